What follows belongs to an exercise in optimizing a design on an open flow for small area, a short achievable clock period and few clock cycles per item; a production flow would make more cautious choices.
RTL that was checked went through simulation tests only; none was proved equivalent to the original.
The runs stand in the order in which they began. Some may have run side by side, so a run need not build on the results above it, and the first need not be the original design.
The series may have gaps, and a smaller design here may also do less where the tests do not look.
For runs 7 to 9, 12, 19 and 22, only the layout was checked, not whether the RTL still works.

===== design/flow/run.sh =====
#!/bin/bash
# synth_recipe.tcl (not shown) runs the flow's synth.tcl, then flattens the netlist and writes it again
# the make line also repeats each setting of config.mk as NAME=value (left out here)
make -C /OpenROAD-flow-scripts/flow DESIGN_CONFIG=/design/flow/config.mk WORK_HOME=/design/flow/orfs CLKGATE_MAP_FILE= SYNTH_SCRIPT=/design/flow/synth_recipe.tcl finish

===== design/flow/config.mk =====
export PLATFORM = sky130hd
export DESIGN_NAME = sha128_simple
export DESIGN_NICKNAME = sha128_simple
export VERILOG_FILES = /design/flow/design.v
export SDC_FILE = /design/flow/constraint.sdc
export NUM_CORES = 4
export LEC_CHECK = 0
export CAP_MARGIN = 20
export CORE_MARGIN = 2
export CORE_UTILIZATION = 40
export PLACE_DENSITY = 0.6
export SLEW_MARGIN = 20

===== design/flow/constraint.sdc =====
create_clock -name core_clock -period 13.0 [get_ports {CLK}]
set_input_delay 2.6000 -clock core_clock [delete_from_list [all_inputs] [get_ports {CLK}]]
set_output_delay 2.6000 -clock core_clock [all_outputs]
set_load 0.01 [all_outputs]

===== design/flow/design.v =====
module sha256 (
    input  wire         clk,
    input  wire         reset,
    input  wire         start,
    input  wire [15:0]  data_in,
    output wire         ready,
    output wire [127:0] hash_out
);
    localparam [31:0] IV0 = 32'h6a09e667, IV1 = 32'hbb67ae85, IV2 = 32'h3c6ef372, IV3 = 32'ha54ff53a;
    localparam [31:0] IV4 = 32'h510e527f, IV5 = 32'h9b05688c, IV6 = 32'h1f83d9ab, IV7 = 32'h5be0cd19;
    localparam [31:0] CA = 32'hfc08884d, CE = 32'h98c7e2a2;
    function [31:0] kconst;
        input [5:0] i;
        begin
            case (i)
            6'd0: kconst = 32'h428a2f98;  6'd1: kconst = 32'h71374491;
            6'd2: kconst = 32'hb5c0fbcf;  6'd3: kconst = 32'he9b5dba5;
            6'd4: kconst = 32'h3956c25b;  6'd5: kconst = 32'h59f111f1;
            6'd6: kconst = 32'h923f82a4;  6'd7: kconst = 32'hab1c5ed5;
            6'd8: kconst = 32'hd807aa98;  6'd9: kconst = 32'h12835b01;
            6'd10: kconst = 32'h243185be; 6'd11: kconst = 32'h550c7dc3;
            6'd12: kconst = 32'h72be5d74; 6'd13: kconst = 32'h80deb1fe;
            6'd14: kconst = 32'h9bdc06a7; 6'd15: kconst = 32'hc19bf174;
            6'd16: kconst = 32'he49b69c1; 6'd17: kconst = 32'hefbe4786;
            6'd18: kconst = 32'h0fc19dc6; 6'd19: kconst = 32'h240ca1cc;
            6'd20: kconst = 32'h2de92c6f; 6'd21: kconst = 32'h4a7484aa;
            6'd22: kconst = 32'h5cb0a9dc; 6'd23: kconst = 32'h76f988da;
            6'd24: kconst = 32'h983e5152; 6'd25: kconst = 32'ha831c66d;
            6'd26: kconst = 32'hb00327c8; 6'd27: kconst = 32'hbf597fc7;
            6'd28: kconst = 32'hc6e00bf3; 6'd29: kconst = 32'hd5a79147;
            6'd30: kconst = 32'h06ca6351; 6'd31: kconst = 32'h14292967;
            6'd32: kconst = 32'h27b70a85; 6'd33: kconst = 32'h2e1b2138;
            6'd34: kconst = 32'h4d2c6dfc; 6'd35: kconst = 32'h53380d13;
            6'd36: kconst = 32'h650a7354; 6'd37: kconst = 32'h766a0abb;
            6'd38: kconst = 32'h81c2c92e; 6'd39: kconst = 32'h92722c85;
            6'd40: kconst = 32'ha2bfe8a1; 6'd41: kconst = 32'ha81a664b;
            6'd42: kconst = 32'hc24b8b70; 6'd43: kconst = 32'hc76c51a3;
            6'd44: kconst = 32'hd192e819; 6'd45: kconst = 32'hd6990624;
            6'd46: kconst = 32'hf40e3585; 6'd47: kconst = 32'h106aa070;
            6'd48: kconst = 32'h19a4c116; 6'd49: kconst = 32'h1e376c08;
            6'd50: kconst = 32'h2748774c; 6'd51: kconst = 32'h34b0bcb5;
            6'd52: kconst = 32'h391c0cb3; 6'd53: kconst = 32'h4ed8aa4a;
            6'd54: kconst = 32'h5b9cca4f; 6'd55: kconst = 32'h682e6ff3;
            6'd56: kconst = 32'h748f82ee; 6'd57: kconst = 32'h78a5636f;
            6'd58: kconst = 32'h84c87814; 6'd59: kconst = 32'h8cc70208;
            6'd60: kconst = 32'h90befffa; 6'd61: kconst = 32'ha4506ceb;
            6'd62: kconst = 32'hbef9a3f7;
            default: kconst = 32'h177fcb71;
            endcase
        end
    endfunction
    function [31:0] rotr;
        input [31:0] x;
        input integer n;
        begin
            rotr = (x >> n) | (x << (32 - n));
        end
    endfunction
    function [31:0] s0;
        input [31:0] x;
        begin
            s0 = rotr(x, 7) ^ rotr(x, 18) ^ (x >> 3);
        end
    endfunction
    function [31:0] s1;
        input [31:0] x;
        begin
            s1 = rotr(x, 17) ^ rotr(x, 19) ^ (x >> 10);
        end
    endfunction
    function [31:0] S0;
        input [31:0] x;
        begin
            S0 = rotr(x, 2) ^ rotr(x, 13) ^ rotr(x, 22);
        end
    endfunction
    function [31:0] S1;
        input [31:0] x;
        begin
            S1 = rotr(x, 6) ^ rotr(x, 11) ^ rotr(x, 25);
        end
    endfunction
    function [63:0] csa;
        input [31:0] x, y, z;
        reg   [31:0] c;
        begin
            c = (x & y) | (x & z) | (y & z);
            csa = {c[30:0], 1'b0, x ^ y ^ z};
        end
    endfunction
    reg [31:0] a, b, c, d, e, f, g, h;
    reg [31:0] w [0:15];       
    reg [5:0]  t;              
    reg        busy;
    wire last = (t == 6'd63);
    wire [31:0] kt  = kconst(t);
    wire [31:0] s1e = S1(e);
    wire [31:0] che = (e & f) | (~e & g);
    wire [31:0] s0a = S0(a);
    wire [31:0] mja = (a & b) | (a & c) | (b & c);
    wire [63:0] r0 = csa(h, kt, w[0]);             
    wire [63:0] e1 = csa(d, r0[31:0], r0[63:32]);
    wire [63:0] e2 = csa(s1e, che, e1[31:0]);
    wire [63:0] e3 = csa(e2[31:0], e2[63:32], e1[63:32]);
    wire [31:0] e_new = e3[31:0] + e3[63:32];
    wire [63:0] a1 = csa(s1e, che, s0a);
    wire [63:0] a2 = csa(mja, r0[31:0], r0[63:32]);
    wire [63:0] a3 = csa(a1[31:0], a1[63:32], a2[31:0]);
    wire [63:0] a4 = csa(a3[31:0], a3[63:32], a2[63:32]);
    wire [31:0] a_new = a4[31:0] + a4[63:32];
    wire [63:0] m1 = csa(s1(w[14]), w[9], s0(w[1]));
    wire [63:0] m2 = csa(m1[31:0], m1[63:32], w[0]);
    wire [31:0] w_new = m2[31:0] + m2[63:32];
    wire [31:0] w0  = {data_in, 16'h8000};
    wire [31:0] a_0 = CA + w0;
    wire [31:0] e_0 = CE + w0;
    wire go = start & ~busy;
    assign ready    = ~busy;
    assign hash_out = {e, f, g, h};
    integer i;
    always @(posedge clk or posedge reset) begin
        if (reset) begin
            busy <= 1'b0;
            e <= IV4; f <= IV5; g <= IV6; h <= IV7;
        end else if (go) begin
            busy <= 1'b1;
            e <= e_0; f <= IV4; g <= IV5; h <= IV6;
        end else if (busy) begin
            if (last) begin
                busy <= 1'b0;
                e <= e_new;         
                f <= e + IV5;
                g <= f + IV6;
                h <= g + IV7;
            end else begin
                e <= e_new; f <= e; g <= f; h <= g;
            end
        end
    end
    always @(posedge clk) begin
        if (go) begin
            t <= 6'd1;
            a <= a_0; b <= IV0; c <= IV1; d <= IV2;
            for (i = 0; i < 14; i = i + 1) w[i] <= 32'd0;
            w[14] <= {16'h0000, data_in};    
            w[15] <= w0;                     
        end else begin
            t <= t + 6'd1;
            a <= a_new; b <= a; c <= b; d <= c;
            for (i = 0; i < 15; i = i + 1) w[i] <= w[i + 1];
            w[15] <= w_new;
        end
    end
endmodule
module sha128_simple (
    input  wire         CLK,
    input  wire [15:0]  DATA_IN,
    input  wire         RESET,
    input  wire         START,
    output wire         READY,
    output wire [127:0] DATA_OUT
);
    sha256 sha256_comp (
        .clk      (CLK),
        .reset    (RESET),
        .start    (START),
        .data_in  (DATA_IN),
        .ready    (READY),
        .hash_out (DATA_OUT)
    );
endmodule

==> results.cfg, run 1 <==
[floorplanning]
core_mm2 = 0.1057
ios = 148
start_util_pct = 40.44
fp.dieW_um = 330.9
die_area_mm2 = 0.1095
num_rows = 119
die_h_um = 330.9

[cts]
postCtsHoldBufs = 0
clockBufferDepth = 3
cts_root_buffer = clkbuf_16
clock_sinks = 807
cts_tree = built
cts_setup_buffers = 0
cts.repair.resized = 0
path_clk_slew_ns = 0.06
cts_made_buffers = 87
htree_num_levels = 3
clkLatencyLatePin_ns = 0.68

[route]
wirelength_mm = 129.3
wl_per_cell_um = 22.33
drc = 0
routed_via_density = 5.266
antenna_left = 0
vias = 30490
first_iter_violations = 3345
first_pass_iters = 6

[logic_synthesis]
synthTopCellsByArea = dfxtp_1, fa_1, and2_1
syn-num-nets = 4778
async_reset_ff_share_pct = 15.99
synth_area_mm2 = 0.04275
post-synth-top-area-cell = dfxtp_1
synthDistinctLibCells = 95
ys_warn_count = 2
synth_top_area_share_pct = 31.75
yosys_register_bits = 807
synth_top_flop_cell = dfxtp_1
synthCells = 4335
avgSynthCellArea_um2 = 9.861
ys_seq_area_share_pct = 39.49
synth-edff-count = 0

[worst_setup_path]
critical_path_arrival_ns = 6.68
cp-start-kind = primary input
setup.worst_path.class = in2reg
cp_slowest_cell = o21ai_1
cp_num_buf_inv = 6
crit_chain = buf_4 -> inv_2 -> buf_4 -> nor2_4 -> buf_4 -> or2_2 -> inv_2 -> buf_4 -> nand2_1 -> o21ai_1 -> nor2_1 -> a22oi_1 -> nor2_1 -> a21oi_1
path_common_cell = buf_4
cp_max_fo = 80
cp_top_family = buffers and inverters
endpoint_kind = flop
max_stage_delay_ns = 0.68
required_ns = 13.60

[grt]
antenna_found_initial = 2
grt_max_degree = 297
grt_pass1_wl_mm = 192.0
grt_overflow = 0
grt_util_all_layers_pct = 23.67
grt_pass1_vias = 28860

[timing]
grt_setup_unrepaired = false
slew_headroom_pct = 27.85
skew_ns = 0.03218
worst_pin_slew_ns = 1.082
setup_tns_ns = 0
finalSetupViolations = 0
finalCritPeriodShare_pct = 46.81
min_period_ns = 6.085
hold_violations = 0
fmax_ghz = 0.1643
drv_slew = 0

[finish]
nNetsFinal = 4772
syn_to_final_growth_pct = 12.57
drive_above_1_share_pct = 7.097

[run_status]
status = finished clean

[placed_design]
gp_congestion = 0.9257
numPortBuffers = 147
place_hpwl_mm = 97.06

[worst_hold_path]
min_path_type = reg2reg

[run]
maxCapViolations = 0
-- worst register-to-register path, stage by stage (launching register included) --
cell       delay, ns
dfrtp_1         0.77
xnor2_1         0.19
xnor2_1         0.45
fa_1            0.56
fa_1            0.50
inv_1           0.05
fa_1            0.43
inv_1           0.07
ha_1            0.17
inv_1           0.07
fa_1            0.44
nand2b_1        0.22
a211oi_1        0.30
o2111ai_1       0.23
a21boi_1        0.30
o31ai_1         0.13
nand2_1         0.29
a21oi_1         0.14
or4b_1          0.48
nand3_1         0.08
-- path summary, 6_finish.rpt --
kind	start	to	slack (ns)	cells after the start
max	START	sha256_comp.kt[18]$_DFF_P_	6.91	14
min	sha256_comp.w[2][26]$_SDFF_PP0_	sha256_comp.w[1][26]$_SDFF_PP0_	0.40	1
max reg2reg	sha256_comp.e[27]$_DFFE_PP0P_	sha256_comp.a[28]$_DFF_P_	7.07	19
min reg2reg	sha256_comp.w[2][26]$_SDFF_PP0_	sha256_comp.w[1][26]$_SDFF_PP0_	0.40	1
max in group asynchronous	RESET	sha256_comp.busy$_DFF_PP0_	9.24	3
min in group asynchronous	RESET	sha256_comp.g[4]$_DFFE_PP0P_	2.41	2
-- cell usage after synthesis, types with 11 or more instances --
cell        n
dfrtp_1    66
o211ai_1   23
dfxtp_1   678
o31ai_1    15
maj3_1     29
a211oi_1   22
nand3_1    84
clkbuf_1  217
a31o_2     11
a21oi_1   246
xor2_1     96
and2_1    516
nand4_1    15
a21o_1     41
a31oi_1    28
o21bai_1   16
o21ai_1    26
nand2_1   267
ha_1      123
buf_2      30
xnor2_1   351
nor3_1     99
o21a_1     12
or3_1      13
mux2i_1    11
fa_1      301
nor2b_1    13
inv_1     236
o21ai_0   194
dfstp_2    63
nor2_1    178
buf_1      17
mux2_2     29
o311ai_0   11
nor3b_1    12
nor4_1     11
nand2b_1   75
-- sequential cells by signal, indices dropped and copies added, names as in the netlist --
name / flops
sha256_comp.f: 32
sha256_comp.busy: 1
sha256_comp.e: 32
sha256_comp.h: 32
sha256_comp.g: 32
sha256_comp.b: 32
sha256_comp.c: 32
sha256_comp.a: 32
sha256_comp.d: 32
sha256_comp.kt: 32
sha256_comp.t: 6
sha256_comp.w: 512
-- logic make-up after synthesis --
group	synth area share, %
AO/OA/AOI/OAI	10.75
XOR/XNOR	9.159
adder cells (fa/ha/maj)	18.38
buffers and inverters	4.604
flip-flops	39.49
multiplexers	1.074
AND/OR/NAND/NOR	16.55
-- metrics by stage --
stage          hold WS (ns)  cells  setup WS [ns]  cell area [um2]  util (%)
2_1_floorplan        0.3988   4335          7.063            42750         -
3_3_place_gp         0.4057   5631          6.300            45130     42.69
3_5_place_dp         0.4097   5631          6.238            45130     42.69
4_1_cts              0.3982   5787          6.953            48120     45.52
5_1_grt              0.4084   5787          6.541            48120     45.52
6_report             0.4002   5789          6.915            48120     45.52
-- metal layers --
metal / global-route usage [%] / routed length [um]
met5: 0 / 0
met4: 7.354 / 3903
met3: 4.318 / 10130
met2: 34.35 / 54240
met1: 35.49 / 61020
-- placed cells by master (no fill, tap or decap), drive strengths merged, types with 13 or more instances in the layout --
| cell | instances |
|---|---|
| dfrtp | 66 |
| a31oi | 28 |
| clkinv | 18 |
| nand4 | 15 |
| ha | 123 |
| fa | 301 |
| xor2 | 96 |
| maj3 | 29 |
| nand2 | 268 |
| o21ai | 222 |
| a21oi | 247 |
| clkdlybuf4s50 | 146 |
| o311ai | 14 |
| dfxtp | 678 |
| nand3 | 84 |
| mux2 | 29 |
| a21o | 41 |
| nor2 | 180 |
| and2 | 517 |
| clkbuf | 124 |
| o21bai | 17 |
| inv | 246 |
| or3 | 13 |
| o31ai | 17 |
| dfstp | 63 |
| nor3 | 101 |
| nor2b | 14 |
| o211ai | 23 |
| a211oi | 23 |
| xnor2 | 351 |
| nand2b | 75 |
| buf | 27 |
| or2 | 13 |
-- area by class of cell --
| class | count | area, um2 |
|---|---|---|
| Fill cell | 9966 | 57590 |
| Multi-Input combinational cell | 3018 | 23920 |
| Sequential cell | 807 | 16880 |
| Clock buffer | 124 | 2486 |
| Tap cell | 1391 | 1740 |
| Timing Repair Buffer | 173 | 1677 |
| Inverter | 242 | 913.4 |
| Clock inverter | 32 | 496.7 |
| Antenna cell | 2 | 5.005 |
Testbench counts, summed over its fixed seeds: cycles 16,384, hashes 256.
Power of run 1 is not shown: default switching activity piles up to over one toggle a cycle in this logic, so the estimate is an artifact.
==> inputs of run 2 (changes only) <==
==> design/flow/design.v (replaced) <==
module sha256 (
    input  wire         clk,
    input  wire         reset,
    input  wire         start,
    input  wire [15:0]  data_in,
    output wire         ready,
    output wire [127:0] hash_out
);
    localparam [31:0] IV0 = 32'h6a09e667, IV1 = 32'hbb67ae85, IV2 = 32'h3c6ef372, IV3 = 32'ha54ff53a;
    localparam [31:0] IV4 = 32'h510e527f, IV5 = 32'h9b05688c, IV6 = 32'h1f83d9ab, IV7 = 32'h5be0cd19;
    localparam [31:0] CA = 32'hfc08884d, CE = 32'h98c7e2a2, H1 = 32'h90bb1e3c;
    localparam [2047:0] KTAB = 2048'h5be0cd19177fcb71bef9a3f7a4506ceb90befffa8cc7020884c8781478a5636f748f82ee682e6ff35b9cca4f4ed8aa4a391c0cb334b0bcb52748774c1e376c0819a4c116106aa070f40e3585d6990624d192e819c76c51a3c24b8b70a81a664ba2bfe8a192722c8581c2c92e766a0abb650a735453380d134d2c6dfc2e1b213827b70a851429296706ca6351d5a79147c6e00bf3bf597fc7b00327c8a831c66d983e515276f988da5cb0a9dc4a7484aa2de92c6f240ca1cc0fc19dc6efbe4786e49b69c1c19bf1749bdc06a780deb1fe72be5d74550c7dc3243185be12835b01d807aa98ab1c5ed5923f82a459f111f13956c25be9b5dba5b5c0fbcf71374491;
    function [31:0] knext;
        input [5:0] i;
        begin
            knext = KTAB >> {i, 5'd0};
        end
    endfunction
    function [31:0] rotr;
        input [31:0] x;
        input integer n;
        begin
            rotr = (x >> n) | (x << (32 - n));
        end
    endfunction
    function [31:0] s0;
        input [31:0] x;
        begin
            s0 = rotr(x, 7) ^ rotr(x, 18) ^ (x >> 3);
        end
    endfunction
    function [31:0] s1;
        input [31:0] x;
        begin
            s1 = rotr(x, 17) ^ rotr(x, 19) ^ (x >> 10);
        end
    endfunction
    function [31:0] S0;
        input [31:0] x;
        begin
            S0 = rotr(x, 2) ^ rotr(x, 13) ^ rotr(x, 22);
        end
    endfunction
    function [31:0] S1;
        input [31:0] x;
        begin
            S1 = rotr(x, 6) ^ rotr(x, 11) ^ rotr(x, 25);
        end
    endfunction
    function [63:0] csa;
        input [31:0] x, y, z;
        reg   [31:0] c;
        begin
            c = (x & y) | (x & z) | (y & z);
            csa = {c[30:0], 1'b0, x ^ y ^ z};
        end
    endfunction
    reg [31:0] a, b, c, d, e, f, g, h;
    reg [31:0] w [0:15];       
    reg [5:0]  t;              
    reg        busy;
    reg        z0, z1, z9, last;
    reg [31:0] kn;             
    wire [31:0] w0m = z0 ? 32'd0 : w[0];              
    wire [31:0] w1m = (z1 | last) ? 32'd0 : w[1];     
    wire [31:0] w9m = z9 ? 32'd0 : w[9];              
    wire [31:0] s1e = S1(e);
    wire [31:0] che = (e & f) | (~e & g);
    wire [31:0] s0a = S0(a);
    wire [31:0] mja = (a & b) | (a & c) | (b & c);
    wire [63:0] e1 = csa(s1e, che, d);
    wire [63:0] e2 = csa(e1[31:0], e1[63:32], h);
    wire [31:0] e_new = e2[31:0] + e2[63:32];
    wire [63:0] a1 = csa(s1e, che, h);
    wire [63:0] a2 = csa(a1[31:0], a1[63:32], s0a);
    wire [63:0] a3 = csa(a2[31:0], a2[63:32], mja);
    wire [31:0] a_new = a3[31:0] + a3[63:32];
    wire [63:0] p1 = csa(g, kn, w1m);
    wire [31:0] h_new = p1[31:0] + p1[63:32];
    wire [63:0] m1 = csa(s1(w[14]), w9m, s0(w1m));
    wire [63:0] m2 = csa(m1[31:0], m1[63:32], w0m);
    wire [31:0] w_new = m2[31:0] + m2[63:32];
    wire [31:0] w0  = {data_in, 16'h8000};
    wire [31:0] a_0 = CA + w0;
    wire [31:0] e_0 = CE + w0;
    wire go = start & ~busy;
    assign ready    = ~busy;
    assign hash_out = {e, f, g, h};
    integer i;
    always @(posedge clk or posedge reset) begin
        if (reset) begin
            busy <= 1'b0;
            e <= IV4; f <= IV5; g <= IV6; h <= IV7;
        end else if (go) begin
            busy <= 1'b1;
            e <= e_0; f <= IV4; g <= IV5; h <= H1;
        end else if (busy) begin
            e <= e_new;
            h <= h_new;
            if (last) begin
                busy <= 1'b0;
                f <= e + IV5;
                g <= f + IV6;
            end else begin
                f <= e; g <= f;
            end
        end
    end
    always @(posedge clk) begin
        kn <= busy ? knext(t + 6'd1) : knext(6'd1);
        if (go) begin
            t <= 6'd1;
            z0 <= 1'b1; z1 <= 1'b1; z9 <= 1'b1; last <= 1'b0;
            a <= a_0; b <= IV0; c <= IV1; d <= IV2;
            w[14] <= {16'h0000, data_in};    
            w[15] <= w0;                     
        end else begin
            t <= t + 6'd1;
            z0 <= (t <= 6'd13); z1 <= (t <= 6'd12); z9 <= (t <= 6'd4); last <= (t == 6'd62);
            a <= a_new; b <= a; c <= b; d <= c;
            w[14] <= w[15];
            w[15] <= w_new;
        end
        for (i = 0; i < 14; i = i + 1) w[i] <= w[i + 1];
    end
endmodule
module sha128_simple (
    input  wire         CLK,
    input  wire [15:0]  DATA_IN,
    input  wire         RESET,
    input  wire         START,
    output wire         READY,
    output wire [127:0] DATA_OUT
);
    sha256 sha256_comp (
        .clk      (CLK),
        .reset    (RESET),
        .start    (START),
        .data_in  (DATA_IN),
        .ready    (READY),
        .hash_out (DATA_OUT)
    );
endmodule
==> run 2 against run 1 <==
First-iteration DRC count fell by 4.2%. Sequential share of layout area up 1.3 points. Via count shrank 0.65%. Cell area is 3.1% lower. Maximum frequency is 5.7% higher. Core utilization rose by 0.31 points. Synthesized cell count fell by 2.5%. Largest cell class unchanged.
==> results.cfg, run 2 <==
[logic_synthesis]
synth_area_mm2 = 0.04104
synth-edff-count = 0
async_reset_ff_share_pct = 15.91
ys_warn_count = 2
synth_top_flop_cell = dfxtp_1
yosys_register_bits = 811
synthDistinctLibCells = 86
avgSynthCellArea_um2 = 9.706
ys_seq_area_share_pct = 41.33
synth_top_area_share_pct = 33.27
syn-num-nets = 4648
synth_most_common_cell = dfxtp_1
post-synth-top-area-cell = dfxtp_1
synthTopCellsByArea = dfxtp_1, fa_1, xnor2_1
synthCells = 4228
synth_common_cells = dfxtp_1, inv_1, nand2_1, xnor2_1, fa_1

[timing]
skew_ns = 0.04471
grt_setup_unrepaired = false
setup_tns_ns = 0
slew_headroom_pct = 23.79
worst_pin_slew_ns = 1.138
hold_violations = 0
fmax_ghz = 0.1736
finalSetupViolations = 0
drv_slew = 0
min_period_ns = 5.760
finalCritPeriodShare_pct = 44.30

[floorplanning]
ios = 148
num_rows = 117
core_mm2 = 0.1017
fp.dieW_um = 324.3
start_util_pct = 40.33
die_area_mm2 = 0.1052
die_h_um = 324.3

[finish]
nNetsFinal = 4696
drive_above_1_share_pct = 6.604
n_fill_cell = 9728
final_cell_mix = dfxtp_1, inv_1, nand2_1, xnor2_1, fa_1
regMostFlops = sha256_comp.w
syn_to_final_growth_pct = 13.63
largest_reg_flops = 512
layout_commonest_cell = dfxtp_1

[worst_setup_path]
critical_path_arrival_ns = 6.28
cp_num_buf_inv = 2
max_stage_delay_ns = 0.64
cp-start-kind = flop
cp_top_family = compound AO/OA/AOI/OAI gates
path_common_cell = fa_1
endpoint_kind = flop
required_ns = 13.52
setup.worst_path.class = reg2reg
cp_slowest_cell = dfrtp_1
ff2ff_setup_slack_ns = 7.24
cp_max_fo = 11
crit_chain = xnor2_1 -> xnor2_1 -> fa_1 -> inv_1 -> fa_1 -> fa_1 -> inv_1 -> ha_1 -> a211oi_1 -> o21ai_1 -> o221a_2 -> a2111oi_4 -> o21ai_2 -> a221oi_2 -> o211ai_1 -> a21oi_1 -> xor2_1 -> o21ai_1

[cts]
clkLatencyLatePin_ns = 0.67
cts_root_buffer = clkbuf_16
cts_tree = built
clockBufferDepth = 3
cts_made_buffers = 83
cts_setup_buffers = 0
htree_num_levels = 3
cts.repair.resized = 0
path_clk_slew_ns = 0.07
clock_sinks = 811
postCtsHoldBufs = 0

[route]
routed_via_density = 5.299
antenna_left = 0
wl_per_cell_um = 22.75
wirelength_mm = 130.0
first_pass_iters = 5
drc = 0
vias = 30290
first_iter_violations = 3204

[placed_design]
numPortBuffers = 147
gp_congestion = 0.9644
place_hpwl_mm = 98.19

[grt]
grt_pass1_wl_mm = 191.1
grt_max_degree = 85
grt_overflow = 0
grt_pass1_vias = 28930
antenna_found_initial = 7
grt_util_all_layers_pct = 24.63

[run_status]
status = finished clean

[run]
maxCapViolations = 0

[worst_hold_path]
min_path_type = reg2reg
==> run 2: cell types whose count changed in the layout (fill, tap and decap cells not counted), moves of 29 or more <==
cell / change
nor2_1: +34
xor2_1: +38
nand2b_1: +46
nor2b_1: +33
xnor2_1: -47
inv_1: +205
fa_1: -54
nand2_1: +58
o21ai_0: -42
ha_1: +30
and2_1: -432
o21ai_1: +52
mux2_2: -29
==> run 2: per-layer routing <==
metal	track usage [%]	vias to the layer above	part of all wire [%]
li1	-	13950	-
met2	38.38	1196	44
met3	4.881	234	8.3
met5	0	-	0.021
met1	34.51	14910	44
met4	7.407	4	3.3
==> run 2: final timing paths <==
check	cells past startpoint	from	end
setup / recovery	18	sha256_comp.e[8]$_DFFE_PP0P_	sha256_comp.a[30]$_DFF_P_
hold / removal	0	sha256_comp.w[2][12]$_DFF_P_	sha256_comp.w[1][12]$_DFF_P_
setup reg to reg	18	sha256_comp.e[8]$_DFFE_PP0P_	sha256_comp.a[30]$_DFF_P_
hold reg to reg	0	sha256_comp.w[2][12]$_DFF_P_	sha256_comp.w[1][12]$_DFF_P_
max in group asynchronous	3	RESET	sha256_comp.busy$_DFF_PP0_
min in group asynchronous	2	RESET	sha256_comp.g[2]$_DFFE_PP0P_
==> run 2: stage by stage <==
stage	worst slack [ns]	hold WS (ns)	util [%]	area (um2)	cells
4_1_cts	7.272	0.3107	45.83	46620	5714
6_report	7.240	0.3206	45.83	46630	5716
3_5_place_dp	7.280	0.3121	42.95	43700	5559
3_3_place_gp	7.338	0.3097	42.95	43700	5559
5_1_grt	6.881	0.3169	45.83	46630	5715
2_1_floorplan	7.063	0.3096	-	41040	4228
==> run 2: final cells by class <==
cell class | count | area, um2 | area share, %
multi-input cells | 2760 | 21660 | 46.46
flip-flops and latches | 811 | 16970 | 36.39
clock buffers | 111 | 2323 | 4.983
well taps | 1368 | 1712 | 3.671
repair buffers | 175 | 1677 | 3.596
inverters | 445 | 1677 | 3.596
clock inverters | 44 | 605.6 | 1.299
diodes | 2 | 5.005 | 0.01073
==> run 2: worst reg2reg max path, delay by kind of cell (launching register included) <==
kind                       cells  cell delay, ns
xor gates and xnor gates       3            0.77
adders and majority gates      4            1.77
DFF                            1            0.64
buffers and inverters          2            0.13
AOI/OAI and AO/OA              9            2.32
==> run 2: cells by family after synthesis <==
family / after synthesis / share of synthesized area [%]
and+or+nand+nor: 1026 / 11.99
DFF: 811 / 41.33
adders and majority gates: 424 / 17.31
buffers and inverters: 657 / 6.095
xor gates and xnor gates: 444 / 9.495
muxes: 37 / 0.9635
AOI/OAI and AO/OA: 829 / 12.82
Testbench counts for the RTL of run 2, summed over its fixed seeds: cycles 16,384, hashes 256.
Power of run 2 is left out for the same reason.
==> inputs of run 3 (changes only) <==
--- a/design/flow/config.mk
+++ b/design/flow/config.mk
@@ -7,6 +7,6 @@
 export LEC_CHECK = 0
 export CAP_MARGIN = 20
 export CORE_MARGIN = 2
-export CORE_UTILIZATION = 40
-export PLACE_DENSITY = 0.6
+export CORE_UTILIZATION = 65
+export PLACE_DENSITY = 0.8
 export SLEW_MARGIN = 20
==> run 3 against run 2 <==
Die area decreased by 38%. Hold slack got worse by 0.012 ns. Still clean on timing, DRC and antenna. Core utilization increased by 27 points. Sequential cell count unchanged. Maximum frequency about the same. Via count increased by 3.6%. Area after synthesis unchanged. Synthesized cell count unchanged. Register-to-register slack about the same. Worst setup slack improved by 0.0012 ns. First-iteration DRC count increased by 13%. Critical path depth increased by 2.
==> results.cfg, run 3 <==
[floorplanning]
ios = 148
core_mm2 = 0.06274
die_area_mm2 = 0.06516
die_h_um = 255.3
fp.dieW_um = 255.3
num_rows = 92
start_util_pct = 65.41

[route]
drc = 0
top_layer = met5
vias = 31370
dr_wl_met3_mm = 15.15
wl_met2_mm = 54.84
wirelength_mm = 127.2
wl_per_cell_um = 24.54
first_iter_violations = 3630
antenna_left = 0
routed_via_density = 6.049
wl_met1_mm = 50.69
first_pass_iters = 9

[worst_setup_path]
cp_slowest_cell = dfstp_2
cp_max_fo = 7
endpoint_kind = flop
cp-start-kind = flop
max_stage_delay_ns = 0.64
required_ns = 13.50
crit_chain = mux2i_1 -> inv_1 -> fa_1 -> inv_1 -> fa_1 -> fa_1 -> inv_1 -> ha_1 -> inv_1 -> fa_1 -> nor2b_1 -> o211ai_1 -> a21oi_1 -> o2111ai_1 -> a21oi_1 -> nor2_1 -> a21oi_1 -> a221oi_1 -> xnor2_1 -> o21ai_1
setup.worst_path.class = reg2reg
critical_path_arrival_ns = 6.25

[logic_synthesis]
synth_top_flop_cell = dfxtp_1
ys_seq_area_share_pct = 41.33
synthDistinctLibCells = 86
ys_warn_count = 2
synthCells = 4228
synth-edff-count = 0
synth_common_cells = dfxtp_1, inv_1, nand2_1, xnor2_1, fa_1
post-synth-top-area-cell = dfxtp_1
async_reset_ff_share_pct = 15.91
synth_most_common_cell = dfxtp_1
yosys_register_bits = 811
synth_top_area_share_pct = 33.27
avgSynthCellArea_um2 = 9.706
synthTopCellsByArea = dfxtp_1, fa_1, xnor2_1
synth_area_mm2 = 0.04104
syn-num-nets = 4648

[timing]
finalCritPeriodShare_pct = 44.30
fmax_ghz = 0.1737
finalSetupViolations = 0
min_period_ns = 5.758
hold_violations = 0
setup_tns_ns = 0
worst_pin_slew_ns = 1.166
slew_headroom_pct = 21.62
skew_ns = 0.03306
grt_setup_unrepaired = false
drv_slew = 0

[cts]
htree_num_levels = 3
path_clk_slew_ns = 0.06
clkLatencyLatePin_ns = 0.66
cts_root_buffer = clkbuf_16
clock_sinks = 811
clockBufferDepth = 3
cts_tree = built
postCtsHoldBufs = 0
cts.repair.resized = 0
cts_made_buffers = 80
cts_setup_buffers = 0

[finish]
regMostFlops = sha256_comp.w
final_cell_mix = dfxtp_1, inv_1, nand2_1, xnor2_1, fa_1
layout_commonest_cell = dfxtp_1
nNetsFinal = 4694
syn_to_final_growth_pct = 11.91
largest_reg_flops = 512
num_antenna_cells = 0
n_fill_cell = 4493
drive_above_1_share_pct = 6.475

[worst_hold_path]
min_path_type = reg2reg

[grt]
grt_pass1_vias = 30300
grt_overflow = 0
grt_util_all_layers_pct = 39.59
grt_max_degree = 106
antenna_found_initial = 4
grt_pass1_wl_mm = 189.9

[placed_design]
place_hpwl_mm = 92.39
gp_congestion = 1.013
numPortBuffers = 147

[run_status]
status = finished clean

[run]
maxCapViolations = 0
-- run 3: cell counts after synthesis --
Identical to the previous run, type by type.
-- run 3: critical path, delay by kind of cell, from the launching register on --
kind	cells	cell delay, ns
fa+ha+maj	5	2.01
compound gates	7	1.71
flops	1	0.64
mux	1	0.45
buf+inv	4	0.31
simple gates	2	0.26
xor+xnor	1	0.20
-- run 3: layout make-up --
class	count	area [um2]	area share, %
Sequential cell	811	16970	36.94
Clock inverter	39	631.9	1.376
Inverter	445	1677	3.651
Tap cell	846	1059	2.305
Clock buffer	109	2251	4.902
Timing Repair Buffer	176	1684	3.667
Multi-Input combinational cell	2760	21660	47.16
-- run 3: kinds of logic after synthesis --
| group | after synthesis | share of synthesized area, % |
|---|---|---|
| buf+inv | 657 | 6.095 |
| fa+ha+maj | 424 | 17.31 |
| xor+xnor | 444 | 9.495 |
| simple gates | 1026 | 11.99 |
| compound gates | 829 | 12.82 |
| mux | 37 | 0.9635 |
| flops | 811 | 41.33 |
-- run 3: final timing paths --
kind,startpoint,to,slack [ns],cells past startpoint
min in group asynchronous,RESET,sha256_comp.h[5]$_DFFE_PP0P_,2.36,2
worst min-delay path,sha256_comp.w[5][27]$_DFF_P_,sha256_comp.w[4][27]$_DFF_P_,0.31,0
worst max register to register,sha256_comp.e[1]$_DFFE_PP1P_,sha256_comp.a[31]$_DFF_P_,7.24,20
max in group asynchronous,RESET,sha256_comp.busy$_DFF_PP0_,9.17,3
worst min register to register,sha256_comp.w[5][27]$_DFF_P_,sha256_comp.w[4][27]$_DFF_P_,0.31,0
worst max-delay path,sha256_comp.e[1]$_DFFE_PP1P_,sha256_comp.a[31]$_DFF_P_,7.24,20
-- run 3: stage by stage --
| stage | hold slack [ns] | std cells | util, % | area, um2 | setup WS [ns] |
|---|---|---|---|---|---|
| final | 0.3090 | 5186 | 73.20 | 45920 | 7.242 |
| after CTS | 0.3067 | 5186 | 73.20 | 45920 | 7.355 |
| after global placement | 0.3095 | 5038 | 68.60 | 43040 | 7.368 |
| after detailed placement | 0.3121 | 5038 | 68.60 | 43040 | 7.375 |
| after global routing | 0.3075 | 5186 | 73.20 | 45920 | 7.002 |
| after floorplan | 0.3096 | 4228 | - | 41040 | 7.063 |
-- run 3: per-layer routing --
metal	track usage, %	vias to the layer above
li1	-	13970
met1	54.21	15140
met2	59.49	1851
met3	9.753	408
met4	18.28	4
met5	0	-
Power of run 3 is left out for the same reason.
==> inputs of run 4 (changes only) <==
==> design/flow/flow/run.sh (new file) <==
#!/bin/bash
set -euo pipefail
export SETUP_SLACK_MARGIN=${MARGIN:-8}
bash standard.sh > standard_flow.log 2>&1
==> design/flow/standard.sh (new file) <==
#!/bin/bash
# synth_recipe.tcl (not shown) runs the flow's synth.tcl, then flattens the netlist and writes it again
# the make line also repeats each setting of config.mk as NAME=value (left out here)
make -C /OpenROAD-flow-scripts/flow DESIGN_CONFIG=/design/flow/config.mk WORK_HOME=/design/flow/orfs CLKGATE_MAP_FILE= SYNTH_SCRIPT=/design/flow/synth_recipe.tcl "${@:-finish}"
--- a/design/flow/config.mk
+++ b/design/flow/config.mk
@@ -7,6 +7,6 @@
 export LEC_CHECK = 0
 export CAP_MARGIN = 20
 export CORE_MARGIN = 2
-export CORE_UTILIZATION = 65
-export PLACE_DENSITY = 0.8
+export CORE_UTILIZATION = 40
+export PLACE_DENSITY = 0.6
 export SLEW_MARGIN = 20
removed: design/flow/run.sh
==> run 4 against run 3 <==
Cell count up 11%. Via count shrank 2.0%. Critical path depth did not move. Global-route usage fell by 15 points. Still clean. First-iteration DRC count decreased by 18%. Hold slack worse by 0.0035 ns.
==> results.cfg, run 4 <==
[route]
wirelength_mm = 132.9
drc = 0
vias = 30740
antenna_left = 0
first_pass_iters = 5
first_iter_violations = 2968
routed_via_density = 5.337
wl_per_cell_um = 23.07

[finish]
layout_commonest_cell = dfxtp_1
n_fill_cell = 9575
regMostFlops = sha256_comp.w
largest_reg_flops = 512
final_cell_mix = dfxtp_1, inv_1, nand2_1, xnor2_1, fa_1
num_antenna_cells = 0
syn_to_final_growth_pct = 16.28
nNetsFinal = 4747
drive_above_1_share_pct = 10.09

[grt]
antenna_found_initial = 1
grt_pass1_wl_mm = 193.7
gr-usage-met2_pct = 38.67
use_met3_pct = 3.866
busiest_layer = met2
grt_overflow = 0
use_met1_pct = 35.71
grt_util_all_layers_pct = 25.00
grt_pass1_vias = 29220
grt_max_degree = 95

[logic_synthesis]
synth_area_mm2 = 0.04104
synth_common_cells = dfxtp_1, inv_1, nand2_1, xnor2_1, fa_1
ys_warn_count = 2
synth_most_common_cell = dfxtp_1
ys_seq_area_share_pct = 41.33
synth_adder_area_share_pct = 17.31
synthCells = 4228
synth_top_family_by_area = adder cells
post-synth-top-area-cell = dfxtp_1
synth.mux.area_fraction_pct = 0.9635
syn-num-nets = 4648
synth-xor-area-share_pct = 9.495
synth_top_area_share_pct = 33.27
synth_top_flop_cell = dfxtp_1
synth-simple-area-share_pct = 11.99
synth_compound_area_share_pct = 12.82
avgSynthCellArea_um2 = 9.706
async_reset_ff_share_pct = 15.91
synthDistinctLibCells = 86
yosys_register_bits = 811
synth-edff-count = 0
synthTopCellsByArea = dfxtp_1, fa_1, xnor2_1

[cts]
postCtsHoldBufs = 0
clkLatencyLatePin_ns = 0.67
cts_tree = built
cts_made_buffers = 82
cts_root_buffer = clkbuf_16
path_clk_slew_ns = 0.07
clock_sinks = 811
htree_num_levels = 3
clockBufferDepth = 3

[placed_design]
gp_congestion = 0.9769
numPortBuffers = 147
place_hpwl_mm = 98.71

[timing]
finalSetupViolations = 0
grt_setup_unrepaired = true
min_period_ns = 4.925
skew_ns = 0.04921
worst_pin_slew_ns = 0.9910
setup_tns_ns = 0
slew_headroom_pct = 33.93
fmax_ghz = 0.2030
drv_slew = 0
hold_violations = 0
finalCritPeriodShare_pct = 37.89

[worst_setup_path]
regToRegStartpoint = sha256_comp.e[8]$_DFFE_PP0P_
setup.worst_path.class = reg2reg
endpoint_kind = flop
cp-start-kind = flop
ff2ff_setup_slack_ns = 8.07
r2r_cells = 20
cp_max_fo = 3
critical_path_arrival_ns = 5.44
required_ns = 13.52
r2r-end = sha256_comp.a[30]$_DFF_P_

[worst_hold_path]
hp-start = sha256_comp.w[3][22]$_DFF_P_
min_to = sha256_comp.w[2][22]$_DFF_P_
whs_path_depth = 0
min_path_type = reg2reg

[run_status]
status = finished clean

[floorplanning]
core_mm2 = 0.1017
start_util_pct = 40.33
die_h_um = 324.3
fp.dieW_um = 324.3
num_rows = 117
die_area_mm2 = 0.1052
ios = 148

[run]
maxCapViolations = 0
-- run 4: repair_timing --
item                       in CTS  in global routing
pin swaps                      20                 46
cloned                          0                  3
setup endpoints to repair      26                 32
buffers inserted               25                 22
resized for setup              60                 91
-- run 4: metal layers --
| layer | part of all wire [%] | vias to the layer above |
|---|---|---|
| li1 | - | 14090 |
| met1 | 44 | 15200 |
| met2 | 45 | 1234 |
| met3 | 8.0 | 225 |
| met4 | 3.4 | 0 |
| met5 | 0 | - |
-- run 4: worst max-delay path by stage --
stage                            startpoint                   endpoint  slack, ns
6_report       sha256_comp.e[8]$_DFFE_PP0P_  sha256_comp.a[30]$_DFF_P_       8.07
4_1_cts        sha256_comp.e[8]$_DFFE_PP0P_  sha256_comp.a[30]$_DFF_P_       7.96
5_1_grt        sha256_comp.e[2]$_DFFE_PP1P_  sha256_comp.a[30]$_DFF_P_       7.90
3_3_place_gp   sha256_comp.e[1]$_DFFE_PP1P_  sha256_comp.a[31]$_DFF_P_       7.40
3_5_place_dp   sha256_comp.e[8]$_DFFE_PP0P_  sha256_comp.a[30]$_DFF_P_       7.34
2_1_floorplan  sha256_comp.e[2]$_DFFE_PP1P_  sha256_comp.a[30]$_DFF_P_       8.02
-- run 4: through the flow --
stage	worst slack (ns)	area (um2)	instances	utilization [%]	hold slack, ns
finish	8.075	47710	5760	46.90	0.3055
global route	7.902	47710	5760	46.90	0.3216
CTS	7.957	47100	5735	46.30	0.3046
detailed placement	7.336	43720	5561	42.97	0.3121
global placement	7.396	43720	5561	42.97	0.3098
floorplan	8.019	41060	4228	-	0.3096
-- run 4: logic make-up (layout without fill, tap and decap cells) --
logic type                 after synthesis  in the layout
AOI/OAI and AO/OA                      829            829
and+or+nand+nor                       1026           1027
xor gates and xnor gates               444            444
DFF                                    811            811
muxes                                   37             37
adders and majority gates              424            424
buffers and inverters                  657            820
-- run 4: final cells by class --
class | count | area (um2) | area share (%)
multi-input combinational | 2761 | 22270 | 46.67
sequential | 811 | 17020 | 35.67
clock buffer | 118 | 2357 | 4.940
timing repair buffer | 226 | 2131 | 4.466
tap | 1368 | 1712 | 3.587
inverter | 445 | 1675 | 3.511
clock inverter | 31 | 550.5 | 1.154
-- run 4: critical path: stages, from the launching register on --
cell and delay, ns:
dfrtp_2 0.43, xnor2_2 0.16, xnor2_2 0.30, buf_4 0.18, fa_1 0.42, inv_2 0.07, fa_1 0.41, fa_1 0.54
inv_2 0.06, ha_4 0.22, a211oi_4 0.22, o21ai_2 0.11, o221a_4 0.25, a2111oi_4 0.30, buf_6 0.18, o21ai_4 0.08
a221oi_4 0.33, o211ai_1 0.12, a21oi_1 0.17, xor2_1 0.16, o21ai_1 0.06
Power of run 4 is left out for the same reason.
==> inputs of run 5 (changes only) <==
==> design/flow/flow/run.sh (replaced) <==
#!/bin/bash
set -euo pipefail
export SETUP_SLACK_MARGIN=${MARGIN:-9.5}
bash standard.sh > standard_flow.log 2>&1
==> run 5 against run 4 <==
Cell count increased by 6.6%. Wire length increased by 11%. Sequential cell count unchanged. Still clean on timing, DRC and antenna.
==> results.cfg, run 5 <==
[run_status]
status = finished clean

[route]
first_pass_iters = 7
wirelength_mm = 148.1
antenna_left = 0
wl_per_cell_um = 24.13
drc = 0
vias = 33190
routed_via_density = 5.406
first_iter_violations = 3233

[cts]
clock_sinks = 811
clockBufferDepth = 3
cts_tree = built
cts_root_buffer = clkbuf_16
postCtsHoldBufs = 0
clkLatencyLatePin_ns = 0.69
path_clk_slew_ns = 0.07
cts_made_buffers = 82
htree_num_levels = 3

[timing]
worst_pin_slew_ns = 0.9853
min_period_ns = 4.930
setup_tns_ns = 0
skew_ns = 0.04896
slew_headroom_pct = 33.84
finalCritPeriodShare_pct = 37.92
finalSetupViolations = 0
grt_setup_unrepaired = true
drv_slew = 0
fmax_ghz = 0.2028
hold_violations = 0

[floorplanning]
ios = 148
core_mm2 = 0.1017
fp.dieW_um = 324.3
num_rows = 117
start_util_pct = 40.33
die_area_mm2 = 0.1052
die_h_um = 324.3

[logic_synthesis]
ys_seq_area_share_pct = 41.33
async_reset_ff_share_pct = 15.91
synthCells = 4228
synth_common_cells = dfxtp_1, inv_1, nand2_1, xnor2_1, fa_1
synthDistinctLibCells = 86
synth_top_flop_cell = dfxtp_1
avgSynthCellArea_um2 = 9.706
syn-num-nets = 4648
synth_top_area_share_pct = 33.27
synth_most_common_cell = dfxtp_1
yosys_register_bits = 811
synth_area_mm2 = 0.04104
ys_warn_count = 2
synth-edff-count = 0
post-synth-top-area-cell = dfxtp_1
synthTopCellsByArea = dfxtp_1, fa_1, xnor2_1

[placed_design]
numPortBuffers = 147
place_hpwl_mm = 99.56
gp_congestion = 0.9655

[worst_setup_path]
path_common_cell = fa_1
r2r_cells = 19
cp_num_buf_inv = 4
crit_chain = buf_4 -> xnor2_1 -> xnor2_2 -> fa_1 -> inv_1 -> fa_1 -> fa_1 -> inv_1 -> ha_1 -> a21o_1 -> o221a_4 -> a2111oi_4 -> buf_6 -> o21ai_4 -> a221oi_4 -> o211ai_1 -> a21oi_1 -> xor2_1 -> o21ai_1
worstSetupEndpoint = sha256_comp.a[30]$_DFF_P_
setup.worst_path.class = reg2reg
worst-path-stages = 19
required_ns = 13.57
endpoint_kind = flop
cp_top_family = adder cells
cp_max_fo = 5
max_stage_delay_ns = 0.48
ff2ff_setup_slack_ns = 8.07
cp-start-kind = flop
regToRegStartpoint = sha256_comp.e[13]$_DFFE_PP0P_
critical_path_arrival_ns = 5.50
r2r-end = sha256_comp.a[30]$_DFF_P_
crit_path_start = sha256_comp.e[13]$_DFFE_PP0P_
cp_slowest_cell = fa_1

[grt]
busiest_layer = met2
use_met1_pct = 38.06
grt_pass1_vias = 31060
grt_util_all_layers_pct = 27.42
grt_max_degree = 98
grt_pass1_wl_mm = 209.2
gr-usage-met2_pct = 42.19
use_met3_pct = 5.827
antenna_found_initial = 3
grt_overflow = 0

[worst_hold_path]
min_path_type = reg2reg

[finish]
largest_reg_flops = 512
drive_above_1_share_pct = 27.62
nNetsFinal = 5122
final_cell_mix = dfxtp_1, inv_1, nand2_1, buf_4, buf_6
layout_commonest_cell = dfxtp_1
regMostFlops = sha256_comp.w
syn_to_final_growth_pct = 31.54

[run]
maxCapViolations = 0
[run 5: area by class of cell]
| class | instances | area [um2] |
|---|---|---|
| fillers | 8943 | 47760 |
| multi-input cells | 2761 | 24340 |
| flip-flops and latches | 811 | 17200 |
| repair buffers | 601 | 6102 |
| clock buffers | 109 | 2305 |
| well taps | 1368 | 1712 |
| inverters | 445 | 1694 |
| clock inverters | 41 | 619.3 |
| diodes | 3 | 7.507 |
[run 5: how the worst min path moves through the flow]
stage / from / endpoint / slack [ns] / cells after the start
global placement: sha256_comp.w[4][21]$_DFF_P_ / sha256_comp.w[3][21]$_DFF_P_ / 0.31 / 0
global route: sha256_comp.w[13][0]$_DFF_P_ / sha256_comp.w[12][0]$_DFF_P_ / 0.29 / 0
floorplan: sha256_comp.w[2][10]$_DFF_P_ / sha256_comp.w[1][10]$_DFF_P_ / 0.31 / 0
detailed placement: sha256_comp.w[12][13]$_DFF_P_ / sha256_comp.w[11][13]$_DFF_P_ / 0.31 / 0
CTS: sha256_comp.w[13][0]$_DFF_P_ / sha256_comp.w[12][0]$_DFF_P_ / 0.28 / 0
finish: sha256_comp.w[6][1]$_DFF_P_ / sha256_comp.w[5][1]$_DFF_P_ / 0.30 / 0
[run 5: per-stage QoR]
stage / instances / utilization [%] / instance area [um2] / hold WS (ns) / worst slack [ns]
finish: 6139 / 53.06 / 53980 / 0.2957 / 8.070
global route: 6136 / 53.05 / 53970 / 0.2902 / 7.897
CTS: 6030 / 51.08 / 51970 / 0.2784 / 8.124
detailed placement: 5562 / 43.43 / 44190 / 0.3121 / 7.423
global placement: 5562 / 43.43 / 44190 / 0.3095 / 7.454
floorplan: 4228 / - / 41730 / 0.3095 / 8.204
[run 5: routing by layer]
layer	wire length (um)	up-vias
li1	-	14850
met1	62440	16530
met2	65450	1517
met3	14210	287
met4	6021	2
met5	13	-
[run 5: cell families (layout without fill, tap and decap cells)]
family	Yosys count	after routing	synth area share, %
buf+inv	657	1196	6.095
flops	811	811	41.33
xor+xnor	444	444	9.495
other cells	0	3	0
mux	37	37	0.9635
fa+ha+maj	424	424	17.31
simple gates	1026	1027	11.99
compound gates	829	829	12.82
[run 5: repair_timing]
item / CTS / global route
gates cloned: 7 / 3
hold endpoints to repair: 0 / 0
pin swaps: 194 / 121
buffers inserted: 311 / 103
gates resized for setup: 1150 / 288
endpoints found under the setup margin: 475 / 355
Power of run 5 is left out for the same reason.
==> inputs of run 6 (changes only) <==
==> design/flow/flow/run.sh (replaced) <==
#!/bin/bash
set -euo pipefail
export SYNTH_ARGS=-noabc
export SETUP_SLACK_MARGIN=${MARGIN:-9.5}
bash standard.sh > standard_flow.log 2>&1
==> run 6 against run 5 <==
Still clean on timing, DRC and antenna. Clock-buffer cell count rose by 10. Via count down 4.2%. Core utilization increased by 1.0 points. Sequential cell count unchanged. Register-to-register slack lost 0.09 ns. Largest cell class unchanged.
==> results.cfg, run 6 <==
[run_status]
status = finished clean

[floorplanning]
start_util_pct = 40.28
core_mm2 = 0.09813
ios = 148
die_h_um = 318.4
die_area_mm2 = 0.1014
num_rows = 115
fp.dieW_um = 318.4

[cts]
clockBufferDepth = 3
cts_root_buffer = clkbuf_16
path_clk_slew_ns = 0.06
cts_tree = built
clock_sinks = 811
clkLatencyLatePin_ns = 0.71
postCtsHoldBufs = 0
htree_num_levels = 3
cts_made_buffers = 83

[logic_synthesis]
post-synth-top-area-cell = dfxtp_1
ys_seq_area_share_pct = 42.90
synth_top_area_share_pct = 34.54
syn-num-nets = 4224
synth_area_mm2 = 0.03953
synthCells = 3823
synthTopCellsByArea = dfxtp_1, fa_1, xnor2_1
async_reset_ff_share_pct = 15.91
yosys_register_bits = 811
synth-edff-count = 0
synth_top_flop_cell = dfxtp_1
synth_common_cells = dfxtp_1, xnor2_1, nand2_1, fa_1, nor2_1
synth_most_common_cell = dfxtp_1
ys_warn_count = 2
synthDistinctLibCells = 94
avgSynthCellArea_um2 = 10.34

[timing]
finalSetupViolations = 0
setup_tns_ns = 0
drv_slew = 0
setup_slack_ns = 7.978
min_period_ns = 5.022
grt_setup_unrepaired = true
hold_violations = 0
skew_ns = 0.05798
fmax_ghz = 0.1991
slew_headroom_pct = 34.63
finalCritPeriodShare_pct = 38.63
finalHoldWorstSlack_ns = 0.2749
worst_pin_slew_ns = 0.9735

[run]
maxCapViolations = 0

[worst_setup_path]
cp_top_family = adder cells
critical_path_arrival_ns = 5.56
endpoint_kind = flop
required_ns = 13.54
path_common_cell = fa_1
setup.worst_path.class = reg2reg
cp_num_buf_inv = 0
max_stage_delay_ns = 0.66
cp_slowest_cell = dfstp_2
cp-start-kind = flop
cp_max_fo = 7
crit_chain = xnor2_1 -> xnor2_1 -> fa_1 -> fa_1 -> fa_1 -> ha_4 -> or4_4 -> nand4_1 -> o21a_1 -> o21ai_2 -> a2111o_1 -> a2111oi_4 -> nor3b_1

[route]
routed_via_density = 5.578
wl_per_cell_um = 25.47
first_pass_iters = 8
wirelength_mm = 145.1
vias = 31790
drc = 0
first_iter_violations = 3345
antenna_left = 0

[placed_design]
numPortBuffers = 147
post-place-ws_ns = 7.533
place_hpwl_mm = 96.19
gp_congestion = 0.9596

[finish]
regMostFlops = sha256_comp.w
drive_above_1_share_pct = 33.21
nNetsFinal = 4745
syn_to_final_growth_pct = 34.31
largest_reg_flops = 512
multi_input_area_mm2 = 0.02467
n_fill_cell = 8412
final_cell_mix = dfxtp_1, buf_4, buf_6, nand2_1, xnor2_1
layout_commonest_cell = dfxtp_1
seqCellArea_mm2 = 0.01718

[grt]
grt_pass1_wl_mm = 208.4
grt_overflow = 0
grt_util_all_layers_pct = 27.76
grt_max_degree = 88
grt_pass1_vias = 30530
antenna_found_initial = 7

[worst_hold_path]
min_path_type = reg2reg
-- run 6: cell types whose count changed after synthesis, moves of 33 or more --
cell	previous run	this run
and2_1	84	38
inv_1	443	55
mux2_2	0	33
nand2b_1	120	19
nor2b_1	46	140
o21ai_0	152	235
o21ai_1	78	9
or2_2	9	62
-- run 6: metal layers --
layer | track usage (%) | wire [um] | up-vias
met3 | 5.323 | 12660 | 269
met2 | 42.40 | 64480 | 1540
met5 | 0 | 50 | -
li1 | - | - | 14100
met1 | 39.24 | 62610 | 15870
met4 | 9.679 | 5335 | 6
-- run 6: logic make-up (layout without fill, tap and decap cells) --
| family | after synthesis | in the layout | synth area share, % |
|---|---|---|---|
| xor+xnor | 438 | 438 | 9.704 |
| simple gates | 1001 | 1004 | 12.26 |
| buf+inv | 284 | 869 | 2.801 |
| other cells | 0 | 1 | 0 |
| flops | 811 | 811 | 42.90 |
| fa+ha+maj | 414 | 414 | 17.61 |
| mux | 41 | 41 | 1.143 |
| compound gates | 834 | 834 | 13.57 |
-- run 6: per-stage QoR --
step | area (um2) | utilization [%] | instances
6_report | 53090 | 54.10 | 5699
3_3_place_gp | 43150 | 43.97 | 5055
2_1_floorplan | 41260 | - | 3823
4_1_cts | 51070 | 52.04 | 5571
5_1_grt | 53090 | 54.10 | 5698
3_5_place_dp | 43150 | 43.97 | 5055
-- run 6: final timing paths --
kind | startpoint | to | slack (ns) | cells past startpoint
worst max-delay path | sha256_comp.e[2]$_DFFE_PP1P_ | sha256_comp.a[30]$_DFF_P_ | 7.98 | 13
worst min-delay path | sha256_comp.w[12][27]$_DFF_P_ | sha256_comp.w[11][27]$_DFF_P_ | 0.27 | 0
worst max register to register | sha256_comp.e[2]$_DFFE_PP1P_ | sha256_comp.a[30]$_DFF_P_ | 7.98 | 13
worst min register to register | sha256_comp.w[12][27]$_DFF_P_ | sha256_comp.w[11][27]$_DFF_P_ | 0.27 | 0
max in group asynchronous | RESET | sha256_comp.e[29]$_DFFE_PP0P_ | 9.62 | 4
min in group asynchronous | RESET | sha256_comp.g[4]$_DFFE_PP0P_ | 2.45 | 3
-- run 6: what timing repair did --
item / CTS / global route
resized for setup: 1096 / 255
gates cloned: 7 / 1
endpoints found under the hold margin: 0 / 0
pin swaps: 186 / 185
endpoints found under the setup margin: 461 / 404
setup buffers: 357 / 126
-- run 6: cell type report --
type	instances	area share, %
antenna	1	0.004713
clock buffer	119	4.489
timing repair buffer	657	12.06
inverter	58	0.4713
sequential	811	32.37
clock inverter	33	1.046
timing repair inverter	2	0.06127
tap	1287	3.033
multi-input combinational	2731	46.46
Power of run 6 is left out for the same reason.
==> inputs of run 7 (changes only) <==
--- a/design/flow/design.v
+++ b/design/flow/design.v
@@ -9,11 +9,13 @@
     localparam [31:0] IV0 = 32'h6a09e667, IV1 = 32'hbb67ae85, IV2 = 32'h3c6ef372, IV3 = 32'ha54ff53a;
     localparam [31:0] IV4 = 32'h510e527f, IV5 = 32'h9b05688c, IV6 = 32'h1f83d9ab, IV7 = 32'h5be0cd19;
     localparam [31:0] CA = 32'hfc08884d, CE = 32'h98c7e2a2, H1 = 32'h90bb1e3c;
-    localparam [2047:0] KTAB = 2048'h5be0cd19177fcb71bef9a3f7a4506ceb90befffa8cc7020884c8781478a5636f748f82ee682e6ff35b9cca4f4ed8aa4a391c0cb334b0bcb52748774c1e376c0819a4c116106aa070f40e3585d6990624d192e819c76c51a3c24b8b70a81a664ba2bfe8a192722c8581c2c92e766a0abb650a735453380d134d2c6dfc2e1b213827b70a851429296706ca6351d5a79147c6e00bf3bf597fc7b00327c8a831c66d983e515276f988da5cb0a9dc4a7484aa2de92c6f240ca1cc0fc19dc6efbe4786e49b69c1c19bf1749bdc06a780deb1fe72be5d74550c7dc3243185be12835b01d807aa98ab1c5ed5923f82a459f111f13956c25be9b5dba5b5c0fbcf71374491;
+    localparam [2047:0] KB = 2048'h3e003fe01f81f0e681f03e1e1871cc9531ce2199874d8a4fe9adf85456e02dbba579810305bb20dc7697341bfc6f8602e03316d5ac532960c02a8c2e940b645fafb498a0b86bf916f61246702c5a301ae945c4d6d9f90a35783d19c585f1fa7d6afa779f64cdfc604de9a48290953ced4cc16bf9b281d9a965811281d74ac3b5e8b4caa0117652aedb638daa2581cd4f3b5769cb662cd4820a06240814825d56da7d0af6cc6a8dc6984f3146071b2e416df21318af0121eee942a62f7ea7df1638cc24d28e77b6f779f2430a7feedc5a79cc56b349187a34ea4cca1f28e05ad99db30933037c128a23a6b06ad52f7a6639f885345cdb360af16c2dd4fd08a55f;
     function [31:0] knext;
         input [5:0] i;
+        integer b;
         begin
-            knext = KTAB >> {i, 5'd0};
+            for (b = 0; b < 32; b = b + 1)
+                knext[b] = KB[64 * b + i];
         end
     endfunction
     function [31:0] rotr;
@@ -55,12 +57,27 @@
             csa = {c[30:0], 1'b0, x ^ y ^ z};
         end
     endfunction
+    function [31:0] add32;
+        input [31:0] x, y;
+        reg   [31:0] g, p;
+        integer i, l;
+        begin
+            g = x & y;
+            p = x ^ y;
+            for (l = 0; l < 5; l = l + 1)
+                for (i = 0; i < 32; i = i + 1)
+                    if (i[l]) begin
+                        g[i] = g[i] | (p[i] & g[((i >> l) << l) - 1]);
+                        p[i] = p[i] & p[((i >> l) << l) - 1];
+                    end
+            add32 = x ^ y ^ {g[30:0], 1'b0};
+        end
+    endfunction
     reg [31:0] a, b, c, d, e, f, g, h;
     reg [31:0] w [0:15];       
     reg [5:0]  t;              
     reg        busy;
     reg        z0, z1, z9, last;
-    reg [31:0] kn;             
     wire [31:0] w0m = z0 ? 32'd0 : w[0];              
     wire [31:0] w1m = (z1 | last) ? 32'd0 : w[1];     
     wire [31:0] w9m = z9 ? 32'd0 : w[9];              
@@ -68,14 +85,13 @@
     wire [31:0] che = (e & f) | (~e & g);
     wire [31:0] s0a = S0(a);
     wire [31:0] mja = (a & b) | (a & c) | (b & c);
-    wire [63:0] e1 = csa(s1e, che, d);
-    wire [63:0] e2 = csa(e1[31:0], e1[63:32], h);
-    wire [31:0] e_new = e2[31:0] + e2[63:32];
-    wire [63:0] a1 = csa(s1e, che, h);
-    wire [63:0] a2 = csa(a1[31:0], a1[63:32], s0a);
-    wire [63:0] a3 = csa(a2[31:0], a2[63:32], mja);
-    wire [31:0] a_new = a3[31:0] + a3[63:32];
-    wire [63:0] p1 = csa(g, kn, w1m);
+    wire [63:0] t1 = csa(s1e, che, h);
+    wire [63:0] e1 = csa(t1[31:0], t1[63:32], d);
+    wire [31:0] e_new = add32(e1[31:0], e1[63:32]);
+    wire [63:0] a1 = csa(t1[31:0], t1[63:32], s0a);
+    wire [63:0] a2 = csa(a1[31:0], a1[63:32], mja);
+    wire [31:0] a_new = add32(a2[31:0], a2[63:32]);
+    wire [63:0] p1 = csa(g, knext(t), w1m);
     wire [31:0] h_new = p1[31:0] + p1[63:32];
     wire [63:0] m1 = csa(s1(w[14]), w9m, s0(w1m));
     wire [63:0] m2 = csa(m1[31:0], m1[63:32], w0m);
@@ -107,7 +123,6 @@
         end
     end
     always @(posedge clk) begin
-        kn <= busy ? knext(t + 6'd1) : knext(6'd1);
         if (go) begin
             t <= 6'd1;
             z0 <= 1'b1; z1 <= 1'b1; z9 <= 1'b1; last <= 1'b0;
==> design/flow/flow/run.sh (replaced) <==
#!/bin/bash
set -euo pipefail
export SYNTH_ARGS=-noabc
export SETUP_SLACK_MARGIN=${MARGIN:-8}
bash standard.sh > standard_flow.log 2>&1
==> run 7 against run 6 <==
Worst setup slack worse by 0.060 ns. Clock skew decreased by 0.025 ns. Still clean. Sequential share of layout area up 4.5 points. Core utilization fell by 5.4 points. Non-clock buffer count decreased by 342. Via count down 13%. Cell area down 16%. Area after synthesis down 6.7%. Hold slack better by 0.032 ns. First-iteration DRC count decreased by 20%. Highest routed layer unchanged. Global-route usage down 1.6 points.
==> results.cfg, run 7 <==
[run_status]
status = finished clean

[route]
first_pass_iters = 8
vias = 27530
wirelength_mm = 127.2
routed_via_density = 5.518
first_iter_violations = 2689
antenna_left = 0
drc = 0
wl_per_cell_um = 25.50

[timing]
finalCritPeriodShare_pct = 39.09
worst_pin_slew_ns = 0.9263
drv_slew = 0
min_period_ns = 5.082
slew_headroom_pct = 38.25
finalSetupViolations = 0
fmax_ghz = 0.1968
setup_tns_ns = 0
grt_setup_unrepaired = true
skew_ns = 0.03308
hold_violations = 0

[floorplanning]
ios = 148
num_rows = 111
fp.dieW_um = 307.7
die_h_um = 307.7
core_mm2 = 0.09152
die_area_mm2 = 0.09467
start_util_pct = 40.31

[worst_hold_path]
hp-start = sha256_comp.w[2][30]$_DFF_P_
min_path_type = reg2reg
min_to = sha256_comp.w[1][30]$_DFF_P_
whs_path_depth = 0

[finish]
nNetsFinal = 4113
largest_reg_flops = 512
n_fill_cell = 8339
drive_above_1_share_pct = 17.86
regMostFlops = sha256_comp.w
syn_to_final_growth_pct = 20.75
final_cell_mix = dfxtp_1, xnor2_1, nand2_1, o21ai_0, nor2_1
fin_area_mm2 = 0.04455
layout_commonest_cell = dfxtp_1

[placed_design]
gp_congestion = 0.9336
place_hpwl_mm = 90.23
placed_area_mm2 = 0.03935
numPortBuffers = 147

[worst_setup_path]
required_ns = 13.53
endpoint_kind = flop
ff2ff_setup_slack_ns = 7.92
r2r-end = sha256_comp.a[31]$_DFF_P_
cp-start-kind = flop
cp_max_fo = 3
regToRegStartpoint = sha256_comp.e[1]$_DFFE_PP1P_
r2r_cells = 16
setup.worst_path.class = reg2reg
critical_path_arrival_ns = 5.61

[logic_synthesis]
synthCells = 3555
synth-edff-count = 0
synth_most_common_cell = dfxtp_1
ys_warn_count = 2
synth_area_mm2 = 0.03689
synth_top_flop_cell = dfxtp_1
synth_common_cells = dfxtp_1, xnor2_1, nand2_1, nor2_1, fa_1
ys_seq_area_share_pct = 44.24
avgSynthCellArea_um2 = 10.38
post-synth-top-area-cell = dfxtp_1
yosys_register_bits = 779
synthDistinctLibCells = 84
syn-num-nets = 3931
synthTopCellsByArea = dfxtp_1, fa_1, xnor2_1
async_reset_ff_share_pct = 16.56
synth_top_area_share_pct = 35.27

[grt]
grt_pass1_vias = 25980
grt_util_all_layers_pct = 26.19
grt_overflow = 0
grt_max_degree = 187
antenna_found_initial = 4
grt_pass1_wl_mm = 180.7

[cts]
path_clk_slew_ns = 0.07
cts_tree = built
clock_sinks = 779
htree_num_levels = 3
clkLatencyLatePin_ns = 0.67
cts_root_buffer = clkbuf_16
cts_made_buffers = 82
clockBufferDepth = 3
postCtsHoldBufs = 0

[run]
maxCapViolations = 0
==> run 7: changes by cell type after synthesis, sizes merged, moves of 14 or more <==
cell    previous run  this run
fa               248       223
dfxtp            682       650
o21ai            244       226
nand3             68        46
o211ai            32        13
inv               56        42
==> run 7: kinds of logic (layout without fill, tap and decap cells) <==
family	after synthesis	in the layout	share of synthesized area, %
buf+inv	261	506	2.741
simple gates	928	930	11.95
flops	779	779	44.24
compound gates	719	719	11.94
xor+xnor	440	440	10.45
other cells	0	1	0
mux	39	39	1.167
fa+ha+maj	389	389	17.52
==> run 7: layout make-up <==
class	instances	area, um2	area share, %
tap	1186	1484	3.331
multi-input combinational	2517	20440	45.88
sequential	779	16410	36.85
clock inverter	35	506.7	1.138
antenna	1	2.502	0.005618
inverter	42	173.9	0.3904
clock buffer	114	2395	5.376
timing repair buffer	315	3132	7.030
==> run 7: timing repair <==
| item | in CTS | in global routing |
|---|---|---|
| setup buffers | 66 | 56 |
| setup endpoints to repair | 56 | 42 |
| endpoints found under the hold margin | 0 | 0 |
| resized for setup | 136 | 159 |
| pin swaps | 44 | 96 |
| gates cloned | 2 | 8 |
==> run 7: worst max path at each step <==
stage                               endpoint                     startpoint  slack (ns)
2_1_floorplan      sha256_comp.a[31]$_DFF_P_   sha256_comp.e[2]$_DFFE_PP1P_        8.04
6_report           sha256_comp.a[31]$_DFF_P_   sha256_comp.e[1]$_DFFE_PP1P_        7.92
4_1_cts            sha256_comp.a[31]$_DFF_P_   sha256_comp.e[2]$_DFFE_PP1P_        7.99
5_1_grt            sha256_comp.a[31]$_DFF_P_  sha256_comp.e[17]$_DFFE_PP1P_        7.81
3_5_place_dp   sha256_comp.h[29]$_DFFE_PP0P_    sha256_comp.t[2]$_SDFF_PP0_        6.70
3_3_place_gp   sha256_comp.h[29]$_DFFE_PP0P_    sha256_comp.t[2]$_SDFF_PP0_        6.72
==> run 7: stage by stage <==
| stage | setup slack, ns | cells | util (%) | hold WS, ns |
|---|---|---|---|---|
| 4_1_cts | 7.989 | 4924 | 47.27 | 0.3052 |
| 6_report | 7.918 | 4989 | 48.67 | 0.3068 |
| 5_1_grt | 7.813 | 4988 | 48.67 | 0.3117 |
| 2_1_floorplan | 8.040 | 3555 | - | 0.3096 |
| 3_5_place_dp | 6.704 | 4707 | 42.99 | 0.3121 |
| 3_3_place_gp | 6.725 | 4707 | 42.99 | 0.3095 |
==> run 7: critical path, cell delays in order (launching register included) <==
cell      delay [ns]
dfstp_2         0.56
mux2_2          0.37
fa_2            0.64
fa_2            0.47
fa_2            0.48
ha_1            0.24
a21o_1          0.18
a21o_1          0.20
a31oi_4         0.20
o211a_1         0.26
o21bai_4        0.08
a32o_2          0.27
a41o_1          0.22
o41a_1          0.37
a21oi_2         0.17
xnor2_1         0.14
o21ai_1         0.08
==> run 7: metal layers <==
layer  global-route usage [%]  vias to the layer above  part of all wire (%)
li1                         -                    12350                     -
met1                    38.71                    13610                    45
met2                    37.87                     1296                    42
met3                    5.278                      273                   9.1
met4                    8.962                        2                   3.7
met5                        0                        -                0.0094
Power of run 7 is left out for the same reason.
==> inputs of run 8 (changes only) <==
--- a/design/flow/design.v
+++ b/design/flow/design.v
@@ -57,22 +57,6 @@
             csa = {c[30:0], 1'b0, x ^ y ^ z};
         end
     endfunction
-    function [31:0] add32;
-        input [31:0] x, y;
-        reg   [31:0] g, p;
-        integer i, l;
-        begin
-            g = x & y;
-            p = x ^ y;
-            for (l = 0; l < 5; l = l + 1)
-                for (i = 0; i < 32; i = i + 1)
-                    if (i[l]) begin
-                        g[i] = g[i] | (p[i] & g[((i >> l) << l) - 1]);
-                        p[i] = p[i] & p[((i >> l) << l) - 1];
-                    end
-            add32 = x ^ y ^ {g[30:0], 1'b0};
-        end
-    endfunction
     reg [31:0] a, b, c, d, e, f, g, h;
     reg [31:0] w [0:15];       
     reg [5:0]  t;              
@@ -87,10 +71,10 @@
     wire [31:0] mja = (a & b) | (a & c) | (b & c);
     wire [63:0] t1 = csa(s1e, che, h);
     wire [63:0] e1 = csa(t1[31:0], t1[63:32], d);
-    wire [31:0] e_new = add32(e1[31:0], e1[63:32]);
+    wire [31:0] e_new = e1[31:0] + e1[63:32];
     wire [63:0] a1 = csa(t1[31:0], t1[63:32], s0a);
     wire [63:0] a2 = csa(a1[31:0], a1[63:32], mja);
-    wire [31:0] a_new = add32(a2[31:0], a2[63:32]);
+    wire [31:0] a_new = a2[31:0] + a2[63:32];
     wire [63:0] p1 = csa(g, knext(t), w1m);
     wire [31:0] h_new = p1[31:0] + p1[63:32];
     wire [63:0] m1 = csa(s1(w[14]), w9m, s0(w1m));
==> design/flow/flow/run.sh (replaced) <==
#!/bin/bash
set -euo pipefail
export ADDER_MAP_FILE=
export SETUP_SLACK_MARGIN=${MARGIN:-8.3}
bash standard.sh > standard_flow.log 2>&1
==> run 8 against run 7 <==
Still clean on timing, DRC and antenna. Cell count is 27% higher. Maximum frequency is 4.9% higher. Worst setup slack better by 0.24 ns. Clock skew shrank 0.0054 ns. Global-route usage rose by 1.3 points. Cell area increased by 17%. Hold slack improved by 0.011 ns.
==> results.cfg, run 8 <==
[grt]
grt_overflow = 0
grt_pass1_vias = 32660
grt_max_degree = 86
grt_pass1_wl_mm = 224.2
antenna_found_initial = 7
grt_util_all_layers_pct = 27.53

[worst_setup_path]
r2r-end = sha256_comp.a[29]$_DFF_P_
required_ns = 13.53
ff2ff_setup_slack_ns = 8.15
r2r_cells = 15
cp-start-kind = flop
cp_max_fo = 6
setup.worst_path.class = reg2reg
regToRegStartpoint = sha256_comp.e[12]$_DFFE_PP1P_
crit_path_start = sha256_comp.e[12]$_DFFE_PP1P_
critical_path_arrival_ns = 5.38
endpoint_kind = flop

[route]
wl_per_cell_um = 25.05
wirelength_mm = 158.4
antenna_left = 0
first_iter_violations = 4025
drc = 0
routed_via_density = 5.584
vias = 35320
first_pass_iters = 5

[worst_hold_path]
hp-start = sha256_comp.w[13][6]$_DFF_P_
min_path_type = reg2reg
whs_path_depth = 0
min_to = sha256_comp.w[12][6]$_DFF_P_

[logic_synthesis]
post-synth-top-area-cell = dfxtp_1
synth_top_area_share_pct = 30.38
async_reset_ff_share_pct = 16.56
yosys_register_bits = 779
avgSynthCellArea_um2 = 9.290
synth-edff-count = 0
synthTopCellsByArea = dfxtp_1, xnor2_1, maj3_1
synth_most_common_cell = dfxtp_1
ys_warn_count = 2
ys_seq_area_share_pct = 38.11
synth_area_mm2 = 0.04283
synthCells = 4610
syn-num-nets = 4629
synth_common_cells = dfxtp_1, nand2_1, xnor2_1, nor2_1, a21oi_1
synth_top_flop_cell = dfxtp_1
synthDistinctLibCells = 102

[finish]
drive_above_1_share_pct = 18.61
layout_commonest_cell = dfxtp_1
nNetsFinal = 4874
n_fill_cell = 9873
regMostFlops = sha256_comp.w
seqCellArea_mm2 = 0.01646
syn_to_final_growth_pct = 21.41
largest_reg_flops = 512
final_cell_mix = dfxtp_1, nand2_1, xnor2_1, nor2_1, a21oi_1
multi_input_area_mm2 = 0.02644
num_antenna_cells = 0

[cts]
htree_num_levels = 3
postCtsHoldBufs = 0
cts_tree = built
clock_sinks = 779
cts_made_buffers = 85
path_clk_slew_ns = 0.07
clockBufferDepth = 3
cts_root_buffer = clkbuf_16
clkLatencyLatePin_ns = 0.68

[placed_design]
gp_congestion = 0.9198
place_hpwl_mm = 109.8
numPortBuffers = 147

[timing]
skew_ns = 0.02765
min_period_ns = 4.846
finalSetupViolations = 0
hold_violations = 0
worst_pin_slew_ns = 1.077
grt_setup_unrepaired = true
fmax_ghz = 0.2064
drv_slew = 0
finalCritPeriodShare_pct = 37.28
slew_headroom_pct = 28.20
setup_tns_ns = 0

[run_status]
status = finished clean

[floorplanning]
die_area_mm2 = 0.1097
fp.dieW_um = 331.2
ios = 148
core_mm2 = 0.1066
start_util_pct = 40.17
die_h_um = 331.2
num_rows = 120

[run]
maxCapViolations = 0
## run 8: changes by cell type after synthesis, sizes merged, moves of 50 or more
cell / previous run / this run
xnor3: 0 / 108
xnor2: 318 / 461
o21ai: 226 / 276
nor2: 229 / 320
ha: 134 / 0
xor2: 122 / 223
fa: 223 / 0
nand2b: 10 / 141
nor2b: 143 / 73
a21oi: 214 / 277
nand2: 291 / 471
and2: 39 / 119
inv: 42 / 124
maj3: 32 / 236
## run 8: kinds of logic after synthesis
family	Yosys count	share of synthesized area, %
and+or+nand+nor	1409	15.82
AOI/OAI and AO/OA	920	13.28
xor gates and xnor gates	835	22.18
adders and majority gates	236	5.554
DFF	779	38.11
muxes	62	1.513
buffers and inverters	369	3.550
## run 8: metal layers
layer  GRT usage, %  up-vias  wire length (um)  part of all wire (%)
met1          39.46    17130             70990                    45
met4          10.69        2              6942                   4.4
met3          5.554      345             14480                   9.1
li1               -    16180                 -                     -
met2          40.53     1660             66010                    42
met5              0        -                11                0.0069
## run 8: worst max path at each step
stage                                               end  slack (ns)  cells after the start
after global routing          sha256_comp.a[29]$_DFF_P_        8.04                     17
after global placement    sha256_comp.h[31]$_DFFE_PP0P_        6.94                     17
after detailed placement  sha256_comp.h[31]$_DFFE_PP0P_        6.89                     17
final                         sha256_comp.a[29]$_DFF_P_        8.15                     15
after floorplan               sha256_comp.a[16]$_DFF_P_        8.30                     17
after CTS                     sha256_comp.a[31]$_DFF_P_        8.17                     19
## run 8: through the flow
stage	hold slack [ns]	cell area (um2)	cells	util [%]	setup slack, ns
after floorplan	0.3096	42870	4610	-	8.302
after global placement	0.3096	45430	5966	42.62	6.943
after detailed placement	0.3121	45430	5966	42.62	6.892
after CTS	0.3137	50410	6247	47.29	8.173
after global routing	0.3133	51990	6325	48.77	8.042
final	0.3177	51990	6325	48.77	8.154
## run 8: cell type report
| type | count | area share, % |
|---|---|---|
| clock buffer | 121 | 4.702 |
| clock inverter | 33 | 0.8711 |
| inverter | 126 | 0.9409 |
| multi-input combinational | 3462 | 50.86 |
| sequential | 779 | 31.66 |
| tap | 1403 | 3.376 |
| timing repair buffer | 401 | 7.595 |
## run 8: worst max-delay path: stages, from the launching register on
cell     delay (ns)
dfstp_4        0.72
buf_4          0.18
xor3_1         0.48
maj3_1         0.48
maj3_1         0.49
maj3_1         0.44
xor2_1         0.39
and2_1         0.21
nand2_1        0.07
inv_1          0.10
nand2_1        0.11
o32ai_2        0.38
a21oi_2        0.11
maj3_2         0.31
xnor2_1        0.15
o21ai_1        0.07
## run 8: timing repair
action / in CTS / in global routing
pin swaps: 83 / 68
gates cloned: 4 / 7
resized for setup: 268 / 194
setup endpoints to repair: 101 / 65
buffers inserted: 123 / 70
Power of run 8 is left out for the same reason.
==> inputs of run 9 (changes only) <==
--- a/design/flow/design.v
+++ b/design/flow/design.v
@@ -8,7 +8,7 @@
 );
     localparam [31:0] IV0 = 32'h6a09e667, IV1 = 32'hbb67ae85, IV2 = 32'h3c6ef372, IV3 = 32'ha54ff53a;
     localparam [31:0] IV4 = 32'h510e527f, IV5 = 32'h9b05688c, IV6 = 32'h1f83d9ab, IV7 = 32'h5be0cd19;
-    localparam [31:0] CA = 32'hfc08884d, CE = 32'h98c7e2a2, H1 = 32'h90bb1e3c;
+    localparam [31:0] T1C = 32'hf377ed68, CE = 32'h98c7e2a2, H1 = 32'h90bb1e3c;
     localparam [2047:0] KB = 2048'h3e003fe01f81f0e681f03e1e1871cc9531ce2199874d8a4fe9adf85456e02dbba579810305bb20dc7697341bfc6f8602e03316d5ac532960c02a8c2e940b645fafb498a0b86bf916f61246702c5a301ae945c4d6d9f90a35783d19c585f1fa7d6afa779f64cdfc604de9a48290953ced4cc16bf9b281d9a965811281d74ac3b5e8b4caa0117652aedb638daa2581cd4f3b5769cb662cd4820a06240814825d56da7d0af6cc6a8dc6984f3146071b2e416df21318af0121eee942a62f7ea7df1638cc24d28e77b6f779f2430a7feedc5a79cc56b349187a34ea4cca1f28e05ad99db30933037c128a23a6b06ad52f7a6639f885345cdb360af16c2dd4fd08a55f;
     function [31:0] knext;
         input [5:0] i;
@@ -57,7 +57,9 @@
             csa = {c[30:0], 1'b0, x ^ y ^ z};
         end
     endfunction
-    reg [31:0] a, b, c, d, e, f, g, h;
+    reg [31:0] a, b, c, e, f, g, h;
+    reg [31:0] t1s, t1c;       
+    reg [31:0] kn;             
     reg [31:0] w [0:15];       
     reg [5:0]  t;              
     reg        busy;
@@ -67,21 +69,20 @@
     wire [31:0] w9m = z9 ? 32'd0 : w[9];              
     wire [31:0] s1e = S1(e);
     wire [31:0] che = (e & f) | (~e & g);
+    wire [63:0] t1 = csa(s1e, che, h);
+    wire [63:0] e1 = csa(t1[31:0], t1[63:32], c);
+    wire [31:0] e_new = e1[31:0] + e1[63:32];
     wire [31:0] s0a = S0(a);
     wire [31:0] mja = (a & b) | (a & c) | (b & c);
-    wire [63:0] t1 = csa(s1e, che, h);
-    wire [63:0] e1 = csa(t1[31:0], t1[63:32], d);
-    wire [31:0] e_new = e1[31:0] + e1[63:32];
-    wire [63:0] a1 = csa(t1[31:0], t1[63:32], s0a);
-    wire [63:0] a2 = csa(a1[31:0], a1[63:32], mja);
+    wire [63:0] a1 = csa(s0a, mja, t1s);
+    wire [63:0] a2 = csa(a1[31:0], a1[63:32], t1c);
     wire [31:0] a_new = a2[31:0] + a2[63:32];
-    wire [63:0] p1 = csa(g, knext(t), w1m);
+    wire [63:0] p1 = csa(g, kn, w1m);
     wire [31:0] h_new = p1[31:0] + p1[63:32];
     wire [63:0] m1 = csa(s1(w[14]), w9m, s0(w1m));
     wire [63:0] m2 = csa(m1[31:0], m1[63:32], w0m);
     wire [31:0] w_new = m2[31:0] + m2[63:32];
     wire [31:0] w0  = {data_in, 16'h8000};
-    wire [31:0] a_0 = CA + w0;
     wire [31:0] e_0 = CE + w0;
     wire go = start & ~busy;
     assign ready    = ~busy;
@@ -107,16 +108,20 @@
         end
     end
     always @(posedge clk) begin
-        if (go) begin
+        if (!busy) begin
             t <= 6'd1;
+            kn <= knext(6'd1);
             z0 <= 1'b1; z1 <= 1'b1; z9 <= 1'b1; last <= 1'b0;
-            a <= a_0; b <= IV0; c <= IV1; d <= IV2;
+            a <= IV0; b <= IV1; c <= IV2;
+            t1s <= w0; t1c <= T1C;           
             w[14] <= {16'h0000, data_in};    
             w[15] <= w0;                     
         end else begin
             t <= t + 6'd1;
+            kn <= knext(t + 6'd1);
             z0 <= (t <= 6'd13); z1 <= (t <= 6'd12); z9 <= (t <= 6'd4); last <= (t == 6'd62);
-            a <= a_new; b <= a; c <= b; d <= c;
+            a <= a_new; b <= a; c <= b;
+            t1s <= t1[31:0]; t1c <= t1[63:32];
             w[14] <= w[15];
             w[15] <= w_new;
         end
==> design/flow/flow/run.sh (replaced) <==
#!/bin/bash
set -euo pipefail
export SYNTH_ARGS=-noabc
export SETUP_SLACK_MARGIN=${MARGIN:-8.5}
bash standard.sh > standard_flow.log 2>&1
==> run 9 against run 8 <==
Core utilization shrank 1.7 points. Via count decreased by 16%. Critical endpoint is now sha256_comp.w[15][19]$_DFF_P_. Register-to-register slack better by 0.35 ns. Clock skew increased by 0.018 ns.
==> results.cfg, run 9 <==
[timing]
skew_ns = 0.04558
setup_tns_ns = 0
drv_slew = 0
min_period_ns = 4.498
hold_violations = 0
fmax_ghz = 0.2223
slew_headroom_pct = 24.63
grt_setup_unrepaired = true
finalSetupViolations = 0
worst_pin_slew_ns = 1.129
finalCritPeriodShare_pct = 34.60

[logic_synthesis]
synthDistinctLibCells = 81
synth_top_area_share_pct = 36.15
synthCells = 3867
post-synth-top-area-cell = dfxtp_1
synth-edff-count = 0
avgSynthCellArea_um2 = 10.21
yosys_register_bits = 842
ys_warn_count = 2
synth_top_flop_cell = dfxtp_1
synth_common_cells = dfxtp_1, nand2_1, xnor2_1, nor2_1, a21oi_1
synth_area_mm2 = 0.03949
synth_most_common_cell = dfxtp_1
syn-num-nets = 4233
ys_seq_area_share_pct = 44.52
synthTopCellsByArea = dfxtp_1, fa_1, xnor2_1
async_reset_ff_share_pct = 15.32

[grt]
grt_max_degree = 124
grt_util_all_layers_pct = 25.28
grt_pass1_wl_mm = 190.8
antenna_found_initial = 3
grt_overflow = 0
grt_pass1_vias = 28060

[cts]
path_clk_slew_ns = 0.07
htree_num_levels = 3
cts_tree = built
clockBufferDepth = 3
cts_root_buffer = clkbuf_16
clock_sinks = 842
postCtsHoldBufs = 0
cts_made_buffers = 87
clkLatencyLatePin_ns = 0.67

[placed_design]
gp_congestion = 0.9905
numPortBuffers = 147
placed_cells = 5106
place_hpwl_mm = 94.97

[worst_setup_path]
max_stage_delay_ns = 0.64
ff2ff_setup_slack_ns = 8.50
cp-start-kind = flop
cp_top_family = adder cells
endpoint_kind = flop
crit_chain = xor2_1 -> xnor2_1 -> nor2_1 -> fa_1 -> fa_1 -> ha_1 -> and4_1 -> and4bb_1 -> or4b_4 -> a41o_1 -> a21o_1 -> o31ai_4 -> xor2_1 -> o21ai_1
cp_num_buf_inv = 0
required_ns = 13.50
cp_slowest_cell = dfxtp_1
cp_max_fo = 6
critical_path_arrival_ns = 5.00
setup.worst_path.class = reg2reg

[finish]
drive_above_1_share_pct = 12.39
largest_reg_flops = 512
nNetsFinal = 4353
layout_commonest_cell = dfxtp_1
syn_to_final_growth_pct = 17.03
seqCellArea_mm2 = 0.01770
multi_input_area_mm2 = 0.02119
regMostFlops = sha256_comp.w
final_cell_mix = dfxtp_1, nand2_1, xnor2_1, nor2_1, a21oi_1
n_fill_cell = 9091
stdcell_count = 5349

[route]
first_pass_iters = 6
antenna_left = 0
wl_per_cell_um = 24.39
wirelength_mm = 130.4
routed_via_density = 5.534
first_iter_violations = 2996
vias = 29600
drc = 0

[run]
maxCapViolations = 0

[floorplanning]
die_area_mm2 = 0.1012
start_util_pct = 40.24
fp.dieW_um = 318.2
ios = 148
num_rows = 115
core_mm2 = 0.09813
die_h_um = 318.2

[run_status]
status = finished clean

[worst_hold_path]
min_path_type = reg2reg
==> run 9: worst register-to-register path: cells and delay by family (launching register included) <==
family | cells | cell delay (ns)
adders and majority gates | 3 | 1.37
AOI/OAI and AO/OA | 4 | 0.74
xor gates and xnor gates | 3 | 0.52
and+or+nand+nor | 4 | 1.06
DFF | 1 | 0.64
==> run 9: what timing repair did <==
action | 4_1_cts | 5_1_grt
gates resized for setup | 63 | 76
pin swaps | 3 | 24
buffers inserted | 53 | 25
endpoints found under the setup margin | 108 | 47
cloned | 1 | 0
==> run 9: layout make-up <==
type | count | share of cell area (%)
Multi-Input combinational cell | 2746 | 45.86
Sequential cell | 842 | 38.29
Clock buffer | 120 | 5.434
Timing Repair Buffer | 259 | 5.158
Tap cell | 1287 | 3.485
Clock inverter | 41 | 1.324
Inverter | 51 | 0.4278
Antenna cell | 3 | 0.01625
==> run 9: metrics by stage <==
| stage | setup WS, ns | area, um2 | utilization, % | hold WS (ns) |
|---|---|---|---|---|
| after CTS | 8.332 | 45770 | 46.64 | 0.2903 |
| final | 8.502 | 46210 | 47.09 | 0.2966 |
| after detailed placement | 7.557 | 42060 | 42.86 | 0.3121 |
| after global routing | 8.375 | 46200 | 47.08 | 0.3016 |
| after floorplan | 8.514 | 39510 | - | 0.3096 |
| after global placement | 7.581 | 42060 | 42.86 | 0.3099 |
==> run 9: kinds of logic (layout without fill, tap and decap cells) <==
group	count (synthesis)	count (layout)	share of synthesized area [%]
AO/OA/AOI/OAI	852	852	13.71
XOR/XNOR	398	398	8.828
adder cells (fa/ha/maj)	379	379	15.95
buffers and inverters	280	471	2.709
flip-flops	842	842	44.52
multiplexers	44	44	1.226
other	0	3	0
AND/OR/NAND/NOR	1072	1073	13.05
==> run 9: worst paths after layout <==
| kind | start | to | cells past startpoint |
|---|---|---|---|
| worst min-delay path | sha256_comp.w[4][0]$_DFF_P_ | sha256_comp.w[3][0]$_DFF_P_ | 0 |
| max in group asynchronous | RESET | sha256_comp.e[31]$_DFFE_PP0P_ | 4 |
| min in group asynchronous | RESET | sha256_comp.h[2]$_DFFE_PP0P_ | 3 |
| worst min register to register | sha256_comp.w[4][0]$_DFF_P_ | sha256_comp.w[3][0]$_DFF_P_ | 0 |
| worst max-delay path | sha256_comp.w[1][14]$_DFF_P_ | sha256_comp.w[15][19]$_DFF_P_ | 14 |
| worst max register to register | sha256_comp.w[1][14]$_DFF_P_ | sha256_comp.w[15][19]$_DFF_P_ | 14 |
==> run 9: metal layers <==
| metal | GRT usage [%] | vias up | share of wire (%) |
|---|---|---|---|
| met5 | 0 | - | 0 |
| met4 | 9.415 | 0 | 4.1 |
| met3 | 3.949 | 250 | 8.5 |
| met2 | 37.38 | 1376 | 42 |
| met1 | 37.11 | 14500 | 45 |
| li1 | - | 13480 | - |
Power of run 9 is left out for the same reason.
==> inputs of run 10 (changes only) <==
--- a/design/flow/design.v
+++ b/design/flow/design.v
@@ -57,6 +57,22 @@
             csa = {c[30:0], 1'b0, x ^ y ^ z};
         end
     endfunction
+    function [31:0] add32;
+        input [31:0] x, y;
+        reg   [31:0] g, p;
+        integer i, l;
+        begin
+            g = x & y;
+            p = x ^ y;
+            for (l = 0; l < 5; l = l + 1)
+                for (i = 0; i < 32; i = i + 1)
+                    if (i[l]) begin
+                        g[i] = g[i] | (p[i] & g[((i >> l) << l) - 1]);
+                        p[i] = p[i] & p[((i >> l) << l) - 1];
+                    end
+            add32 = x ^ y ^ {g[30:0], 1'b0};
+        end
+    endfunction
     reg [31:0] a, b, c, e, f, g, h;
     reg [31:0] t1s, t1c;       
     reg [31:0] kn;             
@@ -71,12 +87,12 @@
     wire [31:0] che = (e & f) | (~e & g);
     wire [63:0] t1 = csa(s1e, che, h);
     wire [63:0] e1 = csa(t1[31:0], t1[63:32], c);
-    wire [31:0] e_new = e1[31:0] + e1[63:32];
+    wire [31:0] e_new = add32(e1[31:0], e1[63:32]);
     wire [31:0] s0a = S0(a);
     wire [31:0] mja = (a & b) | (a & c) | (b & c);
     wire [63:0] a1 = csa(s0a, mja, t1s);
     wire [63:0] a2 = csa(a1[31:0], a1[63:32], t1c);
-    wire [31:0] a_new = a2[31:0] + a2[63:32];
+    wire [31:0] a_new = add32(a2[31:0], a2[63:32]);
     wire [63:0] p1 = csa(g, kn, w1m);
     wire [31:0] h_new = p1[31:0] + p1[63:32];
     wire [63:0] m1 = csa(s1(w[14]), w9m, s0(w1m));
==> run 10 against run 9 <==
Non-clock buffer count rose by 19. Sequential cell count did not move. Via count fell by 4.7%. Highest routed layer is now met5. First-iteration DRC count fell by 9.9%. Worst setup slack improved by 0.0042 ns. Area after synthesis fell by 2.0%. Critical path type is now reg2out. Global-route usage barely moved. Die area fell by 2.0%. Maximum frequency barely moved. Sequential share of layout area rose by 0.27 points. Wire length fell by 2.3%.
==> results.cfg, run 10 <==
[worst_hold_path]
whs_path_depth = 0
min_path_type = reg2reg

[route]
vias = 28220
first_iter_violations = 2700
wirelength_mm = 127.4
drc = 0
routed_via_density = 5.415
first_pass_iters = 8
antenna_left = 0
wl_per_cell_um = 24.45

[grt]
grt_pass1_wl_mm = 184.4
antenna_found_initial = 17
grt_overflow = 0
grt_pass1_vias = 27330
grt_util_all_layers_pct = 25.27
grt_max_degree = 100

[logic_synthesis]
synthDistinctLibCells = 82
synth_most_common_cell = dfxtp_1
synth_top_area_share_pct = 36.90
ys_warn_count = 2
syn-num-nets = 4071
synth_top_flop_cell = dfxtp_1
synth-edff-count = 0
synth_area_mm2 = 0.03868
synthTopCellsByArea = dfxtp_1, fa_1, xnor2_1
synth_common_cells = dfxtp_1, nand2_1, xnor2_1, a21oi_1, fa_1
ys_seq_area_share_pct = 45.45
avgSynthCellArea_um2 = 10.45
post-synth-top-area-cell = dfxtp_1
synthCells = 3700
async_reset_ff_share_pct = 15.32
yosys_register_bits = 842

[placed_design]
gp_congestion = 0.9650
placed_area_mm2 = 0.04127
post-place-ws_ns = 7.935
place_hpwl_mm = 92.74
numPortBuffers = 147

[timing]
skew_ns = 0.05336
worst_pin_slew_ns = 1.099
finalCritPeriodShare_pct = 34.57
finalHoldWorstSlack_ns = 0.2878
slew_headroom_pct = 26.76
setup_tns_ns = 0
setup_slack_ns = 8.506
drv_slew = 0
min_period_ns = 4.494
finalSetupViolations = 0
hold_violations = 0
grt_setup_unrepaired = true
fmax_ghz = 0.2225

[finish]
nNetsFinal = 4222
final_cell_mix = dfxtp_1, nand2_1, xnor2_1, a21oi_1, nor2_1
syn_to_final_growth_pct = 18.80
fin_area_mm2 = 0.04595
largest_reg_flops = 512
multi_input_area_mm2 = 0.02075
layout_commonest_cell = dfxtp_1
seqCellArea_mm2 = 0.01772
drive_above_1_share_pct = 14.56
n_fill_cell = 8826
regMostFlops = sha256_comp.w

[worst_setup_path]
cp-start-kind = flop
setup.worst_path.class = reg2out
critical_path_arrival_ns = 1.89
cp_top_family = flip-flops
cp_num_buf_inv = 1
crit_chain = clkdlybuf4s50_1
cp_slowest_cell = dfstp_2
max_stage_delay_ns = 0.64
r2r_cells = 16
endpoint_kind = output pin
worst-path-stages = 1
required_ns = 10.40
cp_max_fo = 3

[floorplanning]
start_util_pct = 40.17
ios = 148
num_rows = 114
fp.dieW_um = 315.0
die_h_um = 315.0
core_mm2 = 0.09628
die_area_mm2 = 0.09920

[run_status]
status = finished clean

[cts]
path_clk_slew_ns = 0.07
cts_made_buffers = 89
cts_root_buffer = clkbuf_16
clockBufferDepth = 3
cts_tree = built
htree_num_levels = 3
postCtsHoldBufs = 0
clock_sinks = 842
clkLatencyLatePin_ns = 0.69

[run]
maxCapViolations = 0
==> run 10: cell count changes after synthesis, moves of 11 or more <==
cell       previous run  this run
o21ai_0             208       192
o21bai_1              8        23
o2111ai_1            16         5
buf_2                15         2
xnor2_1             286       305
nor3_1               55        68
nor2_1              244       215
a31oi_1              47        18
or3_1                21         8
nand3_1              61        46
nand2_1             341       307
clkbuf_1            182       194
==> run 10: metrics by stage <==
step / cells / util [%]
floorplan: 3700 / -
global placement: 4934 / 42.87
detailed placement: 4934 / 42.87
CTS: 5177 / 46.99
global route: 5206 / 47.71
finish: 5212 / 47.73
==> run 10: area by class of cell <==
class,count,area share (%)
diodes,8,0.04357
clock buffers,119,5.582
clock inverters,49,1.228
inverters,42,0.3785
multi-input cells,2598,45.15
flip-flops and latches,842,38.56
well taps,1276,3.474
repair buffers,278,5.577
==> run 10: layer usage <==
layer  routed length [um]  part of all wire (%)  global-route usage, %  up-vias
met3                 9996                   7.8                  4.947      236
met4                 4741                   3.7                  8.766        2
met5                   12                0.0094                      0        -
met2                54720                    43                  37.60     1168
li1                     -                     -                      -    12850
met1                57960                    45                  36.51    13970
==> run 10: cell families (layout without fill, tap and decap cells) <==
logic type / after synthesis / after routing / share of synthesized area (%)
adder cells (fa/ha/maj): 384 / 384 / 16.56
buffers and inverters: 261 / 488 / 2.539
AO/OA/AOI/OAI: 756 / 756 / 12.29
other: 0 / 8 / 0
flip-flops: 842 / 842 / 45.45
AND/OR/NAND/NOR: 1001 / 1002 / 12.57
XOR/XNOR: 409 / 409 / 9.261
multiplexers: 47 / 47 / 1.323
==> run 10: timing repair <==
| action | 4_1_cts | 5_1_grt |
|---|---|---|
| pin swaps | 31 | 49 |
| endpoints found under the setup margin | 102 | 54 |
| endpoints found under the hold margin | 0 | 0 |
| setup buffers | 74 | 24 |
| cloned | 1 | 3 |
| gates resized for setup | 97 | 122 |
==> run 10: final timing paths <==
path / startpoint / slack [ns] / to
setup / recovery: sha256_comp.g[26]$_DFFE_PP1P_ / 8.51 / DATA_OUT[58]
hold / removal: sha256_comp.w[2][2]$_DFF_P_ / 0.29 / sha256_comp.w[1][2]$_DFF_P_
setup reg to reg: sha256_comp.last$_SDFF_PN0_ / 8.53 / sha256_comp.h[29]$_DFFE_PP0P_
hold reg to reg: sha256_comp.w[2][2]$_DFF_P_ / 0.29 / sha256_comp.w[1][2]$_DFF_P_
max in group asynchronous: RESET / 8.86 / sha256_comp.e[16]$_DFFE_PP0P_
min in group asynchronous: RESET / 2.54 / sha256_comp.f[0]$_DFFE_PP0P_
Testbench counts for the RTL of run 10, summed over its fixed seeds: cycles 16,384, hashes 256.
Power of run 10 is left out for the same reason.
==> inputs of run 11 (changes only) <==
==> design/flow/flow/run.sh (replaced) <==
#!/bin/bash
set -euo pipefail
export SYNTH_ARGS=-noabc
export BUFFER_PORTS_ARGS="-buffer_cell sky130_fd_sc_hd__buf_2"
export CTS_ARGS="-sink_clustering_enable -repair_clock_nets -dont_use_dummy_load -buf_list sky130_fd_sc_hd__clkbuf_8"
export SETUP_SLACK_MARGIN=${MARGIN:-8.8}
bash standard.sh > standard_flow.log 2>&1
==> run 11 against run 10 <==
Via count is 2.3% higher. Non-clock buffer count is 77 higher. Global-route usage rose by 0.57 points. Hold slack worse by 0.023 ns. Sequential cell count unchanged. First-iteration DRC count grew 10%. Register-to-register slack better by 0.04 ns. Core utilization is 0.34 points lower. Clock skew rose by 0.049 ns. Worst setup slack better by 0.066 ns. Critical path type is now reg2reg. Largest cell class unchanged.
==> results.cfg, run 11 <==
[run_status]
status = finished clean

[worst_setup_path]
setup.worst_path.class = reg2reg
cp_max_fo = 3
max_stage_delay_ns = 0.57
r2r_cells = 13
critical_path_arrival_ns = 5.11
crit_chain = mux2_2 -> fa_2 -> fa_1 -> ha_1 -> a21o_1 -> a21oi_2 -> o211a_1 -> o211a_4 -> nor3_4 -> o21a_1 -> o2111a_1 -> or4_1 -> a31o_1
regToRegStartpoint = sha256_comp.e[2]$_DFFE_PP1P_
endpoint_kind = flop
r2r-end = sha256_comp.e[31]$_DFFE_PP0P_
cp-start-kind = flop
required_ns = 13.68
cp_slowest_cell = dfstp_2
ff2ff_setup_slack_ns = 8.57

[placed_design]
gp_congestion = 0.9578
place_hpwl_mm = 90.06
numPortBuffers = 147

[logic_synthesis]
avgSynthCellArea_um2 = 10.45
synth_area_mm2 = 0.03868
post-synth-top-area-cell = dfxtp_1
synth_common_cells = dfxtp_1, nand2_1, xnor2_1, a21oi_1, fa_1
synth_most_common_cell = dfxtp_1
synth_top_area_share_pct = 36.90
synth-edff-count = 0
syn-num-nets = 4071
synthDistinctLibCells = 82
synth_adder_area_share_pct = 16.56
ys_seq_area_share_pct = 45.45
synth_top_family_by_area = adder cells
synth-xor-area-share_pct = 9.261
synth.mux.area_fraction_pct = 1.323
async_reset_ff_share_pct = 15.32
synth-simple-area-share_pct = 12.57
synthTopCellsByArea = dfxtp_1, fa_1, xnor2_1
synth_compound_area_share_pct = 12.29
ys_warn_count = 2
synthCells = 3700
synth_top_flop_cell = dfxtp_1
yosys_register_bits = 842

[route]
vias = 28880
wl_per_cell_um = 24.46
routed_via_density = 5.494
antenna_left = 0
first_pass_iters = 9
first_iter_violations = 2982
drc = 0
wirelength_mm = 128.6

[floorplanning]
num_rows = 114
ios = 148
fp.dieW_um = 315.0
start_util_pct = 40.17
core_mm2 = 0.09628
die_h_um = 315.0
die_area_mm2 = 0.09920

[worst_hold_path]
min_to = sha256_comp.w[5][10]$_DFF_P_
min_path_type = reg2reg
whs_path_depth = 0
hp-start = sha256_comp.w[6][10]$_DFF_P_

[timing]
fmax_ghz = 0.2258
worst_pin_slew_ns = 0.9767
slew_headroom_pct = 34.89
grt_setup_unrepaired = true
setup_tns_ns = 0
hold_violations = 0
finalCritPeriodShare_pct = 34.06
drv_slew = 0
finalSetupViolations = 0
skew_ns = 0.1020
min_period_ns = 4.428

[cts]
cts_made_buffers = 139
cts_root_buffer = clkbuf_8
clock_sinks = 842
htree_num_levels = 4
postCtsHoldBufs = 0
path_clk_slew_ns = 0.06
cts_tree = built
clockBufferDepth = 3
clkLatencyLatePin_ns = 0.83

[finish]
final_util_pct = 47.39
nNetsFinal = 4349
final_cell_mix = dfxtp_1, nand2_1, xnor2_1, a21oi_1, fa_1
drive_above_1_share_pct = 22.36
regMostFlops = sha256_comp.w
layout_commonest_cell = dfxtp_1
largest_reg_flops = 512
syn_to_final_growth_pct = 17.96

[grt]
grt_overflow = 0
grt_max_degree = 100
grt_pass1_vias = 27790
grt_pass1_wl_mm = 187.8
grt_util_all_layers_pct = 25.84
antenna_found_initial = 9

[run]
maxCapViolations = 0
==> run 11: cell type report <==
cell class	instances	area, um2
diodes	5	12.51
clock buffers	139	1913
fillers	8913	50650
inverters	42	173.9
multi-input cells	2598	21320
flip-flops and latches	842	17790
well taps	1276	1597
repair buffers	355	2821
==> run 11: kinds of logic (layout without fill, tap and decap cells) <==
kind of cell,count (synthesis),count (layout)
other cells,0,5
compound gates,756,756
buf+inv,261,536
mux,47,47
fa+ha+maj,384,384
xor+xnor,409,409
simple gates,1001,1002
flops,842,842
==> run 11: metrics by stage <==
step | setup WS, ns | std cells | instance area, um2 | hold slack [ns]
after floorplan | 8.697 | 3700 | 38920 | 0.3096
after global placement | 7.833 | 4933 | 40630 | 0.3096
after detailed placement | 7.767 | 4933 | 40630 | 0.3121
after CTS | 8.520 | 5218 | 44660 | 0.2633
after global routing | 8.492 | 5256 | 45620 | 0.2752
final | 8.572 | 5257 | 45630 | 0.2651
==> run 11: timing repair <==
| item | 4_1_cts | 5_1_grt |
|---|---|---|
| buffers inserted | 142 | 33 |
| cloned | 4 | 1 |
| pin swaps | 73 | 115 |
| setup endpoints to repair | 150 | 82 |
| resized for setup | 250 | 176 |
==> run 11: per-layer routing <==
metal	vias to the layer above	wire, um	share of wire, %	global-route usage (%)
met3	253	11250	8.8	5.249
met5	-	13	0.010	0
met1	14220	56690	44	37.09
li1	12990	-	-	-
met4	2	4872	3.8	9.654
met2	1414	55750	43	38.29
==> run 11: critical path, delay by kind of cell (launching register included) <==
kind | cells | cell delay [ns]
AO/OA/AOI/OAI | 7 | 1.53
adder cells (fa/ha/maj) | 3 | 1.32
flip-flops | 1 | 0.57
multiplexers | 1 | 0.38
AND/OR/NAND/NOR | 2 | 0.52
==> run 11: how the worst max path moves through the flow <==
stage / start / end
CTS: sha256_comp.e[24]$_DFFE_PP1P_ / sha256_comp.e[31]$_DFFE_PP0P_
global placement: sha256_comp.last$_SDFF_PN0_ / sha256_comp.w[15][27]$_DFF_P_
detailed placement: sha256_comp.last$_SDFF_PN0_ / sha256_comp.w[15][27]$_DFF_P_
global route: sha256_comp.e[18]$_DFFE_PP1P_ / sha256_comp.e[31]$_DFFE_PP0P_
floorplan: sha256_comp.e[14]$_DFFE_PP1P_ / sha256_comp.e[31]$_DFFE_PP0P_
finish: sha256_comp.e[2]$_DFFE_PP1P_ / sha256_comp.e[31]$_DFFE_PP0P_
Power of run 11 is left out for the same reason.
==> inputs of run 12 (changes only) <==
--- a/design/flow/design.v
+++ b/design/flow/design.v
@@ -86,17 +86,18 @@
     wire [31:0] s1e = S1(e);
     wire [31:0] che = (e & f) | (~e & g);
     wire [63:0] t1 = csa(s1e, che, h);
-    wire [63:0] e1 = csa(t1[31:0], t1[63:32], c);
-    wire [31:0] e_new = add32(e1[31:0], e1[63:32]);
+    wire [63:0] e1 = csa(che, h, c);
+    wire [63:0] e2 = csa(e1[31:0], e1[63:32], s1e);
+    wire [31:0] e_new = add32(e2[31:0], e2[63:32]);
     wire [31:0] s0a = S0(a);
     wire [31:0] mja = (a & b) | (a & c) | (b & c);
-    wire [63:0] a1 = csa(s0a, mja, t1s);
-    wire [63:0] a2 = csa(a1[31:0], a1[63:32], t1c);
+    wire [63:0] a1 = csa(t1s, t1c, mja);
+    wire [63:0] a2 = csa(a1[31:0], a1[63:32], s0a);
     wire [31:0] a_new = add32(a2[31:0], a2[63:32]);
     wire [63:0] p1 = csa(g, kn, w1m);
     wire [31:0] h_new = p1[31:0] + p1[63:32];
-    wire [63:0] m1 = csa(s1(w[14]), w9m, s0(w1m));
-    wire [63:0] m2 = csa(m1[31:0], m1[63:32], w0m);
+    wire [63:0] m1 = csa(w9m, w0m, s1(w[14]));
+    wire [63:0] m2 = csa(m1[31:0], m1[63:32], s0(w1m));
     wire [31:0] w_new = m2[31:0] + m2[63:32];
     wire [31:0] w0  = {data_in, 16'h8000};
     wire [31:0] e_0 = CE + w0;
==> design/flow/flow/run.sh (replaced) <==
#!/bin/bash
set -euo pipefail
export SYNTH_ARGS=-noabc
export BUFFER_PORTS_ARGS="-buffer_cell sky130_fd_sc_hd__buf_2"
export CTS_ARGS="-sink_clustering_enable -repair_clock_nets -dont_use_dummy_load -buf_list sky130_fd_sc_hd__clkbuf_8"
export SETUP_SLACK_MARGIN=${MARGIN:-8.5}
bash standard.sh > standard_flow.log 2>&1
==> run 12 against run 11 <==
Cell count decreased by 2.3%. Non-clock buffer count down 151. Sequential share of layout area grew 1.6 points.
==> results.cfg, run 12 <==
[run_status]
status = finished clean

[timing]
min_period_ns = 4.463
drv_slew = 0
grt_setup_unrepaired = true
finalSetupViolations = 0
worst_pin_slew_ns = 1.010
finalCritPeriodShare_pct = 34.33
skew_ns = 0.1056
hold_violations = 0
slew_headroom_pct = 32.65
setup_tns_ns = 0
fmax_ghz = 0.2241

[placed_design]
numPortBuffers = 147
gp_congestion = 0.9500
place_hpwl_mm = 94.22

[logic_synthesis]
synth-edff-count = 0
synth_area_mm2 = 0.03926
synthCells = 3722
ys_warn_count = 2
yosys_register_bits = 842
synth_common_cells = dfxtp_1, xnor2_1, nand2_1, fa_1, a21oi_1
async_reset_ff_share_pct = 15.32
post-synth-top-area-cell = dfxtp_1
synth_top_flop_cell = dfxtp_1
syn-num-nets = 4127
synthTopCellsByArea = dfxtp_1, fa_1, xnor2_1
synth_top_area_share_pct = 36.36
synthDistinctLibCells = 83
synth_most_common_cell = dfxtp_1
avgSynthCellArea_um2 = 10.55
ys_seq_area_share_pct = 44.78

[cts]
clkLatencyLatePin_ns = 0.84
clock_sinks = 842
htree_num_levels = 4
cts_made_buffers = 140
cts_tree = built
cts_root_buffer = clkbuf_8
clockBufferDepth = 3
path_clk_slew_ns = 0.06

[floorplanning]
die_area_mm2 = 0.1007
core_mm2 = 0.09699
die_h_um = 317.3
num_rows = 114
start_util_pct = 40.48
fp.dieW_um = 317.3
ios = 148

[worst_setup_path]
regToRegStartpoint = sha256_comp.w[14][25]$_SDFF_PN0_
cp_max_fo = 33
endpoint_kind = output pin
setup.worst_path.class = reg2out
cp_slowest_cell = dfrtp_4
max_stage_delay_ns = 0.61
cp-start-kind = flop
crit_path_start = sha256_comp.busy$_DFF_PP0_
crit_chain = inv_8 -> buf_2
critical_path_arrival_ns = 1.86
required_ns = 10.40

[grt]
grt_max_degree = 92
grt_overflow = 0
antenna_found_initial = 13
grt_pass1_vias = 27060
grt_util_all_layers_pct = 25.20
grt_pass1_wl_mm = 184.4

[route]
drc = 0
first_pass_iters = 8
wl_per_cell_um = 24.81
vias = 28280
first_iter_violations = 3115
wirelength_mm = 127.4
antenna_left = 0
routed_via_density = 5.508

[run]
maxCapViolations = 0

[worst_hold_path]
min_path_type = reg2reg
hp-start = sha256_comp.w[6][11]$_DFF_P_

[finish]
final_cell_mix = dfxtp_1, xnor2_1, nand2_1, fa_1, a21oi_1
syn_to_final_growth_pct = 10.56
nNetsFinal = 4251
layout_commonest_cell = dfxtp_1
drive_above_1_share_pct = 13.24
largest_reg_flops = 512
regMostFlops = sha256_comp.w
run 12: changes by cell type after synthesis, moves of 12 or more:
cell / previous run / this run
a211oi_1: 31 / 18
a31oi_1: 18 / 30
clkbuf_1: 194 / 181
fa_1: 224 / 254
nor3_1: 68 / 54
o21ai_0: 192 / 210
o21bai_1: 23 / 11
xor2_1: 104 / 117
run 12: area by class of cell:
class / instances / area (um2)
timing repair buffer: 204 / 1197
antenna: 14 / 35.03
tap: 1276 / 1597
inverter: 41 / 165.2
multi-input combinational: 2617 / 20880
clock buffer: 140 / 1927
fill: 9265 / 53590
sequential: 842 / 17610
run 12: worst max-delay path: cells and delay by family (launching register included):
kind                   cells  cell delay (ns)
buffers and inverters      2             0.47
flip-flops                 1             0.61
run 12: kinds of logic (layout without fill, tap and decap cells):
family / Yosys count / after routing / synth area share, %
xor+xnor: 426 / 426 / 9.503
other cells: 0 / 14 / 0
buf+inv: 264 / 385 / 2.565
compound gates: 746 / 746 / 11.85
flops: 842 / 842 / 44.78
fa+ha+maj: 418 / 418 / 17.97
simple gates: 982 / 983 / 12.09
mux: 44 / 44 / 1.230
run 12: final timing paths:
path / end / slack [ns] / cells after the start
max in group asynchronous: sha256_comp.e[29]$_DFFE_PP0P_ / 9.27 / 4
min in group asynchronous: sha256_comp.g[2]$_DFFE_PP0P_ / 1.89 / 2
max: READY / 8.54 / 2
min: sha256_comp.w[5][11]$_DFF_P_ / 0.29 / 0
max reg2reg: sha256_comp.w[15][29]$_DFF_P_ / 8.63 / 14
min reg2reg: sha256_comp.w[5][11]$_DFF_P_ / 0.29 / 0
run 12: metrics by stage:
step / cells / hold slack [ns] / instance area, um2 / worst slack, ns / utilization, %
floorplan: 3722 / 0.3096 / 39260 / 8.679 / -
global placement: 4957 / 0.3096 / 41100 / 8.002 / 42.38
detailed placement: 4957 / 0.3121 / 41100 / 7.922 / 42.38
CTS: 5103 / 0.2838 / 43120 / 8.431 / 44.46
global route: 5126 / 0.2902 / 43380 / 8.414 / 44.73
finish: 5134 / 0.2898 / 43400 / 8.537 / 44.75
run 12: layer usage:
metal,up-vias,GRT usage (%),routed length [um],share of wire [%]
met5,-,0,43,0.034
met4,6,10.06,4614,3.6
met3,265,5.661,10880,8.5
met2,1285,36.05,53730,42
met1,13950,36.70,58130,46
li1,12770,-,-,-
run 12: repair_timing:
action                     in CTS  in global routing
gates cloned                    0                  1
hold endpoints to repair        0                  0
resized for setup              13                 36
pin swaps                       0                  4
buffers inserted                6                 16
hold buffers                    0                  0
setup endpoints to repair      39                 37
Power of run 12 is left out for the same reason.
==> inputs of run 13 (changes only) <==
--- a/design/flow/design.v
+++ b/design/flow/design.v
@@ -86,18 +86,17 @@
     wire [31:0] s1e = S1(e);
     wire [31:0] che = (e & f) | (~e & g);
     wire [63:0] t1 = csa(s1e, che, h);
-    wire [63:0] e1 = csa(che, h, c);
-    wire [63:0] e2 = csa(e1[31:0], e1[63:32], s1e);
-    wire [31:0] e_new = add32(e2[31:0], e2[63:32]);
+    wire [63:0] e1 = csa(t1[31:0], t1[63:32], c);
+    wire [31:0] e_new = add32(e1[31:0], e1[63:32]);
     wire [31:0] s0a = S0(a);
     wire [31:0] mja = (a & b) | (a & c) | (b & c);
-    wire [63:0] a1 = csa(t1s, t1c, mja);
-    wire [63:0] a2 = csa(a1[31:0], a1[63:32], s0a);
+    wire [63:0] a1 = csa(s0a, mja, t1s);
+    wire [63:0] a2 = csa(a1[31:0], a1[63:32], t1c);
     wire [31:0] a_new = add32(a2[31:0], a2[63:32]);
     wire [63:0] p1 = csa(g, kn, w1m);
     wire [31:0] h_new = p1[31:0] + p1[63:32];
-    wire [63:0] m1 = csa(w9m, w0m, s1(w[14]));
-    wire [63:0] m2 = csa(m1[31:0], m1[63:32], s0(w1m));
+    wire [63:0] m1 = csa(s1(w[14]), w9m, s0(w1m));
+    wire [63:0] m2 = csa(m1[31:0], m1[63:32], w0m);
     wire [31:0] w_new = m2[31:0] + m2[63:32];
     wire [31:0] w0  = {data_in, 16'h8000};
     wire [31:0] e_0 = CE + w0;
==> run 13 against run 12 <==
Still clean on timing, DRC and antenna. Wire length down 1.2%. Sequential cell count unchanged. Non-clock buffer count up 69. Clock-buffer cell count did not move. Clock skew grew 0.0024 ns. Area after synthesis down 1.5%. Worst setup slack improved by 0.0023 ns. Critical path depth rose by 12. Global-route usage shrank 0.18 points. Via count down 0.18%. Die area shrank 1.5%. Largest cell class unchanged.
==> results.cfg, run 13 <==
[run_status]
status = finished clean

[worst_setup_path]
cp_max_fo = 4
cp_slowest_cell = dfstp_4
endpoint_kind = flop
crit_chain = xnor2_2 -> xnor2_2 -> fa_2 -> fa_1 -> ha_4 -> and3_4 -> a221o_1 -> a21oi_2 -> o211a_4 -> nor3_4 -> o21a_1 -> o2111a_1 -> or4_4 -> a31o_1
cp_top_family = compound AO/OA/AOI/OAI gates
max_stage_delay_ns = 0.67
critical_path_arrival_ns = 5.14
cp-start-kind = flop
setup.worst_path.class = reg2reg
cp_num_buf_inv = 0
required_ns = 13.67
path_common_cell = xnor2_2

[timing]
drv_slew = 0
worst_pin_slew_ns = 1.063
finalCritPeriodShare_pct = 34.31
slew_headroom_pct = 28.84
min_period_ns = 4.461
skew_ns = 0.1080
setup_tns_ns = 0
fmax_ghz = 0.2242
finalSetupViolations = 0
grt_setup_unrepaired = true
hold_violations = 0

[finish]
n_fill_cell = 9084
multi_input_area_mm2 = 0.02075
syn_to_final_growth_pct = 13.65
drive_above_1_share_pct = 17.59
regMostFlops = sha256_comp.w
seqCellArea_mm2 = 0.01769
final_cell_mix = dfxtp_1, nand2_1, xnor2_1, a21oi_1, nor2_1
largest_reg_flops = 512
layout_commonest_cell = dfxtp_1
nNetsFinal = 4268

[logic_synthesis]
synth_common_cells = dfxtp_1, nand2_1, xnor2_1, a21oi_1, fa_1
ys_seq_area_share_pct = 45.45
post-synth-top-area-cell = dfxtp_1
ys_warn_count = 2
yosys_register_bits = 842
synth_top_area_share_pct = 36.90
synthCells = 3700
synthDistinctLibCells = 82
synth-edff-count = 0
synthTopCellsByArea = dfxtp_1, fa_1, xnor2_1
synth_top_flop_cell = dfxtp_1
synth_area_mm2 = 0.03868
async_reset_ff_share_pct = 15.32
avgSynthCellArea_um2 = 10.45
syn-num-nets = 4071
synth_most_common_cell = dfxtp_1

[route]
wirelength_mm = 125.9
drc = 0
antenna_left = 0
vias = 28230
first_pass_iters = 6
first_iter_violations = 2628
routed_via_density = 5.452
wl_per_cell_um = 24.31

[cts]
cts_root_buffer = clkbuf_8
postCtsHoldBufs = 0
clkLatencyLatePin_ns = 0.82
cts_tree = built
clock_sinks = 842
clockBufferDepth = 3
path_clk_slew_ns = 0.06
htree_num_levels = 4
cts_made_buffers = 140

[placed_design]
gp_congestion = 0.9532
numPortBuffers = 147
place_hpwl_mm = 91.98

[grt]
grt_pass1_vias = 27280
antenna_found_initial = 16
grt_pass1_wl_mm = 182.4
grt_overflow = 0
grt_util_all_layers_pct = 25.01
grt_max_degree = 118

[floorplanning]
die_area_mm2 = 0.09920
die_h_um = 315.0
num_rows = 114
ios = 148
core_mm2 = 0.09628
fp.dieW_um = 315.0
start_util_pct = 40.17

[worst_hold_path]
min_path_type = reg2reg

[run]
maxCapViolations = 0
[run 13: changes by cell type after synthesis, moves of 12 or more]
| cell | previous run | this run |
|---|---|---|
| a211oi_1 | 18 | 31 |
| a31oi_1 | 30 | 18 |
| clkbuf_1 | 181 | 194 |
| fa_1 | 254 | 224 |
| nor3_1 | 54 | 68 |
| o21ai_0 | 210 | 192 |
| o21bai_1 | 11 | 23 |
| xor2_1 | 117 | 104 |
[run 13: worst paths after layout]
kind	slack (ns)	cells after the start	start	endpoint
setup / recovery	8.54	14	sha256_comp.e[24]$_DFFE_PP1P_	sha256_comp.e[31]$_DFFE_PP0P_
hold / removal	0.27	0	sha256_comp.w[12][30]$_DFF_P_	sha256_comp.w[11][30]$_DFF_P_
setup reg to reg	8.54	14	sha256_comp.e[24]$_DFFE_PP1P_	sha256_comp.e[31]$_DFFE_PP0P_
hold reg to reg	0.27	0	sha256_comp.w[12][30]$_DFF_P_	sha256_comp.w[11][30]$_DFF_P_
max in group asynchronous	9.35	4	RESET	sha256_comp.e[26]$_DFFE_PP0P_
min in group asynchronous	2.07	3	RESET	sha256_comp.f[12]$_DFFE_PP0P_
[run 13: area by class of cell]
| cell class | count | area share, % |
|---|---|---|
| Tap cell | 1276 | 3.632 |
| Clock buffer | 140 | 4.383 |
| Antenna cell | 6 | 0.03416 |
| Multi-Input combinational cell | 2598 | 47.21 |
| Inverter | 42 | 0.3956 |
| Timing Repair Buffer | 273 | 4.087 |
| Sequential cell | 842 | 40.25 |
[run 13: cell families after synthesis]
group	share of synthesized area [%]
buf+inv	2.539
mux	1.323
flops	45.45
simple gates	12.57
compound gates	12.29
xor+xnor	9.261
fa+ha+maj	16.56
[run 13: routing by layer]
| metal | up-vias | routed length, um | GRT usage, % |
|---|---|---|---|
| met3 | 272 | 10580 | 5.414 |
| met5 | - | 0 | 0 |
| li1 | 12840 | - | - |
| met1 | 13880 | 55910 | 35.46 |
| met4 | 0 | 5417 | 10.26 |
| met2 | 1235 | 53960 | 36.89 |
[run 13: through the flow]
step,setup slack [ns],instances,area [um2],utilization [%],hold slack (ns)
finish,8.539,5177,43960,45.66,0.2724
global route,8.398,5172,43950,45.64,0.2773
CTS,8.471,5116,43040,44.71,0.2615
detailed placement,8.102,4933,40540,42.11,0.3121
global placement,8.125,4933,40540,42.11,0.3096
floorplan,8.504,3700,38730,-,0.3096
[run 13: repair_timing]
action | CTS | global route
setup endpoints to repair | 43 | 38
buffers inserted | 41 | 52
gates resized for setup | 63 | 115
gates cloned | 2 | 3
pin swaps | 27 | 65
Testbench counts for the RTL of run 13, summed over its fixed seeds: cycles 16,384, hashes 256.
Power of run 13 is left out for the same reason.
==> inputs of run 14 (changes only) <==
--- a/design/flow/design.v
+++ b/design/flow/design.v
@@ -75,6 +75,7 @@
     endfunction
     reg [31:0] a, b, c, e, f, g, h;
     reg [31:0] t1s, t1c;       
+    reg [31:0] ew;             
     reg [31:0] kn;             
     reg [31:0] w [0:15];       
     reg [5:0]  t;              
@@ -83,20 +84,21 @@
     wire [31:0] w0m = z0 ? 32'd0 : w[0];              
     wire [31:0] w1m = (z1 | last) ? 32'd0 : w[1];     
     wire [31:0] w9m = z9 ? 32'd0 : w[9];              
-    wire [31:0] s1e = S1(e);
-    wire [31:0] che = (e & f) | (~e & g);
+    wire [31:0] s1e = S1(ew);
+    wire [31:0] che = (ew & f) | (~ew & g);
     wire [63:0] t1 = csa(s1e, che, h);
-    wire [63:0] e1 = csa(t1[31:0], t1[63:32], c);
-    wire [31:0] e_new = add32(e1[31:0], e1[63:32]);
+    wire [63:0] e1 = csa(che, h, c);
+    wire [63:0] e2 = csa(e1[31:0], e1[63:32], s1e);
+    wire [31:0] e_new = add32(e2[31:0], e2[63:32]);
     wire [31:0] s0a = S0(a);
     wire [31:0] mja = (a & b) | (a & c) | (b & c);
-    wire [63:0] a1 = csa(s0a, mja, t1s);
-    wire [63:0] a2 = csa(a1[31:0], a1[63:32], t1c);
+    wire [63:0] a1 = csa(t1s, t1c, mja);
+    wire [63:0] a2 = csa(a1[31:0], a1[63:32], s0a);
     wire [31:0] a_new = add32(a2[31:0], a2[63:32]);
     wire [63:0] p1 = csa(g, kn, w1m);
     wire [31:0] h_new = p1[31:0] + p1[63:32];
-    wire [63:0] m1 = csa(s1(w[14]), w9m, s0(w1m));
-    wire [63:0] m2 = csa(m1[31:0], m1[63:32], w0m);
+    wire [63:0] m1 = csa(w9m, w0m, s1(w[14]));
+    wire [63:0] m2 = csa(m1[31:0], m1[63:32], s0(w1m));
     wire [31:0] w_new = m2[31:0] + m2[63:32];
     wire [31:0] w0  = {data_in, 16'h8000};
     wire [31:0] e_0 = CE + w0;
@@ -129,6 +131,7 @@
             kn <= knext(6'd1);
             z0 <= 1'b1; z1 <= 1'b1; z9 <= 1'b1; last <= 1'b0;
             a <= IV0; b <= IV1; c <= IV2;
+            ew <= e_0;
             t1s <= w0; t1c <= T1C;           
             w[14] <= {16'h0000, data_in};    
             w[15] <= w0;                     
@@ -137,6 +140,7 @@
             kn <= knext(t + 6'd1);
             z0 <= (t <= 6'd13); z1 <= (t <= 6'd12); z9 <= (t <= 6'd4); last <= (t == 6'd62);
             a <= a_new; b <= a; c <= b;
+            ew <= e_new;
             t1s <= t1[31:0]; t1c <= t1[63:32];
             w[14] <= w[15];
             w[15] <= w_new;
==> design/flow/flow/run.sh (replaced) <==
#!/bin/bash
set -euo pipefail
export SYNTH_ARGS=-noabc
export BUFFER_PORTS_ARGS="-buffer_cell sky130_fd_sc_hd__buf_2"
export CTS_ARGS="-sink_clustering_enable -repair_clock_nets -dont_use_dummy_load -buf_list sky130_fd_sc_hd__clkbuf_8"
export SETUP_SLACK_MARGIN=${MARGIN:-8.7}
bash standard.sh > standard_flow.log 2>&1
==> run 14 against run 13 <==
Core utilization decreased by 0.10 points. Hold slack improved by 0.0023 ns. Largest cell class unchanged. Cell count increased by 0.17%. Still clean. Cell area increased by 2.0%. Sequential cell count increased by 32. Wire length increased by 2.8%. Critical path type is now reg2out. Die area increased by 2.6%. Highest routed layer unchanged. First-iteration DRC count increased by 1.0%. Worst setup slack improved by 0.19 ns. Clock skew decreased by 0.021 ns. Area after synthesis increased by 2.6%.
==> results.cfg, run 14 <==
[logic_synthesis]
async_reset_ff_share_pct = 14.76
syn-num-nets = 4101
synthTopCellsByArea = dfxtp_1, fa_1, xnor2_1
yosys_register_bits = 874
synth-edff-count = 0
ys_warn_count = 2
synth_most_common_cell = dfxtp_1
synthCells = 3696
post-synth-top-area-cell = dfxtp_1
synth_top_area_share_pct = 37.57
synthDistinctLibCells = 79
synth_area_mm2 = 0.03970
avgSynthCellArea_um2 = 10.74
synth_top_flop_cell = dfxtp_1
synth_common_cells = dfxtp_1, xnor2_1, nand2_1, fa_1, a21oi_1
ys_seq_area_share_pct = 45.90

[finish]
multi_input_area_mm2 = 0.02123
stdcell_count = 5186
syn_to_final_growth_pct = 12.95
largest_reg_flops = 512
n_fill_cell = 9255
drive_above_1_share_pct = 16.14
seqCellArea_mm2 = 0.01833
layout_commonest_cell = dfxtp_1
regMostFlops = sha256_comp.w
nNetsFinal = 4298
final_cell_mix = dfxtp_1, xnor2_1, nand2_1, fa_1, a21oi_1

[route]
wirelength_mm = 129.4
drc = 0
first_pass_iters = 6
first_iter_violations = 2655
vias = 28340
routed_via_density = 5.464
antenna_left = 0
wl_per_cell_um = 24.96

[worst_setup_path]
max_stage_delay_ns = 0.65
cp_max_fo = 2
critical_path_arrival_ns = 1.67
cp_num_buf_inv = 1
crit_chain = buf_2
required_ns = 10.40
cp_slowest_cell = dfstp_2
cp-start-kind = flop
setup.worst_path.class = reg2out
endpoint_kind = output pin
cp_top_family = flip-flops

[grt]
antenna_found_initial = 11
grt_pass1_wl_mm = 187.4
grt_max_degree = 200
grt_pass1_vias = 27200
grt_util_all_layers_pct = 25.06
grt_overflow = 0

[placed_design]
placed_cells = 4980
gp_congestion = 0.9612
place_hpwl_mm = 94.98
numPortBuffers = 147

[floorplanning]
start_util_pct = 40.33
die_area_mm2 = 0.1018
die_h_um = 319.0
fp.dieW_um = 319.0
num_rows = 115
core_mm2 = 0.09842
ios = 148

[timing]
hold_violations = 0
min_period_ns = 4.270
slew_headroom_pct = 27.74
drv_slew = 0
grt_setup_unrepaired = false
setup_tns_ns = 0
worst_pin_slew_ns = 1.080
finalCritPeriodShare_pct = 32.85
finalSetupViolations = 0
fmax_ghz = 0.2342
skew_ns = 0.08696

[cts]
clockBufferDepth = 3
path_clk_slew_ns = 0.07
clock_sinks = 874
clkLatencyLatePin_ns = 0.84
postCtsHoldBufs = 0
cts_tree = built
htree_num_levels = 4
cts_root_buffer = clkbuf_8
cts_made_buffers = 144

[run_status]
status = finished clean

[worst_hold_path]
min_path_type = reg2reg

[run]
maxCapViolations = 0
run 14: changes by cell type after synthesis, moves of 14 or more:
cell	before	now
clkbuf_1	194	161
o21ai_0	192	225
dfxtp_1	713	745
fa_1	224	254
nand2_1	307	285
nor3_1	68	46
a21o_1	47	67
xnor2_1	305	319
run 14: stage by stage:
step / hold slack (ns) / setup slack (ns) / utilization (%) / cell area [um2]
final: 0.2748 / 8.730 / 45.55 / 44830
after global routing: 0.2876 / 8.668 / 45.55 / 44830
after floorplan: 0.3096 / 8.757 / - / 39700
after detailed placement: 0.3121 / 8.042 / 42.35 / 41680
after global placement: 0.3097 / 8.105 / 42.35 / 41680
after CTS: 0.2745 / 8.648 / 44.76 / 44050
run 14: path summary, 6_finish.rpt:
kind | start | to | slack, ns | cells past startpoint
max in group asynchronous | RESET | sha256_comp.f[21]$_DFFE_PP0P_ | 9.47 | 4
min in group asynchronous | RESET | sha256_comp.f[0]$_DFFE_PP0P_ | 2.09 | 3
worst max-delay path | sha256_comp.h[24]$_DFFE_PP1P_ | DATA_OUT[24] | 8.73 | 1
worst min register to register | sha256_comp.w[2][12]$_DFF_P_ | sha256_comp.w[1][12]$_DFF_P_ | 0.27 | 0
worst min-delay path | sha256_comp.w[2][12]$_DFF_P_ | sha256_comp.w[1][12]$_DFF_P_ | 0.27 | 0
worst max register to register | sha256_comp.z9$_SDFF_PN1_ | sha256_comp.w[15][24]$_DFF_P_ | 8.75 | 15
run 14: cells by family (layout without fill, tap and decap cells):
kind of cell,after synthesis,in the layout,synth area share [%]
adders and majority gates,418,418,17.78
other,0,8,0
AOI/OAI and AO/OA,780,780,12.15
buffers and inverters,221,415,2.099
xor gates and xnor gates,426,426,9.399
muxes,51,51,1.396
and+or+nand+nor,926,927,11.27
DFF,874,874,45.90
run 14: cell type report:
| cell class | instances | area share [%] |
|---|---|---|
| Inverter | 38 | 0.3321 |
| Antenna cell | 8 | 0.04465 |
| Timing Repair Buffer | 233 | 3.380 |
| Clock buffer | 144 | 4.421 |
| Multi-Input combinational cell | 2602 | 47.34 |
| Sequential cell | 874 | 40.89 |
| Tap cell | 1287 | 3.592 |
run 14: what timing repair did:
item / CTS / global route
pin swaps: 9 / 46
cloned: 1 / 3
gates resized for setup: 60 / 118
setup buffers: 25 / 25
endpoints found under the setup margin: 77 / 57
run 14: per-layer routing:
metal	up-vias	GRT usage (%)	routed length, um
li1	12840	-	-
met1	14090	36.79	59660
met2	1186	36.19	54840
met3	221	6.204	11400
met4	0	7.516	3527
met5	-	0	0
Testbench counts for the RTL of run 14, summed over its fixed seeds: cycles 16,384, hashes 256.
Power of run 14 is left out for the same reason.
==> inputs of run 15 (changes only) <==
==> design/flow/flow/run.sh (replaced) <==
#!/bin/bash
set -euo pipefail
export SYNTH_ARGS=-noabc
export BUFFER_PORTS_ARGS="-buffer_cell sky130_fd_sc_hd__buf_2"
export CTS_ARGS="-sink_clustering_enable -repair_clock_nets -dont_use_dummy_load -buf_list sky130_fd_sc_hd__clkbuf_8 -sink_clustering_size 12 -sink_clustering_max_diameter 60"
export SETUP_SLACK_MARGIN=${MARGIN:-8.9}
bash standard.sh > standard_flow.log 2>&1
==> run 15 against run 14 <==
First-iteration DRC count up 24%. Cell count up 0.37%. Global-route usage up 0.22 points. Highest routed layer is now met5. Core utilization up 0.53 points. Wire length up 2.3%. Critical path type is now reg2reg.
==> results.cfg, run 15 <==
[finish]
regMostFlops = sha256_comp.w
multi_input_area_mm2 = 0.02150
final_cell_mix = dfxtp_1, xnor2_1, nand2_1, fa_1, a21oi_1
seqCellArea_mm2 = 0.01844
nNetsFinal = 4320
largest_reg_flops = 512
layout_commonest_cell = dfxtp_1
drive_above_1_share_pct = 19.17
syn_to_final_growth_pct = 14.27
n_fill_cell = 9212

[timing]
slew_headroom_pct = 27.40
skew_ns = 0.08772
hold_violations = 0
worst_pin_slew_ns = 1.089
setup_tns_ns = 0
finalCritPeriodShare_pct = 32.83
grt_setup_unrepaired = true
drv_slew = 0
min_period_ns = 4.268
fmax_ghz = 0.2343
finalSetupViolations = 0

[logic_synthesis]
synthCells = 3696
avgSynthCellArea_um2 = 10.74
synth-edff-count = 0
ys_warn_count = 2
syn-num-nets = 4101
synthTopCellsByArea = dfxtp_1, fa_1, xnor2_1
async_reset_ff_share_pct = 14.76
synth_top_flop_cell = dfxtp_1
synth_common_cells = dfxtp_1, xnor2_1, nand2_1, fa_1, a21oi_1
post-synth-top-area-cell = dfxtp_1
synth_most_common_cell = dfxtp_1
ys_seq_area_share_pct = 45.90
synth_top_area_share_pct = 37.57
synth_area_mm2 = 0.03970
yosys_register_bits = 874
synthDistinctLibCells = 79

[cts]
clkLatencyLatePin_ns = 0.74
postCtsHoldBufs = 0
cts_made_buffers = 92
cts_root_buffer = clkbuf_8
path_clk_slew_ns = 0.08
clock_sinks = 874
htree_num_levels = 3
clockBufferDepth = 3
cts_tree = built

[grt]
antenna_found_initial = 16
grt_pass1_wl_mm = 190.1
grt_max_degree = 194
grt_pass1_vias = 27600
grt_util_all_layers_pct = 25.27
grt_overflow = 0

[worst_setup_path]
endpoint_kind = flop
required_ns = 13.58
cp-start-kind = flop
crit_chain = xnor2_1 -> xnor2_1 -> fa_1 -> ha_4 -> o21a_1 -> o21a_1 -> o21a_1 -> o2111a_1 -> o211a_4 -> o21ai_4 -> a211oi_2 -> or3_1 -> a31o_2
cp_max_fo = 4
max_stage_delay_ns = 0.59
cp_num_buf_inv = 0
path_common_cell = o21a_1
critical_path_arrival_ns = 4.85
setup.worst_path.class = reg2reg
cp_top_family = compound AO/OA/AOI/OAI gates
cp_slowest_cell = dfxtp_1

[placed_design]
gp_congestion = 0.9452
place_hpwl_mm = 95.91
numPortBuffers = 147

[route]
first_iter_violations = 3302
wl_per_cell_um = 25.43
antenna_left = 0
wirelength_mm = 132.4
drc = 0
vias = 28650
routed_via_density = 5.505
first_pass_iters = 6

[run]
maxCapViolations = 0

[floorplanning]
die_area_mm2 = 0.1018
start_util_pct = 40.33
num_rows = 115
die_h_um = 319.0
ios = 148
core_mm2 = 0.09842
fp.dieW_um = 319.0

[worst_hold_path]
min_path_type = reg2reg

[run_status]
status = finished clean
==> run 15: cell counts after synthesis <==
Identical to the previous run, type by type.
==> run 15: logic make-up after synthesis <==
logic type,synth area share (%)
compound gates,12.15
simple gates,11.27
mux,1.396
flops,45.90
xor+xnor,9.399
buf+inv,2.099
fa+ha+maj,17.78
==> run 15: routing by layer <==
layer  up-vias  GRT usage [%]  routed length (um)  part of all wire (%)
li1      12870              -                   -                     -
met1     14130          36.43               58500                    44
met2      1379          37.16               56170                    42
met3       271          6.427               13350                    10
met4         6          7.600                4302                   3.3
met5         -              0                  41                 0.031
==> run 15: worst reg2reg max path, cell delays in order, from the launching register on <==
cell	delay [ns]
dfxtp_1	0.59
xnor2_1	0.22
xnor2_1	0.53
fa_1	0.57
ha_4	0.27
o21a_1	0.18
o21a_1	0.16
o21a_1	0.21
o2111a_1	0.29
o211a_4	0.20
o21ai_4	0.22
a211oi_2	0.10
or3_1	0.40
a31o_2	0.24
==> run 15: layout make-up <==
type	count	area share [%]
multi-input combinational	2601	47.40
sequential	874	40.65
timing repair buffer	307	5.200
tap	1287	3.550
clock buffer	92	2.792
inverter	38	0.3558
antenna	5	0.02758
timing repair inverter	1	0.01931
==> run 15: path summary, 6_finish.rpt <==
path / depth (start not counted) / endpoint / slack [ns] / from
max: 13 / sha256_comp.e[31]$_DFFE_PP0P_ / 8.73 / sha256_comp.ew[23]$_DFF_P_
min: 0 / sha256_comp.w[5][9]$_DFF_P_ / 0.30 / sha256_comp.w[6][9]$_DFF_P_
max reg2reg: 13 / sha256_comp.e[31]$_DFFE_PP0P_ / 8.73 / sha256_comp.ew[23]$_DFF_P_
min reg2reg: 0 / sha256_comp.w[5][9]$_DFF_P_ / 0.30 / sha256_comp.w[6][9]$_DFF_P_
max in group asynchronous: 4 / sha256_comp.h[26]$_DFFE_PP0P_ / 9.30 / RESET
min in group asynchronous: 3 / sha256_comp.f[5]$_DFFE_PP0P_ / 2.12 / RESET
==> run 15: metrics by stage <==
| stage | util [%] | hold WS (ns) | instances | setup slack, ns | area [um2] |
|---|---|---|---|---|---|
| 3_3_place_gp | 42.35 | 0.3096 | 4980 | 8.324 | 41680 |
| 6_report | 46.09 | 0.3002 | 5205 | 8.732 | 45360 |
| 5_1_grt | 46.08 | 0.2968 | 5203 | 8.709 | 45350 |
| 4_1_cts | 45.12 | 0.2933 | 5162 | 8.808 | 44410 |
| 2_1_floorplan | - | 0.3096 | 3696 | 8.822 | 39710 |
| 3_5_place_dp | 42.35 | 0.3121 | 4980 | 8.228 | 41680 |
==> run 15: what timing repair did <==
item                       CTS  global route
setup endpoints to repair  186            89
pin swaps                   41            78
cloned                       1             5
setup buffers               89            33
gates resized for setup    227           136
Power of run 15 is left out for the same reason.
==> inputs of run 16 (changes only) <==
==> design/flow/flow/run.sh (replaced) <==
#!/bin/bash
set -euo pipefail
export SYNTH_ARGS=-noabc
export BUFFER_PORTS_ARGS="-buffer_cell sky130_fd_sc_hd__buf_2"
export CTS_ARGS="-sink_clustering_enable -repair_clock_nets -dont_use_dummy_load -buf_list sky130_fd_sc_hd__clkbuf_8 -sink_clustering_size 12 -sink_clustering_max_diameter 60"
export SETUP_SLACK_MARGIN=${MARGIN:-8.7}
bash standard.sh > standard_flow.log 2>&1
--- a/design/flow/config.mk
+++ b/design/flow/config.mk
@@ -7,6 +7,6 @@
 export LEC_CHECK = 0
 export CAP_MARGIN = 20
 export CORE_MARGIN = 2
-export CORE_UTILIZATION = 40
-export PLACE_DENSITY = 0.6
+export CORE_UTILIZATION = 55
+export PLACE_DENSITY = 0.7
 export SLEW_MARGIN = 20
==> run 16 against run 15 <==
Sequential share of layout area up 1.6 points. Cell area down 4.2%. Critical path type unchanged. First-iteration DRC count up 9.0%. Clock-buffer cell count down 2. Worst setup slack better by 0.028 ns. Sequential cell count unchanged. Synthesized cell count unchanged. Wire length down 10%. Highest routed layer is now met4. Largest cell class unchanged.
==> results.cfg, run 16 <==
[route]
wl_met2_mm = 50.06
first_iter_violations = 3599
top_layer = met4
wl_met1_mm = 53.85
dr_wl_met3_mm = 10.17
wirelength_mm = 118.9
routed_via_density = 5.903
drc = 0
antenna_left = 0
first_pass_iters = 7
vias = 28250
wl_per_cell_um = 24.85

[timing]
fmax_ghz = 0.2359
finalSetupViolations = 0
finalCritPeriodShare_pct = 32.61
worst_pin_slew_ns = 1.062
drv_slew = 0
grt_setup_unrepaired = true
skew_ns = 0.08451
slew_headroom_pct = 28.91
min_period_ns = 4.240
setup_tns_ns = 0
hold_violations = 0

[finish]
layout_commonest_cell = dfxtp_1
syn_to_final_growth_pct = 9.450
final_cell_mix = dfxtp_1, xnor2_1, nand2_1, fa_1, a21oi_1
regMostFlops = sha256_comp.w
largest_reg_flops = 512
nNetsFinal = 4236
n_fill_cell = 5905
drive_above_1_share_pct = 14.55

[cts]
clock_sinks = 874
cts_tree = built
clockBufferDepth = 3
clkLatencyLatePin_ns = 0.71
postCtsHoldBufs = 0
path_clk_slew_ns = 0.09
cts_made_buffers = 90
cts_root_buffer = clkbuf_8
htree_num_levels = 3

[logic_synthesis]
async_reset_ff_share_pct = 14.76
ys_warn_count = 2
synth_top_flop_cell = dfxtp_1
synth_area_mm2 = 0.03970
synth-edff-count = 0
synth_top_area_share_pct = 37.57
synthTopCellsByArea = dfxtp_1, fa_1, xnor2_1
synthCells = 3696
synthDistinctLibCells = 79
post-synth-top-area-cell = dfxtp_1
avgSynthCellArea_um2 = 10.74
ys_seq_area_share_pct = 45.90
synth_common_cells = dfxtp_1, xnor2_1, nand2_1, fa_1, a21oi_1
yosys_register_bits = 874
syn-num-nets = 4101
synth_most_common_cell = dfxtp_1

[floorplanning]
core_mm2 = 0.07149
start_util_pct = 55.53
ios = 148
die_h_um = 272.7
die_area_mm2 = 0.07434
num_rows = 98
fp.dieW_um = 272.7

[grt]
grt_pass1_wl_mm = 175.0
grt_overflow = 0
antenna_found_initial = 10
grt_pass1_vias = 26680
grt_util_all_layers_pct = 31.83
grt_max_degree = 108

[worst_setup_path]
required_ns = 13.56
cp-start-kind = flop
critical_path_arrival_ns = 4.80
r2r_cells = 13
setup.worst_path.class = reg2reg
ff2ff_setup_slack_ns = 8.76
r2r-end = sha256_comp.w[15][28]$_DFF_P_
regToRegStartpoint = sha256_comp.z0$_SDFF_PN1_
endpoint_kind = flop
cp_max_fo = 32

[worst_hold_path]
hp-start = sha256_comp.w[2][21]$_DFF_P_
whs_path_depth = 0
min_to = sha256_comp.w[1][21]$_DFF_P_
min_path_type = reg2reg

[run_status]
status = finished clean

[placed_design]
place_hpwl_mm = 88.96
numPortBuffers = 147
gp_congestion = 0.9998

[run]
maxCapViolations = 0
run 16: cell counts after synthesis:
Identical to the previous run, type by type.
run 16: critical path, stage by stage, from the launching register on:
cell,delay (ns)
dfxtp_1,0.32
buf_8,0.18
nor2b_1,0.24
fa_1,0.48
fa_1,0.52
ha_2,0.31
a2111oi_2,0.37
inv_1,0.07
o31a_1,0.39
a2111oi_4,0.48
nor3_2,0.13
o31ai_2,0.29
mux2i_1,0.21
nand3_1,0.08
run 16: how the worst max path moves through the flow:
stage	start	to	slack [ns]	depth (start not counted)
global route	sha256_comp.last$_SDFF_PN0_	sha256_comp.h[31]$_DFFE_PP0P_	8.61	16
global placement	sha256_comp.last$_SDFF_PN0_	sha256_comp.h[31]$_DFFE_PP0P_	8.31	16
finish	sha256_comp.z0$_SDFF_PN1_	sha256_comp.w[15][28]$_DFF_P_	8.76	13
detailed placement	sha256_comp.last$_SDFF_PN0_	sha256_comp.h[31]$_DFFE_PP0P_	8.25	16
floorplan	sha256_comp.ew[2]$_SDFF_PN0_	sha256_comp.e[31]$_DFFE_PP0P_	8.76	13
CTS	sha256_comp.busy$_DFF_PP0_	READY	8.69	2
run 16: routing by layer:
metal	global-route usage, %	vias up
met2	46.19	1404
met1	47.77	13870
met3	5.193	261
met5	0	-
met4	11.87	0
li1	-	12710
run 16: through the flow:
step	cell area, um2	setup WS [ns]	std cells	util (%)	hold slack (ns)
detailed placement	41240	8.245	4642	57.69	0.3121
finish	43450	8.760	4785	60.78	0.2815
global route	43440	8.614	4781	60.76	0.2711
floorplan	39700	8.757	3696	-	0.3096
global placement	41240	8.308	4642	57.69	0.3096
CTS	42910	8.690	4752	60.03	0.2654
run 16: area by class of cell:
class / instances / area, um2 / area share [%]
diodes: 6 / 15.01 / 0.03456
clock buffers: 90 / 1239 / 2.851
inverters: 38 / 162.7 / 0.3744
multi-input cells: 2601 / 21080 / 48.52
flip-flops and latches: 874 / 18340 / 42.20
well taps: 950 / 1189 / 2.736
repair buffers: 225 / 1415 / 3.257
repair inverters: 1 / 8.758 / 0.02016
run 16: what timing repair did:
item,4_1_cts,5_1_grt
gates cloned,3,0
pin swaps,8,40
resized for setup,73,86
buffers inserted,17,27
setup endpoints to repair,49,40
run 16: cell families (layout without fill, tap and decap cells):
group,Yosys count,count (layout),share of synthesized area [%]
other,0,6,0
multiplexers,51,51,1.396
adder cells (fa/ha/maj),418,418,17.78
buffers and inverters,221,354,2.099
XOR/XNOR,426,426,9.399
AND/OR/NAND/NOR,926,926,11.27
AO/OA/AOI/OAI,780,780,12.15
flip-flops,874,874,45.90
Power of run 16 is left out for the same reason.
==> inputs of run 17 (changes only) <==
==> design/flow/flow/run.sh (replaced) <==
#!/bin/bash
set -euo pipefail
export SYNTH_ARGS=-noabc
export BUFFER_PORTS_ARGS="-buffer_cell sky130_fd_sc_hd__buf_2"
export CTS_ARGS="-sink_clustering_enable -repair_clock_nets -dont_use_dummy_load -buf_list sky130_fd_sc_hd__clkbuf_8 -sink_clustering_size 16 -sink_clustering_max_diameter 80"
export SETUP_SLACK_MARGIN=${MARGIN:-8.7}
bash standard.sh > standard_flow.log 2>&1
--- a/design/flow/config.mk
+++ b/design/flow/config.mk
@@ -7,6 +7,6 @@
 export LEC_CHECK = 0
 export CAP_MARGIN = 20
 export CORE_MARGIN = 2
-export CORE_UTILIZATION = 55
-export PLACE_DENSITY = 0.7
+export CORE_UTILIZATION = 40
+export PLACE_DENSITY = 0.6
 export SLEW_MARGIN = 20
==> run 17 against run 16 <==
Non-clock buffer count grew 11. Die area grew 37%. Cell area grew 0.87%. Maximum frequency shrank 1.2%. Clock-buffer cell count shrank 20. Cell count grew 6.8%. Wire length grew 7.2%. Largest cell class unchanged. Highest routed layer unchanged.
==> results.cfg, run 17 <==
[placed_design]
numPortBuffers = 147
gp_congestion = 0.9612
place_hpwl_mm = 94.98

[route]
antenna_left = 0
top_layer = met4
vias = 27840
wl_met2_mm = 54.28
dr_wl_met3_mm = 10.07
drc = 0
first_iter_violations = 2761
wl_per_cell_um = 24.94
routed_via_density = 5.446
wl_met1_mm = 59.77
first_pass_iters = 6
wirelength_mm = 127.5

[worst_hold_path]
whs_path_depth = 0
min_path_type = reg2reg

[run]
maxCapViolations = 0

[grt]
grt_util_all_layers_pct = 24.52
grt_overflow = 0
grt_pass1_wl_mm = 184.6
grt_pass1_vias = 26560
antenna_found_initial = 11
grt_max_degree = 200

[floorplanning]
core_mm2 = 0.09842
fp.dieW_um = 319.0
die_area_mm2 = 0.1018
num_rows = 115
ios = 148
start_util_pct = 40.33
die_h_um = 319.0

[logic_synthesis]
async_reset_ff_share_pct = 14.76
synthCells = 3696
synth_top_flop_cell = dfxtp_1
synth_common_cells = dfxtp_1, xnor2_1, nand2_1, fa_1, a21oi_1
synth_area_mm2 = 0.03970
ys_seq_area_share_pct = 45.90
ys_warn_count = 2
synth_most_common_cell = dfxtp_1
synthDistinctLibCells = 79
yosys_register_bits = 874
synth-edff-count = 0
synth_top_area_share_pct = 37.57
synthTopCellsByArea = dfxtp_1, fa_1, xnor2_1
syn-num-nets = 4101
post-synth-top-area-cell = dfxtp_1
avgSynthCellArea_um2 = 10.74

[worst_setup_path]
cp_max_fo = 5
critical_path_arrival_ns = 4.87
required_ns = 13.58
endpoint_kind = flop
cp-start-kind = flop
setup.worst_path.class = reg2reg
r2r_cells = 15

[cts]
cts_root_buffer = clkbuf_8
postCtsHoldBufs = 0
clockBufferDepth = 3
cts_made_buffers = 70
path_clk_slew_ns = 0.10
cts_tree = built
clkLatencyLatePin_ns = 0.72
htree_num_levels = 3
clock_sinks = 874

[timing]
grt_setup_unrepaired = true
hold_violations = 0
drv_slew = 0
fmax_ghz = 0.2329
worst_pin_slew_ns = 1.118
slew_headroom_pct = 25.19
finalCritPeriodShare_pct = 33.03
skew_ns = 0.08600
min_period_ns = 4.293
finalSetupViolations = 0
setup_tns_ns = 0

[finish]
nNetsFinal = 4227
syn_to_final_growth_pct = 10.40
layout_commonest_cell = dfxtp_1
drive_above_1_share_pct = 14.69
largest_reg_flops = 512
final_cell_mix = dfxtp_1, xnor2_1, nand2_1, fa_1, a21oi_1
regMostFlops = sha256_comp.w
final_util_pct = 44.53

[run_status]
status = finished clean
## run 17: cell counts after synthesis
Identical to the previous run, type by type.
## run 17: cell type report
| class | instances | area (um2) |
|---|---|---|
| clock buffer | 70 | 963.4 |
| timing repair buffer | 236 | 1544 |
| antenna | 5 | 12.51 |
| fill | 9299 | 54600 |
| tap | 1287 | 1610 |
| sequential | 874 | 18360 |
| inverter | 38 | 148.9 |
| multi-input combinational | 2602 | 21180 |
## run 17: stage by stage
| stage | instances | hold slack (ns) | worst slack, ns | area (um2) |
|---|---|---|---|---|
| 6_report | 5112 | 0.3048 | 8.707 | 43820 |
| 5_1_grt | 5111 | 0.3190 | 8.629 | 43820 |
| 4_1_cts | 5068 | 0.3066 | 8.631 | 43000 |
| 3_5_place_dp | 4980 | 0.3121 | 8.042 | 41680 |
| 3_3_place_gp | 4980 | 0.3097 | 8.105 | 41680 |
| 2_1_floorplan | 3696 | 0.3096 | 8.757 | 39700 |
## run 17: path summary, 6_finish.rpt
kind                                             startpoint                            end  slack [ns]
min in group asynchronous                             RESET   sha256_comp.f[6]$_DFFE_PP0P_        2.16
setup / recovery           sha256_comp.w[14][21]$_SDFF_PN0_  sha256_comp.w[15][28]$_DFF_P_        8.71
hold reg to reg               sha256_comp.w[10][13]$_DFF_P_   sha256_comp.w[9][13]$_DFF_P_        0.30
max in group asynchronous                             RESET  sha256_comp.f[17]$_DFFE_PP0P_        9.37
setup reg to reg           sha256_comp.w[14][21]$_SDFF_PN0_  sha256_comp.w[15][28]$_DFF_P_        8.71
hold / removal                sha256_comp.w[10][13]$_DFF_P_   sha256_comp.w[9][13]$_DFF_P_        0.30
## run 17: cells by family (layout without fill, tap and decap cells)
logic type | after synthesis | in the layout | share of synthesized area [%]
AOI/OAI and AO/OA | 780 | 780 | 12.15
muxes | 51 | 51 | 1.396
DFF | 874 | 874 | 45.90
adders and majority gates | 418 | 418 | 17.78
buffers and inverters | 221 | 344 | 2.099
and+or+nand+nor | 926 | 927 | 11.27
xor gates and xnor gates | 426 | 426 | 9.399
other | 0 | 5 | 0
## run 17: worst max-delay path, stage by stage, from the launching register on
cell	delay [ns]
dfxtp_4	0.41
xnor2_2	0.15
xnor2_1	0.22
fa_1	0.47
fa_1	0.57
ha_4	0.25
a21oi_2	0.16
o211ai_1	0.11
nor3b_2	0.17
o31a_1	0.38
a2111oi_4	0.45
buf_4	0.20
nor3_4	0.05
o31ai_2	0.28
mux2i_1	0.22
nand3_1	0.09
## run 17: repair_timing
item                                   in CTS  in global routing
endpoints found under the hold margin       0                  0
setup buffers                              17                 35
setup endpoints to repair                  63                 54
pin swaps                                  10                 41
gates cloned                                1                  4
resized for setup                          70                113
## run 17: per-layer routing
metal | GRT usage (%) | vias to the layer above
met5 | 0 | -
met4 | 6.237 | 0
met3 | 4.737 | 198
met2 | 36.17 | 1116
met1 | 36.66 | 13850
li1 | - | 12680
Power of run 17 is left out for the same reason.
==> inputs of run 18 (changes only) <==
==> design/flow/flow/run.sh (replaced) <==
#!/bin/bash
set -euo pipefail
export SYNTH_ARGS=-noabc
export BUFFER_PORTS_ARGS="-buffer_cell sky130_fd_sc_hd__buf_2"
export CTS_ARGS="-sink_clustering_enable -repair_clock_nets -dont_use_dummy_load -buf_list sky130_fd_sc_hd__clkbuf_8 -sink_clustering_size 12 -sink_clustering_max_diameter 60"
export SETUP_SLACK_MARGIN=${MARGIN:-8.7}
bash standard.sh > standard_flow.log 2>&1
==> run 18 against run 17 <==
Cell count grew 0.31%. Non-clock buffer count is 8 lower. Clock-buffer cell count grew 23. Still clean on timing, DRC and antenna. Critical path depth down 14. Sequential share of layout area decreased by 0.32 points. Hold slack got worse by 0.012 ns.
==> results.cfg, run 18 <==
[worst_setup_path]
cp_slowest_cell = dfstp_2
r2r_cells = 13
cp_top_family = flip-flops
crit_chain = buf_2
cp_max_fo = 4
endpoint_kind = output pin
critical_path_arrival_ns = 1.65
regToRegStartpoint = sha256_comp.g[2]$_DFFE_PP0P_
required_ns = 10.40
cp_num_buf_inv = 1
max_stage_delay_ns = 0.68
cp-start-kind = flop
setup.worst_path.class = reg2out
ff2ff_setup_slack_ns = 8.76
r2r-end = sha256_comp.e[31]$_DFFE_PP0P_

[placed_design]
numPortBuffers = 147
post-place-ws_ns = 8.042
place_hpwl_mm = 94.98
gp_congestion = 0.9612

[cts]
clock_sinks = 874
clkLatencyLatePin_ns = 0.78
htree_num_levels = 3
clockBufferDepth = 3
cts_root_buffer = clkbuf_8
cts_tree = built
path_clk_slew_ns = 0.08
cts_made_buffers = 93

[logic_synthesis]
synth_top_flop_cell = dfxtp_1
synth_area_mm2 = 0.03970
synthTopCellsByArea = dfxtp_1, fa_1, xnor2_1
post-synth-top-area-cell = dfxtp_1
synth_top_area_share_pct = 37.57
syn-num-nets = 4101
avgSynthCellArea_um2 = 10.74
synth_common_cells = dfxtp_1, xnor2_1, nand2_1, fa_1, a21oi_1
synth-edff-count = 0
async_reset_ff_share_pct = 14.76
ys_warn_count = 2
yosys_register_bits = 874
ys_seq_area_share_pct = 45.90
synth_most_common_cell = dfxtp_1
synthCells = 3696
synthDistinctLibCells = 79

[worst_hold_path]
min_path_type = reg2reg
whs_path_depth = 0
hp-start = sha256_comp.w[12][13]$_DFF_P_
min_to = sha256_comp.w[11][13]$_DFF_P_

[route]
routed_via_density = 5.440
wl_per_cell_um = 24.92
first_pass_iters = 8
antenna_left = 0
vias = 27900
wirelength_mm = 127.8
first_iter_violations = 2750
drc = 0

[timing]
worst_pin_slew_ns = 1.137
finalSetupViolations = 0
fmax_ghz = 0.2353
skew_ns = 0.09580
finalCritPeriodShare_pct = 32.69
slew_headroom_pct = 23.92
grt_setup_unrepaired = true
finalHoldWorstSlack_ns = 0.2924
drv_slew = 0
hold_violations = 0
min_period_ns = 4.250
setup_tns_ns = 0
setup_slack_ns = 8.750

[finish]
largest_reg_flops = 512
layout_commonest_cell = dfxtp_1
final_util_pct = 44.79
n_fill_cell = 9291
final_cell_mix = dfxtp_1, xnor2_1, nand2_1, fa_1, a21oi_1
syn_to_final_growth_pct = 11.06
drive_above_1_share_pct = 14.87
seqCellArea_mm2 = 0.01833
multi_input_area_mm2 = 0.02118
regMostFlops = sha256_comp.w
nNetsFinal = 4241

[grt]
grt_pass1_wl_mm = 185.2
grt_overflow = 0
grt_pass1_vias = 26690
grt_util_all_layers_pct = 24.63
grt_max_degree = 200
antenna_found_initial = 11

[floorplanning]
start_util_pct = 40.33
die_area_mm2 = 0.1018
fp.dieW_um = 319.0
core_mm2 = 0.09842
ios = 148
die_h_um = 319.0
num_rows = 115

[run_status]
status = finished clean

[run]
maxCapViolations = 0
run 18: cell counts after synthesis:
Identical to the previous run, type by type.
run 18: kinds of logic (layout without fill, tap and decap cells):
kind of cell | after synthesis | after routing | synth area share [%]
buf+inv | 221 | 359 | 2.099
flops | 874 | 874 | 45.90
xor+xnor | 426 | 426 | 9.399
fa+ha+maj | 418 | 418 | 17.78
other cells | 0 | 7 | 0
simple gates | 926 | 926 | 11.27
mux | 51 | 51 | 1.396
compound gates | 780 | 780 | 12.15
run 18: area by class of cell:
class | instances | area share [%]
clock buffer | 93 | 2.903
multi-input combinational | 2601 | 48.05
timing repair buffer | 228 | 3.431
inverter | 38 | 0.3377
sequential | 874 | 41.58
antenna | 7 | 0.03973
tap | 1287 | 3.653
run 18: repair_timing:
| action | 4_1_cts | 5_1_grt |
|---|---|---|
| setup buffers | 18 | 27 |
| gates cloned | 0 | 3 |
| setup endpoints to repair | 65 | 55 |
| gates resized for setup | 64 | 108 |
| hold buffers | 0 | 0 |
| pin swaps | 9 | 41 |
run 18: worst max-delay path by stage:
stage	startpoint	endpoint	slack, ns	cells past startpoint
after CTS	sha256_comp.w[14][18]$_SDFF_PN0_	sha256_comp.w[15][31]$_DFF_P_	8.65	15
after global routing	sha256_comp.g[2]$_DFFE_PP0P_	sha256_comp.ew[31]$_DFF_P_	8.66	13
final	sha256_comp.h[28]$_DFFE_PP1P_	DATA_OUT[28]	8.75	1
after global placement	sha256_comp.last$_SDFF_PN0_	sha256_comp.w[15][31]$_DFF_P_	8.11	15
after floorplan	sha256_comp.ew[2]$_SDFF_PN0_	sha256_comp.e[31]$_DFFE_PP0P_	8.76	13
after detailed placement	sha256_comp.last$_SDFF_PN0_	sha256_comp.w[15][31]$_DFF_P_	8.04	15
run 18: routing by layer:
layer	wire, um	up-vias	GRT usage, %	share of wire (%)
met5	13	-	0	0.010
met4	3582	2	6.834	2.8
met3	11200	211	5.474	8.8
met2	53940	1210	35.97	42
met1	59050	13750	36.46	46
li1	-	12720	-	-
run 18: through the flow:
stage,cells,cell area (um2)
floorplan,3696,39700
global placement,4980,41680
detailed placement,4980,41680
CTS,5091,43320
global route,5125,44080
finish,5128,44080
Power of run 18 is left out for the same reason.
==> inputs of run 19 (changes only) <==
--- a/design/flow/design.v
+++ b/design/flow/design.v
@@ -76,7 +76,6 @@
     reg [31:0] a, b, c, e, f, g, h;
     reg [31:0] t1s, t1c;       
     reg [31:0] ew;             
-    reg [31:0] kn;             
     reg [31:0] w [0:15];       
     reg [5:0]  t;              
     reg        busy;
@@ -95,7 +94,7 @@
     wire [63:0] a1 = csa(t1s, t1c, mja);
     wire [63:0] a2 = csa(a1[31:0], a1[63:32], s0a);
     wire [31:0] a_new = add32(a2[31:0], a2[63:32]);
-    wire [63:0] p1 = csa(g, kn, w1m);
+    wire [63:0] p1 = csa(g, knext(t), w1m);
     wire [31:0] h_new = p1[31:0] + p1[63:32];
     wire [63:0] m1 = csa(w9m, w0m, s1(w[14]));
     wire [63:0] m2 = csa(m1[31:0], m1[63:32], s0(w1m));
@@ -128,7 +127,6 @@
     always @(posedge clk) begin
         if (!busy) begin
             t <= 6'd1;
-            kn <= knext(6'd1);
             z0 <= 1'b1; z1 <= 1'b1; z9 <= 1'b1; last <= 1'b0;
             a <= IV0; b <= IV1; c <= IV2;
             ew <= e_0;
@@ -137,7 +135,6 @@
             w[15] <= w0;                     
         end else begin
             t <= t + 6'd1;
-            kn <= knext(t + 6'd1);
             z0 <= (t <= 6'd13); z1 <= (t <= 6'd12); z9 <= (t <= 6'd4); last <= (t == 6'd62);
             a <= a_new; b <= a; c <= b;
             ew <= e_new;
==> run 19 against run 18 <==
Non-clock buffer count increased by 108. Worst setup slack lost 0.34 ns. Maximum frequency down 7.5%. Register-to-register slack lost 0.35 ns. First-iteration DRC count grew 16%. Clock skew down 0.018 ns.
==> results.cfg, run 19 <==
[cts]
cts_tree = built
clkLatencyLatePin_ns = 0.75
cts_root_buffer = clkbuf_8
clockBufferDepth = 3
cts_made_buffers = 87
htree_num_levels = 3
path_clk_slew_ns = 0.07
clock_sinks = 842

[logic_synthesis]
synth_common_cells = dfxtp_1, xnor2_1, nand2_1, fa_1, nor2_1
synthCells = 3693
avgSynthCellArea_um2 = 10.60
synthDistinctLibCells = 82
post-synth-top-area-cell = dfxtp_1
ys_seq_area_share_pct = 44.90
yosys_register_bits = 842
syn-num-nets = 4098
synth_top_flop_cell = dfxtp_1
synthTopCellsByArea = dfxtp_1, fa_1, xnor2_1
synth_area_mm2 = 0.03916
ys_warn_count = 2
synth-edff-count = 0
async_reset_ff_share_pct = 15.32
synth_top_area_share_pct = 36.45
synth_most_common_cell = dfxtp_1

[placed_design]
gp_congestion = 0.9716
placed_area_mm2 = 0.04102
numPortBuffers = 147
place_hpwl_mm = 92.77

[worst_hold_path]
whs_path_depth = 0
min_to = sha256_comp.w[11][25]$_DFF_P_
min_path_type = reg2reg
hp-start = sha256_comp.w[12][25]$_DFF_P_

[finish]
nNetsFinal = 4339
largest_reg_flops = 512
layout_commonest_cell = dfxtp_1
drive_above_1_share_pct = 20.45
n_fill_cell = 9008
final_util_pct = 46.98
regMostFlops = sha256_comp.w
syn_to_final_growth_pct = 16.20
fin_area_mm2 = 0.04550
final_cell_mix = dfxtp_1, xnor2_1, nand2_1, fa_1, nor2_1

[route]
first_iter_violations = 3202
wl_met1_mm = 56.52
wl_per_cell_um = 25.03
top_layer = met4
routed_via_density = 5.545
first_pass_iters = 8
antenna_left = 0
dr_wl_met3_mm = 12.28
wirelength_mm = 130.4
vias = 28890
wl_met2_mm = 56.04
drc = 0

[worst_setup_path]
setup.worst_path.class = reg2reg
required_ns = 13.65
ff2ff_setup_slack_ns = 8.41
critical_path_arrival_ns = 5.24
r2r-end = sha256_comp.h[31]$_DFFE_PP0P_
r2r_cells = 19
cp_max_fo = 13
endpoint_kind = flop
cp-start-kind = flop
regToRegStartpoint = sha256_comp.t[0]$_SDFF_PN1_
crit_path_start = sha256_comp.t[0]$_SDFF_PN1_

[grt]
grt_pass1_wl_mm = 187.8
grt_pass1_vias = 27730
grt_overflow = 0
antenna_found_initial = 6
grt_max_degree = 238
grt_util_all_layers_pct = 25.58

[timing]
hold_violations = 0
fmax_ghz = 0.2177
setup_tns_ns = 0
drv_slew = 0
worst_pin_slew_ns = 1.133
grt_setup_unrepaired = true
min_period_ns = 4.594
finalSetupViolations = 0
skew_ns = 0.07780
slew_headroom_pct = 23.84
finalCritPeriodShare_pct = 35.34

[run_status]
status = finished clean

[floorplanning]
die_h_um = 316.9
fp.dieW_um = 316.9
ios = 148
num_rows = 114
die_area_mm2 = 0.1004
core_mm2 = 0.09685
start_util_pct = 40.43

[run]
maxCapViolations = 0
-- run 19: cell types whose count changed after synthesis, moves of 12 or more --
cell and delta:
nor2_1 +14, nand2_1 +34, dfxtp_1 -32, a21oi_1 -27
o21ai_0 -12, inv_1 +12
-- run 19: repair_timing --
item,in CTS,in global routing
setup endpoints to repair,107,74
buffers inserted,80,69
cloned,13,5
hold buffers,0,0
gates resized for setup,247,175
pin swaps,60,72
-- run 19: how the worst max path moves through the flow --
stage / to / slack, ns
global route: sha256_comp.h[31]$_DFFE_PP0P_ / 8.23
finish: sha256_comp.h[31]$_DFFE_PP0P_ / 8.41
detailed placement: sha256_comp.h[27]$_DFFE_PP1P_ / 7.08
global placement: sha256_comp.h[27]$_DFFE_PP1P_ / 7.15
CTS: sha256_comp.h[31]$_DFFE_PP0P_ / 8.49
floorplan: sha256_comp.h[27]$_DFFE_PP1P_ / 8.71
-- run 19: stage by stage --
stage	cells	setup WS, ns	hold WS [ns]
5_1_grt	5210	8.232	0.2827
2_1_floorplan	3693	8.706	0.3096
3_3_place_gp	4954	7.154	0.3096
4_1_cts	5134	8.491	0.2827
6_report	5210	8.406	0.2856
3_5_place_dp	4954	7.084	0.3121
-- run 19: layer usage --
| layer | global-route usage [%] | vias to the layer above |
|---|---|---|
| met3 | 6.000 | 320 |
| met1 | 36.21 | 14360 |
| li1 | - | 12890 |
| met4 | 9.134 | 0 |
| met2 | 38.13 | 1331 |
| met5 | 0 | - |
-- run 19: area by class of cell --
type / instances / area [um2] / area share (%)
repair buffers: 336 / 2821 / 6.201
multi-input cells: 2615 / 21850 / 48.02
diodes: 2 / 5.005 / 0.01100
inverters: 50 / 264.0 / 0.5803
repair inverters: 2 / 18.77 / 0.04125
clock buffers: 87 / 1197 / 2.632
flip-flops and latches: 842 / 17740 / 39.00
well taps: 1276 / 1597 / 3.509
-- run 19: worst max-delay path, cell delays in order (launching register included) --
cell and delay (ns):
dfxtp_4 0.38, buf_4 0.15, bufbuf_16 0.29, nor2_2 0.28, a222oi_1 0.22, nor2_1 0.17, nor3_1 0.09, fa_1 0.41
ha_2 0.21, fa_2 0.42, a211oi_4 0.28, o21ai_2 0.10, a21oi_2 0.25, a211oi_2 0.13, o211ai_2 0.24, buf_4 0.16
a211oi_2 0.05, o31ai_1 0.24, mux2_2 0.36, nor2_1 0.08
-- run 19: kinds of logic (layout without fill, tap and decap cells) --
family	after synthesis	count (layout)	share of synthesized area [%]
buffers and inverters	237	475	2.285
AO/OA/AOI/OAI	759	759	12.15
XOR/XNOR	422	422	9.440
other	0	2	0
multiplexers	49	49	1.364
flip-flops	842	842	44.90
AND/OR/NAND/NOR	966	967	11.84
adder cells (fa/ha/maj)	418	418	18.02
Power of run 19 is left out for the same reason.
==> inputs of run 20 (changes only) <==
--- a/design/flow/design.v
+++ b/design/flow/design.v
@@ -76,6 +76,7 @@
     reg [31:0] a, b, c, e, f, g, h;
     reg [31:0] t1s, t1c;       
     reg [31:0] ew;             
+    reg [31:0] kn;             
     reg [31:0] w [0:15];       
     reg [5:0]  t;              
     reg        busy;
@@ -94,7 +95,7 @@
     wire [63:0] a1 = csa(t1s, t1c, mja);
     wire [63:0] a2 = csa(a1[31:0], a1[63:32], s0a);
     wire [31:0] a_new = add32(a2[31:0], a2[63:32]);
-    wire [63:0] p1 = csa(g, knext(t), w1m);
+    wire [63:0] p1 = csa(g, kn, w1m);
     wire [31:0] h_new = p1[31:0] + p1[63:32];
     wire [63:0] m1 = csa(w9m, w0m, s1(w[14]));
     wire [63:0] m2 = csa(m1[31:0], m1[63:32], s0(w1m));
@@ -127,6 +128,7 @@
     always @(posedge clk) begin
         if (!busy) begin
             t <= 6'd1;
+            kn <= knext(6'd1);
             z0 <= 1'b1; z1 <= 1'b1; z9 <= 1'b1; last <= 1'b0;
             a <= IV0; b <= IV1; c <= IV2;
             ew <= e_0;
@@ -135,6 +137,7 @@
             w[15] <= w0;                     
         end else begin
             t <= t + 6'd1;
+            kn <= knext(t + 6'd1);
             z0 <= (t <= 6'd13); z1 <= (t <= 6'd12); z9 <= (t <= 6'd4); last <= (t == 6'd62);
             a <= a_new; b <= a; c <= b;
             ew <= e_new;
==> design/flow/flow/run.sh (replaced) <==
#!/bin/bash
set -euo pipefail
export SYNTH_ARGS=-noabc
export BUFFER_PORTS_ARGS="-buffer_cell sky130_fd_sc_hd__buf_2"
export CTS_ARGS="-sink_clustering_enable -repair_clock_nets -dont_use_dummy_load -buf_list sky130_fd_sc_hd__clkbuf_8 -sink_clustering_size 12 -sink_clustering_max_diameter 60"
export SETUP_SLACK_MARGIN=${MARGIN:-8.8}
bash standard.sh > standard_flow.log 2>&1
==> run 20 against run 19 <==
Critical path depth fell by 18. Cell area fell by 1.8%. Critical path type is now reg2out. Sequential share of layout area rose by 2.1 points. Maximum frequency rose by 10%. Clock skew rose by 0.011 ns. Global-route usage fell by 0.69 points. Worst setup slack improved by 0.43 ns.
==> results.cfg, run 20 <==
[run_status]
status = finished clean

[floorplanning]
die_area_mm2 = 0.1018
num_rows = 115
start_util_pct = 40.33
ios = 148
die_h_um = 319.0
core_mm2 = 0.09842
fp.dieW_um = 319.0

[logic_synthesis]
synth_most_common_cell = dfxtp_1
synth_top_flop_cell = dfxtp_1
synth-edff-count = 0
async_reset_ff_share_pct = 14.76
synth_area_mm2 = 0.03970
yosys_register_bits = 874
avgSynthCellArea_um2 = 10.74
synth_top_area_share_pct = 37.57
synthCells = 3696
synthDistinctLibCells = 79
ys_seq_area_share_pct = 45.90
post-synth-top-area-cell = dfxtp_1
ys_warn_count = 2
syn-num-nets = 4101
synth_common_cells = dfxtp_1, xnor2_1, nand2_1, fa_1, a21oi_1
synthTopCellsByArea = dfxtp_1, fa_1, xnor2_1

[route]
first_pass_iters = 5
dr_wl_met3_mm = 11.95
first_iter_violations = 3040
routed_via_density = 5.490
drc = 0
wl_per_cell_um = 25.09
wirelength_mm = 129.4
wl_met2_mm = 54.31
wl_met1_mm = 58.97
antenna_left = 0
top_layer = met5
vias = 28320

[cts]
cts_made_buffers = 92
htree_num_levels = 3
clkLatencyLatePin_ns = 0.73
path_clk_slew_ns = 0.08
cts_root_buffer = clkbuf_8
clock_sinks = 874
postCtsHoldBufs = 0
cts_tree = built
clockBufferDepth = 3

[finish]
syn_to_final_growth_pct = 12.60
regMostFlops = sha256_comp.w
final_cell_mix = dfxtp_1, xnor2_1, nand2_1, fa_1, a21oi_1
final_util_pct = 45.42
nNetsFinal = 4277
drive_above_1_share_pct = 17.44
largest_reg_flops = 512
n_fill_cell = 9380
layout_commonest_cell = dfxtp_1

[timing]
hold_violations = 0
setup_tns_ns = 0
fmax_ghz = 0.2402
min_period_ns = 4.164
finalSetupViolations = 0
finalCritPeriodShare_pct = 32.03
drv_slew = 0
slew_headroom_pct = 28.73
worst_pin_slew_ns = 1.065
skew_ns = 0.08903
grt_setup_unrepaired = true

[grt]
grt_overflow = 0
grt_max_degree = 212
grt_util_all_layers_pct = 24.89
grt_pass1_vias = 26960
grt_pass1_wl_mm = 186.5
antenna_found_initial = 18

[worst_setup_path]
crit_chain = buf_2
cp_top_family = flip-flops
cp_max_fo = 2
cp_slowest_cell = dfstp_2
endpoint_kind = output pin
cp-start-kind = flop
required_ns = 10.40
max_stage_delay_ns = 0.66
critical_path_arrival_ns = 1.56
setup.worst_path.class = reg2out
cp_num_buf_inv = 1

[placed_design]
numPortBuffers = 147
gp_congestion = 0.9728
place_hpwl_mm = 95.45

[worst_hold_path]
min_path_type = reg2reg

[run]
maxCapViolations = 0
==> run 20: changes by cell type after synthesis, moves of 12 or more <==
cell and delta:
a21oi_1 +27, dfxtp_1 +32, inv_1 -12, nand2_1 -34
nor2_1 -14, o21ai_0 +12
==> run 20: kinds of logic after synthesis <==
group                    count (synthesis)  synth area share, %
flip-flops                             874                45.90
AND/OR/NAND/NOR                        926                11.27
multiplexers                            51                1.396
XOR/XNOR                               426                9.399
AO/OA/AOI/OAI                          780                12.15
buffers and inverters                  221                2.099
adder cells (fa/ha/maj)                418                17.78
==> run 20: through the flow <==
step	hold WS [ns]	area [um2]	setup slack, ns	cells
global placement	0.3096	41660	8.292	4977
CTS	0.2746	43550	8.705	5110
detailed placement	0.3121	41660	8.197	4977
finish	0.2714	44700	8.836	5159
floorplan	0.3096	39700	8.809	3696
global route	0.2796	44700	8.736	5158
==> run 20: path summary, 6_finish.rpt <==
path	startpoint	to	slack, ns	cells after the start
max in group asynchronous	RESET	sha256_comp.f[19]$_DFFE_PP0P_	9.13	4
worst max-delay path	sha256_comp.h[21]$_DFFE_PP1P_	DATA_OUT[21]	8.84	1
worst max register to register	sha256_comp.g[10]$_DFFE_PP0P_	sha256_comp.e[17]$_DFFE_PP1P_	8.86	12
worst min register to register	sha256_comp.w[5][20]$_DFF_P_	sha256_comp.w[4][20]$_DFF_P_	0.27	0
worst min-delay path	sha256_comp.w[5][20]$_DFF_P_	sha256_comp.w[4][20]$_DFF_P_	0.27	0
min in group asynchronous	RESET	sha256_comp.h[7]$_DFFE_PP0P_	1.98	2
==> run 20: area by class of cell <==
class / instances / area (um2) / area share [%]
multi-input cells: 2601 / 21440 / 47.97
flip-flops and latches: 874 / 18390 / 41.15
diodes: 2 / 5.005 / 0.01120
repair inverters: 2 / 17.52 / 0.03919
inverters: 38 / 162.7 / 0.3639
repair buffers: 263 / 1803 / 4.034
well taps: 1287 / 1610 / 3.603
clock buffers: 92 / 1266 / 2.833
==> run 20: routing by layer <==
metal	GRT usage, %	up-vias
li1	-	12800
met1	36.85	14030
met2	35.89	1276
met3	5.531	214
met4	7.820	2
met5	0	-
==> run 20: repair_timing <==
item | 4_1_cts | 5_1_grt
endpoints found under the hold margin | 0 | 0
endpoints found under the setup margin | 83 | 66
gates resized for setup | 93 | 175
cloned | 3 | 4
pin swaps | 16 | 71
setup buffers | 38 | 43
Testbench counts for the RTL of run 20, summed over its fixed seeds: cycles 16,384, hashes 256.
Power of run 20 is left out for the same reason.
==> inputs of run 21 (changes only) <==
==> design/flow/flow/run.sh (replaced) <==
#!/bin/bash
set -euo pipefail
export SYNTH_ARGS=-noabc
export BUFFER_PORTS_ARGS="-buffer_cell sky130_fd_sc_hd__buf_2"
export CTS_ARGS="-sink_clustering_enable -repair_clock_nets -dont_use_dummy_load -buf_list sky130_fd_sc_hd__clkbuf_8 -sink_clustering_size 12 -sink_clustering_max_diameter 60"
export SETUP_SLACK_MARGIN=${MARGIN:-8.6}
bash standard.sh > standard_flow.log 2>&1
==> run 21 against run 20 <==
Still clean. Hold slack improved by 0.028 ns. Die area unchanged. Maximum frequency shrank 2.6%. Highest routed layer unchanged.
==> results.cfg, run 21 <==
[worst_hold_path]
min_to = sha256_comp.w[11][13]$_DFF_P_
min_path_type = reg2reg
hp-start = sha256_comp.w[12][13]$_DFF_P_
whs_path_depth = 0

[cts]
clkLatencyLatePin_ns = 0.77
cts_tree = built
clockBufferDepth = 3
postCtsHoldBufs = 0
htree_num_levels = 3
cts_made_buffers = 93
path_clk_slew_ns = 0.07
clock_sinks = 874
cts_root_buffer = clkbuf_8

[grt]
grt_pass1_vias = 26630
grt_pass1_wl_mm = 184.6
grt_util_all_layers_pct = 24.53
grt_overflow = 0
antenna_found_initial = 11
grt_max_degree = 200

[timing]
finalSetupViolations = 0
finalCritPeriodShare_pct = 32.89
drv_slew = 0
grt_setup_unrepaired = true
worst_pin_slew_ns = 1.145
hold_violations = 0
skew_ns = 0.09155
fmax_ghz = 0.2339
slew_headroom_pct = 23.67
min_period_ns = 4.276
setup_tns_ns = 0

[worst_setup_path]
ff2ff_setup_slack_ns = 8.72
critical_path_arrival_ns = 4.90
cp_max_fo = 6
r2r-end = sha256_comp.ew[31]$_DFF_P_
endpoint_kind = flop
cp-start-kind = flop
required_ns = 13.62
setup.worst_path.class = reg2reg
r2r_cells = 13
regToRegStartpoint = sha256_comp.g[2]$_DFFE_PP0P_

[floorplanning]
core_mm2 = 0.09842
die_area_mm2 = 0.1018
ios = 148
fp.dieW_um = 319.0
num_rows = 115
die_h_um = 319.0
start_util_pct = 40.33

[logic_synthesis]
synth-edff-count = 0
synthCells = 3696
avgSynthCellArea_um2 = 10.74
synth_most_common_cell = dfxtp_1
yosys_register_bits = 874
synth_area_mm2 = 0.03970
async_reset_ff_share_pct = 14.76
synth_top_area_share_pct = 37.57
synthDistinctLibCells = 79
post-synth-top-area-cell = dfxtp_1
synthTopCellsByArea = dfxtp_1, fa_1, xnor2_1
syn-num-nets = 4101
synth_top_flop_cell = dfxtp_1
ys_seq_area_share_pct = 45.90
ys_warn_count = 2
synth_common_cells = dfxtp_1, xnor2_1, nand2_1, fa_1, a21oi_1

[route]
wl_met2_mm = 53.02
top_layer = met5
wl_per_cell_um = 24.68
wl_met1_mm = 59.20
first_pass_iters = 7
dr_wl_met3_mm = 10.11
vias = 27520
drc = 0
antenna_left = 0
first_iter_violations = 2740
routed_via_density = 5.399
wirelength_mm = 125.8

[placed_design]
gp_congestion = 0.9612
numPortBuffers = 147
place_hpwl_mm = 94.98

[finish]
largest_reg_flops = 512
final_util_pct = 44.19
final_cell_mix = dfxtp_1, xnor2_1, nand2_1, fa_1, a21oi_1
n_fill_cell = 9350
syn_to_final_growth_pct = 9.573
drive_above_1_share_pct = 13.21
regMostFlops = sha256_comp.w
nNetsFinal = 4214
layout_commonest_cell = dfxtp_1

[run_status]
status = finished clean

[run]
maxCapViolations = 0
[run 21: changes by cell type in the layout (fill, tap and decap cells not counted), sizes merged]
cell and delta:
buf -58, clkbuf -3, diode +2, inv -2
[run 21: worst max-delay path, stage by stage (launching register included)]
cell      delay [ns]
dfrtp_2         0.45
mux2_4          0.31
fa_1            0.47
fa_1            0.53
ha_1            0.30
a21o_1          0.17
a21o_1          0.18
a31o_1          0.27
a41o_4          0.27
o211a_4         0.29
o21ai_4         0.16
a211oi_1        0.10
or3_1           0.41
a31o_2          0.25
[run 21: worst max path at each step]
stage | from | endpoint | slack (ns)
final | sha256_comp.g[2]$_DFFE_PP0P_ | sha256_comp.ew[31]$_DFF_P_ | 8.72
after global routing | sha256_comp.w[14][18]$_SDFF_PN0_ | sha256_comp.w[15][31]$_DFF_P_ | 8.55
after CTS | sha256_comp.z0$_SDFF_PN1_ | sha256_comp.w[15][28]$_DFF_P_ | 8.60
after detailed placement | sha256_comp.last$_SDFF_PN0_ | sha256_comp.w[15][31]$_DFF_P_ | 8.04
after global placement | sha256_comp.last$_SDFF_PN0_ | sha256_comp.w[15][31]$_DFF_P_ | 8.11
after floorplan | sha256_comp.ew[2]$_SDFF_PN0_ | sha256_comp.e[31]$_DFFE_PP0P_ | 8.76
[run 21: what timing repair did]
item                                   in CTS  in global routing
endpoints found under the hold margin       0                  0
pin swaps                                   6                 12
gates resized for setup                    44                 67
buffers inserted                            8                 13
setup endpoints to repair                  43                 43
[run 21: kinds of logic (layout without fill, tap and decap cells)]
family          count (synthesis)  after routing  synth area share [%]
flops                         874            874                 45.90
mux                            51             51                 1.396
buf+inv                       221            332                 2.099
fa+ha+maj                     418            418                 17.78
compound gates                780            780                 12.15
xor+xnor                      426            426                 9.399
simple gates                  926            926                 11.27
other cells                     0              4                     0
[run 21: through the flow]
step                      hold slack [ns]  worst slack [ns]  instance area [um2]  cells
after floorplan                    0.3096             8.757                39700   3696
after global placement             0.3097             8.105                41680   4980
after detailed placement           0.3121             8.042                41680   4980
after CTS                          0.3120             8.601                43160   5081
after global routing               0.3104             8.548                43500   5098
final                              0.2989             8.724                43500   5098
[run 21: final cells by class]
cell class | count | area [um2] | area share (%)
multi-input combinational | 2601 | 20940 | 48.13
inverter | 38 | 148.9 | 0.3423
clock buffer | 93 | 1280 | 2.943
timing repair buffer | 201 | 1211 | 2.785
antenna | 4 | 10.01 | 0.02301
sequential | 874 | 18300 | 42.07
tap | 1287 | 1610 | 3.702
[run 21: layer usage]
| metal | GRT usage, % | vias up |
|---|---|---|
| li1 | - | 12660 |
| met1 | 36.24 | 13560 |
| met2 | 35.91 | 1105 |
| met3 | 5.449 | 200 |
| met4 | 6.813 | 2 |
| met5 | 0 | - |
Power of run 21 is left out for the same reason.
==> inputs of run 22 (changes only) <==
--- a/design/flow/design.v
+++ b/design/flow/design.v
@@ -96,10 +96,10 @@
     wire [63:0] a2 = csa(a1[31:0], a1[63:32], s0a);
     wire [31:0] a_new = add32(a2[31:0], a2[63:32]);
     wire [63:0] p1 = csa(g, kn, w1m);
-    wire [31:0] h_new = p1[31:0] + p1[63:32];
+    wire [31:0] h_new = add32(p1[31:0], p1[63:32]);
     wire [63:0] m1 = csa(w9m, w0m, s1(w[14]));
     wire [63:0] m2 = csa(m1[31:0], m1[63:32], s0(w1m));
-    wire [31:0] w_new = m2[31:0] + m2[63:32];
+    wire [31:0] w_new = add32(m2[31:0], m2[63:32]);
     wire [31:0] w0  = {data_in, 16'h8000};
     wire [31:0] e_0 = CE + w0;
     wire go = start & ~busy;
@@ -112,16 +112,16 @@
             e <= IV4; f <= IV5; g <= IV6; h <= IV7;
         end else if (go) begin
             busy <= 1'b1;
-            e <= e_0; f <= IV4; g <= IV5; h <= H1;
+            f <= IV4; g <= IV5; h <= H1;
         end else if (busy) begin
-            e <= e_new;
             h <= h_new;
             if (last) begin
                 busy <= 1'b0;
-                f <= e + IV5;
+                e <= e_new;
+                f <= ew + IV5;
                 g <= f + IV6;
             end else begin
-                f <= e; g <= f;
+                f <= ew; g <= f;
             end
         end
     end
==> design/flow/flow/run.sh (replaced) <==
#!/bin/bash
set -euo pipefail
export SYNTH_ARGS=-noabc
export BUFFER_PORTS_ARGS="-buffer_cell sky130_fd_sc_hd__buf_2"
export CTS_ARGS="-sink_clustering_enable -repair_clock_nets -dont_use_dummy_load -buf_list sky130_fd_sc_hd__clkbuf_8 -sink_clustering_size 12 -sink_clustering_max_diameter 60"
export SETUP_SLACK_MARGIN=${MARGIN:-8.7}
bash standard.sh > standard_flow.log 2>&1
==> run 22 against run 21 <==
Register-to-register slack worse by 0.04 ns. Die area shrank 1.2%. Critical path type unchanged. Critical endpoint is now sha256_comp.e[18]$_DFFE_PP1P_. Core utilization grew 0.92 points. Hold slack lost 0.0043 ns. Wire length decreased by 4.4%. Via count down 2.4%. Global-route usage fell by 0.77 points. Still clean. Clock skew up 0.011 ns. First-iteration DRC count rose by 9.2%. Largest cell class unchanged.
==> results.cfg, run 22 <==
[timing]
fmax_ghz = 0.2319
slew_headroom_pct = 28.92
finalCritPeriodShare_pct = 33.17
setup_slack_ns = 8.687
grt_setup_unrepaired = true
worst_pin_slew_ns = 1.064
drv_slew = 0
min_period_ns = 4.313
hold_violations = 0
skew_ns = 0.1028
finalSetupViolations = 0
setup_tns_ns = 0

[grt]
grt_max_degree = 98
grt_pass1_wl_mm = 174.8
grt_pass1_vias = 25930
grt_util_all_layers_pct = 23.76
antenna_found_initial = 9
grt_overflow = 0

[finish]
syn_to_final_growth_pct = 11.45
regMostFlops = sha256_comp.w
final_util_pct = 45.11
stdcell_count = 5015
layout_commonest_cell = dfxtp_1
nNetsFinal = 4146
final_cell_mix = dfxtp_1, nand2_1, xnor2_1, fa_1
largest_reg_flops = 512
drive_above_1_share_pct = 16.66

[worst_hold_path]
hp-start = sha256_comp.w[13][21]$_DFF_P_
whs_path_depth = 0
min_path_type = reg2reg

[worst_setup_path]
endpoint_kind = flop
critical_path_arrival_ns = 4.97
max_stage_delay_ns = 0.59
required_ns = 13.66
regToRegStartpoint = sha256_comp.g[2]$_DFFE_PP0P_
cp_top_family = compound AO/OA/AOI/OAI gates
cp-start-kind = flop
r2r-end = sha256_comp.e[18]$_DFFE_PP1P_
r2r_cells = 13
crit_chain = mux2_4 -> fa_1 -> fa_1 -> ha_4 -> a211oi_4 -> o211ai_1 -> a32o_2 -> o21a_1 -> o31a_1 -> or4_4 -> a31oi_4 -> xnor2_2 -> mux2_4
crit_path_start = sha256_comp.g[2]$_DFFE_PP0P_
cp_max_fo = 4
ff2ff_setup_slack_ns = 8.69
worst-path-stages = 13
setup.worst_path.class = reg2reg
cp_num_buf_inv = 0
cp_slowest_cell = fa_1
worstSetupEndpoint = sha256_comp.e[18]$_DFFE_PP1P_

[cts]
htree_num_levels = 3
path_clk_slew_ns = 0.09
cts_made_buffers = 93
cts_root_buffer = clkbuf_8
cts_tree = built
clock_sinks = 874
clkLatencyLatePin_ns = 0.77
clockBufferDepth = 3

[placed_design]
place_hpwl_mm = 88.63
numPortBuffers = 147
placed_cells = 4865
gp_congestion = 0.9357
post-place-ws_ns = 8.022

[route]
vias = 26870
wirelength_mm = 120.2
routed_via_density = 5.359
wl_per_cell_um = 23.98
antenna_left = 0
drc = 0
first_pass_iters = 6
first_iter_violations = 2992

[floorplanning]
die_area_mm2 = 0.1005
num_rows = 114
fp.dieW_um = 317.1
core_mm2 = 0.09685
die_h_um = 317.1
start_util_pct = 40.48
ios = 148

[logic_synthesis]
ys_seq_area_share_pct = 46.48
post-synth-top-area-cell = dfxtp_1
synthCells = 3628
synth-edff-count = 0
syn-num-nets = 4039
synth_common_cells = dfxtp_1, xnor2_1, nand2_1, fa_1, a21oi_1
yosys_register_bits = 874
synthDistinctLibCells = 77
avgSynthCellArea_um2 = 10.81
synth_area_mm2 = 0.03920
synthTopCellsByArea = dfxtp_1, fa_1, xnor2_1
synth_top_flop_cell = dfxtp_1
ys_warn_count = 2
synth_most_common_cell = dfxtp_1
synth_top_area_share_pct = 38.05
async_reset_ff_share_pct = 14.76

[run_status]
status = finished clean

[run]
maxCapViolations = 0
[run 22: worst register-to-register path, stage by stage (launching register included)]
cell and delay, ns:
dfrtp_2 0.42, mux2_4 0.30, fa_1 0.47, fa_1 0.59, ha_4 0.23, a211oi_4 0.22, o211ai_1 0.17, a32o_2 0.31
o21a_1 0.21, o31a_1 0.28, or4_4 0.44, a31oi_4 0.21, xnor2_2 0.12, mux2_4 0.27
[run 22: worst min-delay path by stage]
| stage | to | slack (ns) |
|---|---|---|
| 6_report | sha256_comp.w[12][21]$_DFF_P_ | 0.29 |
| 5_1_grt | sha256_comp.w[12][21]$_DFF_P_ | 0.29 |
| 4_1_cts | sha256_comp.w[12][21]$_DFF_P_ | 0.30 |
| 3_5_place_dp | sha256_comp.w[1][14]$_DFF_P_ | 0.31 |
| 3_3_place_gp | sha256_comp.w[11][4]$_DFF_P_ | 0.31 |
| 2_1_floorplan | sha256_comp.w[10][0]$_DFF_P_ | 0.31 |
[run 22: repair_timing]
| item | 4_1_cts | 5_1_grt |
|---|---|---|
| pin swaps | 18 | 55 |
| setup buffers | 29 | 17 |
| gates cloned | 2 | 3 |
| hold buffers | 0 | 0 |
| gates resized for setup | 83 | 148 |
| endpoints found under the setup margin | 67 | 52 |
| endpoints found under the hold margin | 0 | 0 |
[run 22: kinds of logic after synthesis]
kind of cell	after synthesis	share of synthesized area, %
AND/OR/NAND/NOR	928	11.38
AO/OA/AOI/OAI	673	10.43
flip-flops	874	46.48
XOR/XNOR	434	9.696
adder cells (fa/ha/maj)	424	18.31
buffers and inverters	249	2.387
multiplexers	46	1.318
[run 22: routing by layer]
layer | wire length, um | track usage, % | share of wire [%] | vias to the layer above
met4 | 4209 | 7.880 | 3.5 | 0
met5 | 0 | 0 | 0 | -
met2 | 51360 | 35.43 | 43 | 999
li1 | - | - | - | 12280
met1 | 55730 | 34.66 | 46 | 13400
met3 | 8947 | 4.402 | 7.4 | 204
[run 22: area by class of cell]
class                      count  area, um2
fill                        8999      53160
inverter                      36      155.1
clock buffer                  93       1280
timing repair buffer         223       1416
tap                         1276       1597
antenna                        6      15.01
timing repair inverter         1      8.758
sequential                   874      18380
multi-input combinational   2506      20840
[run 22: stage by stage]
stage	hold WS, ns	area [um2]
final	0.2946	43690
after global routing	0.2919	43690
after CTS	0.2971	42810
after detailed placement	0.3121	41050
after global placement	0.3096	41050
after floorplan	0.3096	39230
Power of run 22 is left out for the same reason.
==> inputs of run 23 (changes only) <==
--- a/design/flow/design.v
+++ b/design/flow/design.v
@@ -96,10 +96,10 @@
     wire [63:0] a2 = csa(a1[31:0], a1[63:32], s0a);
     wire [31:0] a_new = add32(a2[31:0], a2[63:32]);
     wire [63:0] p1 = csa(g, kn, w1m);
-    wire [31:0] h_new = add32(p1[31:0], p1[63:32]);
+    wire [31:0] h_new = p1[31:0] + p1[63:32];
     wire [63:0] m1 = csa(w9m, w0m, s1(w[14]));
     wire [63:0] m2 = csa(m1[31:0], m1[63:32], s0(w1m));
-    wire [31:0] w_new = add32(m2[31:0], m2[63:32]);
+    wire [31:0] w_new = m2[31:0] + m2[63:32];
     wire [31:0] w0  = {data_in, 16'h8000};
     wire [31:0] e_0 = CE + w0;
     wire go = start & ~busy;
==> run 23 against run 22 <==
Still clean on timing, DRC and antenna. Cell area up 0.53%. Non-clock buffer count down 6. Worst setup slack better by 0.060 ns. Hold slack better by 0.0072 ns. Cell count up 2.1%. Die area up 2.0%. Sequential cell count unchanged. Maximum frequency up 1.4%. Largest cell class unchanged.
==> results.cfg, run 23 <==
[route]
vias = 27770
antenna_left = 0
routed_via_density = 5.426
drc = 0
first_pass_iters = 8
wl_per_cell_um = 24.19
wirelength_mm = 123.8
first_iter_violations = 3108

[logic_synthesis]
syn-num-nets = 4147
synth_top_flop_cell = dfxtp_1
avgSynthCellArea_um2 = 10.69
synth_common_cells = dfxtp_1, nand2_1, xnor2_1, fa_1, a21oi_1
synthDistinctLibCells = 88
synth_top_family_by_area = adder cells
post-synth-top-area-cell = dfxtp_1
synthCells = 3742
ys_warn_count = 2
synth_adder_area_share_pct = 17.65
ys_seq_area_share_pct = 45.57
synth_compound_area_share_pct = 11.61
synthTopCellsByArea = dfxtp_1, fa_1, xnor2_1
synth-xor-area-share_pct = 9.590
yosys_register_bits = 874
synth_most_common_cell = dfxtp_1
synth-simple-area-share_pct = 11.46
synth.mux.area_fraction_pct = 1.458
synth_top_area_share_pct = 37.30
synth-edff-count = 0
synth_area_mm2 = 0.03999
async_reset_ff_share_pct = 14.76

[cts]
clkLatencyLatePin_ns = 0.74
htree_num_levels = 3
cts_made_buffers = 95
cts_tree = built
clockBufferDepth = 3
clock_sinks = 874
postCtsHoldBufs = 0
cts_root_buffer = clkbuf_8
path_clk_slew_ns = 0.08

[finish]
n_fill_cell = 9287
final_cell_mix = dfxtp_1, nand2_1, xnor2_1, fa_1, a21oi_1
nNetsFinal = 4233
largest_reg_flops = 512
regMostFlops = sha256_comp.w
syn_to_final_growth_pct = 9.844
layout_commonest_cell = dfxtp_1
drive_above_1_share_pct = 14.79

[placed_design]
post-place-ws_ns = 7.992
gp_congestion = 0.9548
numPortBuffers = 147
place_hpwl_mm = 91.67

[floorplanning]
num_rows = 115
die_area_mm2 = 0.1025
start_util_pct = 40.51
die_h_um = 320.2
fp.dieW_um = 320.2
ios = 148
core_mm2 = 0.09871

[timing]
slew_headroom_pct = 15.61
fmax_ghz = 0.2352
finalHoldWorstSlack_ns = 0.3018
setup_slack_ns = 8.748
drv_slew = 0
finalSetupViolations = 0
hold_violations = 0
min_period_ns = 4.252
setup_tns_ns = 0
worst_pin_slew_ns = 1.261
skew_ns = 0.09165
grt_setup_unrepaired = false
finalCritPeriodShare_pct = 32.71

[grt]
grt_overflow = 0
grt_max_degree = 86
grt_pass1_wl_mm = 181.0
antenna_found_initial = 9
grt_util_all_layers_pct = 23.85
grt_pass1_vias = 26880

[worst_setup_path]
setup.worst_path.class = reg2out
r2r_cells = 13
crit_chain = buf_2
ff2ff_setup_slack_ns = 8.85
cp_top_family = flip-flops
regToRegStartpoint = sha256_comp.a[11]$_SDFF_PN0_
cp_slowest_cell = dfstp_2
r2r-end = sha256_comp.a[31]$_SDFF_PN0_
endpoint_kind = output pin
max_stage_delay_ns = 0.67
required_ns = 10.40
cp_max_fo = 4
cp_num_buf_inv = 1
critical_path_arrival_ns = 1.65
cp-start-kind = flop

[worst_hold_path]
whs_path_depth = 0
min_path_type = reg2reg
min_to = sha256_comp.w[2][8]$_DFF_P_
hp-start = sha256_comp.w[3][8]$_DFF_P_

[run_status]
status = finished clean

[run]
maxCapViolations = 0
==> run 23: cell types whose count changed after synthesis, moves of 8 or more <==
cell      change
a21o_1       +29
clkbuf_1      -9
o22ai_1      +35
and2_1       -13
xor2_1       +17
nor2_1        -8
buf_2        +18
nand2_1      +12
a21oi_1      +16
xnor2_1      -15
a31oi_1      +10
nor3_1       +17
o21ai_0      -37
==> run 23: area by class of cell <==
class,instances,area [um2],share of cell area (%)
Multi-Input combinational cell,2605,21150,48.14
Tap cell,1287,1610,3.666
Inverter,35,151.4,0.3447
Sequential cell,874,18330,41.73
Timing Repair Buffer,217,1366,3.111
Clock buffer,95,1308,2.977
Antenna cell,5,12.51,0.02849
==> run 23: cell families (layout without fill, tap and decap cells) <==
kind of cell             Yosys count  in the layout
flip-flops                       874            874
XOR/XNOR                         437            437
AO/OA/AOI/OAI                    746            746
multiplexers                      52             52
AND/OR/NAND/NOR                  951            952
adder cells (fa/ha/maj)          418            418
other                              0              5
buffers and inverters            264            347
==> run 23: routing by layer <==
| metal | up-vias | share of wire, % | GRT usage (%) |
|---|---|---|---|
| met2 | 1274 | 42 | 35.30 |
| met1 | 13540 | 45 | 34.47 |
| met5 | - | 0 | 0 |
| met4 | 0 | 3.5 | 7.846 |
| li1 | 12690 | - | - |
| met3 | 264 | 8.8 | 5.235 |
==> run 23: timing repair <==
item / CTS / global route
gates cloned: 2 / 2
pin swaps: 7 / 23
endpoints found under the setup margin: 69 / 56
buffers inserted: 9 / 26
gates resized for setup: 58 / 84
==> run 23: worst max-delay path by stage <==
stage          slack (ns)  cells past startpoint                           from                             to
6_report             8.75                      1  sha256_comp.h[28]$_DFFE_PP1P_                   DATA_OUT[28]
2_1_floorplan        8.85                     14     sha256_comp.ew[17]$_DFF_P_  sha256_comp.e[29]$_DFFE_PP0P_
5_1_grt              8.68                     14   sha256_comp.f[5]$_DFFE_PP0P_  sha256_comp.e[31]$_DFFE_PP0P_
3_5_place_dp         7.99                     15    sha256_comp.last$_SDFF_PN0_  sha256_comp.w[15][25]$_DFF_P_
3_3_place_gp         8.02                     15    sha256_comp.last$_SDFF_PN0_  sha256_comp.w[15][25]$_DFF_P_
4_1_cts              8.70                      1  sha256_comp.h[27]$_DFFE_PP1P_                   DATA_OUT[27]
==> run 23: stage by stage <==
stage | std cells | area [um2] | utilization, %
2_1_floorplan | 3742 | 39990 | -
3_3_place_gp | 4979 | 41760 | 42.31
3_5_place_dp | 4979 | 41760 | 42.31
4_1_cts | 5085 | 43390 | 43.95
5_1_grt | 5116 | 43920 | 44.49
6_report | 5118 | 43920 | 44.50
Testbench counts for the RTL of run 23, summed over its fixed seeds: cycles 16,384, hashes 256.
Power of run 23 is left out for the same reason.
==> inputs of run 24 (changes only) <==
==> design/flow/flow/run.sh (replaced) <==
#!/bin/bash
set -euo pipefail
export SYNTH_ARGS=-noabc
export BUFFER_PORTS_ARGS="-buffer_cell sky130_fd_sc_hd__buf_2"
export CTS_ARGS="-sink_clustering_enable -repair_clock_nets -dont_use_dummy_load -buf_list sky130_fd_sc_hd__clkbuf_8 -sink_clustering_size 12 -sink_clustering_max_diameter 60"
export SETUP_SLACK_MARGIN=${MARGIN:-8.8}
bash standard.sh > standard_flow.log 2>&1
==> run 24 against run 23 <==
Core utilization increased by 0.52 points. Highest routed layer is now met5. Wire length up 1.4%. Maximum frequency increased by 1.8%. Still clean. Area after synthesis unchanged. Sequential share of layout area is 0.41 points lower. Cell area is 1.2% higher. Synthesized cell count unchanged. Register-to-register slack better by 0.07 ns. Hold slack better by 0.00091 ns. Via count is 0.63% higher. Global-route usage up 0.34 points. Worst setup slack gained 0.077 ns.
==> results.cfg, run 24 <==
[run_status]
status = finished clean

[timing]
min_period_ns = 4.176
finalCritPeriodShare_pct = 32.12
fmax_ghz = 0.2395
setup_tns_ns = 0
worst_pin_slew_ns = 1.223
slew_headroom_pct = 18.14
hold_violations = 0
drv_slew = 0
skew_ns = 0.08773
grt_setup_unrepaired = true
finalHoldWorstSlack_ns = 0.3027
finalSetupViolations = 0

[worst_setup_path]
setup.worst_path.class = reg2out
cp_max_fo = 3
crit_chain = buf_4 -> buf_2
critical_path_arrival_ns = 1.58
endpoint_kind = output pin
cp_num_buf_inv = 2
cp_slowest_cell = dfstp_2
required_ns = 10.40
max_stage_delay_ns = 0.57
cp_top_family = flip-flops
cp-start-kind = flop

[logic_synthesis]
syn-num-nets = 4147
post-synth-top-area-cell = dfxtp_1
synth-edff-count = 0
yosys_register_bits = 874
ys_seq_area_share_pct = 45.57
synth_most_common_cell = dfxtp_1
synth_common_cells = dfxtp_1, nand2_1, xnor2_1, fa_1, a21oi_1
async_reset_ff_share_pct = 14.76
synth_top_area_share_pct = 37.30
synthTopCellsByArea = dfxtp_1, fa_1, xnor2_1
synth_top_flop_cell = dfxtp_1
synthCells = 3742
avgSynthCellArea_um2 = 10.69
synthDistinctLibCells = 88
ys_warn_count = 2
synth_area_mm2 = 0.03999

[grt]
antenna_found_initial = 12
grt_pass1_vias = 26980
grt_pass1_wl_mm = 183.1
grt_max_degree = 86
grt_overflow = 0
grt_util_all_layers_pct = 24.19

[finish]
seqCellArea_mm2 = 0.01836
largest_reg_flops = 512
final_cell_mix = dfxtp_1, nand2_1, xnor2_1, fa_1, a21oi_1
n_fill_cell = 9251
syn_to_final_growth_pct = 11.13
layout_commonest_cell = dfxtp_1
multi_input_area_mm2 = 0.02129
regMostFlops = sha256_comp.w
nNetsFinal = 4267
drive_above_1_share_pct = 16.48

[route]
wirelength_mm = 125.6
first_pass_iters = 8
antenna_left = 0
first_iter_violations = 3214
routed_via_density = 5.424
vias = 27940
wl_per_cell_um = 24.37
drc = 0

[floorplanning]
die_h_um = 320.2
ios = 148
start_util_pct = 40.51
core_mm2 = 0.09871
fp.dieW_um = 320.2
num_rows = 115
die_area_mm2 = 0.1025

[placed_design]
gp_congestion = 0.9548
numPortBuffers = 147
place_hpwl_mm = 91.67

[cts]
clock_sinks = 874
cts_root_buffer = clkbuf_8
clkLatencyLatePin_ns = 0.75
cts_made_buffers = 95
cts_tree = built
clockBufferDepth = 3
htree_num_levels = 3
path_clk_slew_ns = 0.09

[worst_hold_path]
min_path_type = reg2reg

[run]
maxCapViolations = 0
run 24: cell counts after synthesis:
No cell type changed its count.
run 24: repair_timing:
action                                 CTS  global route
endpoints found under the hold margin    0             0
setup endpoints to repair               98            66
buffers inserted                        28            40
pin swaps                               13            39
resized for setup                       95           106
cloned                                   4             1
hold buffers                             0             0
run 24: layout make-up:
type | count | area share, %
inverter | 35 | 0.3407
clock buffer | 95 | 2.942
antenna | 5 | 0.02816
timing repair inverter | 1 | 0.01971
timing repair buffer | 250 | 3.812
tap | 1287 | 3.624
sequential | 874 | 41.32
multi-input combinational | 2605 | 47.92
run 24: worst register-to-register path, cell delays in order (launching register included):
cell     delay (ns)
dfxtp_2        0.37
maj3_1         0.39
fa_1           0.51
fa_1           0.49
ha_1           0.37
a21oi_1        0.15
o21ai_1        0.16
a41oi_2        0.29
o31ai_4        0.13
a31o_4         0.26
a21oi_4        0.20
o21ai_4        0.10
a31oi_2        0.20
mux2_2         0.34
run 24: final timing paths:
path	from	endpoint	slack, ns	cells after the start
max in group asynchronous	RESET	sha256_comp.busy$_DFF_PP0_	9.27	4
hold / removal	sha256_comp.w[5][22]$_DFF_P_	sha256_comp.w[4][22]$_DFF_P_	0.30	0
setup / recovery	sha256_comp.g[3]$_DFFE_PP1P_	DATA_OUT[35]	8.82	2
setup reg to reg	sha256_comp.a[11]$_SDFF_PN0_	sha256_comp.a[31]$_SDFF_PN0_	8.92	13
min in group asynchronous	RESET	sha256_comp.f[1]$_DFFE_PP0P_	2.18	3
hold reg to reg	sha256_comp.w[5][22]$_DFF_P_	sha256_comp.w[4][22]$_DFF_P_	0.30	0
run 24: kinds of logic after synthesis:
logic type	count (synthesis)	share of synthesized area, %
adders and majority gates	418	17.65
AOI/OAI and AO/OA	746	11.61
DFF	874	45.57
buffers and inverters	264	2.666
muxes	52	1.458
xor gates and xnor gates	437	9.590
and+or+nand+nor	951	11.46
run 24: per-stage QoR:
step	cell area (um2)	setup slack, ns	cells	util (%)
3_3_place_gp	41760	8.016	4979	42.31
5_1_grt	44430	8.754	5150	45.01
4_1_cts	43710	8.776	5106	44.28
6_report	44440	8.824	5152	45.02
3_5_place_dp	41760	7.992	4979	42.31
2_1_floorplan	39990	8.855	3742	-
run 24: routing by layer:
layer  track usage, %  vias to the layer above  routed length (um)
li1                 -                    12760                   -
met1            35.03                    13700               57050
met2            35.45                     1229               52640
met3            5.557                      249               11420
met4            8.117                        4                4444
met5                0                        -                  23
Power of run 24 is left out for the same reason.

[re-timing with driven ports]
How much do the figures lean on ideal ports? The routed layouts below were timed once more, with nothing changed but the port constraints.
Step 1 sets driving cells, clkbuf_16 on the clock port and buf_2 on the other inputs (assumed; they add their load-dependent delay and slew).
Step 2, shift: input delay + t, output delay - t, t = (earliest + latest rising clock arrival at the registers) / 2. This alone moves slack from input paths to output paths.
a / b / c = ideal ports / drivers / drivers and shift; a / b = the first two.
run	shift t [ns]	slack for setup (ns)	worst register clock-pin slew, ns
run 1	0.726	6.915 / 6.951 / 6.225	0.07 / 0.07
run 2	0.709	7.240 / 7.240 / 7.240	0.07 / 0.07
run 3	0.720	7.242 / 7.242 / 7.242	0.07 / 0.07
run 4	0.720	8.075 / 8.075 / 7.665	0.08 / 0.08
run 5	0.738	8.070 / 8.070 / 7.867	0.07 / 0.07
run 6	0.744	7.978 / 7.978 / 7.668	0.07 / 0.07
run 7	0.718	7.918 / 7.918 / 7.832	0.07 / 0.07
run 8	0.739	8.154 / 8.154 / 7.595	0.07 / 0.07
run 9	0.718	8.502 / 8.450 / 7.995	0.07 / 0.07
run 10	0.731	8.506 / 8.440 / 8.116	0.07 / 0.07
run 11	0.845	8.572 / 8.532 / 8.355	0.07 / 0.07
run 12	0.862	8.537 / 8.467 / 8.464	0.07 / 0.07
run 13	0.830	8.539 / 8.524 / 8.281	0.06 / 0.06
run 14	0.865	8.730 / 8.658 / 8.305	0.07 / 0.07
run 15	0.761	8.732 / 8.732 / 8.445	0.09 / 0.09
run 16	0.732	8.760 / 8.760 / 8.296	0.09 / 0.09
run 17	0.746	8.707 / 8.702 / 8.275	0.11 / 0.11
run 18	0.796	8.750 / 8.681 / 8.343	0.09 / 0.09
run 19	0.774	8.406 / 8.406 / 8.279	0.09 / 0.09
run 20	0.754	8.836 / 8.767 / 8.341	0.09 / 0.09
run 21	0.792	8.724 / 8.661 / 8.346	0.09 / 0.09
run 22	0.785	8.687 / 8.687 / 8.217	0.09 / 0.09
run 23	0.766	8.748 / 8.678 / 8.422	0.09 / 0.09
run 24	0.776	8.824 / 8.755 / 8.427	0.09 / 0.09
After both steps setup and hold are still met in every run listed. For run 1, which loses most, drivers alone change the setup slack by +0.036 ns; drivers and shift together by -0.690 ns. The worst setup slack also covers recovery checks on asynchronous resets.
